What follows belongs to an exercise in optimizing a design on an open flow for small area; a production flow would make more cautious choices.
The RTL was checked by simulation tests, not by an equivalence proof against the original design.
Order is by start time. A run may have started before the one above it ended, and the first run may already hold edits.
Not every run is shown, and edits may drop behaviour that the tests do not exercise.

==> flow/design.v <==
module ws2812b(
    input logic clk, 
    input logic rst,
    input logic serial_in, 
    input logic transmit, 
    output logic ws2812b_out, 
    output logic shift
);
    localparam IDLE = 1'b0;
    localparam TRANSMITTING = 1'b1;
    localparam T0_CYCLE_COUNT = 4'd5;
    localparam T1_CYCLE_COUNT = 4'd10;
    localparam MAX_CYCLE_COUNT = 4'd15;
    logic state;
    logic [3:0] cycle_count;
    logic bit_being_sent;
    always_ff @(posedge clk) begin
        if (rst) begin
            state <= IDLE;
            cycle_count <= 4'd0;
            bit_being_sent <= 1'b0;
        end
        else begin
        unique case (state)
            IDLE:
                if (transmit == 1'b1) begin
                    state <= TRANSMITTING;
                    cycle_count <= 4'd0;
                    bit_being_sent <= serial_in;
                end
            TRANSMITTING:
                if (transmit == 1'b0) begin
                    state <= IDLE;
                end
                else if (cycle_count == MAX_CYCLE_COUNT - 1) begin
                    cycle_count <= 4'd0;
                    bit_being_sent <= serial_in;
                end
                else begin
                    cycle_count <= cycle_count + 1;
                end
        endcase
        end
    end
    always_comb begin
        if (state == TRANSMITTING)
            if (bit_being_sent == 1'b0)
                ws2812b_out = (cycle_count < T0_CYCLE_COUNT);
            else
                ws2812b_out = (cycle_count < T1_CYCLE_COUNT);
        else
            ws2812b_out = 1'b0;
    end
    assign shift = (state == TRANSMITTING) && (cycle_count == 4'd0);
endmodule
module controller (
    input logic clk, 
    input logic rst,
    output logic load_sreg, 
    output logic transmit_pixel, 
    output logic [5:0] pixel, 
    output logic [4:0] frame
);
    localparam TRANSMIT_FRAME       = 1'b0;
    localparam IDLE                 = 1'b1;
    localparam [2:0] READ_CH_VALS   = 3'b001;
    localparam [2:0] LOAD_SREG      = 3'b010;
    localparam [2:0] TRANSMIT_PIXEL = 3'b100;
    localparam [8:0] TRANSMIT_CYCLES    = 9'd360;        
    localparam [19:0] IDLE_CYCLES       = 20'd2000;      
    logic state;
    logic next_state;
    logic [2:0] transmit_phase;
    logic [2:0] next_transmit_phase;
    logic [5:0] pixel_counter;
    logic [4:0] frame_counter;
    logic [8:0] transmit_counter;
    logic [19:0] idle_counter;
    logic transmit_pixel_done;
    logic idle_done;
    assign transmit_pixel_done = (transmit_counter == TRANSMIT_CYCLES - 1);
    assign idle_done = (idle_counter == IDLE_CYCLES - 1);
    always_ff @(posedge clk) begin
        if (rst) begin
            state <= TRANSMIT_FRAME;
            transmit_phase <= READ_CH_VALS;
        end
        else begin
            state <= next_state;
            transmit_phase <= next_transmit_phase;
        end
    end
    always_comb begin
        next_state = 1'bx;
        unique case (state)
            TRANSMIT_FRAME:
                if ((pixel_counter == 6'd63) && (transmit_pixel_done))
                    next_state = IDLE;
                else
                    next_state = TRANSMIT_FRAME;
            IDLE:
                if (idle_done)
                    next_state = TRANSMIT_FRAME;
                else
                    next_state = IDLE;
        endcase
    end
    always_comb begin
        next_transmit_phase = READ_CH_VALS;
        if (state == TRANSMIT_FRAME) begin
            case (transmit_phase)
                READ_CH_VALS:
                    next_transmit_phase = LOAD_SREG;
                LOAD_SREG:
                    next_transmit_phase = TRANSMIT_PIXEL;
                TRANSMIT_PIXEL:
                    next_transmit_phase = transmit_pixel_done ? READ_CH_VALS : TRANSMIT_PIXEL;
            endcase
        end
    end
    always_ff @(posedge clk) begin
        if (rst) begin
            pixel_counter <= 6'd0;
        end
        else if ((state == TRANSMIT_FRAME) && transmit_pixel_done) begin
            pixel_counter <= pixel_counter + 1;
        end
    end
    always_ff @(posedge clk) begin
        if (rst) begin
            frame_counter <= 5'd0;
        end
        else if (idle_done) begin
            frame_counter <= frame_counter + 1;
        end
    end
    always_ff @(posedge clk) begin
        if (rst) begin
            transmit_counter <= 9'd0;
        end
        else if (transmit_phase == TRANSMIT_PIXEL) begin
            transmit_counter <= transmit_counter + 1;
        end
        else begin
            transmit_counter <= 9'd0;
        end
    end
    always_ff @(posedge clk) begin
        if (rst) begin
            idle_counter <= 20'd0;
        end
        else if (state == IDLE) begin
            idle_counter <= idle_counter + 1;
        end
        else begin
            idle_counter <= 20'd0;
        end
    end
    assign pixel = pixel_counter;
    assign frame = frame_counter;
    assign load_sreg = (transmit_phase == LOAD_SREG);
    assign transmit_pixel = (transmit_phase == TRANSMIT_PIXEL);
endmodule
module game_of_life #(
    parameter [63:0] INIT_GRID = 64'hFFFF_FFFF_FFFF_FFFF
)(
    input  logic clk,
    input  logic rst,
    input  logic tick,          
    input  logic load,          
    input  logic load_bit,
    output logic [63:0] grid_out
);
    logic [63:0] grid;
    logic [63:0] next_grid;
    logic [63:0] north, south, east, west;
    logic [63:0] ne, nw, se, sw;
    logic [3:0] neighbors [63:0];
    integer i;
    always_comb begin
        for (i = 0; i < 64; i = i + 1) begin
            north[i] = grid[(((i / 8) + 1) % 8) * 8 + (i % 8)];
            south[i] = grid[(((i / 8) + 7) % 8) * 8 + (i % 8)];
            east[i]  = grid[(i / 8) * 8 + ((i % 8) + 1) % 8];
            west[i]  = grid[(i / 8) * 8 + ((i % 8) + 7) % 8];
            ne[i]    = grid[(((i / 8) + 1) % 8) * 8 + ((i % 8) + 1) % 8];
            nw[i]    = grid[(((i / 8) + 1) % 8) * 8 + ((i % 8) + 7) % 8];
            se[i]    = grid[(((i / 8) + 7) % 8) * 8 + ((i % 8) + 1) % 8];
            sw[i]    = grid[(((i / 8) + 7) % 8) * 8 + ((i % 8) + 7) % 8];
        end
        for (i = 0; i < 64; i = i + 1) begin
            neighbors[i] = north[i] + south[i] + east[i] + west[i] +
                           ne[i] + nw[i] + se[i] + sw[i];
        end
        for (i = 0; i < 64; i = i + 1) begin
            if (grid[i])
                next_grid[i] = (neighbors[i] == 2 || neighbors[i] == 3);
            else
                next_grid[i] = (neighbors[i] == 3);
        end
    end
    always_ff @(posedge clk) begin
        if (rst)
            grid <= INIT_GRID;
        else if (load)
            grid <= {load_bit, grid[63:1]};
        else if (tick)
            grid <= next_grid;
    end
    assign grid_out = grid;
endmodule
module top (
    input  logic clk,
    input  logic rst,
    input  logic load,
    input  logic [2:0] load_rgb,
    output logic _48b
);
    logic [5:0] pixel;
    logic load_sreg, transmit_pixel, shift;
    logic ws_out;
    logic [7:0] red_data, green_data, blue_data;
    logic [23:0] shift_reg;
    logic [23:0] div_counter;
    logic tick;
    always_ff @(posedge clk) begin
        if (rst) begin
            div_counter <= 0;
            tick <= 1'b0;
        end else if (div_counter == 24'd29_999) begin  
            div_counter <= 0;
            tick <= 1'b1;
        end else begin
            div_counter <= div_counter + 1;
            tick <= 1'b0;
        end
    end
    logic [63:0] red_grid, green_grid, blue_grid;
    localparam [63:0] RED_INIT   = 64'b11100000_00000000_00000000_00000000_00000000_00000000_00000000_00000000;  
    localparam [63:0] GREEN_INIT = 64'b00000000_00011100_00000000_00000000_00000000_00000000_00000000_00000000;  
    localparam [63:0] BLUE_INIT  = 64'b00000000_00000000_00000111_00000000_00000000_00000000_00000000_00000000;  
    game_of_life #(.INIT_GRID(RED_INIT))   u_red_gol   (.clk(clk), .rst(rst), .tick(tick), .load(load), .load_bit(load_rgb[2]), .grid_out(red_grid));
    game_of_life #(.INIT_GRID(GREEN_INIT)) u_green_gol (.clk(clk), .rst(rst), .tick(tick), .load(load), .load_bit(load_rgb[1]), .grid_out(green_grid));
    game_of_life #(.INIT_GRID(BLUE_INIT))  u_blue_gol  (.clk(clk), .rst(rst), .tick(tick), .load(load), .load_bit(load_rgb[0]), .grid_out(blue_grid));
    always_comb begin
        red_data   = {8{red_grid[pixel]}};
        green_data = {8{green_grid[pixel]}};
        blue_data  = {8{blue_grid[pixel]}};
    end
    controller u_ctrl (
        .clk(clk),
        .rst(rst),
        .load_sreg(load_sreg),
        .transmit_pixel(transmit_pixel),
        .pixel(pixel),
        .frame()
    );
    ws2812b u_ws (
        .clk(clk),
        .rst(rst),
        .serial_in(shift_reg[23]),
        .transmit(transmit_pixel),
        .ws2812b_out(ws_out),
        .shift(shift)
    );
    always_ff @(posedge clk) begin
        if (load_sreg)
            shift_reg <= {green_data, red_data, blue_data};  
        else if (shift)
            shift_reg <= {shift_reg[22:0], 1'b0};
    end
    assign _48b = ws_out;
endmodule
==> flow/run.sh <==
#!/bin/bash
# synth_recipe.tcl (not shown) runs the flow's synth.tcl, then flattens the netlist and writes it again
# the make line also repeats each setting of config.mk as NAME=value (left out here)
make -C /OpenROAD-flow-scripts/flow DESIGN_CONFIG=/design/flow/config.mk WORK_HOME=/design/flow/orfs CLKGATE_MAP_FILE= SYNTH_SCRIPT=/design/flow/synth_recipe.tcl finish
==> flow/config.mk <==
export PLATFORM = sky130hd
export DESIGN_NAME = top
export DESIGN_NICKNAME = top
export VERILOG_FILES = /design/flow/design.v
export SDC_FILE = /design/flow/constraint.sdc
export NUM_CORES = 4
export LEC_CHECK = 0
export CAP_MARGIN = 20
export CORE_MARGIN = 2
export CORE_UTILIZATION = 45
export SLEW_MARGIN = 20
==> flow/constraint.sdc <==
create_clock -name core_clock -period 10.0 [get_ports {clk}]
set_input_delay 2.0000 -clock core_clock [delete_from_list [all_inputs] [get_ports {clk}]]
set_output_delay 2.0000 -clock core_clock [all_outputs]
set_load 0.01 [all_outputs]
==> results of run 1 <==
==> cell usage after synthesis, types with 4 or more instances <==
library cell	count	area [µm²]
sky130_fd_sc_hd__nor4_1	10	62.6
sky130_fd_sc_hd__buf_2	8	40.0
sky130_fd_sc_hd__clkbuf_1	111	417
sky130_fd_sc_hd__dfxtp_1	262	5250
sky130_fd_sc_hd__inv_1	1352	5070
sky130_fd_sc_hd__mux4_2	24	541
sky130_fd_sc_hd__a31oi_1	108	676
sky130_fd_sc_hd__mux2_2	12	135
sky130_fd_sc_hd__xor2_1	22	193
sky130_fd_sc_hd__nor2b_1	132	826
sky130_fd_sc_hd__a211oi_1	75	563
sky130_fd_sc_hd__a22oi_1	189	1420
sky130_fd_sc_hd__o211ai_1	4	30.0
sky130_fd_sc_hd__or3_1	7	43.8
sky130_fd_sc_hd__nand2b_1	7	43.8
sky130_fd_sc_hd__xnor2_1	27	236
sky130_fd_sc_hd__nor3_1	9	45.0
sky130_fd_sc_hd__and4_1	10	87.6
sky130_fd_sc_hd__nand2_1	141	529
sky130_fd_sc_hd__and3_1	6	37.5
sky130_fd_sc_hd__a221o_1	9	90.1
sky130_fd_sc_hd__mux2i_1	98	981
sky130_fd_sc_hd__nor2_1	574	2150
sky130_fd_sc_hd__and2_1	8	50.1
sky130_fd_sc_hd__edfxtp_1	24	721
sky130_fd_sc_hd__a2111oi_0	9	78.8
sky130_fd_sc_hd__a21oi_1	250	1250
sky130_fd_sc_hd__nand3_1	28	140
sky130_fd_sc_hd__nand4_1	9	56.3
sky130_fd_sc_hd__ha_1	580	7260
sky130_fd_sc_hd__o2111ai_1	4	35.0
sky130_fd_sc_hd__buf_1	8	30.0
sky130_fd_sc_hd__buf_4	7	52.6
sky130_fd_sc_hd__o21ai_0	200	1000
sky130_fd_sc_hd__fa_1	768	15400
sky130_fd_sc_hd__buf_6	6	67.6
==> logic make-up (layout without fill, tap and decap cells) <==
kind of cell | Yosys count | after routing | share of synthesized area
AO/OA/AOI/OAI | 871 | 871 | 0.117
XOR/XNOR | 49 | 49 | 0.00930
adder cells (fa/ha/maj) | 1348 | 1348 | 0.490
buffers and inverters | 1493 | 1465 | 0.124
flip-flops | 286 | 286 | 0.129
multiplexers | 141 | 141 | 0.0387
AND/OR/NAND/NOR | 959 | 959 | 0.0918
==> stage by stage <==
stage / utilization / setup slack, ns / std cells
final: 0.483 / 5.76 / 6487
after global routing: 0.483 / 5.67 / 6487
after CTS: 0.483 / 5.70 / 6487
after detailed placement: 0.467 / 5.67 / 6409
after global placement: 0.467 / 5.70 / 6409
after floorplan: - / 6.79 / 5147
==> per-layer routing <==
metal,vias to the layer above,part of all wire,GRT usage
li1,16211,-,-
met1,17138,0.44,0.315
met2,817,0.48,0.404
met3,206,0.057,0.0331
met4,0,0.031,0.0721
met5,-,0,0
==> critical path, cell delays in order, from the launching register on <==
cell and delay (ns):
sky130_fd_sc_hd__dfxtp_1 0.36, sky130_fd_sc_hd__nor2_1 0.16, sky130_fd_sc_hd__a21oi_1 0.05, sky130_fd_sc_hd__o22ai_1 0.13
sky130_fd_sc_hd__and2_1 0.29, sky130_fd_sc_hd__clkdlybuf4s50_1 0.63
==> worst max-delay path by stage <==
stage / end / slack, ns / depth (start not counted)
floorplan: u_red_gol.grid[63]$_SDFFE_PP1P_ / 6.79 / 12
global placement: u_ctrl.idle_counter[16]$_SDFF_PP0_ / 5.70 / 4
detailed placement: u_ctrl.idle_counter[11]$_SDFF_PP0_ / 5.67 / 4
CTS: _48b / 5.70 / 5
global route: _48b / 5.67 / 5
finish: _48b / 5.76 / 5
==> cell type report <==
| class | count | area (µm²) | share of cell area |
|---|---|---|---|
| Clock buffer | 56 | 1190 | 0.0243 |
| Timing Repair Buffer | 35 | 300 | 0.00611 |
| Clock inverter | 22 | 369 | 0.00752 |
| Sequential cell | 286 | 5980 | 0.122 |
| Tap cell | 1368 | 1710 | 0.0349 |
| Multi-Input combinational cell | 3368 | 34500 | 0.702 |
| Inverter | 1352 | 5070 | 0.103 |
==> flow_summary.ini, run 1 <==
[hold_path]
timing.hold.worst.start = u_ctrl.transmit_counter[0]$_SDFF_PP0_
hold-path-cell-count = 1
timing.hold.worst_endpoint = u_ctrl.transmit_counter[0]$_SDFF_PP0_
holdCritPathClass = register to register

[cts]
cts_tree = yes
cts_hold_repair.buffers = 0
root_buffer = sky130_fd_sc_hd__clkbuf_16
post_cts_buffers = 0
clock_latency_at_the_later_pin_of_the_worst_skew_pair_ns = 0.61
htree_num_levels = 2
cts_sinks = 286
tritoncts.num_buffers = 43
cts_resized = 0
cts.clk_slew.worst_paths_ns = 0.05
cts_buffer_depth = 3

[setup_path]
timing.reg2reg.setup_slack_ns = 6.25
start_kind = register
rr_worst_depth = 12
timing.critical_path.to_type = output port
data_required_time_of_the_critical_path_ns = 8.00
worstReg2RegStart = u_red_gol.grid[8]$_SDFFE_PP0P_
cp.arrival_ns = 2.24
r2r-end = u_red_gol.grid[23]$_SDFFE_PP0P_
crit_type = register to output port
path_max_fanout = 6
setup.worst_path.start = u_ws.cycle_count[0]$_SDFFE_PP0P_

[floorplan]
rows = 117
floorplan.die.height_um = 324
initial_util = 0.454
core_area_um2 = 102000
die_width_um = 324
design.portCount = 7
area_of_the_die_um2 = 105000

[yosys]
synth.avg_cell_area_um2 = 8.97
yosysUniqueCellTypes = 64
synth_top_flop_cell = sky130_fd_sc_hd__dfxtp_1
number_of_storage_elements_in_the_synthesis_netlist = 286
synthesis.yosys.warnings = 9
seq_area_frac_synth = 0.129
nets_in_the_synthesized_netlist = 6501
edff_count_synth = 24
async_reset_ff_frac = 0
mapped_area_um2 = 46100
synth_cells = 5147

[final_layout]
final_cell_mix = sky130_fd_sc_hd__inv_1, sky130_fd_sc_hd__fa_1, sky130_fd_sc_hd__ha_1, sky130_fd_sc_hd__nor2_1, sky130_fd_sc_hd__dfxtp_1
final_net_count = 6440
final_design_area_excluding_fillers_um2 = 49100
final_common_cell = sky130_fd_sc_hd__inv_1
fill_cell_count = 9657
area_growth_syn_to_layout_pct = 6.42
layout_top_registers = u_blue_gol.grid (64), u_green_gol.grid (64), u_red_gol.grid (64)
insertedDiodeCount = 0
drive_gt1_frac = 0.0309

[routing]
routed_wl_um = 120000
via_per_instance_ratio = 5.30
drt_pre_antenna_iters = 6
vias = 34372
drt-wirelength-per-cell_um = 18.4
drt_iter0_drc = 2049
detail_route.drc_violations = 0
ant_nets = 0

[placement]
postPlaceCellArea_um2 = 47500
post-dp-hpwl_um = 90200
numPortBuffers = 6
finalWeightedCongestion = 0.841

[timing]
clock.fmax_mhz = 236
timing_max_transition_violations_final = 0
timing.final.setup_violations = 0
finalHoldViolations = 0
setup_repair_after_global_routing_missed_its_margin = false
worstMarginPinSlew_ns = 1.08
max_slew_margin = 0.279
finalClockSkew_ns = 0.0183
fin_tns_setup_ns = 0
timing.hold.ws_ns = 0.446
period_share = 0.424
post-route-min-period_ns = 4.24

[global_route]
first_global_vias = 35285
globalRouteTotalUtil = 0.238
grt_max_degree = 181
grt_first_pass_wirelength_um = 194000
grt_antenna_before_repair = 0
remaining_overflow_grt = 0

[run]
maxCapViolations = 0

[run_status]
outcome = complete, no violations
Power of run 1 is not shown: the default activity estimate is doubtful for this run.
==> run 2, diff against run 1 <==
==> flow/design.v (replaced) <==
module ws2812b (
    input  logic       bits,
    input  logic [4:0] bitn,
    input  logic [3:0] sub,
    input  logic [2:0] rgb,       
    output logic       ws2812b_out
);
    logic bitval;
    always_comb begin
        if (bitn < 5'd8)
            bitval = rgb[1];
        else if (bitn < 5'd16)
            bitval = rgb[2];
        else
            bitval = rgb[0];
        ws2812b_out = bits & ((sub < 4'd5) | (bitval & (sub < 4'd10)));
    end
endmodule
module controller (
    input  logic       clk,
    input  logic       rst,
    output logic       rd,
    output logic       bits,
    output logic [5:0] pixel,
    output logic [4:0] bitn,
    output logic [3:0] sub
);
    localparam [2:0] READ = 3'd0, LOAD = 3'd1, GAP = 3'd2, BITS = 3'd3, IDLE = 3'd4;
    logic [2:0] ph;
    logic [3:0] j;
    logic [4:0] n;
    logic [5:0] pix;    
    always_ff @(posedge clk) begin
        if (rst) begin
            ph <= READ;
            j <= 4'd0;
            n <= 5'd0;
            pix <= 6'd0;
        end else begin
            case (ph)
                READ: ph <= LOAD;
                LOAD: ph <= GAP;
                GAP: begin
                    ph <= BITS;
                    j <= 4'd0;
                    n <= 5'd0;
                end
                BITS: begin
                    if (n == 5'd23 && j == 4'd13) begin
                        j <= 4'd0;
                        n <= 5'd0;
                        if (pix == 6'd63) begin
                            ph <= IDLE;
                            pix <= 6'd0;
                        end else begin
                            ph <= READ;
                            pix <= pix + 6'd1;
                        end
                    end else if (j == 4'd14) begin
                        j <= 4'd0;
                        n <= n + 5'd1;
                    end else begin
                        j <= j + 4'd1;
                    end
                end
                default: begin  
                    if (pix == 6'd5 && n == 5'd13 && j == 4'd4) begin
                        ph <= READ;
                        pix <= 6'd0;
                        n <= 5'd0;
                        j <= 4'd0;
                    end else if (j == 4'd14) begin
                        j <= 4'd0;
                        if (n == 5'd23) begin
                            n <= 5'd0;
                            pix <= pix + 6'd1;
                        end else begin
                            n <= n + 5'd1;
                        end
                    end else begin
                        j <= j + 4'd1;
                    end
                end
            endcase
        end
    end
    assign rd = (ph == READ);
    assign bits = (ph == BITS);
    assign pixel = pix;
    assign bitn = n;
    assign sub = j;
endmodule
module game_of_life #(
    parameter [63:0] INIT_GRID = 64'h0
)(
    input  logic       clk,
    input  logic       rst,
    input  logic       load,
    input  logic       load_bit,
    input  logic [2:0] fcol,       
    input  logic       use_s0,     
    input  logic       save_s0,    
    input  logic       borrow,     
    input  logic [7:0] wcol,       
    input  logic [7:0] wcol7,      
    output logic [7:0] fetch,      
    output logic [7:0] wdata       
);
    logic [63:0] grid;
    logic [7:0]  a, b, s0;          
    logic [7:0]  nxt;               
    logic [7:0]  rcol;
    always_comb begin
        for (int m = 0; m < 8; m++)
            fetch[m] = grid[m * 8 + fcol];
    end
    assign rcol = use_s0 ? s0 : fetch;
    always_comb begin
        for (int r = 0; r < 8; r++) begin
            logic [3:0] sum;
            sum = 4'(b[(r + 7) % 8]) + 4'(b[r]) + 4'(b[(r + 1) % 8])
                + 4'(a[(r + 7) % 8]) + 4'(a[(r + 1) % 8])
                + 4'(rcol[(r + 7) % 8]) + 4'(rcol[r]) + 4'(rcol[(r + 1) % 8]);
            nxt[r] = (sum == 4'd3) | (a[r] & (sum == 4'd2));
        end
        for (int m = 0; m < 8; m++)
            wdata[m] = borrow ? nxt[(m + 1) % 8] : nxt[m];
    end
    always_ff @(posedge clk) begin
        a <= fetch;
        b <= a;
        if (save_s0)
            s0 <= fetch;
    end
    always_ff @(posedge clk) begin
        for (int q = 0; q < 64; q++) begin
            if (rst)
                grid[q] <= INIT_GRID[q];
            else if ((q / 8 == 7) ? wcol7[q % 8] : wcol[q % 8])
                grid[q] <= wdata[q / 8];
            else if (load)
                grid[q] <= (q == 63) ? load_bit : grid[(q + 1) % 64];
        end
    end
endmodule
module top (
    input  logic clk,
    input  logic rst,
    input  logic load,
    input  logic [2:0] load_rgb,
    output logic _48b
);
    localparam [14:0] TICK_LAST = 15'd29_999;   
    logic [14:0] div_counter;
    logic tick;
    always_ff @(posedge clk) begin
        if (rst) begin
            div_counter <= 15'd0;
            tick <= 1'b0;
        end else if (div_counter == TICK_LAST) begin
            div_counter <= 15'd0;
            tick <= 1'b1;
        end else begin
            div_counter <= div_counter + 15'd1;
            tick <= 1'b0;
        end
    end
    logic       go;
    logic [3:0] wstep;      
    logic [3:0] dcnt;       
    logic [2:0] fcolr;      
    assign go = tick & ~load;
    always_ff @(posedge clk) begin
        if (rst) begin
            wstep <= 4'd0;
            dcnt <= 4'd0;
            fcolr <= 3'd0;
        end else if (go) begin
            wstep <= 4'd1;
            dcnt <= 4'd0;
            fcolr <= 3'd0;
        end else begin
            wstep <= (wstep == 4'd0 || wstep == 4'd9) ? 4'd0 : wstep + 4'd1;
            dcnt <= dcnt + 4'(load);
            fcolr <= fcolr + 3'd1 - 3'(load);
        end
    end
    logic       busy;       
    logic       cw;         
    logic [2:0] ccol;       
    logic       borrow;
    logic [2:0] jw;
    logic [7:0] wcol, wcol7;
    assign busy = go | (wstep != 4'd0 && wstep != 4'd9);
    assign cw = (wstep >= 4'd2);
    assign ccol = 3'(wstep - 4'd2);
    assign borrow = cw & ((dcnt + 4'(load)) > {1'b0, ccol});
    assign jw = fcolr - 3'd1 - 3'(load);
    always_comb begin
        for (int j = 0; j < 8; j++) begin
            wcol[j] = cw & (jw == 3'(j));
            wcol7[j] = wcol[j] & ~borrow;
        end
    end
    logic       rd;
    logic       bits;
    logic [5:0] pixel;
    logic [4:0] bitn;
    logic [3:0] sub;
    logic       pend;
    logic [5:0] pos;        
    logic [2:0] rgb;        
    logic [5:0] tgt;        
    logic [2:0] fcol;
    assign tgt = rd ? pixel : pos - 6'(load);
    assign fcol = go ? 3'd7 : busy ? fcolr : pos[2:0];
    logic [7:0] r_fetch, g_fetch, b_fetch;
    logic [7:0] r_wdata, g_wdata, b_wdata;
    game_of_life #(.INIT_GRID(64'hE000_0000_0000_0000)) u_red_gol (
        .clk(clk), .rst(rst), .load(load), .load_bit(load_rgb[2]),
        .fcol(fcol), .use_s0(wstep == 4'd9), .save_s0(wstep == 4'd1), .borrow(borrow),
        .wcol(wcol), .wcol7(wcol7), .fetch(r_fetch), .wdata(r_wdata));
    game_of_life #(.INIT_GRID(64'h001C_0000_0000_0000)) u_green_gol (
        .clk(clk), .rst(rst), .load(load), .load_bit(load_rgb[1]),
        .fcol(fcol), .use_s0(wstep == 4'd9), .save_s0(wstep == 4'd1), .borrow(borrow),
        .wcol(wcol), .wcol7(wcol7), .fetch(g_fetch), .wdata(g_wdata));
    game_of_life #(.INIT_GRID(64'h0000_0700_0000_0000)) u_blue_gol (
        .clk(clk), .rst(rst), .load(load), .load_bit(load_rgb[0]),
        .fcol(fcol), .use_s0(wstep == 4'd9), .save_s0(wstep == 4'd1), .borrow(borrow),
        .wcol(wcol), .wcol7(wcol7), .fetch(b_fetch), .wdata(b_wdata));
    logic wrp;          
    logic wrp_now;
    logic tgt_written;
    assign wrp_now = ~rd & (wrp | (pos == 6'd0 & load));
    assign tgt_written = (tgt[5:3] == 3'd7) ? (wrp_now ? wcol[tgt[2:0]] : wcol7[tgt[2:0]])
                                            : wcol[tgt[2:0]];
    always_ff @(posedge clk) begin
        if (rst) begin
            pend <= 1'b0;
        end else if (rd | pend) begin
            pos <= tgt;
            wrp <= wrp_now;
            if (tgt_written) begin
                rgb <= {r_wdata[tgt[5:3]], g_wdata[tgt[5:3]], b_wdata[tgt[5:3]]};
                pend <= 1'b0;
            end else if (!rd && !busy) begin
                rgb <= {r_fetch[pos[5:3]], g_fetch[pos[5:3]], b_fetch[pos[5:3]]};
                pend <= 1'b0;
            end else begin
                pend <= 1'b1;
            end
        end
    end
    controller u_ctrl (
        .clk(clk), .rst(rst), .rd(rd), .bits(bits),
        .pixel(pixel), .bitn(bitn), .sub(sub));
    ws2812b u_ws (
        .bits(bits), .bitn(bitn), .sub(sub), .rgb(rgb), .ws2812b_out(_48b));
endmodule
--- a/flow/config.mk
+++ b/flow/config.mk
@@ -6,4 +6,5 @@
 export NUM_CORES = 4
 export LEC_CHECK = 0
+export ABC_AREA = 1
 export CAP_MARGIN = 20
 export CORE_MARGIN = 2
==> run 2 against run 1 <==
  * Still clean
  * Non-clock buffer count up 4
  * Fmax down 50%
  * Synthesized area fell by 55%
  * Critical endpoint is now rgb[2]$_DFFE_PP_
==> flow_summary.ini, run 2 <==
[run_status]
outcome = complete, no violations

[final_layout]
final_cell_mix = sky130_fd_sc_hd__nand2_1, sky130_fd_sc_hd__inv_1, sky130_fd_sc_hd__dfxtp_1, sky130_fd_sc_hd__o21ai_0, sky130_fd_sc_hd__nand3_1
final_common_cell = sky130_fd_sc_hd__nand2_1
layout.core_utilization = 0.496
drive_gt1_frac = 0.0625
area_growth_syn_to_layout_pct = 8.30
layout_top_registers = u_blue_gol.grid (64), u_green_gol.grid (64), u_red_gol.grid (64)
insertedDiodeCount = 0
final_net_count = 2965

[cts]
clock_latency_at_the_later_pin_of_the_worst_skew_pair_ns = 0.58
cts_tree = yes
cts_hold_repair.buffers = 0
cts.clk_slew.worst_paths_ns = 0.06
cts_sinks = 320
cts_resized = 0
root_buffer = sky130_fd_sc_hd__clkbuf_16
post_cts_buffers = 0
cts_buffer_depth = 3
tritoncts.num_buffers = 39
htree_num_levels = 2

[placement]
finalWeightedCongestion = 0.862
numPortBuffers = 6
post-dp-hpwl_um = 44500

[global_route]
grt_antenna_before_repair = 1
remaining_overflow_grt = 0
grt_max_degree = 95
globalRouteTotalUtil = 0.277
first_global_vias = 18476
grt_first_pass_wirelength_um = 104000

[timing]
setup_repair_after_global_routing_missed_its_margin = false
finalClockSkew_ns = 0.0337
clock.fmax_mhz = 118
fin_tns_setup_ns = 0
period_share = 0.845
post-route-min-period_ns = 8.45
max_slew_margin = 0.195
finalHoldViolations = 0
worstMarginPinSlew_ns = 1.20
timing.final.setup_violations = 0
timing_max_transition_violations_final = 0

[yosys]
synth_top_flop_cell = sky130_fd_sc_hd__dfxtp_1
synth_top_area_share = 0.275
async_reset_ff_frac = 0
number_of_storage_elements_in_the_synthesis_netlist = 320
mapped_area_um2 = 20800
synthesis.yosys.warnings = 6
synth_cells = 2830
seq_area_frac_synth = 0.324
synth.avg_cell_area_um2 = 7.35
count_leader_synth = sky130_fd_sc_hd__nand2_1
synthDominantAreaCellType = sky130_fd_sc_hd__dfxtp_1
nets_in_the_synthesized_netlist = 3024
edff_count_synth = 34
post_synth_main_area_contributors = sky130_fd_sc_hd__dfxtp_1, sky130_fd_sc_hd__nand2_1, sky130_fd_sc_hd__inv_1, sky130_fd_sc_hd__fa_1, sky130_fd_sc_hd__ha_1
synth_common_cells = sky130_fd_sc_hd__nand2_1, sky130_fd_sc_hd__inv_1, sky130_fd_sc_hd__dfxtp_1, sky130_fd_sc_hd__o21ai_0, sky130_fd_sc_hd__nand3_1
yosysUniqueCellTypes = 65

[routing]
highest-signal-layer = met5
vias = 19360
drt-wirelength-per-cell_um = 19.4
routed-wl-met3_um = 5260
via_per_instance_ratio = 5.69
routed_wl_um = 66000
drt_iter0_drc = 1878
wl_met1_um = 28700
detail_route.drc_violations = 0
routed-wl-met2_um = 29400
drt_pre_antenna_iters = 8
ant_nets = 0

[setup_path]
critical-path-slowest-cell = sky130_fd_sc_hd__buf_4
crit_type = primary input to register
worstReg2RegStart = wstep[1]$_SDFF_PP0_
start_kind = primary input
timing.critical_path.to_type = register
max_incr_delay_on_cp_ns = 0.73
rr_worst_depth = 34
data_required_time_of_the_critical_path_ns = 10.33
setup.worst_path.start = load
timing.reg2reg.setup_slack_ns = 2.38
path_max_fanout = 80
cp_common_cell = sky130_fd_sc_hd__inv_1
cp.arrival_ns = 8.78
r2r-end = rgb[2]$_DFFE_PP_
critical_path.endpoint = rgb[2]$_DFFE_PP_

[floorplan]
core_area_um2 = 45500
floorplan.die.height_um = 219
initial_util = 0.458
rows = 78
area_of_the_die_um2 = 48000
design.portCount = 7
die_width_um = 219

[run]
maxCapViolations = 0

[hold_path]
holdCritPathClass = register to register
-- run 2: worst min-delay path by stage --
stage,startpoint,to,slack [ns],cells after the start
after floorplan,u_blue_gol.a[1]$_DFF_P_,u_blue_gol.b[1]$_DFF_P_,0.33,0
after global placement,u_blue_gol.a[4]$_DFF_P_,u_blue_gol.b[4]$_DFF_P_,0.34,0
after detailed placement,u_red_gol.a[3]$_DFF_P_,u_red_gol.b[3]$_DFF_P_,0.34,0
after CTS,u_green_gol.a[3]$_DFF_P_,u_green_gol.b[3]$_DFF_P_,0.35,0
after global routing,u_red_gol.a[4]$_DFF_P_,u_red_gol.b[4]$_DFF_P_,0.35,0
final,u_green_gol.a[3]$_DFF_P_,u_green_gol.b[3]$_DFF_P_,0.34,0
-- run 2: final cells by class --
| type | count | area [µm²] |
|---|---|---|
| Clock buffer | 61 | 1150 |
| Fill cell | 4566 | 22900 |
| Tap cell | 600 | 751 |
| Timing Repair Buffer | 39 | 307 |
| Sequential cell | 320 | 6750 |
| Multi-Input combinational cell | 1847 | 11500 |
| Clock inverter | 9 | 81.3 |
| Inverter | 524 | 1970 |
-- run 2: cell families after synthesis --
logic type / after synthesis / synth area share
AO/OA/AOI/OAI: 686 / 0.195
XOR/XNOR: 24 / 0.0101
multiplexers: 1 / 0.000481
AND/OR/NAND/NOR: 948 / 0.202
adder cells (fa/ha/maj): 188 / 0.145
flip-flops: 320 / 0.324
buffers and inverters: 663 / 0.124
-- run 2: through the flow --
| step | worst slack (ns) | hold slack (ns) | std cells | area [µm²] |
|---|---|---|---|---|
| floorplan | 2.70 | 0.331 | 2830 | 20800 |
| global placement | 1.28 | 0.335 | 3330 | 21300 |
| detailed placement | 1.10 | 0.337 | 3330 | 21300 |
| CTS | 1.65 | 0.348 | 3400 | 22500 |
| global route | 1.06 | 0.353 | 3400 | 22500 |
| finish | 1.55 | 0.343 | 3400 | 22500 |
-- run 2: layer usage --
metal,GRT usage,vias to the layer above
li1,-,9192
met1,0.372,9183
met2,0.439,811
met3,0.0506,172
met4,0.115,2
met5,0,-
-- run 2: critical path: cells and delay by family --
family          cells  cell delay [ns]
simple gates       10             1.38
buf+inv            13             2.00
fa+ha+maj           4             1.66
compound gates      6             1.64
Power of run 2 is not shown: the default activity estimate is doubtful for this run.
==> run 3, diff against run 2 <==
--- a/flow/design.v
+++ b/flow/design.v
@@ -116,11 +116,12 @@
     end
     assign rcol = use_s0 ? s0 : fetch;
-    always_comb begin
+    logic [1:0] h [8];
+    always_comb begin
+        for (int r = 0; r < 8; r++)
+            h[r] = 2'(b[r]) + 2'(a[r]) + 2'(rcol[r]);
         for (int r = 0; r < 8; r++) begin
             logic [3:0] sum;
-            sum = 4'(b[(r + 7) % 8]) + 4'(b[r]) + 4'(b[(r + 1) % 8])
-                + 4'(a[(r + 7) % 8]) + 4'(a[(r + 1) % 8])
-                + 4'(rcol[(r + 7) % 8]) + 4'(rcol[r]) + 4'(rcol[(r + 1) % 8]);
-            nxt[r] = (sum == 4'd3) | (a[r] & (sum == 4'd2));
+            sum = 4'(h[(r + 7) % 8]) + 4'(h[r]) + 4'(h[(r + 1) % 8]);
+            nxt[r] = (sum == 4'd3) | (a[r] & (sum == 4'd4));
         end
         for (int m = 0; m < 8; m++)
@@ -133,12 +134,19 @@
             s0 <= fetch;
     end
+    logic [7:0] x0, x1;     
+    logic [7:0] sel, sel7;  
+    logic [7:0] en, en7;
+    assign x0 = wdata & {8{~rst}};
+    assign x1 = wdata | {8{rst}};
+    assign sel = wcol | {8{rst}};
+    assign sel7 = wcol7 | {8{rst}};
+    assign en = sel | {8{load}};
+    assign en7 = sel7 | {8{load}};
     always_ff @(posedge clk) begin
         for (int q = 0; q < 64; q++) begin
-            if (rst)
-                grid[q] <= INIT_GRID[q];
-            else if ((q / 8 == 7) ? wcol7[q % 8] : wcol[q % 8])
-                grid[q] <= wdata[q / 8];
-            else if (load)
-                grid[q] <= (q == 63) ? load_bit : grid[(q + 1) % 64];
+            if ((q / 8 == 7) ? en7[q % 8] : en[q % 8])
+                grid[q] <= ((q / 8 == 7) ? sel7[q % 8] : sel[q % 8])
+                         ? (INIT_GRID[q] ? x1[q / 8] : x0[q / 8])
+                         : ((q == 63) ? load_bit : grid[(q + 1) % 64]);
         end
     end
==> run 3 against run 2 <==
  * Synthesized cell count is 18% lower
  * Clock skew is 0.016 ns lower
  * Synthesized area decreased by 6.2%
  * Cell count is 14% lower
  * Fmax rose by 6.4%
  * First-iteration DRC count shrank 8.3%
  * Worst setup slack improved by 0.51 ns
  * Die area fell by 6.1%
  * Critical endpoint is now u_green_gol.grid[55]$_DFFE_PP_
  * Largest cell class unchanged
==> flow_summary.ini, run 3 <==
[timing]
setup_repair_after_global_routing_missed_its_margin = false
timing.final.setup_violations = 0
clock.fmax_mhz = 126
period_share = 0.795
finalHoldViolations = 0
fin_tns_setup_ns = 0
worstMarginPinSlew_ns = 0.981
layout_setup_ws_ns = 2.05
post-route-min-period_ns = 7.95
timing.hold.ws_ns = 0.348
finalClockSkew_ns = 0.0181
max_slew_margin = 0.344
timing_max_transition_violations_final = 0

[yosys]
yosysUniqueCellTypes = 45
synth-compound-area-share = 0.0751
synthDominantAreaCellType = sky130_fd_sc_hd__edfxtp_1
synth_cells = 2319
count_leader_synth = sky130_fd_sc_hd__nand2_1
synth_adder_area_share = 0.133
mapped_area_um2 = 19500
synth_common_cells = sky130_fd_sc_hd__nand2_1, sky130_fd_sc_hd__inv_1, sky130_fd_sc_hd__nand3_1, sky130_fd_sc_hd__edfxtp_1, sky130_fd_sc_hd__o21ai_0
nets_in_the_synthesized_netlist = 2489
yosys-mux-area-fraction = 0.00577
edff_count_synth = 226
number_of_storage_elements_in_the_synthesis_netlist = 320
post_synth_and_or_nand_nor_area_fraction = 0.258
seq_area_frac_synth = 0.444
async_reset_ff_frac = 0
synthesis.yosys.warnings = 9
synth_top_flop_cell = sky130_fd_sc_hd__edfxtp_1
post_synth_main_area_contributors = sky130_fd_sc_hd__edfxtp_1, sky130_fd_sc_hd__nand2_1, sky130_fd_sc_hd__dfxtp_1, sky130_fd_sc_hd__fa_1, sky130_fd_sc_hd__ha_1
xor_xnor_cell_area_share_of_the_yosys_netlist = 0.0179
dominant_combinational_cell_family_by_area_after_synthesis = simple AND/OR/NAND/NOR gates
synth_top_area_share = 0.348
synth.avg_cell_area_um2 = 8.42

[final_layout]
drive_gt1_frac = 0.0504
final_cell_mix = sky130_fd_sc_hd__nand2_1, sky130_fd_sc_hd__inv_1, sky130_fd_sc_hd__nand3_1, sky130_fd_sc_hd__edfxtp_1, sky130_fd_sc_hd__o21ai_0
layout_top_registers = u_blue_gol.grid (64), u_green_gol.grid (64), u_red_gol.grid (64)
insertedDiodeCount = 0
area_growth_syn_to_layout_pct = 9.47
final_common_cell = sky130_fd_sc_hd__nand2_1
final_net_count = 2482

[global_route]
grt_antenna_before_repair = 0
remaining_overflow_grt = 0
grt_first_pass_wirelength_um = 91900
grt_max_degree = 77
first_global_vias = 15975
globalRouteTotalUtil = 0.268

[cts]
tritoncts.num_buffers = 39
htree_num_levels = 2
cts.clk_slew.worst_paths_ns = 0.06
root_buffer = sky130_fd_sc_hd__clkbuf_16
cts_sinks = 320
cts_tree = yes
post_cts_buffers = 0
cts_hold_repair.buffers = 0
clock_latency_at_the_later_pin_of_the_worst_skew_pair_ns = 0.56
cts_buffer_depth = 3
cts_resized = 0

[routing]
drt_iter0_drc = 1722
routed_wl_um = 58600
drt_pre_antenna_iters = 6
vias = 16424
drt-wirelength-per-cell_um = 20.1
detail_route.drc_violations = 0
via_per_instance_ratio = 5.62
ant_nets = 0

[placement]
finalWeightedCongestion = 0.903
detailedPlace.worstSlack_ns = 1.52
post-dp-hpwl_um = 39600
numPortBuffers = 6

[floorplan]
die_width_um = 212
core_area_um2 = 43000
design.portCount = 7
rows = 76
floorplan.die.height_um = 212
area_of_the_die_um2 = 45100
initial_util = 0.454

[setup_path]
start_kind = primary input
path_delay_family = simple AND/OR/NAND/NOR gates
crit_type = primary input to register
r2r-end = u_green_gol.grid[55]$_DFFE_PP_
worstReg2RegStart = wstep[1]$_SDFF_PP0_
rr_worst_depth = 26
critical-path-slowest-cell = sky130_fd_sc_hd__fa_1
timing.critical_path.to_type = register
timing.reg2reg.setup_slack_ns = 2.88
max_incr_delay_on_cp_ns = 0.56
cp.arrival_ns = 8.37
data_required_time_of_the_critical_path_ns = 10.43
path_max_fanout = 32
critical_path.n_buffers_inverters = 6
critical_path.cell_chain = clkdlybuf4s50_1 -> inv_2 -> nand2_2 -> buf_4 -> nand3_4 -> inv_2 -> buf_4 -> nand2_1 -> nand3_1 -> nand3_1 -> nand3_1 -> o21ai_0 -> fa_1 -> inv_1 -> ha_1 -> fa_1 -> fa_1 -> nor3_1 -> nor2_1 -> nand3b_1 -> nand2_1 -> nand2_1 -> nor2_1 -> mux2_2

[hold_path]
hold-path-cell-count = 0
timing.hold.worst.start = u_green_gol.a[7]$_DFF_P_
timing.hold.worst_endpoint = u_green_gol.b[7]$_DFF_P_
holdCritPathClass = register to register

[run_status]
outcome = complete, no violations

[run]
maxCapViolations = 0
run 3: changes by cell type in the layout (fill, tap and decap cells not counted), moves of 17 or more:
cell and delta:
sky130_fd_sc_hd__o21ai_1 -36, sky130_fd_sc_hd__o21ai_0 -76, sky130_fd_sc_hd__inv_1 -269, sky130_fd_sc_hd__o211ai_1 -68
sky130_fd_sc_hd__nand2_1 +178, sky130_fd_sc_hd__nand4_1 +21, sky130_fd_sc_hd__a21oi_1 -115, sky130_fd_sc_hd__edfxtp_1 +192
sky130_fd_sc_hd__nand3_1 +52, sky130_fd_sc_hd__nor3_1 +17, sky130_fd_sc_hd__dfxtp_1 -192, sky130_fd_sc_hd__a31oi_1 -75
run 3: cell families after synthesis:
family	Yosys count
AO/OA/AOI/OAI	265
XOR/XNOR	40
flip-flops	320
multiplexers	10
buffers and inverters	327
adder cells (fa/ha/maj)	164
AND/OR/NAND/NOR	1193
run 3: worst max path at each step:
stage	start	cells after the start	slack (ns)	end
global placement	load	27	1.67	rgb[0]$_DFFE_PP_
global route	load	25	1.53	u_blue_gol.grid[31]$_DFFE_PP_
floorplan	load	24	3.73	u_blue_gol.grid[31]$_DFFE_PP_
finish	load	24	2.05	u_green_gol.grid[55]$_DFFE_PP_
detailed placement	load	22	1.52	u_blue_gol.grid[57]$_DFFE_PP_
CTS	load	22	2.09	u_blue_gol.grid[60]$_DFFE_PP_
run 3: layer usage:
layer	share of wire	GRT usage	vias up
met4	0.028	0.0817	0
met1	0.42	0.372	7848
met2	0.45	0.419	748
met5	0	0	-
met3	0.10	0.0598	121
li1	-	-	7707
run 3: layout make-up:
type                            instances  area [µm²]
Inverter                              237         890
Tap cell                              585         732
Multi-Input combinational cell       1672        9570
Timing Repair Buffer                   42         343
Fill cell                            4153       21600
Clock buffer                           55        1090
Clock inverter                         13        83.8
Sequential cell                       320        8670
run 3: metrics by stage:
| step | std cells | instance area, µm² | util |
|---|---|---|---|
| 6_report | 2924 | 21400 | 0.497 |
| 5_1_grt | 2924 | 21400 | 0.497 |
| 4_1_cts | 2924 | 21400 | 0.497 |
| 3_5_place_dp | 2856 | 20200 | 0.470 |
| 3_3_place_gp | 2856 | 20200 | 0.470 |
| 2_1_floorplan | 2319 | 19500 | - |
Power of run 3 is left out: the tool's default activity adds up to more than one toggle a clock period on the data nets, which glitch-free logic cannot reach.
==> run 4, diff against run 3 <==
--- a/flow/config.mk
+++ b/flow/config.mk
@@ -9,4 +9,4 @@
 export CAP_MARGIN = 20
 export CORE_MARGIN = 2
-export CORE_UTILIZATION = 45
+export CORE_UTILIZATION = 70
 export SLEW_MARGIN = 20
==> run 4 against run 3 <==
  * Wire length down 6.1%
  * Critical path depth up 1
  * Cell count down 7.6%
  * Non-clock buffer count down 11
  * Register-to-register slack worse by 0.79 ns
==> flow_summary.ini, run 4 <==
[final_layout]
fill_cell_count = 2104
fin_cells = 2701
final_common_cell = sky130_fd_sc_hd__nand2_1
area_growth_syn_to_layout_pct = 7.24
drive_gt1_frac = 0.0465
final_net_count = 2468
layout_top_registers = u_blue_gol.grid (64), u_green_gol.grid (64), u_red_gol.grid (64)
final_cell_mix = sky130_fd_sc_hd__nand2_1, sky130_fd_sc_hd__inv_1, sky130_fd_sc_hd__nand3_1, sky130_fd_sc_hd__edfxtp_1, sky130_fd_sc_hd__o21ai_0
insertedDiodeCount = 0

[yosys]
number_of_storage_elements_in_the_synthesis_netlist = 320
synth.avg_cell_area_um2 = 8.42
synth_common_cells = sky130_fd_sc_hd__nand2_1, sky130_fd_sc_hd__inv_1, sky130_fd_sc_hd__nand3_1, sky130_fd_sc_hd__edfxtp_1, sky130_fd_sc_hd__o21ai_0
edff_count_synth = 226
async_reset_ff_frac = 0
synthesis.yosys.warnings = 9
mapped_area_um2 = 19500
synthDominantAreaCellType = sky130_fd_sc_hd__edfxtp_1
synth_top_area_share = 0.348
yosysUniqueCellTypes = 45
count_leader_synth = sky130_fd_sc_hd__nand2_1
synth_cells = 2319
post_synth_main_area_contributors = sky130_fd_sc_hd__edfxtp_1, sky130_fd_sc_hd__nand2_1, sky130_fd_sc_hd__dfxtp_1, sky130_fd_sc_hd__fa_1, sky130_fd_sc_hd__ha_1
nets_in_the_synthesized_netlist = 2489
synth_top_flop_cell = sky130_fd_sc_hd__edfxtp_1
seq_area_frac_synth = 0.444

[setup_path]
start_kind = primary input
r2r-end = u_red_gol.grid[31]$_DFFE_PP_
timing.critical_path.to_type = register
crit_type = primary input to register
max_incr_delay_on_cp_ns = 0.62
path_max_fanout = 35
cp.arrival_ns = 8.57
worstReg2RegStart = wstep[1]$_SDFF_PP0_
data_required_time_of_the_critical_path_ns = 10.41
rr_worst_depth = 29
cp_common_cell = sky130_fd_sc_hd__nand3_1
critical-path-slowest-cell = sky130_fd_sc_hd__inv_2
timing.reg2reg.setup_slack_ns = 2.09

[run_status]
outcome = complete, no violations

[placement]
post-dp-hpwl_um = 37100
detailedPlace.worstSlack_ns = 1.55
finalWeightedCongestion = 0.968
number_of_cells_in_the_design_after_placement = 2638
numPortBuffers = 6

[cts]
cts_resized = 0
cts_hold_repair.buffers = 0
cts_sinks = 320
cts.clk_slew.worst_paths_ns = 0.06
tritoncts.num_buffers = 36
root_buffer = sky130_fd_sc_hd__clkbuf_16
cts_tree = yes
cts_buffer_depth = 3
post_cts_buffers = 0
clock_latency_at_the_later_pin_of_the_worst_skew_pair_ns = 0.54
htree_num_levels = 2

[routing]
detail_route.drc_violations = 0
vias = 16761
routed_wl_um = 55100
wl_met1_um = 20900
drt_iter0_drc = 2097
highest-signal-layer = met4
via_per_instance_ratio = 6.21
drt_pre_antenna_iters = 6
ant_nets = 0
drt-wirelength-per-cell_um = 20.4
routed-wl-met2_um = 24200
routed-wl-met3_um = 7090

[floorplan]
floorplan.die.height_um = 171
core_area_um2 = 27600
design.portCount = 7
die_width_um = 171
area_of_the_die_um2 = 29200
rows = 61
initial_util = 0.707

[global_route]
remaining_overflow_grt = 0
grt_antenna_before_repair = 0
grt_first_pass_wirelength_um = 86000
globalRouteTotalUtil = 0.384
grt_max_degree = 52
first_global_vias = 16032

[timing]
finalHoldViolations = 0
period_share = 0.816
finalClockSkew_ns = 0.0169
clock.fmax_mhz = 123
max_slew_margin = 0.245
timing.final.setup_violations = 0
timing_max_transition_violations_final = 0
layout_setup_ws_ns = 1.84
timing.hold.ws_ns = 0.351
fin_tns_setup_ns = 0
setup_repair_after_global_routing_missed_its_margin = false
post-route-min-period_ns = 8.16
worstMarginPinSlew_ns = 1.13

[hold_path]
timing.hold.worst.start = u_red_gol.a[1]$_DFF_P_
timing.hold.worst_endpoint = u_red_gol.b[1]$_DFF_P_
hold-path-cell-count = 0
holdCritPathClass = register to register

[run]
maxCapViolations = 0
==> run 4: metal layers <==
metal | track usage | vias up
met1 | 0.517 | 7791
met5 | 0 | -
met4 | 0.188 | 0
met2 | 0.593 | 1069
li1 | - | 7673
met3 | 0.0854 | 228
==> run 4: worst max path at each step <==
stage                     from                       endpoint  slack, ns  cells after the start
after floorplan           load  u_blue_gol.grid[31]$_DFFE_PP_       3.73                     24
after global placement    load   u_red_gol.grid[31]$_DFFE_PP_       1.73                     25
after detailed placement  load   u_red_gol.grid[31]$_DFFE_PP_       1.55                     25
after CTS                 load   u_red_gol.grid[31]$_DFFE_PP_       2.09                     25
after global routing      load   u_red_gol.grid[31]$_DFFE_PP_       1.42                     25
final                     load   u_red_gol.grid[31]$_DFFE_PP_       1.84                     25
==> run 4: logic make-up after synthesis <==
group	share of synthesized area
XOR/XNOR	0.0179
multiplexers	0.00577
AO/OA/AOI/OAI	0.0751
buffers and inverters	0.0664
AND/OR/NAND/NOR	0.258
flip-flops	0.444
adder cells (fa/ha/maj)	0.133
==> run 4: per-stage QoR <==
stage,area [µm²],utilization
after floorplan,19500,-
after global placement,19800,0.718
after detailed placement,19800,0.718
after CTS,20900,0.758
after global routing,20900,0.758
final,20900,0.758
==> run 4: area by class of cell <==
type | count | area, µm² | share of cell area
multi-input combinational | 1672 | 9570 | 0.457
sequential | 320 | 8670 | 0.414
clock buffer | 51 | 997 | 0.0476
inverter | 237 | 890 | 0.0425
tap | 378 | 473 | 0.0226
timing repair buffer | 31 | 248 | 0.0118
clock inverter | 12 | 88.8 | 0.00424
==> run 4: critical path: cells and delay by family <==
kind                       cells  cell delay (ns)
muxes                          1             0.27
and+or+nand+nor               10             2.02
AOI/OAI and AO/OA              4             0.69
adders and majority gates      4             1.70
buffers and inverters          6             1.88
Power of run 4 is left out for the same reason.
==> run 5, diff against run 4 <==
--- a/flow/design.v
+++ b/flow/design.v
@@ -1,6 +1,6 @@
 module ws2812b (
     input  logic       bits,
-    input  logic [4:0] bitn,
-    input  logic [3:0] sub,
+    input  logic [1:0] colour,    
+    input  logic [1:0] third,
     input  logic [2:0] rgb,       
     output logic       ws2812b_out
@@ -8,11 +8,10 @@
     logic bitval;
     always_comb begin
-        if (bitn < 5'd8)
-            bitval = rgb[1];
-        else if (bitn < 5'd16)
-            bitval = rgb[2];
-        else
-            bitval = rgb[0];
-        ws2812b_out = bits & ((sub < 4'd5) | (bitval & (sub < 4'd10)));
+        case (colour)
+            2'd0: bitval = rgb[1];
+            2'd1: bitval = rgb[2];
+            default: bitval = rgb[0];
+        endcase
+        ws2812b_out = bits & ((third == 2'd0) | (bitval & (third == 2'd1)));
     end
 endmodule
@@ -23,61 +22,69 @@
     output logic       bits,
     output logic [5:0] pixel,
-    output logic [4:0] bitn,
-    output logic [3:0] sub
-);
-    localparam [2:0] READ = 3'd0, LOAD = 3'd1, GAP = 3'd2, BITS = 3'd3, IDLE = 3'd4;
-    logic [2:0] ph;
-    logic [3:0] j;
-    logic [4:0] n;
+    output logic [1:0] colour,   
+    output logic [1:0] third
+);
+    localparam [1:0] READ = 2'd0, PRE = 2'd1, BITS = 2'd2, IDLE = 2'd3;
+    logic [1:0] ph;
+    logic       gap;    
+    logic [2:0] q5;     
+    logic [1:0] t3;     
+    logic [2:0] b8;     
+    logic [1:0] c3;     
     logic [5:0] pix;    
+    logic q_end, t_end, b_end, c_end;
+    assign q_end = (q5 == 3'd4);
+    assign t_end = q_end & (t3 == 2'd2);
+    assign b_end = t_end & (b8 == 3'd7);
+    assign c_end = b_end & (c3 == 2'd2);
     always_ff @(posedge clk) begin
         if (rst) begin
             ph <= READ;
-            j <= 4'd0;
-            n <= 5'd0;
+            gap <= 1'b0;
+            q5 <= 3'd0;
+            t3 <= 2'd0;
+            b8 <= 3'd0;
+            c3 <= 2'd0;
             pix <= 6'd0;
         end else begin
             case (ph)
-                READ: ph <= LOAD;
-                LOAD: ph <= GAP;
-                GAP: begin
-                    ph <= BITS;
-                    j <= 4'd0;
-                    n <= 5'd0;
+                READ: begin
+                    ph <= PRE;
+                    gap <= 1'b0;
+                end
+                PRE: begin
+                    gap <= 1'b1;
+                    if (gap)
+                        ph <= BITS;
                 end
                 BITS: begin
-                    if (n == 5'd23 && j == 4'd13) begin
-                        j <= 4'd0;
-                        n <= 5'd0;
-                        if (pix == 6'd63) begin
-                            ph <= IDLE;
-                            pix <= 6'd0;
-                        end else begin
-                            ph <= READ;
-                            pix <= pix + 6'd1;
-                        end
-                    end else if (j == 4'd14) begin
-                        j <= 4'd0;
-                        n <= n + 5'd1;
+                    if (c3 == 2'd2 && b8 == 3'd7 && t3 == 2'd2 && q5 == 3'd3) begin
+                        q5 <= 3'd0;
+                        t3 <= 2'd0;
+                        b8 <= 3'd0;
+                        c3 <= 2'd0;
+                        pix <= pix + 6'd1;    
+                        ph <= (pix == 6'd63) ? IDLE : READ;
                     end else begin
-                        j <= j + 4'd1;
+                        q5 <= q_end ? 3'd0 : q5 + 3'd1;
+                        if (q_end) t3 <= (t3 == 2'd2) ? 2'd0 : t3 + 2'd1;
+                        if (t_end) b8 <= b8 + 3'd1;
+                        if (b_end) c3 <= (c3 == 2'd2) ? 2'd0 : c3 + 2'd1;
                     end
                 end
-                default: begin  
-                    if (pix == 6'd5 && n == 5'd13 && j == 4'd4) begin
+                default: begin
+                    if (pix == 6'd5 && c3 == 2'd1 && b8 == 3'd5 && t3 == 2'd0 && q5 == 3'd4) begin
+                        q5 <= 3'd0;
+                        t3 <= 2'd0;
+                        b8 <= 3'd0;
+                        c3 <= 2'd0;
+                        pix <= 6'd0;
                         ph <= READ;
-                        pix <= 6'd0;
-                        n <= 5'd0;
-                        j <= 4'd0;
-                    end else if (j == 4'd14) begin
-                        j <= 4'd0;
-                        if (n == 5'd23) begin
-                            n <= 5'd0;
-                            pix <= pix + 6'd1;
-                        end else begin
-                            n <= n + 5'd1;
-                        end
                     end else begin
-                        j <= j + 4'd1;
+                        q5 <= q_end ? 3'd0 : q5 + 3'd1;
+                        if (q_end) t3 <= (t3 == 2'd2) ? 2'd0 : t3 + 2'd1;
+                        if (t_end) b8 <= b8 + 3'd1;
+                        if (b_end) c3 <= (c3 == 2'd2) ? 2'd0 : c3 + 2'd1;
+                        if (c_end) pix <= pix + 6'd1;
                     end
                 end
@@ -88,6 +95,6 @@
     assign bits = (ph == BITS);
     assign pixel = pix;
-    assign bitn = n;
-    assign sub = j;
+    assign colour = c3;
+    assign third = t3;
 endmodule
 module game_of_life #(
@@ -159,16 +166,17 @@
     output logic _48b
 );
-    localparam [14:0] TICK_LAST = 15'd29_999;   
-    logic [14:0] div_counter;
+    localparam [14:0] TICK_FIRST = 15'h0001;
+    localparam [14:0] TICK_LAST  = 15'h57EA;
+    logic [14:0] div_lfsr;
     logic tick;
     always_ff @(posedge clk) begin
         if (rst) begin
-            div_counter <= 15'd0;
+            div_lfsr <= TICK_FIRST;
             tick <= 1'b0;
-        end else if (div_counter == TICK_LAST) begin
-            div_counter <= 15'd0;
+        end else if (div_lfsr == TICK_LAST) begin
+            div_lfsr <= TICK_FIRST;
             tick <= 1'b1;
         end else begin
-            div_counter <= div_counter + 15'd1;
+            div_lfsr <= {div_lfsr[13:0], div_lfsr[14] ^ div_lfsr[13]};
             tick <= 1'b0;
         end
@@ -176,33 +184,28 @@
     logic       go;
     logic [3:0] wstep;      
-    logic [3:0] dcnt;       
-    logic [2:0] fcolr;      
+    logic [3:0] eoff;       
     assign go = tick & ~load;
     always_ff @(posedge clk) begin
-        if (rst) begin
+        if (rst)
             wstep <= 4'd0;
-            dcnt <= 4'd0;
-            fcolr <= 3'd0;
-        end else if (go) begin
+        else if (go)
             wstep <= 4'd1;
-            dcnt <= 4'd0;
-            fcolr <= 3'd0;
-        end else begin
+        else
             wstep <= (wstep == 4'd0 || wstep == 4'd9) ? 4'd0 : wstep + 4'd1;
-            dcnt <= dcnt + 4'(load);
-            fcolr <= fcolr + 3'd1 - 3'(load);
-        end
+        eoff <= go ? 4'hF : eoff + 4'd1 - 4'(load);
     end
     logic       busy;       
     logic       cw;         
-    logic [2:0] ccol;       
+    logic [3:0] wpos;       
     logic       borrow;
     logic [2:0] jw;
+    logic [2:0] fcolr;      
     logic [7:0] wcol, wcol7;
     assign busy = go | (wstep != 4'd0 && wstep != 4'd9);
     assign cw = (wstep >= 4'd2);
-    assign ccol = 3'(wstep - 4'd2);
-    assign borrow = cw & ((dcnt + 4'(load)) > {1'b0, ccol});
-    assign jw = fcolr - 3'd1 - 3'(load);
+    assign wpos = eoff - 4'(load);
+    assign borrow = cw & wpos[3];
+    assign jw = wpos[2:0];
+    assign fcolr = 3'(eoff + 4'd1);
     always_comb begin
         for (int j = 0; j < 8; j++) begin
@@ -214,6 +217,6 @@
     logic       bits;
     logic [5:0] pixel;
-    logic [4:0] bitn;
-    logic [3:0] sub;
+    logic [1:0] colour;
+    logic [1:0] third;
     logic       pend;
     logic [5:0] pos;        
@@ -241,6 +244,5 @@
     logic tgt_written;
     assign wrp_now = ~rd & (wrp | (pos == 6'd0 & load));
-    assign tgt_written = (tgt[5:3] == 3'd7) ? (wrp_now ? wcol[tgt[2:0]] : wcol7[tgt[2:0]])
-                                            : wcol[tgt[2:0]];
+    assign tgt_written = cw & (tgt[2:0] == jw) & ((tgt[5:3] != 3'd7) | ~borrow | wrp_now);
     always_ff @(posedge clk) begin
         if (rst) begin
@@ -262,6 +264,6 @@
     controller u_ctrl (
         .clk(clk), .rst(rst), .rd(rd), .bits(bits),
-        .pixel(pixel), .bitn(bitn), .sub(sub));
+        .pixel(pixel), .colour(colour), .third(third));
     ws2812b u_ws (
-        .bits(bits), .bitn(bitn), .sub(sub), .rgb(rgb), .ws2812b_out(_48b));
-endmodule
+        .bits(bits), .colour(colour), .third(third), .rgb(rgb), .ws2812b_out(_48b));
+endmodule
--- a/flow/config.mk
+++ b/flow/config.mk
@@ -9,4 +9,5 @@
 export CAP_MARGIN = 20
 export CORE_MARGIN = 2
-export CORE_UTILIZATION = 70
+export CORE_UTILIZATION = 45
+export CTS_BUF_LIST = sky130_fd_sc_hd__clkbuf_4 sky130_fd_sc_hd__clkbuf_8
 export SLEW_MARGIN = 20
==> run 5 against run 4 <==
  * Sequential cell count decreased by 2
  * First-iteration DRC count decreased by 22%
  * Final area decreased by 0.16%
  * Critical path depth decreased by 1
  * Count of clock-buffer cells in the layout increased by 44
  * Cell count increased by 3.9%
  * Worst setup slack improved by 0.043 ns
  * Synthesized cell count decreased by 3.8%
  * Clock skew increased by 0.0049 ns
  * Via count decreased by 4.8%
  * Die area increased by 51%
  * Fmax increased by 0.53%
==> flow_summary.ini, run 5 <==
[run_status]
outcome = complete, no violations

[cts]
cts_hold_repair.buffers = 0
cts_resized = 0
clock_latency_at_the_later_pin_of_the_worst_skew_pair_ns = 0.66
tritoncts.num_buffers = 56
post_cts_buffers = 0
cts_tree = yes
root_buffer = sky130_fd_sc_hd__clkbuf_8
cts.clk_slew.worst_paths_ns = 0.06
htree_num_levels = 2
cts_sinks = 318
cts_buffer_depth = 3

[timing]
period_share = 0.812
clock.fmax_mhz = 123
worstMarginPinSlew_ns = 0.960
finalHoldViolations = 0
timing_max_transition_violations_final = 0
max_slew_margin = 0.353
post-route-min-period_ns = 8.12
timing.hold.ws_ns = 0.350
finalClockSkew_ns = 0.0218
setup_repair_after_global_routing_missed_its_margin = false
fin_tns_setup_ns = 0
timing.final.setup_violations = 0

[final_layout]
layout.core_utilization = 0.497
area_growth_syn_to_layout_pct = 9.00
final_cell_mix = sky130_fd_sc_hd__nand2_1, sky130_fd_sc_hd__nand3_1, sky130_fd_sc_hd__edfxtp_1, sky130_fd_sc_hd__inv_1, sky130_fd_sc_hd__o21ai_0
final_common_cell = sky130_fd_sc_hd__nand2_1
insertedDiodeCount = 0
drive_gt1_frac = 0.0763
final_net_count = 2391
layout_top_registers = u_blue_gol.grid (64), u_green_gol.grid (64), u_red_gol.grid (64)
fill_cell_count = 4049

[setup_path]
path_max_fanout = 39
data_required_time_of_the_critical_path_ns = 10.51
timing.critical_path.to_type = register
start_kind = primary input
crit_type = primary input to register
cp.arrival_ns = 8.63

[yosys]
yosysUniqueCellTypes = 39
count_leader_synth = sky130_fd_sc_hd__nand2_1
number_of_storage_elements_in_the_synthesis_netlist = 318
seq_area_frac_synth = 0.450
nets_in_the_synthesized_netlist = 2399
synth.avg_cell_area_um2 = 8.60
synth_top_flop_cell = sky130_fd_sc_hd__edfxtp_1
mapped_area_um2 = 19200
async_reset_ff_frac = 0
synthDominantAreaCellType = sky130_fd_sc_hd__edfxtp_1
edff_count_synth = 226
synth_cells = 2230
post_synth_main_area_contributors = sky130_fd_sc_hd__edfxtp_1, sky130_fd_sc_hd__nand2_1, sky130_fd_sc_hd__dfxtp_1, sky130_fd_sc_hd__fa_1, sky130_fd_sc_hd__nand3_1
synth_common_cells = sky130_fd_sc_hd__nand2_1, sky130_fd_sc_hd__nand3_1, sky130_fd_sc_hd__edfxtp_1, sky130_fd_sc_hd__inv_1, sky130_fd_sc_hd__o21ai_0
synthesis.yosys.warnings = 9
synth_top_area_share = 0.354

[routing]
drt_pre_antenna_iters = 6
detail_route.drc_violations = 0
routed_wl_um = 56500
drt-wirelength-per-cell_um = 20.1
drt_iter0_drc = 1639
via_per_instance_ratio = 5.69
ant_nets = 0
vias = 15956

[run]
maxCapViolations = 0

[placement]
post-dp-hpwl_um = 37900
numPortBuffers = 6
finalWeightedCongestion = 0.879

[floorplan]
initial_util = 0.456
area_of_the_die_um2 = 44300
floorplan.die.height_um = 210
rows = 75
design.portCount = 7
core_area_um2 = 42000
die_width_um = 210

[global_route]
first_global_vias = 15399
grt_first_pass_wirelength_um = 87400
grt_max_degree = 52
grt_antenna_before_repair = 0
globalRouteTotalUtil = 0.258
remaining_overflow_grt = 0

[hold_path]
holdCritPathClass = register to register
## run 5: metrics by stage
stage,setup slack (ns),std cells,instance area (µm²)
after floorplan,3.96,2230,19200
after global placement,1.56,2702,19600
after detailed placement,1.40,2702,19600
after CTS,2.05,2805,20900
after global routing,1.52,2806,20900
final,1.88,2806,20900
## run 5: cells by family after synthesis
kind of cell / synth area share
fa+ha+maj: 0.135
mux: 0.0117
compound gates: 0.0722
simple gates: 0.248
buf+inv: 0.0681
xor+xnor: 0.0151
flops: 0.450
## run 5: cell type report
class | instances | area, µm² | area share
sequential | 318 | 8630 | 0.413
clock inverter | 8 | 90.1 | 0.00431
inverter | 223 | 837 | 0.0400
timing repair buffer | 32 | 268 | 0.0128
tap | 539 | 674 | 0.0323
clock buffer | 95 | 1150 | 0.0551
multi-input combinational | 1591 | 9250 | 0.443
## run 5: worst max-delay path, cell delays in order
cell,delay [ns]
sky130_fd_sc_hd__clkdlybuf4s50_1,0.60
sky130_fd_sc_hd__inv_1,0.30
sky130_fd_sc_hd__nand2_2,0.41
sky130_fd_sc_hd__nand3_4,0.36
sky130_fd_sc_hd__inv_2,0.78
sky130_fd_sc_hd__nand2_1,0.10
sky130_fd_sc_hd__nand3_1,0.12
sky130_fd_sc_hd__nand3_1,0.25
sky130_fd_sc_hd__nand3_1,0.14
sky130_fd_sc_hd__o21ai_0,0.20
sky130_fd_sc_hd__fa_1,0.54
sky130_fd_sc_hd__inv_1,0.08
sky130_fd_sc_hd__ha_1,0.20
sky130_fd_sc_hd__fa_1,0.50
sky130_fd_sc_hd__fa_1,0.42
sky130_fd_sc_hd__xor2_1,0.21
sky130_fd_sc_hd__nand3_1,0.10
sky130_fd_sc_hd__o21ai_0,0.09
sky130_fd_sc_hd__o21ai_0,0.15
sky130_fd_sc_hd__nand2_1,0.09
sky130_fd_sc_hd__nand2_1,0.20
sky130_fd_sc_hd__nor2_1,0.52
sky130_fd_sc_hd__nand2_1,0.10
sky130_fd_sc_hd__nand2_1,0.09
## run 5: routing by layer
metal	track usage	vias up	share of wire
met2	0.406	723	0.45
li1	-	7471	-
met1	0.362	7639	0.43
met3	0.0469	123	0.089
met4	0.0833	0	0.027
met5	0	-	0
## run 5: path summary, 6_finish.rpt
path                                 from                            to  slack, ns  depth (start not counted)
setup / recovery                     load  u_red_gol.grid[26]$_DFFE_PP_       1.88                         24
hold / removal    u_blue_gol.a[7]$_DFF_P_       u_blue_gol.b[7]$_DFF_P_       0.35                          0
setup reg to reg      wstep[1]$_SDFF_PP0_  u_red_gol.grid[26]$_DFFE_PP_       2.40                         27
hold reg to reg   u_blue_gol.a[7]$_DFF_P_       u_blue_gol.b[7]$_DFF_P_       0.35                          0
Power of run 5 is left out for the same reason.
==> run 6, diff against run 5 <==
--- a/flow/design.v
+++ b/flow/design.v
@@ -105,5 +105,5 @@
     input  logic       load,
     input  logic       load_bit,
-    input  logic [2:0] fcol,       
+    input  logic [7:0] fsel,       
     input  logic       use_s0,     
     input  logic       save_s0,    
@@ -120,5 +120,5 @@
     always_comb begin
         for (int m = 0; m < 8; m++)
-            fetch[m] = grid[m * 8 + fcol];
+            fetch[m] = |(grid[m * 8 +: 8] & fsel);
     end
     assign rcol = use_s0 ? s0 : fetch;
@@ -183,14 +183,14 @@
     end
     logic       go;
-    logic [3:0] wstep;      
+    logic       win;        
     logic [3:0] eoff;       
+    logic [9:1] wstep;
+    assign wstep = div_lfsr[9:1];
     assign go = tick & ~load;
     always_ff @(posedge clk) begin
         if (rst)
-            wstep <= 4'd0;
-        else if (go)
-            wstep <= 4'd1;
+            win <= 1'b0;
         else
-            wstep <= (wstep == 4'd0 || wstep == 4'd9) ? 4'd0 : wstep + 4'd1;
+            win <= go | (win & ~wstep[9]);
         eoff <= go ? 4'hF : eoff + 4'd1 - 4'(load);
     end
@@ -202,6 +202,6 @@
     logic [2:0] fcolr;      
     logic [7:0] wcol, wcol7;
-    assign busy = go | (wstep != 4'd0 && wstep != 4'd9);
-    assign cw = (wstep >= 4'd2);
+    assign busy = go | (win & ~wstep[9]);
+    assign cw = win & ~wstep[1];
     assign wpos = eoff - 4'(load);
     assign borrow = cw & wpos[3];
@@ -226,17 +226,22 @@
     assign tgt = rd ? pixel : pos - 6'(load);
     assign fcol = go ? 3'd7 : busy ? fcolr : pos[2:0];
+    logic [7:0] fsel;
+    always_comb begin
+        for (int j = 0; j < 8; j++)
+            fsel[j] = (fcol == 3'(j));
+    end
     logic [7:0] r_fetch, g_fetch, b_fetch;
     logic [7:0] r_wdata, g_wdata, b_wdata;
     game_of_life #(.INIT_GRID(64'hE000_0000_0000_0000)) u_red_gol (
         .clk(clk), .rst(rst), .load(load), .load_bit(load_rgb[2]),
-        .fcol(fcol), .use_s0(wstep == 4'd9), .save_s0(wstep == 4'd1), .borrow(borrow),
+        .fsel(fsel), .use_s0(win & wstep[9]), .save_s0(win & wstep[1]), .borrow(borrow),
         .wcol(wcol), .wcol7(wcol7), .fetch(r_fetch), .wdata(r_wdata));
     game_of_life #(.INIT_GRID(64'h001C_0000_0000_0000)) u_green_gol (
         .clk(clk), .rst(rst), .load(load), .load_bit(load_rgb[1]),
-        .fcol(fcol), .use_s0(wstep == 4'd9), .save_s0(wstep == 4'd1), .borrow(borrow),
+        .fsel(fsel), .use_s0(win & wstep[9]), .save_s0(win & wstep[1]), .borrow(borrow),
         .wcol(wcol), .wcol7(wcol7), .fetch(g_fetch), .wdata(g_wdata));
     game_of_life #(.INIT_GRID(64'h0000_0700_0000_0000)) u_blue_gol (
         .clk(clk), .rst(rst), .load(load), .load_bit(load_rgb[0]),
-        .fcol(fcol), .use_s0(wstep == 4'd9), .save_s0(wstep == 4'd1), .borrow(borrow),
+        .fsel(fsel), .use_s0(win & wstep[9]), .save_s0(win & wstep[1]), .borrow(borrow),
         .wcol(wcol), .wcol7(wcol7), .fetch(b_fetch), .wdata(b_wdata));
     logic wrp;          
--- a/flow/config.mk
+++ b/flow/config.mk
@@ -9,5 +9,7 @@
 export CAP_MARGIN = 20
 export CORE_MARGIN = 2
-export CORE_UTILIZATION = 45
-export CTS_BUF_LIST = sky130_fd_sc_hd__clkbuf_4 sky130_fd_sc_hd__clkbuf_8
+export CORE_UTILIZATION = 70
+export CTS_BUF_LIST = sky130_fd_sc_hd__clkbuf_8
+export CTS_CLUSTER_DIAMETER = 100
+export CTS_CLUSTER_SIZE = 16
 export SLEW_MARGIN = 20
==> run 6 against run 5 <==
  * Still clean on timing, DRC and antenna
  * First-iteration DRC count up 22%
  * Synthesized area down 2.6%
  * Via count down 4.1%
  * Clock skew up 0.015 ns
  * Hold slack worse by 0.0034 ns
  * Sequential cell count down 3
  * Critical path type unchanged
==> flow_summary.ini, run 6 <==
[global_route]
grt_first_pass_wirelength_um = 78600
groute.layer.met1.usage = 0.502
grtUsageMet3 = 0.0754
met2_layer_usage_reported_by_global_route = 0.561
grt_antenna_before_repair = 0
grt_max_degree = 49
globalRouteTotalUtil = 0.359
first_global_vias = 14750
remaining_overflow_grt = 0
grt-busiest-layer = met2

[routing]
routed_wl_um = 49500
vias = 15305
ant_nets = 0
drt_pre_antenna_iters = 6
drt-wirelength-per-cell_um = 19.8
drt_iter0_drc = 2003
detail_route.drc_violations = 0
via_per_instance_ratio = 6.13

[timing]
max_slew_margin = 0.385
fin_tns_setup_ns = 0
timing_max_transition_violations_final = 0
post-route-min-period_ns = 7.73
finalHoldViolations = 0
worstMarginPinSlew_ns = 0.921
timing.final.setup_violations = 0
clock.fmax_mhz = 129
finalClockSkew_ns = 0.0365
period_share = 0.773
timing.hold.ws_ns = 0.346
setup_repair_after_global_routing_missed_its_margin = false

[setup_path]
crit_type = primary input to register
data_required_time_of_the_critical_path_ns = 10.41
timing.reg2reg.setup_slack_ns = 3.87
path_max_fanout = 31
r2r-end = u_green_gol.grid[23]$_DFFE_PP_
timing.critical_path.to_type = register
start_kind = primary input
rr_worst_depth = 24
cp.arrival_ns = 8.14
worstReg2RegStart = eoff[0]$_SDFF_PP1_

[yosys]
synthDominantAreaCellType = sky130_fd_sc_hd__edfxtp_1
synth_common_cells = sky130_fd_sc_hd__nand2_1, sky130_fd_sc_hd__o21ai_0, sky130_fd_sc_hd__inv_1, sky130_fd_sc_hd__edfxtp_1, sky130_fd_sc_hd__nand3_1
edff_count_synth = 226
post_synth_main_area_contributors = sky130_fd_sc_hd__edfxtp_1, sky130_fd_sc_hd__nand2_1, sky130_fd_sc_hd__dfxtp_1, sky130_fd_sc_hd__fa_1, sky130_fd_sc_hd__o21ai_0
nets_in_the_synthesized_netlist = 2334
synth.avg_cell_area_um2 = 8.61
synthesis.yosys.warnings = 9
async_reset_ff_frac = 0
yosysUniqueCellTypes = 43
synth_top_area_share = 0.363
count_leader_synth = sky130_fd_sc_hd__nand2_1
synth_top_flop_cell = sky130_fd_sc_hd__edfxtp_1
mapped_area_um2 = 18700
synth_cells = 2169
number_of_storage_elements_in_the_synthesis_netlist = 315
seq_area_frac_synth = 0.459

[hold_path]
holdCritPathClass = register to register
hold-path-cell-count = 0
timing.hold.worst_endpoint = u_blue_gol.b[6]$_DFF_P_
timing.hold.worst.start = u_blue_gol.a[6]$_DFF_P_

[placement]
numPortBuffers = 6
number_of_cells_in_the_design_after_placement = 2457
post-dp-hpwl_um = 35400
finalWeightedCongestion = 0.952

[final_layout]
final_cell_mix = sky130_fd_sc_hd__nand2_1, sky130_fd_sc_hd__o21ai_0, sky130_fd_sc_hd__inv_1, sky130_fd_sc_hd__edfxtp_1, sky130_fd_sc_hd__nand3_1
drive_gt1_frac = 0.0398
fin_cells = 2498
area_growth_syn_to_layout_pct = 3.92
insertedDiodeCount = 0
final_common_cell = sky130_fd_sc_hd__nand2_1
final_net_count = 2312
layout_top_registers = u_blue_gol.grid (64), u_green_gol.grid (64), u_red_gol.grid (64)

[floorplan]
initial_util = 0.715
die_width_um = 167
floorplan.die.height_um = 167
core_area_um2 = 26100
area_of_the_die_um2 = 28000
design.portCount = 7
rows = 59

[cts]
root_buffer = sky130_fd_sc_hd__clkbuf_8
cts_hold_repair.buffers = 0
post_cts_buffers = 0
tritoncts.num_buffers = 23
clock_latency_at_the_later_pin_of_the_worst_skew_pair_ns = 0.59
cts_sinks = 315
cts_buffer_depth = 3
cts_tree = yes
cts_resized = 0
htree_num_levels = 1
cts.clk_slew.worst_paths_ns = 0.12

[run]
maxCapViolations = 0

[run_status]
outcome = complete, no violations
-- run 6: cells by family (layout without fill, tap and decap cells) --
group,Yosys count,in the layout,share of synthesized area
buf+inv,319,313,0.0672
compound gates,349,349,0.0970
mux,2,2,0.00107
flops,315,315,0.459
xor+xnor,33,33,0.0159
fa+ha+maj,159,159,0.135
simple gates,992,992,0.225
-- run 6: through the flow --
| step | setup WS [ns] | area [µm²] | util |
|---|---|---|---|
| after CTS | 2.46 | 19400 | 0.743 |
| after floorplan | 3.97 | 18700 | - |
| after detailed placement | 1.86 | 19000 | 0.728 |
| after global placement | 2.03 | 19000 | 0.728 |
| final | 2.27 | 19400 | 0.743 |
| after global routing | 1.79 | 19400 | 0.743 |
-- run 6: worst max-delay path: stages --
cell and delay, ns:
sky130_fd_sc_hd__clkdlybuf4s50_1 0.63, sky130_fd_sc_hd__inv_2 0.22, sky130_fd_sc_hd__nand2_4 0.17, sky130_fd_sc_hd__nand2_1 0.32, sky130_fd_sc_hd__nor2_2 0.43, sky130_fd_sc_hd__buf_4 0.46, sky130_fd_sc_hd__nand3_1 0.12, sky130_fd_sc_hd__nand2_1 0.11
sky130_fd_sc_hd__nor2_1 0.14, sky130_fd_sc_hd__nand3_1 0.13, sky130_fd_sc_hd__o21ai_0 0.13, sky130_fd_sc_hd__fa_1 0.57, sky130_fd_sc_hd__inv_1 0.09, sky130_fd_sc_hd__ha_1 0.20, sky130_fd_sc_hd__fa_1 0.54, sky130_fd_sc_hd__fa_1 0.45
sky130_fd_sc_hd__nor2_1 0.12, sky130_fd_sc_hd__nand3_1 0.08, sky130_fd_sc_hd__o21ai_0 0.09, sky130_fd_sc_hd__nand3_1 0.19, sky130_fd_sc_hd__nand2_1 0.10, sky130_fd_sc_hd__nand2_1 0.09, sky130_fd_sc_hd__nor2_1 0.33, sky130_fd_sc_hd__inv_1 0.19
sky130_fd_sc_hd__o21ai_0 0.18
-- run 6: cell type report --
type | instances | area, µm²
multi-input cells | 1535 | 8870
flip-flops and latches | 315 | 8570
fillers | 2025 | 6730
inverters | 239 | 897
well taps | 335 | 419
clock buffers | 23 | 317
repair buffers | 33 | 263
clock inverters | 18 | 70.1
-- run 6: worst max-delay path by stage --
stage,start,endpoint,depth (start not counted)
floorplan,load,rgb[0]$_DFFE_PP_,26
global placement,load,u_blue_gol.grid[35]$_DFFE_PP_,23
detailed placement,load,u_red_gol.grid[7]$_DFFE_PP_,25
CTS,load,u_red_gol.grid[7]$_DFFE_PP_,25
global route,load,u_green_gol.grid[17]$_DFFE_PP_,25
finish,load,u_green_gol.grid[23]$_DFFE_PP_,25
-- run 6: per-layer routing --
metal | wire length, µm | vias to the layer above
met1 | 19500 | 7069
met5 | 0 | -
met2 | 21800 | 893
met4 | 1930 | 0
met3 | 6320 | 163
li1 | - | 7180
Power of run 6 is left out for the same reason.
==> run 7, diff against run 6 <==
--- a/flow/config.mk
+++ b/flow/config.mk
@@ -11,5 +11,5 @@
 export CORE_UTILIZATION = 70
 export CTS_BUF_LIST = sky130_fd_sc_hd__clkbuf_8
-export CTS_CLUSTER_DIAMETER = 100
-export CTS_CLUSTER_SIZE = 16
+export CTS_CLUSTER_DIAMETER = 80
+export CTS_CLUSTER_SIZE = 13
 export SLEW_MARGIN = 20
==> run 7 against run 6 <==
  * Synthesized cell count stayed put
  * Highest routed layer unchanged
  * Count of clock-buffer cells in the layout up 5
  * Synthesized area is the same
  * Fmax increased by 0.81%
  * First-iteration DRC count fell by 7.6%
  * Hold slack gained 0.0086 ns
  * Utilization increased by 0.42 points
  * Cell count rose by 0.44%
  * Worst setup slack improved by 0.062 ns
  * Sequential cell count unchanged
  * Register-to-register slack worse by 0.02 ns
==> flow_summary.ini, run 7 <==
[timing]
finalHoldViolations = 0
fin_tns_setup_ns = 0
worstMarginPinSlew_ns = 0.912
max_slew_margin = 0.391
setup_repair_after_global_routing_missed_its_margin = false
period_share = 0.767
finalClockSkew_ns = 0.0522
timing.final.setup_violations = 0
post-route-min-period_ns = 7.67
timing_max_transition_violations_final = 0
layout_setup_ws_ns = 2.33
clock.fmax_mhz = 130

[yosys]
synth_top_area_share = 0.363
seq_area_frac_synth = 0.459
synth_common_cells = sky130_fd_sc_hd__nand2_1, sky130_fd_sc_hd__o21ai_0, sky130_fd_sc_hd__inv_1, sky130_fd_sc_hd__edfxtp_1, sky130_fd_sc_hd__nand3_1
synth.avg_cell_area_um2 = 8.61
synthesis.yosys.warnings = 9
edff_count_synth = 226
async_reset_ff_frac = 0
synth_cells = 2169
nets_in_the_synthesized_netlist = 2334
number_of_storage_elements_in_the_synthesis_netlist = 315
yosysUniqueCellTypes = 43
synth_top_flop_cell = sky130_fd_sc_hd__edfxtp_1
post_synth_main_area_contributors = sky130_fd_sc_hd__edfxtp_1, sky130_fd_sc_hd__nand2_1, sky130_fd_sc_hd__dfxtp_1, sky130_fd_sc_hd__fa_1, sky130_fd_sc_hd__o21ai_0
count_leader_synth = sky130_fd_sc_hd__nand2_1
mapped_area_um2 = 18700
synthDominantAreaCellType = sky130_fd_sc_hd__edfxtp_1

[routing]
ant_nets = 0
drt_pre_antenna_iters = 6
detail_route.drc_violations = 0
vias = 15338
drt-wirelength-per-cell_um = 19.8
routed_wl_um = 49600
drt_iter0_drc = 1850
via_per_instance_ratio = 6.11

[final_layout]
final_design_area_excluding_fillers_um2 = 19500
layout_top_registers = u_blue_gol.grid (64), u_green_gol.grid (64), u_red_gol.grid (64)
area_growth_syn_to_layout_pct = 4.50
drive_gt1_frac = 0.0423
insertedDiodeCount = 0
final_net_count = 2317
final_common_cell = sky130_fd_sc_hd__nand2_1
final_cell_mix = sky130_fd_sc_hd__nand2_1, sky130_fd_sc_hd__o21ai_0, sky130_fd_sc_hd__inv_1, sky130_fd_sc_hd__edfxtp_1, sky130_fd_sc_hd__nand3_1

[cts]
cts_hold_repair.buffers = 0
tritoncts.num_buffers = 28
htree_num_levels = 1
cts_resized = 0
root_buffer = sky130_fd_sc_hd__clkbuf_8
cts_tree = yes
clock_latency_at_the_later_pin_of_the_worst_skew_pair_ns = 0.66
cts_sinks = 315
cts_buffer_depth = 3
post_cts_buffers = 0
cts.clk_slew.worst_paths_ns = 0.10

[setup_path]
data_required_time_of_the_critical_path_ns = 10.47
cp.arrival_ns = 8.14
start_kind = primary input
crit_type = primary input to register
path_max_fanout = 31
timing.critical_path.to_type = register

[floorplan]
initial_util = 0.715
die_width_um = 167
floorplan.die.height_um = 167
area_of_the_die_um2 = 28000
design.portCount = 7
rows = 59
core_area_um2 = 26100

[run]
maxCapViolations = 0

[global_route]
grt_max_degree = 49
grt_first_pass_wirelength_um = 78800
first_global_vias = 14786
globalRouteTotalUtil = 0.360
grt_antenna_before_repair = 0
remaining_overflow_grt = 0

[placement]
numPortBuffers = 6
post-dp-hpwl_um = 35400
postPlaceCellArea_um2 = 19000
finalWeightedCongestion = 0.952
detailedPlace.worstSlack_ns = 1.86

[hold_path]
holdCritPathClass = register to register

[run_status]
outcome = complete, no violations
[run 7: cell families (layout without fill, tap and decap cells)]
kind of cell	Yosys count	after routing	share of synthesized area
compound gates	349	349	0.0970
xor+xnor	33	33	0.0159
fa+ha+maj	159	159	0.135
buf+inv	319	324	0.0672
flops	315	315	0.459
mux	2	2	0.00107
simple gates	992	992	0.225
[run 7: area by class of cell]
| type | instances | area [µm²] |
|---|---|---|
| Clock buffer | 28 | 385 |
| Clock inverter | 24 | 110 |
| Fill cell | 2000 | 6620 |
| Inverter | 239 | 897 |
| Multi-Input combinational cell | 1535 | 8870 |
| Sequential cell | 315 | 8570 |
| Tap cell | 335 | 419 |
| Timing Repair Buffer | 33 | 263 |
[run 7: routing by layer]
layer  GRT usage  up-vias  routed length, µm  part of all wire
met5           0        -                  0                 0
met4       0.127        0               1680             0.034
met3      0.0848      135               6160              0.12
met2       0.567      903              22200              0.45
met1       0.496     7109              19600              0.40
li1            -     7191                  -                 -
[run 7: critical path: stages]
cell and delay [ns]:
sky130_fd_sc_hd__clkdlybuf4s50_1 0.63, sky130_fd_sc_hd__inv_2 0.22, sky130_fd_sc_hd__nand2_4 0.17, sky130_fd_sc_hd__nand2_1 0.32, sky130_fd_sc_hd__nor2_2 0.42, sky130_fd_sc_hd__buf_4 0.47
sky130_fd_sc_hd__nand3_1 0.14, sky130_fd_sc_hd__nand2_1 0.10, sky130_fd_sc_hd__nor2_1 0.17, sky130_fd_sc_hd__nand3_1 0.12, sky130_fd_sc_hd__o21ai_0 0.13, sky130_fd_sc_hd__fa_1 0.57
sky130_fd_sc_hd__inv_1 0.08, sky130_fd_sc_hd__ha_1 0.22, sky130_fd_sc_hd__fa_1 0.55, sky130_fd_sc_hd__fa_1 0.46, sky130_fd_sc_hd__o31ai_1 0.28, sky130_fd_sc_hd__nand3b_1 0.17
sky130_fd_sc_hd__nand2_1 0.09, sky130_fd_sc_hd__nand2_1 0.07, sky130_fd_sc_hd__nor2_1 0.31, sky130_fd_sc_hd__inv_1 0.21, sky130_fd_sc_hd__o21ai_0 0.23
[run 7: metrics by stage]
stage,hold slack (ns),instances,util
floorplan,0.331,2169,-
global placement,0.336,2457,0.728
detailed placement,0.338,2457,0.728
CTS,0.356,2509,0.747
global route,0.370,2509,0.747
finish,0.355,2509,0.747
[run 7: final timing paths]
kind                                                 endpoint  cells after the start  slack (ns)                     from
worst max-delay path            u_blue_gol.grid[37]$_DFFE_PP_                     23        2.33                     load
worst min-delay path                  u_blue_gol.b[6]$_DFF_P_                      0        0.35  u_blue_gol.a[6]$_DFF_P_
worst max register to register  u_blue_gol.grid[37]$_DFFE_PP_                     22        3.85       eoff[0]$_SDFF_PP1_
worst min register to register        u_blue_gol.b[6]$_DFF_P_                      0        0.35  u_blue_gol.a[6]$_DFF_P_
Power of run 7 is left out for the same reason.
==> run 8, diff against run 7 <==
==> flow/flow/run.sh (new file) <==
#!/bin/bash
# The standard layout, except for synthesis: the combinational logic is
# mapped with an area-oriented ABC script (flow/abc_area.script) and without
# Yosys's full-adder extraction. Registers, flattening and renaming are those
# of the standard synthesis (same synth_recipe.tcl).
set -euo pipefail
rm -rf scripts_area
cp -r "$FLOW_HOME/scripts" scripts_area
cp flow/abc_area.script scripts_area/abc_area.script
bash standard.sh SCRIPTS_DIR="$PWD/scripts_area" ADDER_MAP_FILE= synth > synth.log 2>&1
bash standard.sh finish > layout.log 2>&1
==> flow/flow/abc_area.script (new file) <==
strash
&get -n
&deepsyn -T 20
&put
dch -f
amap
strash
dch -f
amap
topo
==> flow/standard.sh (new file) <==
#!/bin/bash
# synth_recipe.tcl (not shown) runs the flow's synth.tcl, then flattens the netlist and writes it again
# the make line also repeats each setting of config.mk as NAME=value (left out here)
make -C /OpenROAD-flow-scripts/flow DESIGN_CONFIG=/design/flow/config.mk WORK_HOME=/design/flow/orfs CLKGATE_MAP_FILE= SYNTH_SCRIPT=/design/flow/synth_recipe.tcl "${@:-finish}"
--- a/flow/config.mk
+++ b/flow/config.mk
@@ -11,5 +11,5 @@
 export CORE_UTILIZATION = 70
 export CTS_BUF_LIST = sky130_fd_sc_hd__clkbuf_8
-export CTS_CLUSTER_DIAMETER = 80
-export CTS_CLUSTER_SIZE = 13
+export CTS_CLUSTER_DIAMETER = 100
+export CTS_CLUSTER_SIZE = 16
 export SLEW_MARGIN = 20
removed: flow/run.sh
==> run 8 against run 7 <==
  * Wire length fell by 1.0%
  * Critical path depth rose by 3
  * First-iteration DRC count is 22% higher
  * Global-route usage is 4.2 points higher
  * Sequential cell count unchanged
  * Synthesized cell count is 19% lower
==> flow_summary.ini, run 8 <==
[yosys]
nets_in_the_synthesized_netlist = 1760
edff_count_synth = 226
mapped_area_um2 = 15800
synth_top_flop_cell = sky130_fd_sc_hd__edfxtp_1
count_leader_synth = sky130_fd_sc_hd__clkinv_1
synth_top_area_share = 0.428
synthesis.yosys.warnings = 9
synth.avg_cell_area_um2 = 9.03
async_reset_ff_frac = 0
synth_common_cells = sky130_fd_sc_hd__clkinv_1, sky130_fd_sc_hd__o22ai_1, sky130_fd_sc_hd__edfxtp_1, sky130_fd_sc_hd__nor2_1, sky130_fd_sc_hd__o21ai_0
yosysUniqueCellTypes = 46
post_synth_main_area_contributors = sky130_fd_sc_hd__edfxtp_1, sky130_fd_sc_hd__o22ai_1, sky130_fd_sc_hd__dfxtp_1, sky130_fd_sc_hd__clkinv_1, sky130_fd_sc_hd__nor2_1
synth_cells = 1754
seq_area_frac_synth = 0.541
synthDominantAreaCellType = sky130_fd_sc_hd__edfxtp_1
number_of_storage_elements_in_the_synthesis_netlist = 315

[setup_path]
crit_type = primary input to register
cp.arrival_ns = 8.89
rr_worst_depth = 28
cp_common_cell = sky130_fd_sc_hd__clkinv_1
critical-path-slowest-cell = sky130_fd_sc_hd__o22ai_1
max_incr_delay_on_cp_ns = 0.72
start_kind = primary input
timing.critical_path.to_type = register
crit_cells = 26
path_delay_family = compound AO/OA/AOI/OAI gates
critical_path.n_buffers_inverters = 7
path_max_fanout = 15
data_required_time_of_the_critical_path_ns = 10.28

[final_layout]
final_net_count = 1823
final_common_cell = sky130_fd_sc_hd__clkinv_1
layout_top_registers = u_blue_gol.grid (64), u_green_gol.grid (64), u_red_gol.grid (64)
area_growth_syn_to_layout_pct = 6.86
final_cell_mix = sky130_fd_sc_hd__clkinv_1, sky130_fd_sc_hd__o22ai_1, sky130_fd_sc_hd__edfxtp_1, sky130_fd_sc_hd__nor2_1, sky130_fd_sc_hd__o21ai_0
drive_gt1_frac = 0.0327

[cts]
tritoncts.num_buffers = 23
cts.clk_slew.worst_paths_ns = 0.10
htree_num_levels = 1
cts_buffer_depth = 3
cts_hold_repair.buffers = 0
post_cts_buffers = 0
root_buffer = sky130_fd_sc_hd__clkbuf_8
cts_resized = 0
clock_latency_at_the_later_pin_of_the_worst_skew_pair_ns = 0.62
cts_sinks = 315
cts_tree = yes

[routing]
drt_iter0_drc = 2261
drt-wirelength-per-cell_um = 23.2
detail_route.drc_violations = 0
routed-wl-met3_um = 6860
wl_met1_um = 17700
vias = 15016
ant_nets = 0
routed-wl-met2_um = 21800
via_per_instance_ratio = 7.09
highest-signal-layer = met4
routed_wl_um = 49100
drt_pre_antenna_iters = 12

[timing]
period_share = 0.861
worstMarginPinSlew_ns = 1.18
timing_max_transition_violations_final = 0
finalClockSkew_ns = 0.0603
max_slew_margin = 0.207
timing.final.setup_violations = 0
fin_tns_setup_ns = 0
clock.fmax_mhz = 116
setup_repair_after_global_routing_missed_its_margin = false
finalHoldViolations = 0
post-route-min-period_ns = 8.61

[global_route]
grt_antenna_before_repair = 0
grt_max_degree = 28
first_global_vias = 13765
remaining_overflow_grt = 0
grt_first_pass_wirelength_um = 74300
globalRouteTotalUtil = 0.402

[floorplan]
area_of_the_die_um2 = 23900
floorplan.die.height_um = 154
rows = 55
core_area_um2 = 22400
die_width_um = 154
initial_util = 0.706
design.portCount = 7

[run]
maxCapViolations = 0

[run_status]
outcome = complete, no violations

[placement]
finalWeightedCongestion = 0.973
post-dp-hpwl_um = 32300
numPortBuffers = 6

[hold_path]
hold-path-cell-count = 0
holdCritPathClass = register to register
run 8: cell types whose count changed in the layout (fill, tap and decap cells not counted), sizes merged, moves of 20 or more:
cell / before / now
nand2: 573 / 105
clkinv: 0 / 362
o22ai: 1 / 338
inv: 263 / 17
nand3: 222 / 16
o21ai: 290 / 113
ha: 87 / 0
fa: 72 / 0
nor2: 149 / 215
a21oi: 34 / 61
nor3: 12 / 39
xor2: 25 / 0
o221ai: 2 / 23
nand4: 25 / 5
run 8: path summary, 6_finish.rpt:
check / end / startpoint / slack [ns]
max: rgb[2]$_DFFE_PP_ / load / 1.39
min reg2reg: u_red_gol.b[4]$_DFF_P_ / u_red_gol.a[4]$_DFF_P_ / 0.38
max reg2reg: rgb[0]$_DFFE_PP_ / eoff[1]$_SDFF_PP1_ / 2.75
min: u_red_gol.b[4]$_DFF_P_ / u_red_gol.a[4]$_DFF_P_ / 0.38
run 8: cell families (layout without fill, tap and decap cells):
family,Yosys count,in the layout,share of synthesized area
AO/OA/AOI/OAI,646,646,0.258
AND/OR/NAND/NOR,431,431,0.116
buffers and inverters,362,441,0.0858
flip-flops,315,315,0.541
other,0,1,0
run 8: layout make-up:
cell class | instances | area (µm²)
Tap cell | 285 | 357
Sequential cell | 315 | 8570
Fill cell | 1661 | 5510
Antenna cell | 1 | 2.50
Inverter | 362 | 1360
Timing Repair Buffer | 38 | 318
Clock inverter | 18 | 78.8
Multi-Input combinational cell | 1077 | 5930
Clock buffer | 23 | 317
run 8: through the flow:
step	hold slack [ns]	setup WS (ns)	cell area [µm²]	instances	utilization
after floorplan	0.351	3.15	15800	1754	-
final	0.380	1.39	16900	2119	0.755
after global routing	0.389	0.883	16900	2118	0.754
after global placement	0.356	1.40	16500	2075	0.735
after CTS	0.378	1.79	16900	2116	0.753
after detailed placement	0.364	1.20	16500	2075	0.735
run 8: per-layer routing:
| metal | GRT usage | vias to the layer above |
|---|---|---|
| met5 | 0 | - |
| met4 | 0.199 | 0 |
| met3 | 0.0838 | 283 |
| met2 | 0.639 | 1181 |
| met1 | 0.530 | 6857 |
| li1 | - | 6695 |
run 8: worst register-to-register path: cells and delay by family (launching register included):
family,cells,cell delay (ns)
AOI/OAI and AO/OA,13,3.00
buffers and inverters,7,1.58
DFF,1,0.46
and+or+nand+nor,8,2.00
Power of run 8 is not shown: the default activity estimate is doubtful for this run.
==> run 9, diff against run 8 <==
--- a/flow/design.v
+++ b/flow/design.v
@@ -141,19 +141,12 @@
             s0 <= fetch;
     end
-    logic [7:0] x0, x1;     
-    logic [7:0] sel, sel7;  
-    logic [7:0] en, en7;
-    assign x0 = wdata & {8{~rst}};
-    assign x1 = wdata | {8{rst}};
-    assign sel = wcol | {8{rst}};
-    assign sel7 = wcol7 | {8{rst}};
-    assign en = sel | {8{load}};
-    assign en7 = sel7 | {8{load}};
     always_ff @(posedge clk) begin
         for (int q = 0; q < 64; q++) begin
-            if ((q / 8 == 7) ? en7[q % 8] : en[q % 8])
-                grid[q] <= ((q / 8 == 7) ? sel7[q % 8] : sel[q % 8])
-                         ? (INIT_GRID[q] ? x1[q / 8] : x0[q / 8])
-                         : ((q == 63) ? load_bit : grid[(q + 1) % 64]);
+            if (rst)
+                grid[q] <= INIT_GRID[q];
+            else if ((q / 8 == 7) ? wcol7[q % 8] : wcol[q % 8])
+                grid[q] <= wdata[q / 8];
+            else if (load)
+                grid[q] <= (q == 63) ? load_bit : grid[(q + 1) % 64];
         end
     end
==> run 9 against run 8 <==
  * Sequential share of layout area down 8.2 points
  * Die area fell by 8.0%
  * Non-clock buffer count up 5
  * Synthesized area shrank 8.2%
  * Global-route usage up 3.6 points
  * Final area is 7.5% lower
  * Critical path depth up 2
  * Hold slack improved by 0.0087 ns
  * Utilization up 1.7 points
  * Largest cell class is now multi-input combinational cells
==> flow_summary.ini, run 9 <==
[run_status]
outcome = complete, no violations

[cts]
post_cts_buffers = 0
clock_latency_at_the_later_pin_of_the_worst_skew_pair_ns = 0.60
cts_hold_repair.buffers = 0
cts.clk_slew.worst_paths_ns = 0.11
htree_num_levels = 1
cts_sinks = 315
tritoncts.num_buffers = 23
cts_buffer_depth = 3
cts_resized = 0
cts_tree = yes
root_buffer = sky130_fd_sc_hd__clkbuf_8

[routing]
via_per_instance_ratio = 7.29
detail_route.drc_violations = 0
ant_nets = 0
drt_pre_antenna_iters = 10
routed_wl_um = 49600
drt-wirelength-per-cell_um = 23.4
vias = 15427
drt_iter0_drc = 2369

[timing]
setup_repair_after_global_routing_missed_its_margin = false
timing.final.setup_violations = 0
worstMarginPinSlew_ns = 1.06
clock.fmax_mhz = 118
timing_max_transition_violations_final = 0
finalHoldViolations = 0
fin_tns_setup_ns = 0
finalClockSkew_ns = 0.0389
period_share = 0.849
max_slew_margin = 0.293
layout_setup_ws_ns = 1.51
post-route-min-period_ns = 8.49
timing.hold.ws_ns = 0.389

[setup_path]
worstReg2RegStart = eoff[1]$_SDFF_PP1_
crit_type = primary input to register
path_max_fanout = 16
cp_common_cell = sky130_fd_sc_hd__clkinv_1
cp.arrival_ns = 8.82
path_delay_family = compound AO/OA/AOI/OAI gates
critical_path.n_buffers_inverters = 9
critical-path-slowest-cell = sky130_fd_sc_hd__a2111oi_0
setup.worst_path.start = load
start_kind = primary input
data_required_time_of_the_critical_path_ns = 10.34
timing.critical_path.to_type = register
max_incr_delay_on_cp_ns = 0.72

[placement]
detailedPlace.worstSlack_ns = 1.29
post-dp-hpwl_um = 32000
finalWeightedCongestion = 0.984
numPortBuffers = 6

[global_route]
first_global_vias = 14396
grt_antenna_before_repair = 0
globalRouteTotalUtil = 0.438
remaining_overflow_grt = 0
grt_first_pass_wirelength_um = 75900
grt_max_degree = 29

[final_layout]
final_net_count = 1842
insertedDiodeCount = 0
drive_gt1_frac = 0.0450
layout_top_registers = u_blue_gol.grid (64), u_green_gol.grid (64), u_red_gol.grid (64)
multi_input_comb_area_um2 = 7270
final_cell_mix = sky130_fd_sc_hd__o21ai_0, sky130_fd_sc_hd__dfxtp_1, sky130_fd_sc_hd__nor2_1, sky130_fd_sc_hd__clkinv_1, sky130_fd_sc_hd__a22oi_1
layout.core_utilization = 0.771
ff_latch_area_um2 = 6650
area_growth_syn_to_layout_pct = 7.64
fill_cell_count = 1545

[floorplan]
floorplan.die.height_um = 148
design.portCount = 7
initial_util = 0.716
area_of_the_die_um2 = 21900
die_width_um = 148
rows = 52
core_area_um2 = 20300

[yosys]
post_synth_main_area_contributors = sky130_fd_sc_hd__dfxtp_1, sky130_fd_sc_hd__o21ai_0, sky130_fd_sc_hd__a22oi_1, sky130_fd_sc_hd__edfxtp_1, sky130_fd_sc_hd__nor2_1
mapped_area_um2 = 14500
synth_top_flop_cell = sky130_fd_sc_hd__dfxtp_1
synth_cells = 1768
synthDominantAreaCellType = sky130_fd_sc_hd__dfxtp_1
synth.avg_cell_area_um2 = 8.23
number_of_storage_elements_in_the_synthesis_netlist = 315
synth_common_cells = sky130_fd_sc_hd__dfxtp_1, sky130_fd_sc_hd__o21ai_0, sky130_fd_sc_hd__nor2_1, sky130_fd_sc_hd__a22oi_1, sky130_fd_sc_hd__clkinv_1
synthesis.yosys.warnings = 9
async_reset_ff_frac = 0
yosysUniqueCellTypes = 41
edff_count_synth = 34
seq_area_frac_synth = 0.457
nets_in_the_synthesized_netlist = 1774
synth_top_area_share = 0.387

[hold_path]
timing.hold.worst.start = u_red_gol.a[7]$_DFF_P_
holdCritPathClass = register to register

[run]
maxCapViolations = 0
==> run 9: layout make-up <==
type	instances	share of cell area
inverters	185	0.0444
flip-flops and latches	315	0.425
multi-input cells	1268	0.464
well taps	270	0.0216
clock inverters	12	0.00336
clock buffers	23	0.0202
repair buffers	43	0.0216
==> run 9: worst reg2reg max path, cell delays in order (launching register included) <==
cell	delay, ns
sky130_fd_sc_hd__dfxtp_1	0.51
sky130_fd_sc_hd__clkinv_1	0.21
sky130_fd_sc_hd__nor2_1	0.19
sky130_fd_sc_hd__a21oi_1	0.09
sky130_fd_sc_hd__o22ai_1	0.38
sky130_fd_sc_hd__clkinv_1	0.26
sky130_fd_sc_hd__nand3_1	0.22
sky130_fd_sc_hd__clkinv_1	0.62
sky130_fd_sc_hd__a2111oi_0	0.72
sky130_fd_sc_hd__buf_4	0.23
sky130_fd_sc_hd__clkinv_1	0.13
sky130_fd_sc_hd__o22ai_1	0.20
sky130_fd_sc_hd__nand2_1	0.09
sky130_fd_sc_hd__o21ai_0	0.27
sky130_fd_sc_hd__clkinv_1	0.28
sky130_fd_sc_hd__o22ai_1	0.30
sky130_fd_sc_hd__clkinv_1	0.13
sky130_fd_sc_hd__o22ai_1	0.32
sky130_fd_sc_hd__nor3_1	0.09
sky130_fd_sc_hd__a21oi_1	0.15
sky130_fd_sc_hd__a211oi_1	0.06
sky130_fd_sc_hd__a21oi_1	0.39
sky130_fd_sc_hd__nand2_1	0.13
sky130_fd_sc_hd__clkinv_1	0.11
sky130_fd_sc_hd__o21ai_0	0.09
sky130_fd_sc_hd__nor4_1	0.25
sky130_fd_sc_hd__a311oi_1	0.07
sky130_fd_sc_hd__a31o_1	0.22
==> run 9: routing by layer <==
| metal | vias to the layer above | share of wire | GRT usage |
|---|---|---|---|
| met5 | - | 0 | 0 |
| met4 | 0 | 0.075 | 0.278 |
| met3 | 339 | 0.14 | 0.107 |
| met2 | 1234 | 0.42 | 0.671 |
| met1 | 6962 | 0.36 | 0.559 |
| li1 | 6892 | - | - |
==> run 9: path summary, 6_finish.rpt <==
path	to	slack [ns]	cells past startpoint
setup reg to reg	rgb[2]$_DFFE_PP_	3.04	27
setup / recovery	rgb[2]$_DFFE_PP_	1.51	28
hold / removal	u_red_gol.b[7]$_DFF_P_	0.39	0
hold reg to reg	u_red_gol.b[7]$_DFF_P_	0.39	0
==> run 9: per-stage QoR <==
| stage | area [µm²] | instances |
|---|---|---|
| floorplan | 14500 | 1768 |
| global placement | 15300 | 2081 |
| detailed placement | 15300 | 2081 |
| CTS | 15700 | 2116 |
| global route | 15700 | 2116 |
| finish | 15700 | 2116 |
==> run 9: logic make-up after synthesis <==
| kind of cell | after synthesis | share of synthesized area |
|---|---|---|
| AOI/OAI and AO/OA | 819 | 0.365 |
| and+or+nand+nor | 449 | 0.130 |
| DFF | 315 | 0.457 |
| buffers and inverters | 185 | 0.0478 |
Power of run 9 is not shown: the default activity estimate is doubtful for this run.
==> run 10, diff against run 9 <==
--- a/flow/config.mk
+++ b/flow/config.mk
@@ -9,5 +9,5 @@
 export CAP_MARGIN = 20
 export CORE_MARGIN = 2
-export CORE_UTILIZATION = 70
+export CORE_UTILIZATION = 85
 export CTS_BUF_LIST = sky130_fd_sc_hd__clkbuf_8
 export CTS_CLUSTER_DIAMETER = 100
==> run 10 against run 9 <==
  * The run now fails in global placement without I/O (3_1_place_gp_skip_io)
  * Synthesized cell count unchanged
  * Synthesized area is the same
==> flow_summary.ini, run 10 <==
[run_status]
halt_stage = global placement without I/O (3_1_place_gp_skip_io)
outcome = aborted with a tool error
firstError = [ERROR GPL-0301] Utilization 103.332 % exceeds 100%.

[yosys]
synth_cells = 1768
synth_common_cells = sky130_fd_sc_hd__dfxtp_1, sky130_fd_sc_hd__o21ai_0, sky130_fd_sc_hd__nor2_1, sky130_fd_sc_hd__a22oi_1, sky130_fd_sc_hd__clkinv_1
seq_area_frac_synth = 0.457
post_synth_main_area_contributors = sky130_fd_sc_hd__dfxtp_1, sky130_fd_sc_hd__o21ai_0, sky130_fd_sc_hd__a22oi_1, sky130_fd_sc_hd__edfxtp_1, sky130_fd_sc_hd__nor2_1
synthDominantAreaCellType = sky130_fd_sc_hd__dfxtp_1
mapped_area_um2 = 14500
nets_in_the_synthesized_netlist = 1774
synth.avg_cell_area_um2 = 8.23
synth_top_area_share = 0.387
yosysUniqueCellTypes = 41
synthesis.yosys.warnings = 9
async_reset_ff_frac = 0
edff_count_synth = 34
synth_top_flop_cell = sky130_fd_sc_hd__dfxtp_1
number_of_storage_elements_in_the_synthesis_netlist = 315

[floorplan]
initial_util = 0.874
rows = 47
floorplan.die.height_um = 135
die_width_um = 135
## run 10: cell counts after synthesis
No cell type changed its count.
## run 10: logic make-up after synthesis
kind of cell	count (synthesis)	synth area share
flops	315	0.457
simple gates	449	0.130
buf+inv	185	0.0478
compound gates	819	0.365
==> run 11, diff against run 10 <==
--- a/flow/design.v
+++ b/flow/design.v
@@ -27,67 +27,42 @@
     localparam [1:0] READ = 2'd0, PRE = 2'd1, BITS = 2'd2, IDLE = 2'd3;
     logic [1:0] ph;
-    logic       gap;    
     logic [2:0] q5;     
     logic [1:0] t3;     
-    logic [2:0] b8;     
-    logic [1:0] c3;     
+    logic [4:0] n;      
     logic [5:0] pix;    
-    logic q_end, t_end, b_end, c_end;
+    logic q_end, t_end, n_end, pix_end, idle_end, clr;
     assign q_end = (q5 == 3'd4);
     assign t_end = q_end & (t3 == 2'd2);
-    assign b_end = t_end & (b8 == 3'd7);
-    assign c_end = b_end & (c3 == 2'd2);
+    assign n_end = t_end & (n == 5'd23);
+    assign pix_end = (ph == BITS) & (n == 5'd23) & (t3 == 2'd2) & (q5 == 3'd3);
+    assign idle_end = (ph == IDLE) & (pix == 6'd5) & (n == 5'd13) & (t3 == 2'd0) & q_end;
+    assign clr = pix_end | idle_end | (ph == PRE);
     always_ff @(posedge clk) begin
         if (rst) begin
             ph <= READ;
-            gap <= 1'b0;
             q5 <= 3'd0;
             t3 <= 2'd0;
-            b8 <= 3'd0;
-            c3 <= 2'd0;
+            n <= 5'd0;
             pix <= 6'd0;
         end else begin
             case (ph)
-                READ: begin
-                    ph <= PRE;
-                    gap <= 1'b0;
-                end
-                PRE: begin
-                    gap <= 1'b1;
-                    if (gap)
-                        ph <= BITS;
-                end
-                BITS: begin
-                    if (c3 == 2'd2 && b8 == 3'd7 && t3 == 2'd2 && q5 == 3'd3) begin
-                        q5 <= 3'd0;
-                        t3 <= 2'd0;
-                        b8 <= 3'd0;
-                        c3 <= 2'd0;
-                        pix <= pix + 6'd1;    
-                        ph <= (pix == 6'd63) ? IDLE : READ;
-                    end else begin
-                        q5 <= q_end ? 3'd0 : q5 + 3'd1;
-                        if (q_end) t3 <= (t3 == 2'd2) ? 2'd0 : t3 + 2'd1;
-                        if (t_end) b8 <= b8 + 3'd1;
-                        if (b_end) c3 <= (c3 == 2'd2) ? 2'd0 : c3 + 2'd1;
-                    end
-                end
-                default: begin
-                    if (pix == 6'd5 && c3 == 2'd1 && b8 == 3'd5 && t3 == 2'd0 && q5 == 3'd4) begin
-                        q5 <= 3'd0;
-                        t3 <= 2'd0;
-                        b8 <= 3'd0;
-                        c3 <= 2'd0;
-                        pix <= 6'd0;
-                        ph <= READ;
-                    end else begin
-                        q5 <= q_end ? 3'd0 : q5 + 3'd1;
-                        if (q_end) t3 <= (t3 == 2'd2) ? 2'd0 : t3 + 2'd1;
-                        if (t_end) b8 <= b8 + 3'd1;
-                        if (b_end) c3 <= (c3 == 2'd2) ? 2'd0 : c3 + 2'd1;
-                        if (c_end) pix <= pix + 6'd1;
-                    end
-                end
+                READ: ph <= PRE;
+                PRE: if (q5 == 3'd1) ph <= BITS;
+                BITS: if (pix_end) ph <= (pix == 6'd63) ? IDLE : READ;
+                default: if (idle_end) ph <= READ;
             endcase
+            if (ph != READ)
+                q5 <= (q_end | (ph == PRE & q5 == 3'd1) | pix_end) ? 3'd0 : q5 + 3'd1;
+            if (pix_end | idle_end) begin
+                t3 <= 2'd0;
+                n <= 5'd0;
+            end else if (ph[1]) begin
+                if (q_end) t3 <= (t3 == 2'd2) ? 2'd0 : t3 + 2'd1;
+                if (t_end) n <= (n == 5'd23) ? 5'd0 : n + 5'd1;
+            end
+            if (idle_end)
+                pix <= 6'd0;
+            else if (pix_end | (ph == IDLE & n_end))
+                pix <= pix + 6'd1;
         end
     end
@@ -95,5 +70,5 @@
     assign bits = (ph == BITS);
     assign pixel = pix;
-    assign colour = c3;
+    assign colour = n[4:3];
     assign third = t3;
 endmodule
--- a/flow/config.mk
+++ b/flow/config.mk
@@ -9,5 +9,5 @@
 export CAP_MARGIN = 20
 export CORE_MARGIN = 2
-export CORE_UTILIZATION = 85
+export CORE_UTILIZATION = 70
 export CTS_BUF_LIST = sky130_fd_sc_hd__clkbuf_8
 export CTS_CLUSTER_DIAMETER = 100
==> run 11 against run 10 <==
  * The run now finishes clean
  * Synthesized cell count up 0.62%
  * Synthesized area up 0.14%
==> flow_summary.ini, run 11 <==
[yosys]
synth-compound-area-share = 0.362
nets_in_the_synthesized_netlist = 1785
number_of_storage_elements_in_the_synthesis_netlist = 314
synth_cells = 1779
synth.avg_cell_area_um2 = 8.19
yosysUniqueCellTypes = 47
seq_area_frac_synth = 0.455
edff_count_synth = 34
xor_xnor_cell_area_share_of_the_yosys_netlist = 0.000601
yosys-mux-area-fraction = 0
synth_adder_area_share = 0
synthDominantAreaCellType = sky130_fd_sc_hd__dfxtp_1
count_leader_synth = sky130_fd_sc_hd__o21ai_0
synth_top_area_share = 0.385
post_synth_main_area_contributors = sky130_fd_sc_hd__dfxtp_1, sky130_fd_sc_hd__o21ai_0, sky130_fd_sc_hd__a22oi_1, sky130_fd_sc_hd__edfxtp_1, sky130_fd_sc_hd__nor2_1
synthesis.yosys.warnings = 9
post_synth_and_or_nand_nor_area_fraction = 0.132
synth_common_cells = sky130_fd_sc_hd__o21ai_0, sky130_fd_sc_hd__dfxtp_1, sky130_fd_sc_hd__nor2_1, sky130_fd_sc_hd__clkinv_1, sky130_fd_sc_hd__a22oi_1
async_reset_ff_frac = 0
dominant_combinational_cell_family_by_area_after_synthesis = compound AO/OA/AOI/OAI gates
mapped_area_um2 = 14600
synth_top_flop_cell = sky130_fd_sc_hd__dfxtp_1

[final_layout]
final_cell_mix = sky130_fd_sc_hd__o21ai_0, sky130_fd_sc_hd__dfxtp_1, sky130_fd_sc_hd__nor2_1, sky130_fd_sc_hd__clkinv_1, sky130_fd_sc_hd__a22oi_1
drive_gt1_frac = 0.0453
final_net_count = 1853
fill_cell_count = 1533
final_common_cell = sky130_fd_sc_hd__o21ai_0
layout_top_registers = u_blue_gol.grid (64), u_green_gol.grid (64), u_red_gol.grid (64)
area_growth_syn_to_layout_pct = 7.78
insertedDiodeCount = 0

[setup_path]
max_incr_delay_on_cp_ns = 0.62
start_kind = primary input
critical_path.n_buffers_inverters = 7
cp.arrival_ns = 9.23
path_delay_family = compound AO/OA/AOI/OAI gates
data_required_time_of_the_critical_path_ns = 10.44
timing.critical_path.to_type = register
cp_common_cell = sky130_fd_sc_hd__clkinv_1
path_max_fanout = 12
crit_type = primary input to register
critical-path-slowest-cell = sky130_fd_sc_hd__nor3_2

[routing]
via_per_instance_ratio = 7.21
drt_pre_antenna_iters = 10
drt_iter0_drc = 2524
ant_nets = 0
drt-wirelength-per-cell_um = 22.7
detail_route.drc_violations = 0
routed_wl_um = 48200
vias = 15316

[timing]
period_share = 0.880
post-route-min-period_ns = 8.80
timing_max_transition_violations_final = 0
setup_repair_after_global_routing_missed_its_margin = false
worstMarginPinSlew_ns = 1.02
timing.final.setup_violations = 0
layout_setup_ws_ns = 1.20
fin_tns_setup_ns = 0
max_slew_margin = 0.311
clock.fmax_mhz = 114
timing.hold.ws_ns = 0.398
finalClockSkew_ns = 0.0266
finalHoldViolations = 0

[global_route]
first_global_vias = 14326
grt_first_pass_wirelength_um = 74900
grt_max_degree = 29
grt_antenna_before_repair = 0
globalRouteTotalUtil = 0.427
remaining_overflow_grt = 0

[cts]
cts_resized = 0
post_cts_buffers = 0
cts_sinks = 314
root_buffer = sky130_fd_sc_hd__clkbuf_8
cts.clk_slew.worst_paths_ns = 0.11
htree_num_levels = 1
cts_hold_repair.buffers = 0
tritoncts.num_buffers = 23
cts_buffer_depth = 3
cts_tree = yes
clock_latency_at_the_later_pin_of_the_worst_skew_pair_ns = 0.59

[floorplan]
initial_util = 0.717
floorplan.die.height_um = 148
area_of_the_die_um2 = 22000
die_width_um = 148
design.portCount = 7
core_area_um2 = 20300
rows = 52

[placement]
detailedPlace.worstSlack_ns = 1.00
post-dp-hpwl_um = 32000
finalWeightedCongestion = 1.01
numPortBuffers = 6

[hold_path]
holdCritPathClass = register to register

[run]
maxCapViolations = 0

[run_status]
outcome = complete, no violations
[run 11: area by class of cell]
cell class                      count  area (µm²)  area share
Sequential cell                   314        6630       0.422
Clock buffer                       23         317      0.0202
Multi-Input combinational cell   1267        7290       0.464
Tap cell                          270         338      0.0215
Clock inverter                     10        46.3     0.00295
Timing Repair Buffer               43         338      0.0215
Inverter                          198         743      0.0473
[run 11: cell families after synthesis]
group / Yosys count
buffers and inverters: 198
DFF: 314
xor gates and xnor gates: 1
and+or+nand+nor: 454
AOI/OAI and AO/OA: 812
[run 11: routing by layer]
layer,up-vias,routed length (µm),global-route usage
met5,-,0,0
met4,0,2840,0.218
met3,290,6730,0.106
met2,1169,20600,0.663
met1,6968,18000,0.557
li1,6889,-,-
[run 11: per-stage QoR]
step	util	cell area (µm²)	cells
after floorplan	-	14600	1779
after global placement	0.755	15300	2092
after detailed placement	0.755	15300	2092
after CTS	0.773	15700	2125
after global routing	0.773	15700	2125
final	0.773	15700	2125
[run 11: worst paths after layout]
kind                                            endpoint  cells after the start                startpoint  slack (ns)
worst min register to register  u_green_gol.b[4]$_DFF_P_                      0  u_green_gol.a[4]$_DFF_P_        0.40
worst max-delay path                    rgb[2]$_DFFE_PP_                     26                      load        1.20
worst max register to register          rgb[2]$_DFFE_PP_                     24    div_lfsr[9]$_SDFF_PP0_        2.91
worst min-delay path            u_green_gol.b[4]$_DFF_P_                      0  u_green_gol.a[4]$_DFF_P_        0.40
Power of run 11 is not shown: the default activity estimate is doubtful for this run.
==> run 12, diff against run 11 <==
==> flow/design.v: back to that of run 9 <==
--- a/flow/config.mk
+++ b/flow/config.mk
@@ -7,5 +7,5 @@
 export LEC_CHECK = 0
 export ABC_AREA = 1
-export CAP_MARGIN = 20
+export CAP_MARGIN = 0
 export CORE_MARGIN = 2
 export CORE_UTILIZATION = 70
@@ -13,3 +13,3 @@
 export CTS_CLUSTER_DIAMETER = 100
 export CTS_CLUSTER_SIZE = 16
-export SLEW_MARGIN = 20
+export SLEW_MARGIN = 0
==> run 12 against run 11 <==
  * Critical path depth rose by 2
  * Cell count fell by 0.42%
  * Critical endpoint unchanged
  * Register-to-register slack improved by 0.13 ns
  * Critical path type unchanged
==> flow_summary.ini, run 12 <==
[run_status]
outcome = complete, no violations

[setup_path]
data_required_time_of_the_critical_path_ns = 10.34
worstReg2RegStart = eoff[1]$_SDFF_PP1_
path_max_fanout = 16
path_delay_family = compound AO/OA/AOI/OAI gates
cp.arrival_ns = 8.82
max_incr_delay_on_cp_ns = 0.72
timing.critical_path.to_type = register
setup.worst_path.start = load
crit_type = primary input to register
critical-path-slowest-cell = sky130_fd_sc_hd__a2111oi_0
critical_path.n_buffers_inverters = 9
cp_common_cell = sky130_fd_sc_hd__clkinv_1
start_kind = primary input

[yosys]
edff_count_synth = 34
mapped_area_um2 = 14500
synth.avg_cell_area_um2 = 8.23
synthDominantAreaCellType = sky130_fd_sc_hd__dfxtp_1
number_of_storage_elements_in_the_synthesis_netlist = 315
async_reset_ff_frac = 0
seq_area_frac_synth = 0.457
synth_top_area_share = 0.387
synth_common_cells = sky130_fd_sc_hd__dfxtp_1, sky130_fd_sc_hd__o21ai_0, sky130_fd_sc_hd__nor2_1, sky130_fd_sc_hd__a22oi_1, sky130_fd_sc_hd__clkinv_1
synth_top_flop_cell = sky130_fd_sc_hd__dfxtp_1
nets_in_the_synthesized_netlist = 1774
post_synth_main_area_contributors = sky130_fd_sc_hd__dfxtp_1, sky130_fd_sc_hd__o21ai_0, sky130_fd_sc_hd__a22oi_1, sky130_fd_sc_hd__edfxtp_1, sky130_fd_sc_hd__nor2_1
yosysUniqueCellTypes = 41
synthesis.yosys.warnings = 9
synth_cells = 1768

[global_route]
grt_antenna_before_repair = 0
groute.layer.met1.usage = 0.559
grt_max_degree = 29
globalRouteTotalUtil = 0.438
grtUsageMet3 = 0.107
grt-busiest-layer = met2
remaining_overflow_grt = 0
grt_first_pass_wirelength_um = 75900
first_global_vias = 14396
met2_layer_usage_reported_by_global_route = 0.671

[cts]
cts_sinks = 315
htree_num_levels = 1
cts_tree = yes
tritoncts.num_buffers = 23
root_buffer = sky130_fd_sc_hd__clkbuf_8
post_cts_buffers = 0
cts_buffer_depth = 3
cts_hold_repair.buffers = 0
cts.clk_slew.worst_paths_ns = 0.11
clock_latency_at_the_later_pin_of_the_worst_skew_pair_ns = 0.60
cts_resized = 0

[floorplan]
die_width_um = 148
floorplan.die.height_um = 148
rows = 52
design.portCount = 7
area_of_the_die_um2 = 21900
core_area_um2 = 20300
initial_util = 0.716

[final_layout]
final_net_count = 1842
fill_cell_count = 1545
area_growth_syn_to_layout_pct = 7.64
final_cell_mix = sky130_fd_sc_hd__o21ai_0, sky130_fd_sc_hd__dfxtp_1, sky130_fd_sc_hd__nor2_1, sky130_fd_sc_hd__clkinv_1, sky130_fd_sc_hd__a22oi_1
insertedDiodeCount = 0
layout_top_registers = u_blue_gol.grid (64), u_green_gol.grid (64), u_red_gol.grid (64)
drive_gt1_frac = 0.0450

[placement]
post-dp-hpwl_um = 32000
finalWeightedCongestion = 0.984
numPortBuffers = 6

[timing]
finalHoldViolations = 0
worstMarginPinSlew_ns = 1.06
clock.fmax_mhz = 118
timing.final.setup_violations = 0
post-route-min-period_ns = 8.49
finalClockSkew_ns = 0.0389
max_slew_margin = 0.293
timing_max_transition_violations_final = 0
setup_repair_after_global_routing_missed_its_margin = false
period_share = 0.849
fin_tns_setup_ns = 0

[routing]
detail_route.drc_violations = 0
via_per_instance_ratio = 7.29
drt-wirelength-per-cell_um = 23.4
ant_nets = 0
drt_iter0_drc = 2369
vias = 15427
routed_wl_um = 49600
drt_pre_antenna_iters = 10

[hold_path]
holdCritPathClass = register to register
timing.hold.worst.start = u_red_gol.a[7]$_DFF_P_

[run]
maxCapViolations = 0
## run 12: cell types whose count changed after synthesis, moves of 8 or more
cell                       before  now
sky130_fd_sc_hd__o21ai_0      296  281
sky130_fd_sc_hd__a21oi_1       66   86
sky130_fd_sc_hd__nand2_1      105   96
sky130_fd_sc_hd__a221oi_1      11   26
sky130_fd_sc_hd__clkinv_1     198  185
sky130_fd_sc_hd__nand3_1       19   27
sky130_fd_sc_hd__a22o_1        36   18
## run 12: cell type report
| cell class | instances | area [µm²] | area share |
|---|---|---|---|
| well taps | 270 | 338 | 0.0216 |
| flip-flops and latches | 315 | 6650 | 0.425 |
| clock inverters | 12 | 52.6 | 0.00336 |
| clock buffers | 23 | 317 | 0.0202 |
| inverters | 185 | 694 | 0.0444 |
| repair buffers | 43 | 338 | 0.0216 |
| multi-input cells | 1268 | 7270 | 0.464 |
## run 12: per-layer routing
metal / routed length (µm) / vias to the layer above
li1: - / 6892
met5: 0 / -
met4: 3710 / 0
met1: 17700 / 6962
met2: 21000 / 1234
met3: 7150 / 339
## run 12: metrics by stage
stage | std cells | area [µm²] | hold slack (ns) | setup WS, ns | utilization
CTS | 2116 | 15700 | 0.376 | 1.84 | 0.771
detailed placement | 2081 | 15300 | 0.384 | 1.29 | 0.753
global route | 2116 | 15700 | 0.386 | 1.20 | 0.771
global placement | 2081 | 15300 | 0.378 | 1.56 | 0.753
floorplan | 1768 | 14500 | 0.369 | 2.55 | -
finish | 2116 | 15700 | 0.389 | 1.51 | 0.771
## run 12: final timing paths
path | endpoint | slack [ns] | cells after the start
max | rgb[2]$_DFFE_PP_ | 1.51 | 28
min | u_red_gol.b[7]$_DFF_P_ | 0.39 | 0
min reg2reg | u_red_gol.b[7]$_DFF_P_ | 0.39 | 0
max reg2reg | rgb[2]$_DFFE_PP_ | 3.04 | 27
## run 12: worst reg2reg max path, cell delays in order (launching register included)
cell	delay, ns
sky130_fd_sc_hd__dfxtp_1	0.51
sky130_fd_sc_hd__clkinv_1	0.21
sky130_fd_sc_hd__nor2_1	0.19
sky130_fd_sc_hd__a21oi_1	0.09
sky130_fd_sc_hd__o22ai_1	0.38
sky130_fd_sc_hd__clkinv_1	0.26
sky130_fd_sc_hd__nand3_1	0.22
sky130_fd_sc_hd__clkinv_1	0.62
sky130_fd_sc_hd__a2111oi_0	0.72
sky130_fd_sc_hd__buf_4	0.23
sky130_fd_sc_hd__clkinv_1	0.13
sky130_fd_sc_hd__o22ai_1	0.20
sky130_fd_sc_hd__nand2_1	0.09
sky130_fd_sc_hd__o21ai_0	0.27
sky130_fd_sc_hd__clkinv_1	0.28
sky130_fd_sc_hd__o22ai_1	0.30
sky130_fd_sc_hd__clkinv_1	0.13
sky130_fd_sc_hd__o22ai_1	0.32
sky130_fd_sc_hd__nor3_1	0.09
sky130_fd_sc_hd__a21oi_1	0.15
sky130_fd_sc_hd__a211oi_1	0.06
sky130_fd_sc_hd__a21oi_1	0.39
sky130_fd_sc_hd__nand2_1	0.13
sky130_fd_sc_hd__clkinv_1	0.11
sky130_fd_sc_hd__o21ai_0	0.09
sky130_fd_sc_hd__nor4_1	0.25
sky130_fd_sc_hd__a311oi_1	0.07
sky130_fd_sc_hd__a31o_1	0.22
## run 12: logic make-up (layout without fill, tap and decap cells)
logic type	count (synthesis)	after routing	synth area share
buffers and inverters	185	263	0.0478
AND/OR/NAND/NOR	449	449	0.130
AO/OA/AOI/OAI	819	819	0.365
flip-flops	315	315	0.457
Power of run 12 is not shown: the default activity estimate is doubtful for this run.
==> run 13, diff against run 12 <==
--- a/flow/design.v
+++ b/flow/design.v
@@ -27,67 +27,42 @@
     localparam [1:0] READ = 2'd0, PRE = 2'd1, BITS = 2'd2, IDLE = 2'd3;
     logic [1:0] ph;
-    logic       gap;    
     logic [2:0] q5;     
     logic [1:0] t3;     
-    logic [2:0] b8;     
-    logic [1:0] c3;     
+    logic [4:0] n;      
     logic [5:0] pix;    
-    logic q_end, t_end, b_end, c_end;
+    logic q_end, t_end, n_end, pix_end, idle_end, clr;
     assign q_end = (q5 == 3'd4);
     assign t_end = q_end & (t3 == 2'd2);
-    assign b_end = t_end & (b8 == 3'd7);
-    assign c_end = b_end & (c3 == 2'd2);
+    assign n_end = t_end & (n == 5'd23);
+    assign pix_end = (ph == BITS) & (n == 5'd23) & (t3 == 2'd2) & (q5 == 3'd3);
+    assign idle_end = (ph == IDLE) & (pix == 6'd5) & (n == 5'd13) & (t3 == 2'd0) & q_end;
+    assign clr = pix_end | idle_end | (ph == PRE);
     always_ff @(posedge clk) begin
         if (rst) begin
             ph <= READ;
-            gap <= 1'b0;
             q5 <= 3'd0;
             t3 <= 2'd0;
-            b8 <= 3'd0;
-            c3 <= 2'd0;
+            n <= 5'd0;
             pix <= 6'd0;
         end else begin
             case (ph)
-                READ: begin
-                    ph <= PRE;
-                    gap <= 1'b0;
-                end
-                PRE: begin
-                    gap <= 1'b1;
-                    if (gap)
-                        ph <= BITS;
-                end
-                BITS: begin
-                    if (c3 == 2'd2 && b8 == 3'd7 && t3 == 2'd2 && q5 == 3'd3) begin
-                        q5 <= 3'd0;
-                        t3 <= 2'd0;
-                        b8 <= 3'd0;
-                        c3 <= 2'd0;
-                        pix <= pix + 6'd1;    
-                        ph <= (pix == 6'd63) ? IDLE : READ;
-                    end else begin
-                        q5 <= q_end ? 3'd0 : q5 + 3'd1;
-                        if (q_end) t3 <= (t3 == 2'd2) ? 2'd0 : t3 + 2'd1;
-                        if (t_end) b8 <= b8 + 3'd1;
-                        if (b_end) c3 <= (c3 == 2'd2) ? 2'd0 : c3 + 2'd1;
-                    end
-                end
-                default: begin
-                    if (pix == 6'd5 && c3 == 2'd1 && b8 == 3'd5 && t3 == 2'd0 && q5 == 3'd4) begin
-                        q5 <= 3'd0;
-                        t3 <= 2'd0;
-                        b8 <= 3'd0;
-                        c3 <= 2'd0;
-                        pix <= 6'd0;
-                        ph <= READ;
-                    end else begin
-                        q5 <= q_end ? 3'd0 : q5 + 3'd1;
-                        if (q_end) t3 <= (t3 == 2'd2) ? 2'd0 : t3 + 2'd1;
-                        if (t_end) b8 <= b8 + 3'd1;
-                        if (b_end) c3 <= (c3 == 2'd2) ? 2'd0 : c3 + 2'd1;
-                        if (c_end) pix <= pix + 6'd1;
-                    end
-                end
+                READ: ph <= PRE;
+                PRE: if (q5 == 3'd1) ph <= BITS;
+                BITS: if (pix_end) ph <= (pix == 6'd63) ? IDLE : READ;
+                default: if (idle_end) ph <= READ;
             endcase
+            if (ph != READ)
+                q5 <= (q_end | (ph == PRE & q5 == 3'd1) | pix_end) ? 3'd0 : q5 + 3'd1;
+            if (pix_end | idle_end) begin
+                t3 <= 2'd0;
+                n <= 5'd0;
+            end else if (ph[1]) begin
+                if (q_end) t3 <= (t3 == 2'd2) ? 2'd0 : t3 + 2'd1;
+                if (t_end) n <= (n == 5'd23) ? 5'd0 : n + 5'd1;
+            end
+            if (idle_end)
+                pix <= 6'd0;
+            else if (pix_end | (ph == IDLE & n_end))
+                pix <= pix + 6'd1;
         end
     end
@@ -95,5 +70,5 @@
     assign bits = (ph == BITS);
     assign pixel = pix;
-    assign colour = c3;
+    assign colour = n[4:3];
     assign third = t3;
 endmodule
@@ -123,12 +98,15 @@
     end
     assign rcol = use_s0 ? s0 : fetch;
+    logic [1:0] g [8];
     logic [1:0] h [8];
     always_comb begin
-        for (int r = 0; r < 8; r++)
-            h[r] = 2'(b[r]) + 2'(a[r]) + 2'(rcol[r]);
         for (int r = 0; r < 8; r++) begin
-            logic [3:0] sum;
-            sum = 4'(h[(r + 7) % 8]) + 4'(h[r]) + 4'(h[(r + 1) % 8]);
-            nxt[r] = (sum == 4'd3) | (a[r] & (sum == 4'd4));
+            g[r] = 2'(b[r]) + 2'(rcol[r]);
+            h[r] = g[r] + 2'(a[r]);
+        end
+        for (int r = 0; r < 8; r++) begin
+            logic [3:0] n;
+            n = 4'(h[(r + 7) % 8]) + 4'(g[r]) + 4'(h[(r + 1) % 8]);
+            nxt[r] = (n[3:1] == 3'd1) & (n[0] | a[r]);
         end
         for (int m = 0; m < 8; m++)
--- a/flow/config.mk
+++ b/flow/config.mk
@@ -7,5 +7,5 @@
 export LEC_CHECK = 0
 export ABC_AREA = 1
-export CAP_MARGIN = 0
+export CAP_MARGIN = 20
 export CORE_MARGIN = 2
 export CORE_UTILIZATION = 70
@@ -13,3 +13,3 @@
 export CTS_CLUSTER_DIAMETER = 100
 export CTS_CLUSTER_SIZE = 16
-export SLEW_MARGIN = 0
+export SLEW_MARGIN = 20
==> run 13 against run 12 <==
  * Non-clock buffer count shrank 3
  * Synthesized cell count shrank 2.3%
  * Sequential cell count shrank 1
  * Utilization shrank 0.69 points
  * Sequential share of layout area grew 0.53 points
  * Cell count shrank 2.1%
  * Via count shrank 4.5%
  * Count of clock-buffer cells in the layout is the same
  * Synthesized area shrank 1.5%
==> flow_summary.ini, run 13 <==
[yosys]
nets_in_the_synthesized_netlist = 1734
synth_cells = 1728
seq_area_frac_synth = 0.462
number_of_storage_elements_in_the_synthesis_netlist = 314
mapped_area_um2 = 14300
synth_top_area_share = 0.391
edff_count_synth = 34
async_reset_ff_frac = 0
synthesis.yosys.warnings = 12
synth.avg_cell_area_um2 = 8.29
yosysUniqueCellTypes = 45
post_synth_main_area_contributors = sky130_fd_sc_hd__dfxtp_1, sky130_fd_sc_hd__a22oi_1, sky130_fd_sc_hd__o21ai_0, sky130_fd_sc_hd__edfxtp_1, sky130_fd_sc_hd__nor2_1
count_leader_synth = sky130_fd_sc_hd__dfxtp_1
synthDominantAreaCellType = sky130_fd_sc_hd__dfxtp_1
synth_common_cells = sky130_fd_sc_hd__dfxtp_1, sky130_fd_sc_hd__o21ai_0, sky130_fd_sc_hd__nor2_1, sky130_fd_sc_hd__clkinv_1, sky130_fd_sc_hd__a22oi_1
synth_top_flop_cell = sky130_fd_sc_hd__dfxtp_1

[timing]
max_slew_margin = 0.204
finalClockSkew_ns = 0.0442
setup_repair_after_global_routing_missed_its_margin = false
worstMarginPinSlew_ns = 1.19
timing_max_transition_violations_final = 0
fin_tns_setup_ns = 0
post-route-min-period_ns = 8.72
period_share = 0.872
timing.final.setup_violations = 0
finalHoldViolations = 0
clock.fmax_mhz = 115

[routing]
drt_pre_antenna_iters = 9
drt_iter0_drc = 2429
detail_route.drc_violations = 0
ant_nets = 0
vias = 14734
via_per_instance_ratio = 7.11
routed_wl_um = 46800
drt-wirelength-per-cell_um = 22.6

[setup_path]
critical-path-slowest-cell = sky130_fd_sc_hd__nor3_2
cp_common_cell = sky130_fd_sc_hd__clkinv_1
critical_path.endpoint = rgb[0]$_DFFE_PP_
max_incr_delay_on_cp_ns = 0.99
timing.critical_path.to_type = register
crit_type = primary input to register
rr_worst_depth = 26
path_max_fanout = 12
start_kind = primary input
setup.worst_path.start = load
worstReg2RegStart = eoff[1]$_SDFF_PP1_
timing.reg2reg.setup_slack_ns = 2.90
cp.arrival_ns = 9.05
r2r-end = rgb[0]$_DFFE_PP_
data_required_time_of_the_critical_path_ns = 10.33

[run]
maxCapViolations = 0

[global_route]
first_global_vias = 13780
grt_antenna_before_repair = 0
grt_first_pass_wirelength_um = 72200
grt_max_degree = 31
remaining_overflow_grt = 0
globalRouteTotalUtil = 0.420

[final_layout]
insertedDiodeCount = 0
drive_gt1_frac = 0.0422
final_common_cell = sky130_fd_sc_hd__dfxtp_1
fill_cell_count = 1542
layout_top_registers = u_blue_gol.grid (64), u_green_gol.grid (64), u_red_gol.grid (64)
area_growth_syn_to_layout_pct = 7.59
final_cell_mix = sky130_fd_sc_hd__dfxtp_1, sky130_fd_sc_hd__o21ai_0, sky130_fd_sc_hd__nor2_1, sky130_fd_sc_hd__clkinv_1, sky130_fd_sc_hd__a22oi_1
final_net_count = 1799

[hold_path]
holdCritPathClass = register to register
hold-path-cell-count = 0

[cts]
cts.clk_slew.worst_paths_ns = 0.12
cts_resized = 0
htree_num_levels = 1
cts_sinks = 314
cts_tree = yes
clock_latency_at_the_later_pin_of_the_worst_skew_pair_ns = 0.60
root_buffer = sky130_fd_sc_hd__clkbuf_8
tritoncts.num_buffers = 23
cts_buffer_depth = 3
post_cts_buffers = 0
cts_hold_repair.buffers = 0

[run_status]
outcome = complete, no violations

[placement]
finalWeightedCongestion = 0.971
numPortBuffers = 6
post-dp-hpwl_um = 31100

[floorplan]
rows = 52
floorplan.die.height_um = 147
initial_util = 0.710
design.portCount = 7
core_area_um2 = 20200
area_of_the_die_um2 = 21600
die_width_um = 147
## run 13: cell count changes in the layout (fill, tap and decap cells not counted), sizes merged, moves of 5 or more
cell	before	now
o21ai	281	241
o32ai	10	5
and3	7	0
a31oi	12	4
a221oi	26	6
o22ai	87	65
nand3	27	13
nor2b	9	25
nor3	32	47
o211ai	7	2
a222oi	21	34
o21a	11	22
a21oi	86	101
## run 13: critical path, delay by kind of cell
family	cells	cell delay, ns
buf+inv	5	1.39
compound gates	15	3.73
simple gates	7	1.90
## run 13: logic make-up (layout without fill, tap and decap cells)
group                  Yosys count  in the layout  synth area share
buffers and inverters          187            260            0.0490
AOI/OAI and AO/OA              761            761             0.348
DFF                            314            314             0.462
and+or+nand+nor                466            466             0.141
## run 13: layout make-up
| cell class | count | area [µm²] | area share |
|---|---|---|---|
| tap | 270 | 338 | 0.0219 |
| multi-input combinational | 1227 | 7070 | 0.458 |
| clock inverter | 10 | 50.0 | 0.00325 |
| clock buffer | 23 | 317 | 0.0205 |
| timing repair buffer | 40 | 315 | 0.0205 |
| sequential | 314 | 6630 | 0.430 |
| inverter | 187 | 702 | 0.0455 |
## run 13: metrics by stage
step	instance area, µm²	hold WS [ns]	utilization	setup slack (ns)	cells
2_1_floorplan	14300	0.338	-	2.41	1728
5_1_grt	15400	0.375	0.764	0.879	2071
6_report	15400	0.374	0.764	1.28	2071
4_1_cts	15400	0.373	0.764	1.65	2071
3_3_place_gp	15000	0.345	0.746	1.48	2038
3_5_place_dp	15000	0.359	0.746	1.09	2038
## run 13: how the worst min path moves through the flow
| stage | start | to | slack [ns] |
|---|---|---|---|
| 6_report | u_red_gol.a[7]$_DFF_P_ | u_red_gol.b[7]$_DFF_P_ | 0.37 |
| 4_1_cts | u_red_gol.a[7]$_DFF_P_ | u_red_gol.b[7]$_DFF_P_ | 0.37 |
| 3_3_place_gp | u_red_gol.a[7]$_DFF_P_ | u_red_gol.b[7]$_DFF_P_ | 0.35 |
| 2_1_floorplan | u_red_gol.a[7]$_DFF_P_ | u_red_gol.b[7]$_DFF_P_ | 0.34 |
| 3_5_place_dp | u_red_gol.a[7]$_DFF_P_ | u_red_gol.b[7]$_DFF_P_ | 0.36 |
| 5_1_grt | u_red_gol.a[7]$_DFF_P_ | u_red_gol.b[7]$_DFF_P_ | 0.37 |
## run 13: routing by layer
| layer | wire [µm] | track usage | vias up | part of all wire |
|---|---|---|---|---|
| li1 | - | - | 6666 | - |
| met2 | 20000 | 0.651 | 1058 | 0.43 |
| met5 | 0 | 0 | - | 0 |
| met4 | 3170 | 0.251 | 0 | 0.068 |
| met3 | 6150 | 0.103 | 291 | 0.13 |
| met1 | 17400 | 0.535 | 6719 | 0.37 |
Power of run 13 is not shown: the default activity estimate is doubtful for this run.
==> run 14, diff against run 13 <==
--- a/flow/config.mk
+++ b/flow/config.mk
@@ -9,5 +9,5 @@
 export CAP_MARGIN = 20
 export CORE_MARGIN = 2
-export CORE_UTILIZATION = 70
+export CORE_UTILIZATION = 75
 export CTS_BUF_LIST = sky130_fd_sc_hd__clkbuf_8
 export CTS_CLUSTER_DIAMETER = 100
==> run 14 against run 13 <==
  * Critical path type unchanged
  * Sequential cell count unchanged
  * Fmax down 1.7%
  * Clock skew down 0.0072 ns
  * Cell count down 1.7%
  * Via count up 1.6%
  * Count of clock-buffer cells in the layout unchanged
  * Sequential share of layout area up 0.14 points
  * Synthesized cell count unchanged
  * Synthesized area unchanged
  * Hold slack worse by 0.0090 ns
  * Global-route usage up 3.3 points
==> flow_summary.ini, run 14 <==
[final_layout]
fin_cells = 2036
final_common_cell = sky130_fd_sc_hd__dfxtp_1
final_net_count = 1801
fill_cell_count = 1254
drive_gt1_frac = 0.0400
layout_top_registers = u_blue_gol.grid (64), u_green_gol.grid (64), u_red_gol.grid (64)
final_cell_mix = sky130_fd_sc_hd__dfxtp_1, sky130_fd_sc_hd__o21ai_0, sky130_fd_sc_hd__nor2_1, sky130_fd_sc_hd__clkinv_1, sky130_fd_sc_hd__a22oi_1
layout.core_utilization = 0.821
area_growth_syn_to_layout_pct = 7.25

[setup_path]
worstReg2RegStart = div_lfsr[9]$_SDFF_PP0_
cp.arrival_ns = 9.20
setup.worst_path.start = load
start_kind = primary input
path_max_fanout = 12
crit_type = primary input to register
critical_path.n_buffers_inverters = 6
critical-path-slowest-cell = sky130_fd_sc_hd__nor3_2
timing.critical_path.to_type = register
path_delay_family = compound AO/OA/AOI/OAI gates
max_incr_delay_on_cp_ns = 1.11
timing.reg2reg.setup_slack_ns = 2.54
rr_worst_depth = 26
cp_common_cell = sky130_fd_sc_hd__o22ai_1
r2r-end = rgb[1]$_DFFE_PP_
data_required_time_of_the_critical_path_ns = 10.34

[timing]
post-route-min-period_ns = 8.86
finalClockSkew_ns = 0.0370
fin_tns_setup_ns = 0
worstMarginPinSlew_ns = 1.31
layout_setup_ws_ns = 1.14
timing.final.setup_violations = 0
finalHoldViolations = 0
max_slew_margin = 0.125
period_share = 0.886
timing_max_transition_violations_final = 0
clock.fmax_mhz = 113
setup_repair_after_global_routing_missed_its_margin = false

[floorplan]
design.portCount = 7
floorplan.die.height_um = 142
rows = 50
initial_util = 0.766
area_of_the_die_um2 = 20200
die_width_um = 142
core_area_um2 = 18700

[global_route]
groute.layer.met1.usage = 0.568
remaining_overflow_grt = 0
grt-busiest-layer = met2
globalRouteTotalUtil = 0.453
first_global_vias = 13996
grt_max_degree = 31
grt_first_pass_wirelength_um = 71800
grtUsageMet3 = 0.105
met2_layer_usage_reported_by_global_route = 0.716
grt_antenna_before_repair = 0

[routing]
via_per_instance_ratio = 7.35
vias = 14966
ant_nets = 0
drt_iter0_drc = 2720
drt_pre_antenna_iters = 10
detail_route.drc_violations = 0
drt-wirelength-per-cell_um = 22.9
routed_wl_um = 46700

[yosys]
synth_top_flop_cell = sky130_fd_sc_hd__dfxtp_1
synthesis.yosys.warnings = 12
yosysUniqueCellTypes = 45
count_leader_synth = sky130_fd_sc_hd__dfxtp_1
synth_top_area_share = 0.391
synthDominantAreaCellType = sky130_fd_sc_hd__dfxtp_1
edff_count_synth = 34
synth_cells = 1728
synth.avg_cell_area_um2 = 8.29
seq_area_frac_synth = 0.462
post_synth_main_area_contributors = sky130_fd_sc_hd__dfxtp_1, sky130_fd_sc_hd__a22oi_1, sky130_fd_sc_hd__o21ai_0, sky130_fd_sc_hd__edfxtp_1, sky130_fd_sc_hd__nor2_1
async_reset_ff_frac = 0
mapped_area_um2 = 14300
number_of_storage_elements_in_the_synthesis_netlist = 314
synth_common_cells = sky130_fd_sc_hd__dfxtp_1, sky130_fd_sc_hd__o21ai_0, sky130_fd_sc_hd__nor2_1, sky130_fd_sc_hd__clkinv_1, sky130_fd_sc_hd__a22oi_1
nets_in_the_synthesized_netlist = 1734

[placement]
numPortBuffers = 6
finalWeightedCongestion = 0.996
detailedPlace.worstSlack_ns = 1.12
post-dp-hpwl_um = 31100
number_of_cells_in_the_design_after_placement = 2004

[cts]
tritoncts.num_buffers = 23
cts_hold_repair.buffers = 0
cts_buffer_depth = 3
post_cts_buffers = 0
cts_sinks = 314
cts.clk_slew.worst_paths_ns = 0.11
cts_tree = yes
clock_latency_at_the_later_pin_of_the_worst_skew_pair_ns = 0.60
htree_num_levels = 1
cts_resized = 0
root_buffer = sky130_fd_sc_hd__clkbuf_8

[run]
maxCapViolations = 0

[run_status]
outcome = complete, no violations

[hold_path]
timing.hold.worst.start = u_red_gol.a[7]$_DFF_P_
holdCritPathClass = register to register
timing.hold.worst_endpoint = u_red_gol.b[7]$_DFF_P_
hold-path-cell-count = 0
run 14: cell count changes in the layout (fill, tap and decap cells not counted), sizes merged:
cell and delta:
diode +1, buf +2, inv -2
run 14: worst max path at each step:
stage | slack, ns | cells past startpoint | to
detailed placement | 1.12 | 26 | rgb[1]$_DFFE_PP_
finish | 1.14 | 26 | rgb[1]$_DFFE_PP_
CTS | 1.64 | 26 | rgb[1]$_DFFE_PP_
global placement | 1.51 | 26 | rgb[1]$_DFFE_PP_
global route | 0.98 | 26 | rgb[2]$_DFFE_PP_
floorplan | 2.41 | 29 | rgb[1]$_DFFE_PP_
run 14: logic make-up (layout without fill, tap and decap cells):
| family | count (synthesis) | count (layout) | share of synthesized area |
|---|---|---|---|
| AO/OA/AOI/OAI | 761 | 761 | 0.348 |
| flip-flops | 314 | 314 | 0.462 |
| AND/OR/NAND/NOR | 466 | 466 | 0.141 |
| other | 0 | 1 | 0 |
| buffers and inverters | 187 | 260 | 0.0490 |
run 14: area by class of cell:
type	count	area, µm²	area share
flip-flops and latches	314	6630	0.431
clock inverters	8	42.5	0.00277
repair buffers	42	330	0.0215
clock buffers	23	317	0.0206
inverters	187	702	0.0457
well taps	234	293	0.0191
diodes	1	2.50	0.000163
multi-input cells	1227	7050	0.459
run 14: layer usage:
layer	up-vias	wire, µm
met3	389	6500
met5	-	0
met4	0	3570
met1	6649	16800
met2	1264	19800
li1	6664	-
run 14: metrics by stage:
step,hold slack (ns),area (µm²)
floorplan,0.338,14300
global placement,0.341,15000
detailed placement,0.349,15000
CTS,0.365,15400
global route,0.385,15400
finish,0.365,15400
Power of run 14 is not shown: the default activity estimate is doubtful for this run.

==> re-timing with driven ports <==
The results above use ideal ports. As a check the final layouts listed here were re-extracted and re-timed, cells and wires unchanged.
Step 1 sets driving cells, clkbuf_16 on the clock port and buf_2 on the other inputs (assumed; they add their load-dependent delay and slew).
Step 2, shift: input delay + t, output delay - t, t = (earliest + latest rising clock arrival at the registers) / 2. This alone moves slack from input paths to output paths.
a / b / c = ideal / step 1 / step 2; a / b = the first two.
| run | t, ns | setup WS [ns] | worst hold slack (ns) | clock arrival spread, ns |
|---|---|---|---|---|
| run 1 | 0.673 | 5.762 / 5.693 / 5.651 | 0.446 / 0.446 / 0.446 | 0.022 / 0.021 |
| run 2 | 0.620 | 1.546 / 1.574 / 0.954 | 0.343 / 0.343 / 0.343 | 0.035 / 0.034 |
| run 3 | 0.608 | 2.055 / 2.079 / 1.471 | 0.348 / 0.348 / 0.348 | 0.019 / 0.020 |
| run 4 | 0.581 | 1.840 / 1.865 / 1.284 | 0.351 / 0.351 / 0.351 | 0.017 / 0.017 |
| run 5 | 0.697 | 1.882 / 1.906 / 1.209 | 0.350 / 0.350 / 0.350 | 0.022 / 0.022 |
| run 6 | 0.625 | 2.268 / 2.289 / 1.663 | 0.346 / 0.346 / 0.346 | 0.041 / 0.041 |
| run 7 | 0.676 | 2.330 / 2.350 / 1.673 | 0.355 / 0.355 / 0.355 | 0.053 / 0.053 |
| run 8 | 0.632 | 1.393 / 1.412 / 0.780 | 0.380 / 0.380 / 0.380 | 0.061 / 0.060 |
| run 9 | 0.627 | 1.514 / 1.532 / 0.905 | 0.389 / 0.389 / 0.389 | 0.039 / 0.039 |
| run 11 | 0.621 | 1.205 / 1.219 / 0.598 | 0.398 / 0.398 / 0.398 | 0.028 / 0.027 |
| run 12 | 0.627 | 1.514 / 1.532 / 0.905 | 0.389 / 0.389 / 0.389 | 0.039 / 0.039 |
| run 13 | 0.629 | 1.283 / 1.308 / 0.680 | 0.374 / 0.374 / 0.374 | 0.044 / 0.045 |
| run 14 | 0.628 | 1.136 / 1.156 / 0.528 | 0.365 / 0.365 / 0.365 | 0.038 / 0.038 |
After both steps setup and hold are still met in every run listed. For run 5, which loses most, drivers alone change the setup slack by +0.024 ns; drivers and shift together by -0.673 ns.
